This is an optimization exercise on Yosys and OpenROAD, whose aim is small area, not a production implementation. RTL that was checked went through simulation tests only; none was proved equivalent to the original. The runs stand in the order in which they began. Some may have run side by side, so a run need not build on the results above it, and the first need not be the original design. Some runs may be left out. An edit can pass the tests and still lose a function that they never use. Only the layout flow was run in runs 2 to 4, 12 to 15 and 17 to 19; the RTL was not checked for function there.

[flow/config.mk]
export PLATFORM = sky130hd
export DESIGN_NAME = cordic_native
export DESIGN_NICKNAME = cordic_native
export VERILOG_FILES = /design/flow/design.v
export SDC_FILE = /design/flow/constraint.sdc
export NUM_CORES = 4
export LEC_CHECK = 0
export CAP_MARGIN = 20
export CORE_MARGIN = 2
export CORE_UTILIZATION = 40
export SLEW_MARGIN = 20
[flow/constraint.sdc]
create_clock -name core_clock -period 5.0 [get_ports {I_clk}]
set_input_delay 1.0000 -clock core_clock [delete_from_list [all_inputs] [get_ports {I_clk}]]
set_output_delay 1.0000 -clock core_clock [all_outputs]
set_load 0.01 [all_outputs]
[flow/design.v]
`timescale 1ns / 1ps
module cordic_sin(
    I_rst_n,         
    I_clk,           
    I_phase,         
    O_cos,           
    O_sin           
    );
    input wire I_rst_n;
    input wire I_clk;
    input wire [14 - 1: 0] I_phase;
    output reg [14 - 1: 0] O_cos ;
    output reg [14 - 1: 0] O_sin ;
    wire [14 - 1: 0] S_cos_0 = 14'd4477;
    wire [14 - 1: 0] S_sin_0 = 0;
    reg [14 - 1: 0] R_cos_1 ;
    reg [14 - 1: 0] R_sin_1 ;
    reg [14 - 1: 0] R_phs_1 ;
    reg [14 - 1: 0] R_cos_2 ;
    reg [14 - 1: 0] R_sin_2 ;
    reg [14 - 1: 0] R_phs_2 ;
    reg [14 - 1: 0] R_cos_3 ;
    reg [14 - 1: 0] R_sin_3 ;
    reg [14 - 1: 0] R_phs_3 ;
    reg [14 - 1: 0] R_cos_4 ;
    reg [14 - 1: 0] R_sin_4 ;
    reg [14 - 1: 0] R_phs_4 ;
    reg [14 - 1: 0] R_cos_5 ;
    reg [14 - 1: 0] R_sin_5 ;
    reg [14 - 1: 0] R_phs_5 ;
    reg [14 - 1: 0] R_cos_6 ;
    reg [14 - 1: 0] R_sin_6 ;
    reg [14 - 1: 0] R_phs_6 ;
    reg [14 - 1: 0] R_cos_7 ;
    reg [14 - 1: 0] R_sin_7 ;
    reg [14 - 1: 0] R_phs_7 ;
    reg [14 - 1: 0] R_cos_8 ;
    reg [14 - 1: 0] R_sin_8 ;
    reg [14 - 1: 0] R_phs_8 ;
    reg [14 - 1: 0] R_cos_9 ;
    reg [14 - 1: 0] R_sin_9 ;
    reg [14 - 1: 0] R_phs_9 ;
    reg [14 - 1: 0] R_cos_10 ;
    reg [14 - 1: 0] R_sin_10 ;
    reg [14 - 1: 0] R_phs_10 ;
    reg [14 - 1: 0] R_cos_11 ;
    reg [14 - 1: 0] R_sin_11 ;
    reg [14 - 1: 0] R_phs_11 ;
    reg [14 - 1: 0] R_cos_12 ;
    reg [14 - 1: 0] R_sin_12 ;
    reg [14 - 1: 0] R_phs_12 ;
    always@(posedge I_clk)
    begin
        if (I_rst_n == 1'b0) begin
            R_cos_1 <= 0;
            R_sin_1 <= 0;
            R_phs_1 <= 0;  
        end
        else begin
            if (I_phase[14 - 1] == 1'b0) begin
                R_cos_1 <= S_cos_0;
                R_sin_1 <= S_sin_0 + S_cos_0;
                R_phs_1 <= I_phase - 14'd1024;
            end
            else begin
                R_cos_1 <= S_cos_0;          
                R_sin_1 <= S_sin_0 - S_cos_0;          
                R_phs_1 <= I_phase + 14'd1024;
            end
        end
    end
    always@(posedge I_clk)                           
    begin                                            
        if (I_rst_n == 1'b0) begin                   
            R_cos_2 <= 0;                            
            R_sin_2 <= 0;                            
            R_phs_2 <= 0;                            
        end                                          
        else begin                                   
            if (R_phs_1[14 - 1] == 1'b0) begin
                R_cos_2 <= R_cos_1 - {R_sin_1[14-1],R_sin_1[14 - 1:1]};                
                R_sin_2 <= R_sin_1 + {R_cos_1[14-1],R_cos_1[14 - 1:1]};                   
                R_phs_2 <= R_phs_1 - 14'd605;        
            end                                      
            else begin                               
                R_cos_2 <= R_cos_1 + {R_sin_1[14-1],R_sin_1[14 - 1:1]};             
                R_sin_2 <= R_sin_1 - {R_cos_1[14-1],R_cos_1[14 - 1:1]};                   
                R_phs_2 <= R_phs_1 + 14'd605;        
            end                                      
        end                                          
    end
    always@(posedge I_clk)                                                           
    begin                                                                            
        if (I_rst_n == 1'b0) begin                                                   
            R_cos_3 <= 0;                                                            
            R_sin_3 <= 0;                                                            
            R_phs_3 <= 0;                                                            
        end                                                                          
        else begin                                                                   
            if (R_phs_2[14 - 1] == 1'b0) begin                                
                R_cos_3 <= R_cos_2 - {R_sin_2[14-1],R_sin_2[14-1],R_sin_2[14 - 1:2]};
                R_sin_3 <= R_sin_2 + {R_cos_2[14-1],R_cos_2[14-1],R_cos_2[14 - 1:2]};
                R_phs_3 <= R_phs_2 - 14'd319;                                        
            end                                                                      
            else begin                                                               
                R_cos_3 <= R_cos_2 + {R_sin_2[14-1],R_sin_2[14-1],R_sin_2[14 - 1:2]};
                R_sin_3 <= R_sin_2 - {R_cos_2[14-1],R_cos_2[14-1],R_cos_2[14 - 1:2]};
                R_phs_3 <= R_phs_2 + 14'd319;                                        
            end                                                                      
        end                                                                          
    end
    always@(posedge I_clk)                                                                                
    begin                                                                                                 
        if (I_rst_n == 1'b0) begin                                                                        
            R_cos_4 <= 0;                                                                                 
            R_sin_4 <= 0;                                                                                 
            R_phs_4 <= 0;                                                                                 
        end                                                                                               
        else begin                                                                                        
            if (R_phs_3[14 - 1] == 1'b0) begin                                                     
                R_cos_4 <= R_cos_3 - {R_sin_3[14-1],R_sin_3[14-1],R_sin_3[14-1],R_sin_3[14 - 1:3]};
                R_sin_4 <= R_sin_3 + {R_cos_3[14-1],R_cos_3[14-1],R_cos_3[14-1],R_cos_3[14 - 1:3]};
                R_phs_4 <= R_phs_3 - 14'd162;                                                             
            end                                                                                           
            else begin                                                                                    
                R_cos_4 <= R_cos_3 + {R_sin_3[14-1],R_sin_3[14-1],R_sin_3[14-1],R_sin_3[14 - 1:3]};
                R_sin_4 <= R_sin_3 - {R_cos_3[14-1],R_cos_3[14-1],R_cos_3[14-1],R_cos_3[14 - 1:3]};
                R_phs_4 <= R_phs_3 + 14'd162;                                                             
            end                                                                                           
        end                                                                                               
    end
    always@(posedge I_clk)                                                                                                     
    begin                                                                                                                      
        if (I_rst_n == 1'b0) begin                                                                                             
            R_cos_5 <= 0;                                                                                                      
            R_sin_5 <= 0;                                                                                                      
            R_phs_5 <= 0;                                                                                                      
        end                                                                                                                    
        else begin                                                                                                             
            if (R_phs_4[14 - 1] == 1'b0) begin                                                                          
                R_cos_5 <= R_cos_4 - {R_sin_4[14-1],R_sin_4[14-1],R_sin_4[14-1],R_sin_4[14-1],R_sin_4[14 - 1:4]};
                R_sin_5 <= R_sin_4 + {R_cos_4[14-1],R_cos_4[14-1],R_cos_4[14-1],R_cos_4[14-1],R_cos_4[14 - 1:4]};
                R_phs_5 <= R_phs_4 - 14'd81;                                                                                  
            end                                                                                                                
            else begin                                                                                                         
                R_cos_5 <= R_cos_4 + {R_sin_4[14-1],R_sin_4[14-1],R_sin_4[14-1],R_sin_4[14-1],R_sin_4[14 - 1:4]};
                R_sin_5 <= R_sin_4 - {R_cos_4[14-1],R_cos_4[14-1],R_cos_4[14-1],R_cos_4[14-1],R_cos_4[14 - 1:4]};
                R_phs_5 <= R_phs_4 + 14'd81;                                                                                  
            end                                                                                                                
        end                                                                                                                    
    end
    always@(posedge I_clk)                                                                                                                          
    begin                                                                                                                                           
        if (I_rst_n == 1'b0) begin                                                                                                                  
            R_cos_6 <= 0;                                                                                                                           
            R_sin_6 <= 0;                                                                                                                           
            R_phs_6 <= 0;                                                                                                                           
        end                                                                                                                                         
        else begin                                                                                                                                  
            if (R_phs_5[14 - 1] == 1'b0) begin                                                                                               
                R_cos_6 <= R_cos_5 - {R_sin_5[14-1],R_sin_5[14-1],R_sin_5[14-1],R_sin_5[14-1],R_sin_5[14-1],R_sin_5[14 - 1:5]};
                R_sin_6 <= R_sin_5 + {R_cos_5[14-1],R_cos_5[14-1],R_cos_5[14-1],R_cos_5[14-1],R_cos_5[14-1],R_cos_5[14 - 1:5]};
                R_phs_6 <= R_phs_5 - 14'd41;                                                                                                       
            end                                                                                                                                     
            else begin                                                                                                                              
                R_cos_6 <= R_cos_5 + {R_sin_5[14-1],R_sin_5[14-1],R_sin_5[14-1],R_sin_5[14-1],R_sin_5[14-1],R_sin_5[14 - 1:5]};
                R_sin_6 <= R_sin_5 - {R_cos_5[14-1],R_cos_5[14-1],R_cos_5[14-1],R_cos_5[14-1],R_cos_5[14-1],R_cos_5[14 - 1:5]};
                R_phs_6 <= R_phs_5 + 14'd41;                                                                                                       
            end                                                                                                                                     
        end                                                                                                                                         
    end
    always@(posedge I_clk)                                                                                                                                                
    begin                                                                                                                                                                 
        if (I_rst_n == 1'b0) begin                                                                                                                                        
            R_cos_7 <= 0;                                                                                                                                                 
            R_sin_7 <= 0;                                                                                                                                                 
            R_phs_7 <= 0;                                                                                                                                                 
        end                                                                                                                                                               
        else begin                                                                                                                                                        
            if (R_phs_6[14 - 1] == 1'b0) begin                                                                                                                     
                R_cos_7 <= R_cos_6 - {R_sin_6[14-1],R_sin_6[14-1],R_sin_6[14-1],R_sin_6[14-1],R_sin_6[14-1],R_sin_6[14-1],R_sin_6[14 - 1:6]}; 
                R_sin_7 <= R_sin_6 + {R_cos_6[14-1],R_cos_6[14-1],R_cos_6[14-1],R_cos_6[14-1],R_cos_6[14-1],R_cos_6[14-1],R_cos_6[14 - 1:6]}; 
                R_phs_7 <= R_phs_6 - 14'd20;                                                                                                                             
            end                                                                                                                                                           
            else begin                                                                                                                                                    
                R_cos_7 <= R_cos_6 + {R_sin_6[14-1],R_sin_6[14-1],R_sin_6[14-1],R_sin_6[14-1],R_sin_6[14-1],R_sin_6[14-1],R_sin_6[14 - 1:6]}; 
                R_sin_7 <= R_sin_6 - {R_cos_6[14-1],R_cos_6[14-1],R_cos_6[14-1],R_cos_6[14-1],R_cos_6[14-1],R_cos_6[14-1],R_cos_6[14 - 1:6]}; 
                R_phs_7 <= R_phs_6 + 14'd20;                                                                                                                             
            end                                                                                                                                                           
        end                                                                                                                                                               
    end                                                                                                                                                                   
    always@(posedge I_clk)                                                                                                                                                                    
    begin                                                                                                                                                                                     
        if (I_rst_n == 1'b0) begin                                                                                                                                                            
            R_cos_8 <= 0;                                                                                                                                                                     
            R_sin_8 <= 0;                                                                                                                                                                     
            R_phs_8 <= 0;                                                                                                                                                                     
        end                                                                                                                                                                                   
        else begin                                                                                                                                                                            
            if (R_phs_7[14 - 1] == 1'b0) begin                                                                                                                                         
                R_cos_8 <= R_cos_7 - {R_sin_7[14-1],R_sin_7[14-1],R_sin_7[14-1],R_sin_7[14-1],R_sin_7[14-1],R_sin_7[14-1],R_sin_7[14-1],R_sin_7[14 - 1:7]};
                R_sin_8 <= R_sin_7 + {R_cos_7[14-1],R_cos_7[14-1],R_cos_7[14-1],R_cos_7[14-1],R_cos_7[14-1],R_cos_7[14-1],R_cos_7[14-1],R_cos_7[14 - 1:7]};
                R_phs_8 <= R_phs_7 - 14'd10;                                                                                                                                                 
            end                                                                                                                                                                               
            else begin                                                                                                                                                                        
                R_cos_8 <= R_cos_7 + {R_sin_7[14-1],R_sin_7[14-1],R_sin_7[14-1],R_sin_7[14-1],R_sin_7[14-1],R_sin_7[14-1],R_sin_7[14-1],R_sin_7[14 - 1:7]};
                R_sin_8 <= R_sin_7 - {R_cos_7[14-1],R_cos_7[14-1],R_cos_7[14-1],R_cos_7[14-1],R_cos_7[14-1],R_cos_7[14-1],R_cos_7[14-1],R_cos_7[14 - 1:7]};
                R_phs_8 <= R_phs_7 + 14'd10;                                                                                                                                                 
            end                                                                                                                                                                               
        end                                                                                                                                                                                   
    end 
    always@(posedge I_clk)                                                                                                                                                                                                     
    begin                                                                                                                                                                                                                      
        if (I_rst_n == 1'b0) begin                                                                                                                                                                                             
            R_cos_9 <= 0;                                                                                                                                                                                                      
            R_sin_9 <= 0;                                                                                                                                                                                                      
            R_phs_9 <= 0;                                                                                                                                                                                                      
        end                                                                                                                                                                                                                    
        else begin                                                                                                                                                                                                             
            if (R_phs_8[14 - 1] == 1'b0) begin                                                                                                                                                                          
                R_cos_9 <= R_cos_8 - {R_sin_8[14-1],R_sin_8[14-1],R_sin_8[14-1],R_sin_8[14-1],R_sin_8[14-1],R_sin_8[14-1],R_sin_8[14-1],R_sin_8[14-1],R_sin_8[14 - 1:8]};            
                R_sin_9 <= R_sin_8 + {R_cos_8[14-1],R_cos_8[14-1],R_cos_8[14-1],R_cos_8[14-1],R_cos_8[14-1],R_cos_8[14-1],R_cos_8[14-1],R_cos_8[14-1],R_cos_8[14 - 1:8]};            
                R_phs_9 <= R_phs_8 - 14'd5;                                                                                                                                                                                  
            end                                                                                                                                                                                                                
            else begin                                                                                                                                                                                                         
                R_cos_9 <= R_cos_8 + {R_sin_8[14-1],R_sin_8[14-1],R_sin_8[14-1],R_sin_8[14-1],R_sin_8[14-1],R_sin_8[14-1],R_sin_8[14-1],R_sin_8[14-1],R_sin_8[14 - 1:8]};             
                R_sin_9 <= R_sin_8 - {R_cos_8[14-1],R_cos_8[14-1],R_cos_8[14-1],R_cos_8[14-1],R_cos_8[14-1],R_cos_8[14-1],R_cos_8[14-1],R_cos_8[14-1],R_cos_8[14 - 1:8]};             
                R_phs_9 <= R_phs_8 + 14'd5;                                                                                                                                                                                  
            end                                                                                                                                                                                                                
        end                                                                                                                                                                                                                    
    end
    always@(posedge I_clk)                                                                                                                                                                                                                       
    begin                                                                                                                                                                                                                                        
        if (I_rst_n == 1'b0) begin                                                                                                                                                                                                               
            R_cos_10 <= 0;                                                                                                                                                                                                                        
            R_sin_10 <= 0;                                                                                                                                                                                                                        
            R_phs_10 <= 0;                                                                                                                                                                                                                        
        end                                                                                                                                                                                                                                      
        else begin                                                                                                                                                                                                                               
            if (R_phs_9[14 - 1] == 1'b0) begin                                                                                                                                                                                            
                R_cos_10 <= R_cos_9 - {R_sin_9[14-1],R_sin_9[14-1],R_sin_9[14-1],R_sin_9[14-1],R_sin_9[14-1],R_sin_9[14-1],R_sin_9[14-1],R_sin_9[14-1],R_sin_9[14-1],R_sin_9[14 - 1:9]};         
                R_sin_10 <= R_sin_9 + {R_cos_9[14-1],R_cos_9[14-1],R_cos_9[14-1],R_cos_9[14-1],R_cos_9[14-1],R_cos_9[14-1],R_cos_9[14-1],R_cos_9[14-1],R_cos_9[14-1],R_cos_9[14 - 1:9]};         
                R_phs_10 <= R_phs_9 - 14'd3;                                                                                                                                                                                                    
            end                                                                                                                                                                                                                                  
            else begin                                                                                                                                                                                                                           
                R_cos_10 <= R_cos_9 + {R_sin_9[14-1],R_sin_9[14-1],R_sin_9[14-1],R_sin_9[14-1],R_sin_9[14-1],R_sin_9[14-1],R_sin_9[14-1],R_sin_9[14-1],R_sin_9[14-1],R_sin_9[14 - 1:9]};          
                R_sin_10 <= R_sin_9 - {R_cos_9[14-1],R_cos_9[14-1],R_cos_9[14-1],R_cos_9[14-1],R_cos_9[14-1],R_cos_9[14-1],R_cos_9[14-1],R_cos_9[14-1],R_cos_9[14-1],R_cos_9[14 - 1:9]};          
                R_phs_10 <= R_phs_9 + 14'd3;                                                                                                                                                                                                    
            end                                                                                                                                                                                                                                  
        end                                                                                                                                                                                                                                      
    end                                                                                                                                                                                                                                                        
    always@(posedge I_clk)                                                                                                                                                                                                                                     
    begin                                                                                                                                                                                                                                                      
        if (I_rst_n == 1'b0) begin                                                                                                                                                                                                                             
            R_cos_11 <= 0;                                                                                                                                                                                                                                     
            R_sin_11 <= 0;                                                                                                                                                                                                                                     
            R_phs_11 <= 0;                                                                                                                                                                                                                                     
        end                                                                                                                                                                                                                                                    
        else begin                                                                                                                                                                                                                                             
            if (R_phs_10[14 - 1] == 1'b0) begin                                                                                                                                                                                                          
                R_cos_11 <= R_cos_10 - {R_sin_10[14-1],R_sin_10[14-1],R_sin_10[14-1],R_sin_10[14-1],R_sin_10[14-1],R_sin_10[14-1],R_sin_10[14-1],R_sin_10[14-1],R_sin_10[14-1],R_sin_10[14-1],R_sin_10[14 - 1:10]}; 
                R_sin_11 <= R_sin_10 + {R_cos_10[14-1],R_cos_10[14-1],R_cos_10[14-1],R_cos_10[14-1],R_cos_10[14-1],R_cos_10[14-1],R_cos_10[14-1],R_cos_10[14-1],R_cos_10[14-1],R_cos_10[14-1],R_cos_10[14 - 1:10]}; 
                R_phs_11 <= R_phs_10 - 14'd1;                                                                                                                                                                                                                
            end                                                                                                                                                                                                                                                
            else begin                                                                                                                                                                                                                                         
                R_cos_11 <= R_cos_10 + {R_sin_10[14-1],R_sin_10[14-1],R_sin_10[14-1],R_sin_10[14-1],R_sin_10[14-1],R_sin_10[14-1],R_sin_10[14-1],R_sin_10[14-1],R_sin_10[14-1],R_sin_10[14-1],R_sin_10[14 - 1:10]};
                R_sin_11 <= R_sin_10 - {R_cos_10[14-1],R_cos_10[14-1],R_cos_10[14-1],R_cos_10[14-1],R_cos_10[14-1],R_cos_10[14-1],R_cos_10[14-1],R_cos_10[14-1],R_cos_10[14-1],R_cos_10[14-1],R_cos_10[14 - 1:10]};
                R_phs_11 <= R_phs_10 + 14'd1;                                                                                                                                                                                                                
            end                                                                                                                                                                                                                                                
        end                                                                                                                                                                                                                                                    
    end                                                                                                                                                                                                                                                                                                                                                          
    always@(posedge I_clk)                                                                                                                                                                                                                                     
    begin                                                                                                                                                                                                                                                      
        if (I_rst_n == 1'b0) begin                                                                                                                                                                                                                             
            R_cos_12 <= 0;                                                                                                                                                                                                                                     
            R_sin_12 <= 0;                                                                                                                                                                                                                                     
            R_phs_12 <= 0;                                                                                                                                                                                                                                     
        end                                                                                                                                                                                                                                                    
        else begin                                                                                                                                                                                                                                             
            if (R_phs_11[14 - 1] == 1'b0) begin                                                                                                                                                                                                          
                R_cos_12 <= R_cos_11 - {R_sin_11[14-1],R_sin_11[14-1],R_sin_11[14-1],R_sin_11[14-1],R_sin_11[14-1],R_sin_11[14-1],R_sin_11[14-1],R_sin_11[14-1],R_sin_11[14-1],R_sin_11[14-1],R_sin_11[14-1],R_sin_11[14 - 1:11]}; 
                R_sin_12 <= R_sin_11 + {R_cos_11[14-1],R_cos_11[14-1],R_cos_11[14-1],R_cos_11[14-1],R_cos_11[14-1],R_cos_11[14-1],R_cos_11[14-1],R_cos_11[14-1],R_cos_11[14-1],R_cos_11[14-1],R_cos_11[14-1],R_cos_11[14 - 1:11]}; 
                R_phs_12 <= R_phs_11 - 14'd1;                                                                                                                                                                                                                
            end                                                                                                                                                                                                                                                
            else begin                                                                                                                                                                                                                                         
                R_cos_12 <= R_cos_11 + {R_sin_11[14-1],R_sin_11[14-1],R_sin_11[14-1],R_sin_11[14-1],R_sin_11[14-1],R_sin_11[14-1],R_sin_11[14-1],R_sin_11[14-1],R_sin_11[14-1],R_sin_11[14-1],R_sin_11[14-1],R_sin_11[14 - 1:11]};
                R_sin_12 <= R_sin_11 - {R_cos_11[14-1],R_cos_11[14-1],R_cos_11[14-1],R_cos_11[14-1],R_cos_11[14-1],R_cos_11[14-1],R_cos_11[14-1],R_cos_11[14-1],R_cos_11[14-1],R_cos_11[14-1],R_cos_11[14-1],R_cos_11[14 - 1:11]};
                R_phs_12 <= R_phs_11 + 14'd1;                                                                                                                                                                                                                
            end                                                                                                                                                                                                                                                
        end                                                                                                                                                                                                                                                    
    end
    always@(posedge I_clk)                                                                                                                                                                                                                                     
    begin                                                                                                                                                                                                                                                      
        if (I_rst_n == 1'b0) begin                                                                                                                                                                                                                             
            O_cos <= 0;                                                                                                                                                                                                                                     
            O_sin <= 0;                                                                                                                                                                                                                                                                                                                                                                                                                                                                         
        end                                                                                                                                                                                                                                                    
        else begin                                                                                                                                                                                                                                             
            if (R_phs_12[14 - 1] == 1'b0) begin                                                                                                                                                                                                          
                O_cos <= R_cos_12 - {R_sin_12[14-1],R_sin_12[14-1],R_sin_12[14-1],R_sin_12[14-1],R_sin_12[14-1],R_sin_12[14-1],R_sin_12[14-1],R_sin_12[14-1],R_sin_12[14-1],R_sin_12[14-1],R_sin_12[14-1],R_sin_12[14-1],R_sin_12[14 - 1:12]}; 
                O_sin <= R_sin_12 + {R_cos_12[14-1],R_cos_12[14-1],R_cos_12[14-1],R_cos_12[14-1],R_cos_12[14-1],R_cos_12[14-1],R_cos_12[14-1],R_cos_12[14-1],R_cos_12[14-1],R_cos_12[14-1],R_cos_12[14-1],R_cos_12[14-1],R_cos_12[14 - 1:12]};                                                                                                                                                                                                             
            end                                                                                                                                                                                                                                                
            else begin                                                                                                                                                                                                                                         
                O_cos <= R_cos_12 + {R_sin_12[14-1],R_sin_12[14-1],R_sin_12[14-1],R_sin_12[14-1],R_sin_12[14-1],R_sin_12[14-1],R_sin_12[14-1],R_sin_12[14-1],R_sin_12[14-1],R_sin_12[14-1],R_sin_12[14-1],R_sin_12[14-1],R_sin_12[14 - 1:12]};
                O_sin <= R_sin_12 - {R_cos_12[14-1],R_cos_12[14-1],R_cos_12[14-1],R_cos_12[14-1],R_cos_12[14-1],R_cos_12[14-1],R_cos_12[14-1],R_cos_12[14-1],R_cos_12[14-1],R_cos_12[14-1],R_cos_12[14-1],R_cos_12[14-1],R_cos_12[14 - 1:12]};                                                                                                                                                                                                          
            end                                                                                                                                                                                                                                                
        end                                                                                                                                                                                                                                                    
    end
endmodule
`timescale 1ns / 1ps
module cordic_native(
    I_rst_n,                 
    I_clk,                   
    I_init_phase,            
    I_change_phase,           
    I_inc_phase,             
    O_cos,                   
    O_sin                    
    );
    input wire I_rst_n;
    input wire I_clk;
    input wire [14 - 1: 0] I_init_phase;
    input wire I_change_phase;
    input wire [14 - 1: 0] I_inc_phase;
    output reg [14 - 1: 0] O_cos;
    output reg [14 - 1: 0] O_sin;
    reg [14 - 1: 0] R_current_phase ;
    wire [14 - 1: 0] S_cos;
    wire [14 - 1: 0] S_sin;
    parameter DIR_FWD = 1'b0;
    parameter DIR_BAK = 1'b1;
    reg R_phase_dir ;
    reg R_cos_dir ;
    parameter MAX_PHASE = 14'd2047;
    parameter MIN_PHASE = -14'd2048;
    wire S_reach_top;  
    assign S_reach_top = (R_current_phase[14 - 1]==0)&&(R_current_phase + I_inc_phase > MAX_PHASE);
    wire S_reach_bottom;  
    assign S_reach_bottom = (R_current_phase[14 - 1]==1)&&(R_current_phase - I_inc_phase < MIN_PHASE);
    always@(posedge I_clk)
    begin
        if (I_rst_n == 0) R_phase_dir <= DIR_FWD;
        else begin
            if (R_phase_dir == DIR_FWD)
                if (S_reach_top) R_phase_dir <= DIR_BAK;
                else R_phase_dir <= DIR_FWD;
            else  
            begin
                if (S_reach_bottom) R_phase_dir <= DIR_FWD;
                else R_phase_dir <= DIR_BAK;
            end
        end
    end
    always @(posedge I_clk)
    begin
        if (I_rst_n == 0) R_current_phase <= I_init_phase;
        else if (I_change_phase == 1'b1) R_current_phase <= I_init_phase;
        else 
            case(R_phase_dir)
            DIR_FWD: if (S_reach_top) R_current_phase <= MAX_PHASE - (R_current_phase + I_inc_phase - MAX_PHASE);
                     else R_current_phase <= R_current_phase + I_inc_phase;
            DIR_BAK: if (S_reach_bottom) R_current_phase <= MIN_PHASE + (R_current_phase - I_inc_phase - MIN_PHASE);
                     else R_current_phase <= R_current_phase - I_inc_phase;
            endcase
    end 
    cordic_sin cordic_sin_inst(
       .I_rst_n(I_rst_n),         
       .I_clk(I_clk),           
       .I_phase(R_current_phase),         
       .O_cos(S_cos),           
       .O_sin(S_sin)           
       );
   reg [13-1:0] R_dir_delay ;
   always @(posedge I_clk)
   begin
       R_dir_delay[0] <= R_phase_dir;
       R_dir_delay[1] <= R_dir_delay[0];
       R_dir_delay[2] <= R_dir_delay[1];
       R_dir_delay[3] <= R_dir_delay[2];
       R_dir_delay[4] <= R_dir_delay[3];
       R_dir_delay[5] <= R_dir_delay[4];
       R_dir_delay[6] <= R_dir_delay[5];
       R_dir_delay[7] <= R_dir_delay[6];
       R_dir_delay[8] <= R_dir_delay[7];
       R_dir_delay[9] <= R_dir_delay[8];
       R_dir_delay[10] <= R_dir_delay[9];
       R_dir_delay[11] <= R_dir_delay[10];
       R_dir_delay[12] <= R_dir_delay[11];
       R_cos_dir <= R_dir_delay[12];
   end
   always @(posedge I_clk)
   begin
       O_sin <= S_sin;
       if (R_cos_dir == DIR_FWD) O_cos <= S_cos;
       else O_cos <= -S_cos;
   end
endmodule
[flow/run.sh]
#!/bin/bash
# synth_recipe.tcl (not shown) runs the flow's synth.tcl, then flattens the netlist and writes it again
# the make line also repeats each setting of config.mk as NAME=value (left out here)
make -C /OpenROAD-flow-scripts/flow DESIGN_CONFIG=/design/flow/config.mk WORK_HOME=/design/flow/orfs CLKGATE_MAP_FILE= SYNTH_SCRIPT=/design/flow/synth_recipe.tcl finish
==> results.tsv, run 1 <==
stage	metric	value	unit
status	run status	no timing/DRC/antenna violations	
logic_synthesis	Ys Warns	2	
timing	Slew Viols, Final	0	
logic_synthesis	ys flop type	dfxtp_1	
floorplanning	die span in y	304.4	um
worst_setup_path	crit path DAT	4550	ps
logic_synthesis	Seq/Total Area, Yosys	0.3056	
placed_design	Placement Cell Area	37860	um^2
clock_network	postcts setup bufs	0	
floorplanning	Starting Density	0.4022	
floorplanning	Core Rows	110	
worst_setup_path	startpoint types	input port	
worst_setup_path	Critical Path Start	I_inc_phase[1]	
worst_hold_path	Min-Delay Path Class	reg -> reg	
timing	fmax	248.4	MHz
logic_synthesis	Post-synth EDFFs	0	
finish	# nets final	4827	
clock_network	Sink Count	551	
finish	share of cells above drive strength 1	0.04267	
clock_network	cts repair resizes	0	
grt	first-pass GRT wire length	129500	um
worst_hold_path	Hold Startpoint	cordic_sin_inst.O_sin[13]	
placed_design	DP Wirelength	59450	um
drt	Detail Route Antenna Nets	0	
logic_synthesis	FF+latch count, synth	551	
logic_synthesis	Synth area leaders	dfxtp_1 (31%), ha_1 (17%), xnor2_1 (7.3%), nor2_1 (6.2%), a21oi_1 (4.9%)	
floorplanning	Die Wd	304.4	um
clock_network	Hold-fix buffers, CTS	0	
timing	slew margin rel.	0.3958	
worst_setup_path	reg2reg start	cordic_sin_inst.R_phs_10[13]	
worst_hold_path	Hold Path Stages	0	
clock_network	TritonCTS clock tree	yes	
grt	largest net degree at the start of global routing	175	
timing	period utilization	0.8053	
logic_synthesis	ys async rst share	0	
finish	Final Cell Area	40210	um^2
drt	Total Wirelength	77220	um
timing	Setup TNS Final	0	ps
logic_synthesis	Synth Cell Area	36090	um^2
placed_design	Buffers on Ports	58	
clock_network	clock buffer depth	3	
timing	Fin. Hold Viols	0	
logic_synthesis	Avg Inst Size Synth	8.545	um^2
logic_synthesis	largest area contributor in the netlist	dfxtp_1	
drt	DRC	0	
worst_setup_path	critical path fanouts, max	7	
timing	unrepaired setup endpoints after global routing	no	
clock_network	H-tree levels	3	
clock_network	CTS root buf	clkbuf_16	
grt	antenna violations before repair	1	
worst_setup_path	WP data required	5530	ps
logic_synthesis	Post-Syn Nets	4792	
finish	ANT cells	0	
drt	Via density	5.090	
drt	drt first pass iters	6	
logic_synthesis	Synth cell types	73	
timing	post-layout min period	4026	ps
worst_setup_path	crit end category	register	
clock_network	CTS buffer count	66	
timing	worst clock skew	24.95	ps
floorplanning	core area	89740	um^2
grt	GRT overflow	0	
timing	Slew @ Worst Pin	905.0	ps
finish	Area Overhead vs Synth	11.40	%
grt	GRT Overall Usage	0.1649	
grt	vias in the first global route	27010	
drt	1st-iter DRT viols	1145	
worst_setup_path	Crit Path Category	in -> reg	
timing	Finish-stage setup viols	0	
placed_design	Placer Congestion	0.8592	
worst_setup_path	worst-case reg-to-reg path depth	11	
floorplanning	IO Count	59	
drt	wire per inst	14.07	um
clock_network	clk latency of the worst-skew pair	610	ps
flow_run	count of maximum capacitance violations	0	
logic_synthesis	Mapped Cells	4224	
drt	Vias	27940	
logic_synthesis	post-synth top area share	0.3056	
floorplanning	die area	92660	um^2
clock_network	Worst-path clk slew	60	ps
## placed cells by master (no fill, tap or decap), drive strengths merged, types with 18 or more instances in the layout
cell           count
o21bai           123
a21oi            350
and3              18
clkbuf            87
a31oi             18
o21a              26
ha               498
mux2              22
inv              283
o31ai             24
and2              71
a211oi            53
o21ai            206
nand2b            31
nand3             73
xor2             161
nor2b             39
mux2i             35
dfxtp            551
xnor2            301
nand2            119
a21o              75
fa                39
or2               18
nor3             173
or3               52
clkdlybuf4s50     57
nor3b             42
nor2             592
## final timing paths
path                                        to  slack [ps]
setup / recovery            R_current_phase[1]         970
hold / removal                       O_sin[13]         320
setup reg to reg  cordic_sin_inst.R_phs_11[13]        1360
hold reg to reg                      O_sin[13]         320
## critical path, stage by stage
cell and delay [ps]:
clkdlybuf4s50_1 560, inv_1 110, fa_1 520, o21ba_2 260, o211a_1 240, o21ai_0 270, a21oi_1 110, or3_4 370
a31oi_2 370, mux2_1 360, mux2_2 260, o21ai_1 100
## kinds of logic (layout without fill, tap and decap cells)
logic type | Yosys count | in the layout | share of synthesized area
AND/OR/NAND/NOR | 1256 | 1256 | 0.1624
AO/OA/AOI/OAI | 980 | 980 | 0.1686
flip-flops | 551 | 551 | 0.3056
adder cells (fa/ha/maj) | 537 | 537 | 0.1943
XOR/XNOR | 463 | 463 | 0.1127
buffers and inverters | 380 | 468 | 0.03976
multiplexers | 57 | 57 | 0.01657
## per-layer routing
metal  up-vias  share of wire  track usage  wire length [um]
li1      14750              -            -                 -
met1     12850           0.48       0.2101             36980
met2       245           0.48       0.2938             37080
met3        89          0.023      0.02047              1803
met4         0          0.018      0.04076              1352
met5         -              0            0                 0
## final cells by class
class	count	area, um^2
inverters	276	1044
clock inverters	34	486.7
well taps	1176	1471
clock buffers	87	1862
repair buffers	71	688.2
fillers	8887	49530
multi-input cells	3293	23630
flip-flops and latches	551	11030
## Yosys cell counts (13+ instances only)
library cell	count
a211oi_1	52
a21boi_0	14
a21o_1	75
a21oi_1	350
a31oi_1	17
and2_1	71
and3_1	18
buf_1	13
clkbuf_1	86
dfxtp_1	551
fa_1	39
ha_1	498
inv_1	275
mux2_2	21
mux2i_1	35
nand2_1	119
nand2b_1	30
nand3_1	73
nor2_1	592
nor2b_1	39
nor3_1	173
nor3b_1	42
o21a_1	26
o21ai_0	203
o21bai_1	123
o31ai_1	24
or2_2	16
or3_1	51
xnor2_1	301
xor2_1	161
## per-stage QoR
step	hold WS, ps	instances	setup WS, ps	utilization
2_1_floorplan	309.6	4224	1473	-
3_3_place_gp	310.1	5367	465.9	0.4219
3_5_place_dp	312.1	5367	437.4	0.4219
4_1_cts	325.1	5488	1071	0.4481
5_1_grt	329.2	5488	870.7	0.4481
6_report	324.7	5488	973.5	0.4481
Power of run 1 is left out: the tool's default activity adds up to more than one toggle a clock period on the data nets, which glitch-free logic cannot reach.
==> run 2: changes to the inputs <==
==> flow/design.v (replaced) <==
module cordic_sin(
    input wire I_clk,
    input wire [13:0] I_phase,    
    input wire I_neg,             
    output reg [13:0] O_cos,      
    output reg [13:0] O_sin
    );
    wire S_hi = ~I_phase[13] & (I_phase > 14'd2272);
    wire S_lo =  I_phase[13] & (I_phase < 14'h3720);
    wire [12:0] S_r0 = S_hi ? 13'd2272 : (S_lo ? 13'h171f : I_phase[12:0]);
    wire [12:0] S_rn1 = ~S_r0[12] ? S_r0 - 13'd1024 : S_r0 + 13'd1024;
    reg [11:0] R_r1;
    always @(posedge I_clk) R_r1 <= S_rn1[11:0];
    reg R_d1_1;
    always @(posedge I_clk) R_d1_1 <= (~S_r0[12]);
    wire [11:0] S_rn2 = ~R_r1[11] ? R_r1 - 12'd605 : R_r1 + 12'd605;
    reg [10:0] R_r2;
    always @(posedge I_clk) R_r2 <= S_rn2[10:0];
    reg R_d1_2;
    always @(posedge I_clk) R_d1_2 <= R_d1_1;
    reg R_d2_2;
    always @(posedge I_clk) R_d2_2 <= (~R_r1[11]);
    wire [10:0] S_rn3 = ~R_r2[10] ? R_r2 - 11'd319 : R_r2 + 11'd319;
    reg [9:0] R_r3;
    always @(posedge I_clk) R_r3 <= S_rn3[9:0];
    reg R_d1_3;
    always @(posedge I_clk) R_d1_3 <= R_d1_2;
    reg R_d2_3;
    always @(posedge I_clk) R_d2_3 <= R_d2_2;
    reg R_d3_3;
    always @(posedge I_clk) R_d3_3 <= (~R_r2[10]);
    wire [9:0] S_rn4 = ~R_r3[9] ? R_r3 - 10'd162 : R_r3 + 10'd162;
    reg [8:0] R_r4;
    always @(posedge I_clk) R_r4 <= S_rn4[8:0];
    reg R_d1_4;
    always @(posedge I_clk) R_d1_4 <= R_d1_3;
    reg R_d2_4;
    always @(posedge I_clk) R_d2_4 <= R_d2_3;
    reg R_d3_4;
    always @(posedge I_clk) R_d3_4 <= R_d3_3;
    reg R_d4_4;
    always @(posedge I_clk) R_d4_4 <= (~R_r3[9]);
    wire [8:0] S_rn5 = ~R_r4[8] ? R_r4 - 9'd81 : R_r4 + 9'd81;
    reg [7:0] R_r5;
    always @(posedge I_clk) R_r5 <= S_rn5[7:0];
    reg R_d1_5;
    always @(posedge I_clk) R_d1_5 <= R_d1_4;
    reg R_d2_5;
    always @(posedge I_clk) R_d2_5 <= R_d2_4;
    reg R_d3_5;
    always @(posedge I_clk) R_d3_5 <= R_d3_4;
    reg R_d4_5;
    always @(posedge I_clk) R_d4_5 <= R_d4_4;
    reg R_d5_5;
    always @(posedge I_clk) R_d5_5 <= (~R_r4[8]);
    wire [7:0] S_rn6 = ~R_r5[7] ? R_r5 - 8'd41 : R_r5 + 8'd41;
    reg [6:0] R_r6;
    always @(posedge I_clk) R_r6 <= S_rn6[6:0];
    reg R_d1_6;
    always @(posedge I_clk) R_d1_6 <= R_d1_5;
    reg R_d2_6;
    always @(posedge I_clk) R_d2_6 <= R_d2_5;
    reg R_d3_6;
    always @(posedge I_clk) R_d3_6 <= R_d3_5;
    reg R_d4_6;
    always @(posedge I_clk) R_d4_6 <= R_d4_5;
    reg R_d5_6;
    always @(posedge I_clk) R_d5_6 <= R_d5_5;
    reg R_d6_6;
    always @(posedge I_clk) R_d6_6 <= (~R_r5[7]);
    wire [6:0] S_rn7 = ~R_r6[6] ? R_r6 - 7'd20 : R_r6 + 7'd20;
    reg [5:0] R_r7;
    always @(posedge I_clk) R_r7 <= S_rn7[5:0];
    reg R_d1_7;
    always @(posedge I_clk) R_d1_7 <= R_d1_6;
    reg R_d2_7;
    always @(posedge I_clk) R_d2_7 <= R_d2_6;
    reg R_d3_7;
    always @(posedge I_clk) R_d3_7 <= R_d3_6;
    reg R_d4_7;
    always @(posedge I_clk) R_d4_7 <= R_d4_6;
    reg R_d5_7;
    always @(posedge I_clk) R_d5_7 <= R_d5_6;
    reg R_d6_7;
    always @(posedge I_clk) R_d6_7 <= R_d6_6;
    reg R_d7_7;
    always @(posedge I_clk) R_d7_7 <= (~R_r6[6]);
    wire [5:0] S_rn8 = ~R_r7[5] ? R_r7 - 6'd10 : R_r7 + 6'd10;
    reg [4:0] R_r8;
    always @(posedge I_clk) R_r8 <= S_rn8[4:0];
    reg R_d1_8;
    always @(posedge I_clk) R_d1_8 <= R_d1_7;
    reg R_d2_8;
    always @(posedge I_clk) R_d2_8 <= R_d2_7;
    reg R_d3_8;
    always @(posedge I_clk) R_d3_8 <= R_d3_7;
    reg R_d4_8;
    always @(posedge I_clk) R_d4_8 <= R_d4_7;
    reg R_d5_8;
    always @(posedge I_clk) R_d5_8 <= R_d5_7;
    reg R_d6_8;
    always @(posedge I_clk) R_d6_8 <= R_d6_7;
    reg R_d7_8;
    always @(posedge I_clk) R_d7_8 <= R_d7_7;
    reg R_d8_8;
    always @(posedge I_clk) R_d8_8 <= (~R_r7[5]);
    wire [4:0] S_rn9 = ~R_r8[4] ? R_r8 - 5'd5 : R_r8 + 5'd5;
    reg [3:0] R_r9;
    always @(posedge I_clk) R_r9 <= S_rn9[3:0];
    reg R_d1_9;
    always @(posedge I_clk) R_d1_9 <= R_d1_8;
    reg R_d2_9;
    always @(posedge I_clk) R_d2_9 <= R_d2_8;
    reg R_d3_9;
    always @(posedge I_clk) R_d3_9 <= R_d3_8;
    reg R_d4_9;
    always @(posedge I_clk) R_d4_9 <= R_d4_8;
    reg R_d5_9;
    always @(posedge I_clk) R_d5_9 <= R_d5_8;
    reg R_d6_9;
    always @(posedge I_clk) R_d6_9 <= R_d6_8;
    reg R_d7_9;
    always @(posedge I_clk) R_d7_9 <= R_d7_8;
    reg R_d8_9;
    always @(posedge I_clk) R_d8_9 <= R_d8_8;
    reg R_d9_9;
    always @(posedge I_clk) R_d9_9 <= (~R_r8[4]);
    wire [3:0] S_rn10 = ~R_r9[3] ? R_r9 - 4'd3 : R_r9 + 4'd3;
    reg [2:0] R_r10;
    always @(posedge I_clk) R_r10 <= S_rn10[2:0];
    reg [13:0] S_lx, S_ly;
    always @(*) begin
        case ({R_d1_9,R_d2_9,R_d3_9,R_d4_9,R_d5_9,R_d6_9,R_d7_9})
            7'd0: begin S_lx = 14'd15231; S_ly = 14'd9106; end
            7'd1: begin S_lx = 14'd15459; S_ly = 14'd9072; end
            7'd2: begin S_lx = 14'd15688; S_ly = 14'd9047; end
            7'd3: begin S_lx = 14'd15918; S_ly = 14'd9027; end
            7'd4: begin S_lx = 14'd16145; S_ly = 14'd9018; end
            7'd5: begin S_lx = 14'd16377; S_ly = 14'd9014; end
            7'd6: begin S_lx = 14'd223; S_ly = 14'd9017; end
            7'd7: begin S_lx = 14'd455; S_ly = 14'd9027; end
            7'd8: begin S_lx = 14'd675; S_ly = 14'd9045; end
            7'd9: begin S_lx = 14'd905; S_ly = 14'd9069; end
            7'd10: begin S_lx = 14'd1132; S_ly = 14'd9100; end
            7'd11: begin S_lx = 14'd1360; S_ly = 14'd9138; end
            7'd12: begin S_lx = 14'd1584; S_ly = 14'd9184; end
            7'd13: begin S_lx = 14'd1810; S_ly = 14'd9236; end
            7'd14: begin S_lx = 14'd2032; S_ly = 14'd9297; end
            7'd15: begin S_lx = 14'd2254; S_ly = 14'd9363; end
            7'd16: begin S_lx = 14'd2408; S_ly = 14'd9419; end
            7'd17: begin S_lx = 14'd2626; S_ly = 14'd9497; end
            7'd18: begin S_lx = 14'd2839; S_ly = 14'd9582; end
            7'd19: begin S_lx = 14'd3051; S_ly = 14'd9674; end
            7'd20: begin S_lx = 14'd3258; S_ly = 14'd9772; end
            7'd21: begin S_lx = 14'd3464; S_ly = 14'd9876; end
            7'd22: begin S_lx = 14'd3665; S_ly = 14'd9988; end
            7'd23: begin S_lx = 14'd3865; S_ly = 14'd10104; end
            7'd24: begin S_lx = 14'd4049; S_ly = 14'd10226; end
            7'd25: begin S_lx = 14'd4241; S_ly = 14'd10354; end
            7'd26: begin S_lx = 14'd4428; S_ly = 14'd10490; end
            7'd27: begin S_lx = 14'd4610; S_ly = 14'd10630; end
            7'd28: begin S_lx = 14'd4787; S_ly = 14'd10776; end
            7'd29: begin S_lx = 14'd4961; S_ly = 14'd10928; end
            7'd30: begin S_lx = 14'd5128; S_ly = 14'd11085; end
            7'd31: begin S_lx = 14'd5292; S_ly = 14'd11247; end
            7'd32: begin S_lx = 14'd5133; S_ly = 14'd11095; end
            7'd33: begin S_lx = 14'd5297; S_ly = 14'd11257; end
            7'd34: begin S_lx = 14'd5454; S_ly = 14'd11424; end
            7'd35: begin S_lx = 14'd5608; S_ly = 14'd11596; end
            7'd36: begin S_lx = 14'd5752; S_ly = 14'd11775; end
            7'd37: begin S_lx = 14'd5894; S_ly = 14'd11955; end
            7'd38: begin S_lx = 14'd6030; S_ly = 14'd12142; end
            7'd39: begin S_lx = 14'd6160; S_ly = 14'd12332; end
            7'd40: begin S_lx = 14'd6278; S_ly = 14'd12520; end
            7'd41: begin S_lx = 14'd6396; S_ly = 14'd12718; end
            7'd42: begin S_lx = 14'd6508; S_ly = 14'd12919; end
            7'd43: begin S_lx = 14'd6614; S_ly = 14'd13123; end
            7'd44: begin S_lx = 14'd6710; S_ly = 14'd13332; end
            7'd45: begin S_lx = 14'd6804; S_ly = 14'd13542; end
            7'd46: begin S_lx = 14'd6889; S_ly = 14'd13755; end
            7'd47: begin S_lx = 14'd6969; S_ly = 14'd13971; end
            7'd48: begin S_lx = 14'd7020; S_ly = 14'd14133; end
            7'd49: begin S_lx = 14'd7088; S_ly = 14'd14353; end
            7'd50: begin S_lx = 14'd7147; S_ly = 14'd14575; end
            7'd51: begin S_lx = 14'd7201; S_ly = 14'd14799; end
            7'd52: begin S_lx = 14'd7246; S_ly = 14'd15024; end
            7'd53: begin S_lx = 14'd7286; S_ly = 14'd15250; end
            7'd54: begin S_lx = 14'd7317; S_ly = 14'd15479; end
            7'd55: begin S_lx = 14'd7343; S_ly = 14'd15707; end
            7'd56: begin S_lx = 14'd7357; S_ly = 14'd15929; end
            7'd57: begin S_lx = 14'd7369; S_ly = 14'd16159; end
            7'd58: begin S_lx = 14'd7372; S_ly = 14'd5; end
            7'd59: begin S_lx = 14'd7370; S_ly = 14'd235; end
            7'd60: begin S_lx = 14'd7359; S_ly = 14'd466; end
            7'd61: begin S_lx = 14'd7341; S_ly = 14'd694; end
            7'd62: begin S_lx = 14'd7316; S_ly = 14'd922; end
            7'd63: begin S_lx = 14'd7284; S_ly = 14'd1150; end
            7'd64: begin S_lx = 14'd7279; S_ly = 14'd15235; end
            7'd65: begin S_lx = 14'd7313; S_ly = 14'd15463; end
            7'd66: begin S_lx = 14'd7338; S_ly = 14'd15691; end
            7'd67: begin S_lx = 14'd7358; S_ly = 14'd15919; end
            7'd68: begin S_lx = 14'd7367; S_ly = 14'd16150; end
            7'd69: begin S_lx = 14'd7371; S_ly = 14'd16380; end
            7'd70: begin S_lx = 14'd7368; S_ly = 14'd226; end
            7'd71: begin S_lx = 14'd7358; S_ly = 14'd456; end
            7'd72: begin S_lx = 14'd7338; S_ly = 14'd679; end
            7'd73: begin S_lx = 14'd7314; S_ly = 14'd907; end
            7'd74: begin S_lx = 14'd7283; S_ly = 14'd1134; end
            7'd75: begin S_lx = 14'd7245; S_ly = 14'd1360; end
            7'd76: begin S_lx = 14'd7199; S_ly = 14'd1586; end
            7'd77: begin S_lx = 14'd7147; S_ly = 14'd1810; end
            7'd78: begin S_lx = 14'd7086; S_ly = 14'd2032; end
            7'd79: begin S_lx = 14'd7020; S_ly = 14'd2252; end
            7'd80: begin S_lx = 14'd6965; S_ly = 14'd2412; end
            7'd81: begin S_lx = 14'd6887; S_ly = 14'd2628; end
            7'd82: begin S_lx = 14'd6802; S_ly = 14'd2841; end
            7'd83: begin S_lx = 14'd6710; S_ly = 14'd3051; end
            7'd84: begin S_lx = 14'd6612; S_ly = 14'd3260; end
            7'd85: begin S_lx = 14'd6508; S_ly = 14'd3464; end
            7'd86: begin S_lx = 14'd6396; S_ly = 14'd3665; end
            7'd87: begin S_lx = 14'd6280; S_ly = 14'd3863; end
            7'd88: begin S_lx = 14'd6158; S_ly = 14'd4051; end
            7'd89: begin S_lx = 14'd6030; S_ly = 14'd4241; end
            7'd90: begin S_lx = 14'd5894; S_ly = 14'd4427; end
            7'd91: begin S_lx = 14'd5754; S_ly = 14'd4609; end
            7'd92: begin S_lx = 14'd5608; S_ly = 14'd4787; end
            7'd93: begin S_lx = 14'd5456; S_ly = 14'd4959; end
            7'd94: begin S_lx = 14'd5299; S_ly = 14'd5126; end
            7'd95: begin S_lx = 14'd5137; S_ly = 14'd5288; end
            7'd96: begin S_lx = 14'd5288; S_ly = 14'd5137; end
            7'd97: begin S_lx = 14'd5126; S_ly = 14'd5299; end
            7'd98: begin S_lx = 14'd4959; S_ly = 14'd5456; end
            7'd99: begin S_lx = 14'd4787; S_ly = 14'd5608; end
            7'd100: begin S_lx = 14'd4609; S_ly = 14'd5754; end
            7'd101: begin S_lx = 14'd4427; S_ly = 14'd5894; end
            7'd102: begin S_lx = 14'd4241; S_ly = 14'd6030; end
            7'd103: begin S_lx = 14'd4051; S_ly = 14'd6158; end
            7'd104: begin S_lx = 14'd3863; S_ly = 14'd6280; end
            7'd105: begin S_lx = 14'd3665; S_ly = 14'd6396; end
            7'd106: begin S_lx = 14'd3464; S_ly = 14'd6508; end
            7'd107: begin S_lx = 14'd3260; S_ly = 14'd6612; end
            7'd108: begin S_lx = 14'd3051; S_ly = 14'd6710; end
            7'd109: begin S_lx = 14'd2841; S_ly = 14'd6802; end
            7'd110: begin S_lx = 14'd2628; S_ly = 14'd6887; end
            7'd111: begin S_lx = 14'd2412; S_ly = 14'd6965; end
            7'd112: begin S_lx = 14'd2252; S_ly = 14'd7020; end
            7'd113: begin S_lx = 14'd2032; S_ly = 14'd7086; end
            7'd114: begin S_lx = 14'd1810; S_ly = 14'd7147; end
            7'd115: begin S_lx = 14'd1586; S_ly = 14'd7199; end
            7'd116: begin S_lx = 14'd1360; S_ly = 14'd7245; end
            7'd117: begin S_lx = 14'd1134; S_ly = 14'd7283; end
            7'd118: begin S_lx = 14'd907; S_ly = 14'd7314; end
            7'd119: begin S_lx = 14'd679; S_ly = 14'd7338; end
            7'd120: begin S_lx = 14'd456; S_ly = 14'd7358; end
            7'd121: begin S_lx = 14'd226; S_ly = 14'd7368; end
            7'd122: begin S_lx = 14'd16380; S_ly = 14'd7371; end
            7'd123: begin S_lx = 14'd16150; S_ly = 14'd7367; end
            7'd124: begin S_lx = 14'd15919; S_ly = 14'd7358; end
            7'd125: begin S_lx = 14'd15691; S_ly = 14'd7338; end
            7'd126: begin S_lx = 14'd15463; S_ly = 14'd7313; end
            7'd127: begin S_lx = 14'd15235; S_ly = 14'd7279; end
            default: begin S_lx = 14'd0; S_ly = 14'd0; end
        endcase
    end
    wire [13:0] S_x8;
    add_bk u_S_x8 (.a(S_lx), .b(({{7{S_ly[13]}},S_ly[13:7]}) ^ {14{R_d8_9}}), .ci(R_d8_9), .s(S_x8));
    wire [13:0] S_y8;
    add_bk u_S_y8 (.a(S_ly), .b(({{7{S_lx[13]}},S_lx[13:7]}) ^ {14{~R_d8_9}}), .ci(~R_d8_9), .s(S_y8));
    reg [13:0] R_x10, R_y10;
    always @(posedge I_clk) begin R_x10 <= S_x8; R_y10 <= S_y8; end
    reg R_d9_10;
    always @(posedge I_clk) R_d9_10 <= R_d9_9;
    reg R_d10_10;
    always @(posedge I_clk) R_d10_10 <= (~R_r9[3]);
    wire [2:0] S_rn11 = ~R_r10[2] ? R_r10 - 3'd1 : R_r10 + 3'd1;
    reg [1:0] R_r11;
    always @(posedge I_clk) R_r11 <= S_rn11[1:0];
    wire [13:0] S_x9;
    add_bk u_S_x9 (.a(R_x10), .b(({{8{R_y10[13]}},R_y10[13:8]}) ^ {14{R_d9_10}}), .ci(R_d9_10), .s(S_x9));
    wire [13:0] S_y9;
    add_bk u_S_y9 (.a(R_y10), .b(({{8{R_x10[13]}},R_x10[13:8]}) ^ {14{~R_d9_10}}), .ci(~R_d9_10), .s(S_y9));
    reg [13:0] R_x11, R_y11;
    always @(posedge I_clk) begin R_x11 <= S_x9; R_y11 <= S_y9; end
    reg R_d10_11;
    always @(posedge I_clk) R_d10_11 <= R_d10_10;
    reg R_d11_11;
    always @(posedge I_clk) R_d11_11 <= (~R_r10[2]);
    wire [1:0] S_rn12 = ~R_r11[1] ? R_r11 - 2'd1 : R_r11 + 2'd1;
    reg [0:0] R_r12;
    always @(posedge I_clk) R_r12 <= S_rn12[0:0];
    wire [13:0] S_x10;
    add_bk u_S_x10 (.a(R_x11), .b(({{9{R_y11[13]}},R_y11[13:9]}) ^ {14{R_d10_11}}), .ci(R_d10_11), .s(S_x10));
    wire [13:0] S_y10;
    add_bk u_S_y10 (.a(R_y11), .b(({{9{R_x11[13]}},R_x11[13:9]}) ^ {14{~R_d10_11}}), .ci(~R_d10_11), .s(S_y10));
    reg [13:0] R_x12, R_y12;
    always @(posedge I_clk) begin R_x12 <= S_x10; R_y12 <= S_y10; end
    reg R_d11_12;
    always @(posedge I_clk) R_d11_12 <= R_d11_11;
    reg R_d12_12;
    always @(posedge I_clk) R_d12_12 <= (~R_r11[1]);
    wire [13:0] S_x11;
    add_bk u_S_x11 (.a(R_x12), .b(({{10{R_y12[13]}},R_y12[13:10]}) ^ {14{R_d11_12}}), .ci(R_d11_12), .s(S_x11));
    wire [13:0] S_y11;
    add_bk u_S_y11 (.a(R_y12), .b(({{10{R_x12[13]}},R_x12[13:10]}) ^ {14{~R_d11_12}}), .ci(~R_d11_12), .s(S_y11));
    wire [13:0] S_x12;
    add_bk u_S_x12 (.a(S_x11), .b(({{11{S_y11[13]}},S_y11[13:11]}) ^ {14{R_d12_12}}), .ci(R_d12_12), .s(S_x12));
    wire [13:0] S_y12;
    add_bk u_S_y12 (.a(S_y11), .b(({{11{S_x11[13]}},S_x11[13:11]}) ^ {14{~R_d12_12}}), .ci(~R_d12_12), .s(S_y12));
    reg [13:0] R_x13, R_y13;
    always @(posedge I_clk) begin R_x13 <= S_x12; R_y13 <= S_y12; end
    reg R_d13_13;
    always @(posedge I_clk) R_d13_13 <= (~R_r12[0]);
    wire [13:0] S_x13;
    add_bk u_S_x13 (.a(R_x13), .b(({{12{R_y13[13]}},R_y13[13:12]}) ^ {14{R_d13_13}}), .ci(R_d13_13), .s(S_x13));
    wire [13:0] S_y13;
    add_bk u_S_y13 (.a(R_y13), .b(({{12{R_x13[13]}},R_x13[13:12]}) ^ {14{~R_d13_13}}), .ci(~R_d13_13), .s(S_y13));
    always @(posedge I_clk) begin
        O_sin <= S_y13;
        O_cos <= I_neg ? -S_x13 : S_x13;
    end
endmodule
module add_bk #(parameter W = 14) (input wire [W-1:0] a, input wire [W-1:0] b, input wire ci, output wire [W-1:0] s);
    wire [W-1:0] p = a ^ b; wire [W-1:0] g = a & b;
    wire G_0 = g[0] | (p[0] & ci);
    wire gg1 = g[1] | (p[1] & G_0);
    wire pp1 = p[1] & p[0];
    wire gg2 = g[3] | (p[3] & g[2]);
    wire pp2 = p[3] & p[2];
    wire gg3 = g[5] | (p[5] & g[4]);
    wire pp3 = p[5] & p[4];
    wire gg4 = g[7] | (p[7] & g[6]);
    wire pp4 = p[7] & p[6];
    wire gg5 = g[9] | (p[9] & g[8]);
    wire pp5 = p[9] & p[8];
    wire gg6 = g[11] | (p[11] & g[10]);
    wire pp6 = p[11] & p[10];
    wire gg7 = g[13] | (p[13] & g[12]);
    wire pp7 = p[13] & p[12];
    wire gg8 = gg2 | (pp2 & gg1);
    wire pp8 = pp2 & pp1;
    wire gg9 = gg4 | (pp4 & gg3);
    wire pp9 = pp4 & pp3;
    wire gg10 = gg6 | (pp6 & gg5);
    wire pp10 = pp6 & pp5;
    wire gg11 = gg9 | (pp9 & gg8);
    wire pp11 = pp9 & pp8;
    wire gg12 = gg10 | (pp10 & gg11);
    wire pp12 = pp10 & pp11;
    wire gg13 = gg3 | (pp3 & gg8);
    wire pp13 = pp3 & pp8;
    wire gg14 = gg5 | (pp5 & gg11);
    wire pp14 = pp5 & pp11;
    wire gg15 = gg7 | (pp7 & gg12);
    wire pp15 = pp7 & pp12;
    wire gg16 = g[2] | (p[2] & gg1);
    wire pp16 = p[2] & pp1;
    wire gg17 = g[4] | (p[4] & gg8);
    wire pp17 = p[4] & pp8;
    wire gg18 = g[6] | (p[6] & gg13);
    wire pp18 = p[6] & pp13;
    wire gg19 = g[8] | (p[8] & gg11);
    wire pp19 = p[8] & pp11;
    wire gg20 = g[10] | (p[10] & gg14);
    wire pp20 = p[10] & pp14;
    wire gg21 = g[12] | (p[12] & gg12);
    wire pp21 = p[12] & pp12;
    assign s[0] = p[0] ^ ci;
    assign s[1] = p[1] ^ G_0;
    assign s[2] = p[2] ^ gg1;
    assign s[3] = p[3] ^ gg16;
    assign s[4] = p[4] ^ gg8;
    assign s[5] = p[5] ^ gg17;
    assign s[6] = p[6] ^ gg13;
    assign s[7] = p[7] ^ gg18;
    assign s[8] = p[8] ^ gg11;
    assign s[9] = p[9] ^ gg19;
    assign s[10] = p[10] ^ gg14;
    assign s[11] = p[11] ^ gg20;
    assign s[12] = p[12] ^ gg12;
    assign s[13] = p[13] ^ gg21;
endmodule
module cordic_native(
    input wire I_rst_n,                 
    input wire I_clk,
    input wire [13:0] I_init_phase,
    input wire I_change_phase,
    input wire [13:0] I_inc_phase,
    output wire [13:0] O_cos,
    output wire [13:0] O_sin
    );
    reg [13:0] R_current_phase;
    reg R_phase_dir;                    
    wire [13:0] S_step = R_current_phase + (I_inc_phase ^ {14{R_phase_dir}}) + {13'd0, R_phase_dir};
    wire S_reach_top = ~R_current_phase[13] & (|S_step[13:11]);       
    wire S_reach_bottom = R_current_phase[13] & ~(&S_step[13:11]);     
    wire S_turn = R_phase_dir ? S_reach_bottom : S_reach_top;
    always @(posedge I_clk) begin
        if (I_rst_n == 1'b0) R_phase_dir <= 1'b0;
        else R_phase_dir <= R_phase_dir ^ S_turn;
    end
    always @(posedge I_clk) begin
        if (I_rst_n == 1'b0 || I_change_phase) R_current_phase <= I_init_phase;
        else if (~R_phase_dir & S_reach_top) R_current_phase <= 14'd4094 - S_step;
        else R_current_phase <= S_step;    
    end
    reg [12:0] R_dir_delay;
    reg R_cos_dir;
    always @(posedge I_clk) begin
        R_dir_delay <= {R_dir_delay[11:0], R_phase_dir};
        R_cos_dir <= R_dir_delay[12];
    end
    cordic_sin cordic_sin_inst(.I_clk(I_clk), .I_phase(R_current_phase), .I_neg(R_cos_dir),
                               .O_cos(O_cos), .O_sin(O_sin));
endmodule
--- a/flow/config.mk
+++ b/flow/config.mk
@@ -5,6 +5,7 @@
 export SDC_FILE = /design/flow/constraint.sdc
 export NUM_CORES = 4
 export LEC_CHECK = 0
+export ABC_AREA = 1
 export CAP_MARGIN = 20
 export CORE_MARGIN = 2
 export CORE_UTILIZATION = 40
==> results.tsv, run 2 <==
stage	metric	value	unit
status	run status	no timing/DRC/antenna violations	
drt	wire per inst	16.72	um
floorplanning	IO Count	59	
timing	final hold slack	321.7	ps
clock_network	H-tree levels	2	
finish	most frequent cells in the layout	nand2_1 (374), inv_1 (358), dfxtp_1 (316)	
clock_network	clock buffer depth	3	
timing	period utilization	0.9220	
grt	vias in the first global route	15880	
floorplanning	Starting Density	0.4020	
worst_setup_path	delay-heaviest family, CP	adder cells	
timing	post-layout min period	4610	ps
grt	GRT Overall Usage	0.2047	
drt	Vias	15850	
finish	Filler cells	4809	
worst_setup_path	crit path DAT	5010	ps
worst_setup_path	worst-case reg-to-reg path depth	24	
worst_setup_path	crit end category	register	
timing	Fin. Hold Viols	0	
timing	Slew Viols, Final	0	
logic_synthesis	ys flop type	dfxtp_1	
flow_run	count of maximum capacitance violations	0	
worst_hold_path	Min-Delay Path Class	reg -> reg	
grt	antenna violations before repair	1	
finish	final core occ	0.4579	
worst_setup_path	flop-to-flop setup slack	390	ps
logic_synthesis	ys async rst share	0	
floorplanning	die area	50670	um^2
logic_synthesis	Avg Inst Size Synth	8.294	um^2
worst_setup_path	CP Cell Sequence	buf_4 > mux2_2 > fa_1 > a31oi_1 > nor4_1 > nor4_1 > buf_4 > o31ai_1 > fa_1 > xor2_2 > inv_1 > nand2_4 > nand2_8 > inv_6 > ha_1 > inv_1 > o21bai_1 > a21oi_1 > nand2_2 > nand4_1 > nand2_1 > ha_1 > a31o_2 > xnor2_1	
drt	Via density	5.129	
worst_setup_path	WP data required	5400	ps
logic_synthesis	post-synth top area share	0.3276	
logic_synthesis	largest area contributor in the netlist	dfxtp_1	
clock_network	Hold-fix buffers, CTS	0	
clock_network	Worst-path clk slew	60	ps
finish	ANT cells	0	
finish	commonest non-fill, non-tap cell in the layout	nand2_1	
logic_synthesis	Mapped Cells	2358	
timing	Finish-stage setup viols	0	
worst_setup_path	critical path fanouts, max	12	
worst_setup_path	reg2reg start	cordic_sin_inst.R_d11_12	
timing	Slew @ Worst Pin	1107	ps
worst_hold_path	Hold EP	R_dir_delay[8]	
timing	worst clock skew	20.94	ps
logic_synthesis	Post-synth EDFFs	0	
placed_design	Buffers on Ports	58	
placed_design	Placer Congestion	0.9581	
clock_network	clk latency of the worst-skew pair	540	ps
logic_synthesis	Post-Syn Nets	2658	
finish	# nets final	2742	
grt	GRT overflow	0	
placed_design	DP Wirelength	40180	um
clock_network	postcts setup bufs	0	
drt	DRC	0	
timing	Setup TNS Final	0	ps
finish	Sequential cell area	6411	um^2
floorplanning	Die Wd	225.1	um
worst_setup_path	startpoint types	register	
finish	area of the multi-input gates	11520	um^2
logic_synthesis	Synth cell types	67	
drt	Total Wirelength	51660	um
logic_synthesis	Ys Warns	2	
logic_synthesis	most common library cells after synthesis	nand2_1 (374), inv_1 (359), dfxtp_1 (320)	
logic_synthesis	most numerous cell in the Yosys netlist	nand2_1	
clock_network	cts repair resizes	0	
clock_network	TritonCTS clock tree	yes	
drt	Detail Route Antenna Nets	0	
clock_network	Sink Count	320	
finish	share of cells above drive strength 1	0.06405	
worst_hold_path	Hold Startpoint	R_dir_delay[7]	
worst_hold_path	Hold Path Stages	0	
clock_network	CTS root buf	clkbuf_16	
clock_network	CTS buffer count	37	
floorplanning	die span in y	225.1	um
drt	1st-iter DRT viols	908	
worst_setup_path	Crit-path slowest cell	fa_1	
timing	slew margin rel.	0.2607	
finish	Area Overhead vs Synth	13.90	%
worst_setup_path	FF-to-FF End	cordic_sin_inst.R_y13[13]	
logic_synthesis	FF+latch count, synth	320	
floorplanning	core area	48650	um^2
grt	largest net degree at the start of global routing	49	
grt	first-pass GRT wire length	82040	um
floorplanning	Core Rows	81	
logic_synthesis	Synth area leaders	dfxtp_1 (33%), ha_1 (12%), fa_1 (8.4%), nand2_1 (7.2%), inv_1 (6.9%)	
worst_setup_path	Worst Path Buf+Inv	5	
logic_synthesis	Synth Cell Area	19560	um^2
logic_synthesis	Seq/Total Area, Yosys	0.3276	
worst_setup_path	Largest stage delay, worst path	460	ps
timing	unrepaired setup endpoints after global routing	no	
worst_setup_path	Crit Path Category	reg -> reg	
timing	fmax	216.9	MHz
drt	drt first pass iters	7	
==> run 2: cell families (layout without fill, tap and decap cells) <==
group / Yosys count / count (layout) / share of synthesized area
AOI/OAI and AO/OA: 431 / 431 / 0.1336
buffers and inverters: 426 / 535 / 0.08407
DFF: 320 / 320 / 0.3276
xor gates and xnor gates: 206 / 206 / 0.09303
and+or+nand+nor: 699 / 699 / 0.1545
muxes: 6 / 6 / 0.003135
adders and majority gates: 270 / 270 / 0.2041
==> run 2: worst max-delay path by stage <==
stage | from | to | cells after the start
after global routing | cordic_sin_inst.R_y12[13] | cordic_sin_inst.R_y13[13] | 26
after CTS | cordic_sin_inst.R_d11_12 | cordic_sin_inst.R_x13[11] | 31
after detailed placement | cordic_sin_inst.R_d11_12 | cordic_sin_inst.R_x13[11] | 31
after floorplan | cordic_sin_inst.R_d11_12 | cordic_sin_inst.R_y13[13] | 26
final | cordic_sin_inst.R_d11_12 | cordic_sin_inst.R_y13[13] | 24
after global placement | cordic_sin_inst.R_d11_12 | cordic_sin_inst.R_y13[13] | 24
==> run 2: metal layers <==
metal  global-route usage  wire length (um)
met2               0.3703             25570
met4               0.1186              3018
met1               0.2278             20180
met5                    0                 0
met3              0.03090              2886
==> run 2: final cells by class <==
cell class | count | share of cell area
inverters | 374 | 0.06348
repair buffers | 97 | 0.03921
flip-flops and latches | 320 | 0.2878
clock buffers | 54 | 0.04803
clock inverters | 10 | 0.009212
well taps | 622 | 0.03494
multi-input cells | 1612 | 0.5173
==> run 2: stage by stage <==
step	area [um^2]	instances	setup slack (ps)
after floorplan	19560	2358	109.9
after global routing	22270	3089	37.76
after detailed placement	20980	3025	240.6
final	22270	3089	390.2
after global placement	20980	3025	323.4
after CTS	22260	3089	212.2
Power of run 2 is left out for the same reason.
==> run 3: changes to the inputs <==
--- a/flow/config.mk
+++ b/flow/config.mk
@@ -8,5 +8,8 @@
 export ABC_AREA = 1
 export CAP_MARGIN = 20
 export CORE_MARGIN = 2
-export CORE_UTILIZATION = 40
+export CORE_UTILIZATION = 60
+export CTS_BUF_LIST = sky130_fd_sc_hd__clkbuf_8
+export CTS_CLUSTER_DIAMETER = 60
+export CTS_CLUSTER_SIZE = 20
 export SLEW_MARGIN = 20
==> results.tsv, run 3 <==
stage	metric	value	unit
worst_setup_path	Critical Path Start	cordic_sin_inst.R_y12[13]	
clock_network	postcts setup bufs	0	
clock_network	Hold-fix buffers, CTS	0	
grt	GRT overflow	0	
finish	commonest non-fill, non-tap cell in the layout	nand2_1	
worst_setup_path	critical path fanouts, max	12	
floorplanning	Core Rows	66	
logic_synthesis	Ys Warns	2	
logic_synthesis	fraction of synthesized area in multiplexers	0.003135	
worst_setup_path	Largest stage delay, worst path	460	ps
clock_network	CTS root buf	clkbuf_8	
worst_setup_path	Crit Path Category	reg -> reg	
timing	slew margin rel.	0.3138	
floorplanning	Die Wd	184.5	um
clock_network	H-tree levels	1	
clock_network	clock buffer depth	3	
clock_network	TritonCTS clock tree	yes	
worst_hold_path	Hold Startpoint	R_dir_delay[10]	
logic_synthesis	ys async rst share	0	
timing	period utilization	0.9558	
drt	DRC	0	
drt	Via density	5.616	
drt	drt first pass iters	8	
placed_design	DP Wirelength	38380	um
drt	Total Wirelength	49230	um
logic_synthesis	post-synthesis compound-gate area fraction	0.1336	
clock_network	Sink Count	320	
logic_synthesis	Synth cell types	67	
timing	post-layout min period	4779	ps
logic_synthesis	post-synth top area share	0.3276	
floorplanning	Starting Density	0.6057	
drt	1st-iter DRT viols	1290	
logic_synthesis	Avg Inst Size Synth	8.294	um^2
clock_network	clk latency of the worst-skew pair	600	ps
logic_synthesis	most common library cells after synthesis	nand2_1 (374), inv_1 (359), dfxtp_1 (320)	
logic_synthesis	largest area contributor in the netlist	dfxtp_1	
finish	Area Overhead vs Synth	9.194	%
timing	worst clock skew	29.37	ps
placed_design	Buffers on Ports	58	
finish	most frequent cells in the layout	nand2_1 (374), inv_1 (360), dfxtp_1 (317)	
floorplanning	IO Count	59	
worst_hold_path	Hold Path Stages	0	
placed_design	DP Cell Count	2839	
worst_setup_path	crit end category	register	
logic_synthesis	simple-gate share of the synthesized area	0.1545	
finish	Post-Layout Cell Count	2883	
logic_synthesis	FF+latch count, synth	320	
timing	Fin. Hold Viols	0	
drt	Vias	16190	
grt	GRT Overall Usage	0.2898	
logic_synthesis	Post-synth EDFFs	0	
drt	wire per inst	17.08	um
finish	ANT cells	0	
placed_design	Placer Congestion	1.066	
timing	Slew @ Worst Pin	1028	ps
drt	Detail Route Antenna Nets	0	
logic_synthesis	XOR/XNOR Fraction of Synth Area	0.09303	
logic_synthesis	ys flop type	dfxtp_1	
worst_setup_path	worst-case reg-to-reg path depth	25	
worst_setup_path	WP data required	5490	ps
logic_synthesis	Post-Syn Nets	2658	
worst_setup_path	startpoint types	register	
timing	Finish-stage setup viols	0	
logic_synthesis	Synth Cell Area	19560	um^2
logic_synthesis	Synth Area in Adders	0.2041	
finish	share of cells above drive strength 1	0.05735	
timing	fmax	209.2	MHz
grt	first-pass GRT wire length	78710	um
floorplanning	die area	34050	um^2
floorplanning	core area	32290	um^2
clock_network	Worst-path clk slew	110	ps
logic_synthesis	most numerous cell in the Yosys netlist	nand2_1	
worst_setup_path	crit path DAT	5260	ps
grt	vias in the first global route	16140	
flow_run	count of maximum capacitance violations	0	
grt	antenna violations before repair	0	
worst_setup_path	reg2reg start	cordic_sin_inst.R_y12[13]	
logic_synthesis	Mapped Cells	2358	
grt	largest net degree at the start of global routing	36	
status	run status	no timing/DRC/antenna violations	
timing	Slew Viols, Final	0	
floorplanning	die span in y	184.5	um
logic_synthesis	Synth area leaders	dfxtp_1 (33%), ha_1 (12%), fa_1 (8.4%), nand2_1 (7.2%), inv_1 (6.9%)	
worst_hold_path	Min-Delay Path Class	reg -> reg	
timing	final hold slack	322.1	ps
finish	# nets final	2725	
logic_synthesis	largest family of logic cells by synthesized area	adder cells	
clock_network	CTS buffer count	26	
finish	Filler cells	2645	
logic_synthesis	Seq/Total Area, Yosys	0.3276	
worst_setup_path	Crit-path slowest cell	fa_1	
-- run 3: cell counts after synthesis --
No cell type changed its count.
-- run 3: final timing paths --
check | slack, ps | to
worst max-delay path | 220 | cordic_sin_inst.R_y13[13]
worst min-delay path | 320 | R_dir_delay[11]
worst max register to register | 220 | cordic_sin_inst.R_y13[13]
worst min register to register | 320 | R_dir_delay[11]
-- run 3: metal layers --
layer	global-route usage	vias to the layer above	part of all wire
met5	0	-	0
met4	0.1603	0	0.060
met3	0.03774	200	0.065
met2	0.5355	665	0.50
met1	0.3202	7513	0.38
li1	-	7812	-
-- run 3: final cells by class --
class | count | area [um^2] | area share
multi-input cells | 1612 | 11550 | 0.5408
flip-flops and latches | 320 | 6410 | 0.3002
inverters | 374 | 1414 | 0.06621
repair buffers | 91 | 832.0 | 0.03896
well taps | 442 | 553.0 | 0.02590
clock buffers | 26 | 357.8 | 0.01676
clock inverters | 18 | 240.2 | 0.01125
-- run 3: kinds of logic (layout without fill, tap and decap cells) --
logic type / Yosys count / in the layout
adder cells (fa/ha/maj): 270 / 270
XOR/XNOR: 206 / 206
AND/OR/NAND/NOR: 699 / 699
flip-flops: 320 / 320
AO/OA/AOI/OAI: 431 / 431
buffers and inverters: 426 / 509
multiplexers: 6 / 6
-- run 3: timing repair --
item                       CTS  global route
gates resized for setup      0            11
setup endpoints to repair    0             8
hold endpoints to repair     0             0
-- run 3: critical path: cells and delay by family, from the launching register on --
kind | cells | cell delay, ps
XOR/XNOR | 3 | 530
AND/OR/NAND/NOR | 9 | 970
buffers and inverters | 4 | 480
flip-flops | 1 | 440
adder cells (fa/ha/maj) | 4 | 1340
AO/OA/AOI/OAI | 5 | 890
-- run 3: stage by stage --
step | instance area (um^2) | setup WS, ps | utilization | TNS (ps)
floorplan | 19560 | 109.9 | - | 0
global placement | 20710 | 331.7 | 0.6414 | 0
detailed placement | 20710 | 161.6 | 0.6414 | 0
CTS | 21310 | 124.8 | 0.6599 | 0
global route | 21350 | -83.29 | 0.6614 | -95.97
finish | 21350 | 220.9 | 0.6614 | 0
Power of run 3 is left out for the same reason.
==> run 4: changes to the inputs <==
--- a/flow/config.mk
+++ b/flow/config.mk
@@ -9,7 +9,7 @@
 export CAP_MARGIN = 20
 export CORE_MARGIN = 2
 export CORE_UTILIZATION = 60
-export CTS_BUF_LIST = sky130_fd_sc_hd__clkbuf_8
-export CTS_CLUSTER_DIAMETER = 60
-export CTS_CLUSTER_SIZE = 20
+export CTS_BUF_LIST = sky130_fd_sc_hd__clkbuf_16
+export CTS_CLUSTER_DIAMETER = 100
+export CTS_CLUSTER_SIZE = 30
 export SLEW_MARGIN = 20
==> results.tsv, run 4 <==
stage	metric	value	unit
status	run status	no timing/DRC/antenna violations	
grt	GRT overflow	0	
timing	fmax	215.3	MHz
floorplanning	IO Count	59	
grt	GRT Overall Usage	0.2890	
logic_synthesis	ys flop type	dfxtp_1	
logic_synthesis	XOR/XNOR Fraction of Synth Area	0.09303	
logic_synthesis	post-synth top area share	0.3276	
finish	Area Overhead vs Synth	8.356	%
drt	Via density	5.653	
logic_synthesis	post-synthesis compound-gate area fraction	0.1336	
floorplanning	Starting Density	0.6057	
logic_synthesis	ys async rst share	0	
logic_synthesis	largest area contributor in the netlist	dfxtp_1	
finish	area of the multi-input gates	11540	um^2
timing	setup ws final	354.3	ps
finish	# nets final	2714	
placed_design	Buffers on Ports	58	
grt	antenna violations before repair	0	
floorplanning	die span in y	184.5	um
logic_synthesis	most numerous cell in the Yosys netlist	nand2_1	
clock_network	CTS buffer count	15	
logic_synthesis	Synth area leaders	dfxtp_1 (33%), ha_1 (12%), fa_1 (8.4%), nand2_1 (7.2%), inv_1 (6.9%)	
clock_network	Sink Count	320	
worst_setup_path	startpoint types	register	
logic_synthesis	Post-Syn Nets	2658	
worst_setup_path	crit path DAT	5020	ps
finish	final core occ	0.6563	
logic_synthesis	Seq/Total Area, Yosys	0.3276	
logic_synthesis	Avg Inst Size Synth	8.294	um^2
drt	drt first pass iters	8	
timing	Slew @ Worst Pin	1039	ps
timing	worst clock skew	31.89	ps
logic_synthesis	FF+latch count, synth	320	
drt	Total Wirelength	49260	um
logic_synthesis	largest family of logic cells by synthesized area	adder cells	
floorplanning	core area	32290	um^2
logic_synthesis	fraction of synthesized area in multiplexers	0.003135	
finish	most frequent cells in the layout	nand2_1 (374), inv_1 (359), dfxtp_1 (317)	
worst_hold_path	Min-Delay Path Class	reg -> reg	
drt	Vias	16170	
finish	Sequential cell area	6410	um^2
placed_design	DP Wirelength	38380	um
clock_network	Worst-path clk slew	110	ps
placed_design	Placer Congestion	1.066	
grt	first-pass GRT wire length	78450	um
worst_setup_path	Crit-path slowest cell	fa_1	
drt	1st-iter DRT viols	1444	
worst_setup_path	crit end category	register	
timing	post-layout min period	4646	ps
logic_synthesis	Synth Area in Adders	0.2041	
clock_network	TritonCTS clock tree	yes	
floorplanning	Die Wd	184.5	um
timing	slew margin rel.	0.3065	
drt	wire per inst	17.22	um
logic_synthesis	Ys Warns	2	
clock_network	H-tree levels	1	
timing	Slew Viols, Final	0	
floorplanning	Core Rows	66	
grt	vias in the first global route	16020	
timing	period utilization	0.9291	
timing	Finish-stage setup viols	0	
logic_synthesis	Synth cell types	67	
finish	Filler cells	2656	
drt	DRC	0	
clock_network	postcts setup bufs	0	
timing	Setup TNS Final	0	ps
worst_setup_path	Crit Path Category	reg -> reg	
logic_synthesis	Mapped Cells	2358	
clock_network	clock buffer depth	3	
finish	commonest non-fill, non-tap cell in the layout	nand2_1	
worst_setup_path	critical path fanouts, max	12	
timing	Fin. Hold Viols	0	
timing	unrepaired setup endpoints after global routing	no	
clock_network	clk latency of the worst-skew pair	520	ps
worst_setup_path	WP data required	5370	ps
floorplanning	die area	34050	um^2
finish	share of cells above drive strength 1	0.04839	
drt	Detail Route Antenna Nets	0	
worst_setup_path	Largest stage delay, worst path	460	ps
clock_network	CTS root buf	clkbuf_16	
grt	largest net degree at the start of global routing	36	
clock_network	Hold-fix buffers, CTS	0	
logic_synthesis	Post-synth EDFFs	0	
placed_design	pre-CTS setup slack	161.6	ps
logic_synthesis	most common library cells after synthesis	nand2_1 (374), inv_1 (359), dfxtp_1 (320)	
logic_synthesis	simple-gate share of the synthesized area	0.1545	
logic_synthesis	Synth Cell Area	19560	um^2
flow_run	count of maximum capacitance violations	0	
[run 4: cell type report]
type,count,area share
diodes,1,0.0001181
clock buffers,15,0.01771
clock inverters,6,0.002775
inverters,374,0.06672
multi-input cells,1612,0.5448
flip-flops and latches,320,0.3025
well taps,442,0.02610
repair buffers,91,0.03927
[run 4: per-stage QoR]
stage	cell area (um^2)	instances	hold slack, ps
global placement	20710	2839	309.8
global route	21190	2860	328.5
CTS	21140	2860	323.4
floorplan	19560	2358	309.6
detailed placement	20710	2839	312.1
finish	21190	2861	319.1
[run 4: worst paths after layout]
path	startpoint	to	slack [ps]	cells past startpoint
max	cordic_sin_inst.R_y12[13]	cordic_sin_inst.R_y13[13]	350	25
min	cordic_sin_inst.R_d1_2	cordic_sin_inst.R_d1_3	320	0
max reg2reg	cordic_sin_inst.R_y12[13]	cordic_sin_inst.R_y13[13]	350	25
min reg2reg	cordic_sin_inst.R_d1_2	cordic_sin_inst.R_d1_3	320	0
[run 4: routing by layer]
| layer | up-vias | share of wire | track usage |
|---|---|---|---|
| met3 | 215 | 0.063 | 0.03497 |
| met2 | 685 | 0.50 | 0.5392 |
| li1 | 7784 | - | - |
| met1 | 7489 | 0.38 | 0.3210 |
| met5 | - | 0 | 0 |
| met4 | 0 | 0.061 | 0.1485 |
[run 4: logic make-up after synthesis]
group | Yosys count
AO/OA/AOI/OAI | 431
XOR/XNOR | 206
adder cells (fa/ha/maj) | 270
buffers and inverters | 426
flip-flops | 320
multiplexers | 6
AND/OR/NAND/NOR | 699
[run 4: worst max-delay path: cells and delay by family (launching register included)]
kind / cells / cell delay (ps)
AND/OR/NAND/NOR: 9 / 940
buffers and inverters: 4 / 410
XOR/XNOR: 3 / 530
flip-flops: 1 / 450
adder cells (fa/ha/maj): 4 / 1370
AO/OA/AOI/OAI: 5 / 850
[run 4: repair_timing]
item	in CTS	in global routing
gates resized for setup	0	11
setup endpoints to repair	0	8
hold endpoints to repair	0	0
Power of run 4 is left out for the same reason.
==> run 5: changes to the inputs <==
--- a/flow/design.v
+++ b/flow/design.v
@@ -128,9 +128,32 @@
     wire [3:0] S_rn10 = ~R_r9[3] ? R_r9 - 4'd3 : R_r9 + 4'd3;
     reg [2:0] R_r10;
     always @(posedge I_clk) R_r10 <= S_rn10[2:0];
+    reg R_d1_10;
+    always @(posedge I_clk) R_d1_10 <= R_d1_9;
+    reg R_d2_10;
+    always @(posedge I_clk) R_d2_10 <= R_d2_9;
+    reg R_d3_10;
+    always @(posedge I_clk) R_d3_10 <= R_d3_9;
+    reg R_d4_10;
+    always @(posedge I_clk) R_d4_10 <= R_d4_9;
+    reg R_d5_10;
+    always @(posedge I_clk) R_d5_10 <= R_d5_9;
+    reg R_d6_10;
+    always @(posedge I_clk) R_d6_10 <= R_d6_9;
+    reg R_d7_10;
+    always @(posedge I_clk) R_d7_10 <= R_d7_9;
+    reg R_d8_10;
+    always @(posedge I_clk) R_d8_10 <= R_d8_9;
+    reg R_d9_10;
+    always @(posedge I_clk) R_d9_10 <= R_d9_9;
+    reg R_d10_10;
+    always @(posedge I_clk) R_d10_10 <= (~R_r9[3]);
+    wire [2:0] S_rn11 = ~R_r10[2] ? R_r10 - 3'd1 : R_r10 + 3'd1;
+    reg [1:0] R_r11;
+    always @(posedge I_clk) R_r11 <= S_rn11[1:0];
     reg [13:0] S_lx, S_ly;
     always @(*) begin
-        case ({R_d1_9,R_d2_9,R_d3_9,R_d4_9,R_d5_9,R_d6_9,R_d7_9})
+        case ({R_d1_10,R_d2_10,R_d3_10,R_d4_10,R_d5_10,R_d6_10,R_d7_10})
             7'd0: begin S_lx = 14'd15231; S_ly = 14'd9106; end
             7'd1: begin S_lx = 14'd15459; S_ly = 14'd9072; end
             7'd2: begin S_lx = 14'd15688; S_ly = 14'd9047; end
@@ -263,24 +286,13 @@
         endcase
     end
     wire [13:0] S_x8;
-    add_bk u_S_x8 (.a(S_lx), .b(({{7{S_ly[13]}},S_ly[13:7]}) ^ {14{R_d8_9}}), .ci(R_d8_9), .s(S_x8));
+    add_sk u_S_x8 (.a(S_lx), .b(({{7{S_ly[13]}},S_ly[13:7]}) ^ {14{R_d8_10}}), .ci(R_d8_10), .s(S_x8));
     wire [13:0] S_y8;
-    add_bk u_S_y8 (.a(S_ly), .b(({{7{S_lx[13]}},S_lx[13:7]}) ^ {14{~R_d8_9}}), .ci(~R_d8_9), .s(S_y8));
-    reg [13:0] R_x10, R_y10;
-    always @(posedge I_clk) begin R_x10 <= S_x8; R_y10 <= S_y8; end
-    reg R_d9_10;
-    always @(posedge I_clk) R_d9_10 <= R_d9_9;
-    reg R_d10_10;
-    always @(posedge I_clk) R_d10_10 <= (~R_r9[3]);
-    wire [2:0] S_rn11 = ~R_r10[2] ? R_r10 - 3'd1 : R_r10 + 3'd1;
-    reg [1:0] R_r11;
-    always @(posedge I_clk) R_r11 <= S_rn11[1:0];
-    wire [13:0] S_x9;
-    add_bk u_S_x9 (.a(R_x10), .b(({{8{R_y10[13]}},R_y10[13:8]}) ^ {14{R_d9_10}}), .ci(R_d9_10), .s(S_x9));
-    wire [13:0] S_y9;
-    add_bk u_S_y9 (.a(R_y10), .b(({{8{R_x10[13]}},R_x10[13:8]}) ^ {14{~R_d9_10}}), .ci(~R_d9_10), .s(S_y9));
+    add_sk u_S_y8 (.a(S_ly), .b(({{7{S_lx[13]}},S_lx[13:7]}) ^ {14{~R_d8_10}}), .ci(~R_d8_10), .s(S_y8));
     reg [13:0] R_x11, R_y11;
-    always @(posedge I_clk) begin R_x11 <= S_x9; R_y11 <= S_y9; end
+    always @(posedge I_clk) begin R_x11 <= S_x8; R_y11 <= S_y8; end
+    reg R_d9_11;
+    always @(posedge I_clk) R_d9_11 <= R_d9_10;
     reg R_d10_11;
     always @(posedge I_clk) R_d10_11 <= R_d10_10;
     reg R_d11_11;
@@ -288,10 +300,14 @@
     wire [1:0] S_rn12 = ~R_r11[1] ? R_r11 - 2'd1 : R_r11 + 2'd1;
     reg [0:0] R_r12;
     always @(posedge I_clk) R_r12 <= S_rn12[0:0];
+    wire [13:0] S_x9;
+    add_sk u_S_x9 (.a(R_x11), .b(({{8{R_y11[13]}},R_y11[13:8]}) ^ {14{R_d9_11}}), .ci(R_d9_11), .s(S_x9));
+    wire [13:0] S_y9;
+    add_sk u_S_y9 (.a(R_y11), .b(({{8{R_x11[13]}},R_x11[13:8]}) ^ {14{~R_d9_11}}), .ci(~R_d9_11), .s(S_y9));
     wire [13:0] S_x10;
-    add_bk u_S_x10 (.a(R_x11), .b(({{9{R_y11[13]}},R_y11[13:9]}) ^ {14{R_d10_11}}), .ci(R_d10_11), .s(S_x10));
+    add_sk u_S_x10 (.a(S_x9), .b(({{9{S_y9[13]}},S_y9[13:9]}) ^ {14{R_d10_11}}), .ci(R_d10_11), .s(S_x10));
     wire [13:0] S_y10;
-    add_bk u_S_y10 (.a(R_y11), .b(({{9{R_x11[13]}},R_x11[13:9]}) ^ {14{~R_d10_11}}), .ci(~R_d10_11), .s(S_y10));
+    add_sk u_S_y10 (.a(S_y9), .b(({{9{S_x9[13]}},S_x9[13:9]}) ^ {14{~R_d10_11}}), .ci(~R_d10_11), .s(S_y10));
     reg [13:0] R_x12, R_y12;
     always @(posedge I_clk) begin R_x12 <= S_x10; R_y12 <= S_y10; end
     reg R_d11_12;
@@ -299,21 +315,21 @@
     reg R_d12_12;
     always @(posedge I_clk) R_d12_12 <= (~R_r11[1]);
     wire [13:0] S_x11;
-    add_bk u_S_x11 (.a(R_x12), .b(({{10{R_y12[13]}},R_y12[13:10]}) ^ {14{R_d11_12}}), .ci(R_d11_12), .s(S_x11));
+    add_sk u_S_x11 (.a(R_x12), .b(({{10{R_y12[13]}},R_y12[13:10]}) ^ {14{R_d11_12}}), .ci(R_d11_12), .s(S_x11));
     wire [13:0] S_y11;
-    add_bk u_S_y11 (.a(R_y12), .b(({{10{R_x12[13]}},R_x12[13:10]}) ^ {14{~R_d11_12}}), .ci(~R_d11_12), .s(S_y11));
+    add_sk u_S_y11 (.a(R_y12), .b(({{10{R_x12[13]}},R_x12[13:10]}) ^ {14{~R_d11_12}}), .ci(~R_d11_12), .s(S_y11));
     wire [13:0] S_x12;
-    add_bk u_S_x12 (.a(S_x11), .b(({{11{S_y11[13]}},S_y11[13:11]}) ^ {14{R_d12_12}}), .ci(R_d12_12), .s(S_x12));
+    add_sk u_S_x12 (.a(S_x11), .b(({{11{S_y11[13]}},S_y11[13:11]}) ^ {14{R_d12_12}}), .ci(R_d12_12), .s(S_x12));
     wire [13:0] S_y12;
-    add_bk u_S_y12 (.a(S_y11), .b(({{11{S_x11[13]}},S_x11[13:11]}) ^ {14{~R_d12_12}}), .ci(~R_d12_12), .s(S_y12));
+    add_sk u_S_y12 (.a(S_y11), .b(({{11{S_x11[13]}},S_x11[13:11]}) ^ {14{~R_d12_12}}), .ci(~R_d12_12), .s(S_y12));
     reg [13:0] R_x13, R_y13;
     always @(posedge I_clk) begin R_x13 <= S_x12; R_y13 <= S_y12; end
     reg R_d13_13;
     always @(posedge I_clk) R_d13_13 <= (~R_r12[0]);
     wire [13:0] S_x13;
-    add_bk u_S_x13 (.a(R_x13), .b(({{12{R_y13[13]}},R_y13[13:12]}) ^ {14{R_d13_13}}), .ci(R_d13_13), .s(S_x13));
+    add_sk u_S_x13 (.a(R_x13), .b(({{12{R_y13[13]}},R_y13[13:12]}) ^ {14{R_d13_13}}), .ci(R_d13_13), .s(S_x13));
     wire [13:0] S_y13;
-    add_bk u_S_y13 (.a(R_y13), .b(({{12{R_x13[13]}},R_x13[13:12]}) ^ {14{~R_d13_13}}), .ci(~R_d13_13), .s(S_y13));
+    add_sk u_S_y13 (.a(R_y13), .b(({{12{R_x13[13]}},R_x13[13:12]}) ^ {14{~R_d13_13}}), .ci(~R_d13_13), .s(S_y13));
     always @(posedge I_clk) begin
         O_sin <= S_y13;
         O_cos <= I_neg ? -S_x13 : S_x13;
@@ -379,6 +395,74 @@
     assign s[12] = p[12] ^ gg12;
     assign s[13] = p[13] ^ gg21;
 endmodule
+module add_sk #(parameter W = 14) (input wire [W-1:0] a, input wire [W-1:0] b, input wire ci, output wire [W-1:0] s);
+    wire [W-1:0] p = a ^ b; wire [W-1:0] g = a & b;
+    wire G_0 = g[0] | (p[0] & ci);
+    wire gg1 = g[1] | (p[1] & G_0);
+    wire pp1 = p[1] & p[0];
+    wire gg2 = g[3] | (p[3] & g[2]);
+    wire pp2 = p[3] & p[2];
+    wire gg3 = g[5] | (p[5] & g[4]);
+    wire pp3 = p[5] & p[4];
+    wire gg4 = g[7] | (p[7] & g[6]);
+    wire pp4 = p[7] & p[6];
+    wire gg5 = g[9] | (p[9] & g[8]);
+    wire pp5 = p[9] & p[8];
+    wire gg6 = g[11] | (p[11] & g[10]);
+    wire pp6 = p[11] & p[10];
+    wire gg7 = g[13] | (p[13] & g[12]);
+    wire pp7 = p[13] & p[12];
+    wire gg8 = g[2] | (p[2] & gg1);
+    wire pp8 = p[2] & pp1;
+    wire gg9 = gg2 | (pp2 & gg1);
+    wire pp9 = pp2 & pp1;
+    wire gg10 = g[6] | (p[6] & gg3);
+    wire pp10 = p[6] & pp3;
+    wire gg11 = gg4 | (pp4 & gg3);
+    wire pp11 = pp4 & pp3;
+    wire gg12 = g[10] | (p[10] & gg5);
+    wire pp12 = p[10] & pp5;
+    wire gg13 = gg6 | (pp6 & gg5);
+    wire pp13 = pp6 & pp5;
+    wire gg14 = g[4] | (p[4] & gg9);
+    wire pp14 = p[4] & pp9;
+    wire gg15 = gg3 | (pp3 & gg9);
+    wire pp15 = pp3 & pp9;
+    wire gg16 = gg10 | (pp10 & gg9);
+    wire pp16 = pp10 & pp9;
+    wire gg17 = gg11 | (pp11 & gg9);
+    wire pp17 = pp11 & pp9;
+    wire gg18 = g[12] | (p[12] & gg13);
+    wire pp18 = p[12] & pp13;
+    wire gg19 = gg7 | (pp7 & gg13);
+    wire pp19 = pp7 & pp13;
+    wire gg20 = g[8] | (p[8] & gg17);
+    wire pp20 = p[8] & pp17;
+    wire gg21 = gg5 | (pp5 & gg17);
+    wire pp21 = pp5 & pp17;
+    wire gg22 = gg12 | (pp12 & gg17);
+    wire pp22 = pp12 & pp17;
+    wire gg23 = gg13 | (pp13 & gg17);
+    wire pp23 = pp13 & pp17;
+    wire gg24 = gg18 | (pp18 & gg17);
+    wire pp24 = pp18 & pp17;
+    wire gg25 = gg19 | (pp19 & gg17);
+    wire pp25 = pp19 & pp17;
+    assign s[0] = p[0] ^ ci;
+    assign s[1] = p[1] ^ G_0;
+    assign s[2] = p[2] ^ gg1;
+    assign s[3] = p[3] ^ gg8;
+    assign s[4] = p[4] ^ gg9;
+    assign s[5] = p[5] ^ gg14;
+    assign s[6] = p[6] ^ gg15;
+    assign s[7] = p[7] ^ gg16;
+    assign s[8] = p[8] ^ gg17;
+    assign s[9] = p[9] ^ gg20;
+    assign s[10] = p[10] ^ gg21;
+    assign s[11] = p[11] ^ gg22;
+    assign s[12] = p[12] ^ gg23;
+    assign s[13] = p[13] ^ gg24;
+endmodule
 module cordic_native(
     input wire I_rst_n,                 
     input wire I_clk,
@@ -390,7 +474,8 @@
     );
     reg [13:0] R_current_phase;
     reg R_phase_dir;                    
-    wire [13:0] S_step = R_current_phase + (I_inc_phase ^ {14{R_phase_dir}}) + {13'd0, R_phase_dir};
+    wire [13:0] S_step;
+    add_bk u_step (.a(R_current_phase), .b(I_inc_phase ^ {14{R_phase_dir}}), .ci(R_phase_dir), .s(S_step));
     wire S_reach_top = ~R_current_phase[13] & (|S_step[13:11]);       
     wire S_reach_bottom = R_current_phase[13] & ~(&S_step[13:11]);     
     wire S_turn = R_phase_dir ? S_reach_bottom : S_reach_top;
==> results.tsv, run 5 <==
stage	metric	value	unit
status	run status	no timing/DRC/antenna violations	
worst_setup_path	flop-to-flop setup slack	470	ps
worst_setup_path	FF-to-FF End	cordic_sin_inst.R_x12[9]	
floorplanning	Starting Density	0.6076	
logic_synthesis	Post-synth EDFFs	0	
finish	# nets final	2760	
placed_design	Buffers on Ports	58	
clock_network	CTS root buf	clkbuf_16	
timing	Slew Viols, Final	0	
worst_setup_path	crit end category	register	
floorplanning	Core Rows	65	
grt	vias in the first global route	17080	
worst_setup_path	WP data required	5410	ps
logic_synthesis	largest area contributor in the netlist	dfxtp_1	
finish	Area Overhead vs Synth	7.929	%
finish	share of cells above drive strength 1	0.04666	
logic_synthesis	most numerous cell in the Yosys netlist	nand2_1	
clock_network	CTS buffer count	14	
worst_setup_path	critical path fanouts, max	8	
logic_synthesis	Ys Warns	2	
flow_run	count of maximum capacitance violations	0	
worst_setup_path	Largest stage delay, worst path	460	ps
clock_network	clk latency of the worst-skew pair	510	ps
logic_synthesis	most common library cells after synthesis	nand2_1 (477), inv_1 (328), dfxtp_1 (301)	
worst_setup_path	Critical Path Start	cordic_sin_inst.R_d9_11	
worst_setup_path	crit path to	cordic_sin_inst.R_x12[9]	
worst_setup_path	Crit-path slowest cell	dfxtp_2	
drt	DRC	0	
logic_synthesis	Avg Inst Size Synth	7.857	um^2
drt	drt first pass iters	5	
finish	final core occ	0.6558	
timing	Fin. Hold Viols	0	
clock_network	clock buffer depth	3	
clock_network	Worst-path clk slew	110	ps
logic_synthesis	Synth cell types	63	
timing	Slew @ Worst Pin	1010	ps
timing	Setup TNS Final	0	ps
clock_network	Sink Count	301	
worst_setup_path	startpoint types	register	
timing	slew margin rel.	0.3244	
grt	first-pass GRT wire length	85930	um
floorplanning	Die Wd	182.5	um
logic_synthesis	post-synth top area share	0.3151	
logic_synthesis	FF+latch count, synth	301	
finish	ANT cells	0	
finish	most frequent cells in the layout	nand2_1 (477), inv_1 (328), dfxtp_1 (298)	
drt	Via density	5.761	
timing	Finish-stage setup viols	0	
placed_design	DP Wirelength	43550	um
worst_hold_path	Min-Delay Path Class	reg -> reg	
floorplanning	die area	33320	um^2
worst_setup_path	crit path DAT	4940	ps
worst_setup_path	Most common cell on crit path	nand2_1	
timing	post-layout min period	4526	ps
worst_setup_path	worst-case reg-to-reg path depth	26	
worst_setup_path	Crit Path Category	reg -> reg	
drt	wire per inst	18.90	um
logic_synthesis	ys flop type	dfxtp_1	
finish	commonest non-fill, non-tap cell in the layout	nand2_1	
drt	1st-iter DRT viols	1326	
floorplanning	die span in y	182.5	um
grt	GRT Overall Usage	0.3274	
logic_synthesis	Synth Cell Area	19120	um^2
clock_network	TritonCTS clock tree	yes	
timing	worst clock skew	14.40	ps
logic_synthesis	ys async rst share	0	
logic_synthesis	Seq/Total Area, Yosys	0.3151	
logic_synthesis	Synth area leaders	dfxtp_1 (32%), ha_1 (12%), nand2_1 (9.4%), xor2_1 (6.5%), inv_1 (6.4%)	
worst_setup_path	reg2reg start	cordic_sin_inst.R_d9_11	
drt	Detail Route Antenna Nets	0	
finish	Post-Layout Cell Count	2888	
grt	antenna violations before repair	0	
floorplanning	IO Count	59	
grt	largest net degree at the start of global routing	41	
drt	Vias	16640	
placed_design	DP Cell Count	2870	
timing	period utilization	0.9051	
drt	Total Wirelength	54600	um
grt	GRT overflow	0	
timing	fmax	221.0	MHz
clock_network	H-tree levels	1	
floorplanning	core area	31470	um^2
placed_design	Placer Congestion	1.038	
clock_network	Hold-fix buffers, CTS	0	
logic_synthesis	Post-Syn Nets	2710	
timing	unrepaired setup endpoints after global routing	no	
logic_synthesis	Mapped Cells	2434	
-- run 5: stage by stage --
step | setup WS (ps) | area [um^2] | hold slack (ps)
floorplan | 653.9 | 19120 | 309.6
global placement | 193.0 | 20230 | 309.8
CTS | 281.3 | 20630 | 320.5
global route | 59.18 | 20640 | 321.9
finish | 474.3 | 20640 | 318.7
detailed placement | 90.68 | 20230 | 312.0
-- run 5: critical path, delay by kind of cell (launching register included) --
family,cells,cell delay [ps]
adders and majority gates,4,1460
xor gates and xnor gates,2,390
AOI/OAI and AO/OA,5,700
buffers and inverters,6,630
and+or+nand+nor,9,780
DFF,1,460
-- run 5: how the worst min path moves through the flow --
stage | startpoint | endpoint | slack (ps) | cells past startpoint
2_1_floorplan | R_dir_delay[12] | R_cos_dir | 310 | 0
6_report | cordic_sin_inst.R_d1_2 | cordic_sin_inst.R_d1_3 | 320 | 0
4_1_cts | cordic_sin_inst.R_d1_2 | cordic_sin_inst.R_d1_3 | 320 | 0
3_3_place_gp | R_dir_delay[6] | R_dir_delay[7] | 310 | 0
5_1_grt | cordic_sin_inst.R_d1_2 | cordic_sin_inst.R_d1_3 | 320 | 0
3_5_place_dp | cordic_sin_inst.R_d5_8 | cordic_sin_inst.R_d5_9 | 310 | 0
-- run 5: cell type report --
class,instances,area (um^2)
clock inverter,3,32.53
multi-input combinational,1732,11580
clock buffer,15,375.4
tap,402,503.0
fill,2611,10830
sequential,301,6030
timing repair buffer,91,828.3
inverter,344,1294
-- run 5: routing by layer --
metal,vias to the layer above,GRT usage,routed length (um)
met2,649,0.6221,28010
li1,7981,-,-
met4,0,0.2371,4446
met1,7769,0.3308,19390
met5,-,0,0
met3,239,0.03552,2758
-- run 5: timing repair --
item	4_1_cts	5_1_grt
hold endpoints to repair	0	0
resized for setup	0	2
endpoints found under the setup margin	0	6
setup buffers	0	0
-- run 5: logic make-up (layout without fill, tap and decap cells) --
kind of cell    count (synthesis)  in the layout  share of synthesized area
simple gates                  851            851                     0.1901
compound gates                409            409                     0.1265
flops                         301            301                     0.3151
xor+xnor                      222            222                     0.1021
buf+inv                       401            453                    0.07975
mux                             5              5                   0.002748
fa+ha+maj                     245            245                     0.1838
Power of run 5 is left out for the same reason.
==> run 6: changes to the inputs <==
--- a/flow/design.v
+++ b/flow/design.v
@@ -151,9 +151,34 @@
     wire [2:0] S_rn11 = ~R_r10[2] ? R_r10 - 3'd1 : R_r10 + 3'd1;
     reg [1:0] R_r11;
     always @(posedge I_clk) R_r11 <= S_rn11[1:0];
+    reg R_d1_11;
+    always @(posedge I_clk) R_d1_11 <= R_d1_10;
+    reg R_d2_11;
+    always @(posedge I_clk) R_d2_11 <= R_d2_10;
+    reg R_d3_11;
+    always @(posedge I_clk) R_d3_11 <= R_d3_10;
+    reg R_d4_11;
+    always @(posedge I_clk) R_d4_11 <= R_d4_10;
+    reg R_d5_11;
+    always @(posedge I_clk) R_d5_11 <= R_d5_10;
+    reg R_d6_11;
+    always @(posedge I_clk) R_d6_11 <= R_d6_10;
+    reg R_d7_11;
+    always @(posedge I_clk) R_d7_11 <= R_d7_10;
+    reg R_d8_11;
+    always @(posedge I_clk) R_d8_11 <= R_d8_10;
+    reg R_d9_11;
+    always @(posedge I_clk) R_d9_11 <= R_d9_10;
+    reg R_d10_11;
+    always @(posedge I_clk) R_d10_11 <= R_d10_10;
+    reg R_d11_11;
+    always @(posedge I_clk) R_d11_11 <= (~R_r10[2]);
+    wire [1:0] S_rn12 = ~R_r11[1] ? R_r11 - 2'd1 : R_r11 + 2'd1;
+    reg [0:0] R_r12;
+    always @(posedge I_clk) R_r12 <= S_rn12[0:0];
     reg [13:0] S_lx, S_ly;
     always @(*) begin
-        case ({R_d1_10,R_d2_10,R_d3_10,R_d4_10,R_d5_10,R_d6_10,R_d7_10})
+        case ({R_d1_11,R_d2_11,R_d3_11,R_d4_11,R_d5_11,R_d6_11,R_d7_11})
             7'd0: begin S_lx = 14'd15231; S_ly = 14'd9106; end
             7'd1: begin S_lx = 14'd15459; S_ly = 14'd9072; end
             7'd2: begin S_lx = 14'd15688; S_ly = 14'd9047; end
@@ -286,53 +311,48 @@
         endcase
     end
     wire [13:0] S_x8;
-    add_sk u_S_x8 (.a(S_lx), .b(({{7{S_ly[13]}},S_ly[13:7]}) ^ {14{R_d8_10}}), .ci(R_d8_10), .s(S_x8));
+    add_sk u_S_x8 (.a(S_lx), .b(({{7{S_ly[13]}},S_ly[13:7]}) ^ {14{R_d8_11}}), .ci(R_d8_11), .s(S_x8));
     wire [13:0] S_y8;
-    add_sk u_S_y8 (.a(S_ly), .b(({{7{S_lx[13]}},S_lx[13:7]}) ^ {14{~R_d8_10}}), .ci(~R_d8_10), .s(S_y8));
-    reg [13:0] R_x11, R_y11;
-    always @(posedge I_clk) begin R_x11 <= S_x8; R_y11 <= S_y8; end
-    reg R_d9_11;
-    always @(posedge I_clk) R_d9_11 <= R_d9_10;
-    reg R_d10_11;
-    always @(posedge I_clk) R_d10_11 <= R_d10_10;
-    reg R_d11_11;
-    always @(posedge I_clk) R_d11_11 <= (~R_r10[2]);
-    wire [1:0] S_rn12 = ~R_r11[1] ? R_r11 - 2'd1 : R_r11 + 2'd1;
-    reg [0:0] R_r12;
-    always @(posedge I_clk) R_r12 <= S_rn12[0:0];
+    add_sk u_S_y8 (.a(S_ly), .b(({{7{S_lx[13]}},S_lx[13:7]}) ^ {14{~R_d8_11}}), .ci(~R_d8_11), .s(S_y8));
     wire [13:0] S_x9;
-    add_sk u_S_x9 (.a(R_x11), .b(({{8{R_y11[13]}},R_y11[13:8]}) ^ {14{R_d9_11}}), .ci(R_d9_11), .s(S_x9));
+    add_sk u_S_x9 (.a(S_x8), .b(({{8{S_y8[13]}},S_y8[13:8]}) ^ {14{R_d9_11}}), .ci(R_d9_11), .s(S_x9));
     wire [13:0] S_y9;
-    add_sk u_S_y9 (.a(R_y11), .b(({{8{R_x11[13]}},R_x11[13:8]}) ^ {14{~R_d9_11}}), .ci(~R_d9_11), .s(S_y9));
-    wire [13:0] S_x10;
-    add_sk u_S_x10 (.a(S_x9), .b(({{9{S_y9[13]}},S_y9[13:9]}) ^ {14{R_d10_11}}), .ci(R_d10_11), .s(S_x10));
-    wire [13:0] S_y10;
-    add_sk u_S_y10 (.a(S_y9), .b(({{9{S_x9[13]}},S_x9[13:9]}) ^ {14{~R_d10_11}}), .ci(~R_d10_11), .s(S_y10));
+    add_sk u_S_y9 (.a(S_y8), .b(({{8{S_x8[13]}},S_x8[13:8]}) ^ {14{~R_d9_11}}), .ci(~R_d9_11), .s(S_y9));
     reg [13:0] R_x12, R_y12;
-    always @(posedge I_clk) begin R_x12 <= S_x10; R_y12 <= S_y10; end
+    always @(posedge I_clk) begin R_x12 <= S_x9; R_y12 <= S_y9; end
+    reg R_d10_12;
+    always @(posedge I_clk) R_d10_12 <= R_d10_11;
     reg R_d11_12;
     always @(posedge I_clk) R_d11_12 <= R_d11_11;
     reg R_d12_12;
     always @(posedge I_clk) R_d12_12 <= (~R_r11[1]);
+    wire [13:0] S_x10;
+    add_sk u_S_x10 (.a(R_x12), .b(({{9{R_y12[13]}},R_y12[13:9]}) ^ {14{R_d10_12}}), .ci(R_d10_12), .s(S_x10));
+    wire [13:0] S_y10;
+    add_sk u_S_y10 (.a(R_y12), .b(({{9{R_x12[13]}},R_x12[13:9]}) ^ {14{~R_d10_12}}), .ci(~R_d10_12), .s(S_y10));
     wire [13:0] S_x11;
-    add_sk u_S_x11 (.a(R_x12), .b(({{10{R_y12[13]}},R_y12[13:10]}) ^ {14{R_d11_12}}), .ci(R_d11_12), .s(S_x11));
+    add_sk u_S_x11 (.a(S_x10), .b(({{10{S_y10[13]}},S_y10[13:10]}) ^ {14{R_d11_12}}), .ci(R_d11_12), .s(S_x11));
     wire [13:0] S_y11;
-    add_sk u_S_y11 (.a(R_y12), .b(({{10{R_x12[13]}},R_x12[13:10]}) ^ {14{~R_d11_12}}), .ci(~R_d11_12), .s(S_y11));
-    wire [13:0] S_x12;
-    add_sk u_S_x12 (.a(S_x11), .b(({{11{S_y11[13]}},S_y11[13:11]}) ^ {14{R_d12_12}}), .ci(R_d12_12), .s(S_x12));
-    wire [13:0] S_y12;
-    add_sk u_S_y12 (.a(S_y11), .b(({{11{S_x11[13]}},S_x11[13:11]}) ^ {14{~R_d12_12}}), .ci(~R_d12_12), .s(S_y12));
+    add_sk u_S_y11 (.a(S_y10), .b(({{10{S_x10[13]}},S_x10[13:10]}) ^ {14{~R_d11_12}}), .ci(~R_d11_12), .s(S_y11));
     reg [13:0] R_x13, R_y13;
-    always @(posedge I_clk) begin R_x13 <= S_x12; R_y13 <= S_y12; end
+    always @(posedge I_clk) begin R_x13 <= S_x11; R_y13 <= S_y11; end
+    reg R_d12_13;
+    always @(posedge I_clk) R_d12_13 <= R_d12_12;
     reg R_d13_13;
     always @(posedge I_clk) R_d13_13 <= (~R_r12[0]);
-    wire [13:0] S_x13;
-    add_sk u_S_x13 (.a(R_x13), .b(({{12{R_y13[13]}},R_y13[13:12]}) ^ {14{R_d13_13}}), .ci(R_d13_13), .s(S_x13));
+    wire [13:0] S_x12;
+    add_sk u_S_x12 (.a(R_x13), .b(({{11{R_y13[13]}},R_y13[13:11]}) ^ {14{R_d12_13}}), .ci(R_d12_13), .s(S_x12));
+    wire [13:0] S_y12;
+    add_sk u_S_y12 (.a(R_y13), .b(({{11{R_x13[13]}},R_x13[13:11]}) ^ {14{~R_d12_13}}), .ci(~R_d12_13), .s(S_y12));
+    wire [2:0] S_v = {S_y12[13], S_y12[13:12]} ^ {3{R_d13_13}};
+    wire [2:0] S_w = I_neg ? 3'd0 - S_v : S_v;
+    wire [13:0] S_xo;
+    add_sk u_S_xo (.a(S_x12 ^ {14{I_neg}}), .b({{11{S_w[2]}},S_w}), .ci(I_neg ^ R_d13_13), .s(S_xo));
     wire [13:0] S_y13;
-    add_sk u_S_y13 (.a(R_y13), .b(({{12{R_x13[13]}},R_x13[13:12]}) ^ {14{~R_d13_13}}), .ci(~R_d13_13), .s(S_y13));
+    add_sk u_S_y13 (.a(S_y12), .b(({{12{S_x12[13]}},S_x12[13:12]}) ^ {14{~R_d13_13}}), .ci(~R_d13_13), .s(S_y13));
     always @(posedge I_clk) begin
         O_sin <= S_y13;
-        O_cos <= I_neg ? -S_x13 : S_x13;
+        O_cos <= S_xo;
     end
 endmodule
 module add_bk #(parameter W = 14) (input wire [W-1:0] a, input wire [W-1:0] b, input wire ci, output wire [W-1:0] s);
--- a/flow/config.mk
+++ b/flow/config.mk
@@ -12,4 +12,5 @@
 export CTS_BUF_LIST = sky130_fd_sc_hd__clkbuf_16
 export CTS_CLUSTER_DIAMETER = 100
 export CTS_CLUSTER_SIZE = 30
+export SETUP_SLACK_MARGIN = 0.15
 export SLEW_MARGIN = 20
==> results.tsv, run 6 <==
stage	metric	value	unit
drt	Vias	15250	
floorplanning	IO Count	59	
logic_synthesis	Synth area leaders	dfxtp_1 (32%), ha_1 (13%), xor2_1 (8.1%), fa_1 (6.9%), nand2_1 (6.8%)	
floorplanning	Starting Density	0.6068	
logic_synthesis	largest area contributor in the netlist	dfxtp_1	
timing	slew margin rel.	0.2145	
status	run status	no timing/DRC/antenna violations	
timing	Slew Viols, Final	0	
logic_synthesis	most common library cells after synthesis	nand2_1 (327), inv_1 (286), dfxtp_1 (283)	
worst_setup_path	Crit Path Category	reg -> reg	
logic_synthesis	Ys Warns	2	
clock_network	CTS buffer count	14	
drt	DRC	0	
drt	drt first pass iters	6	
clock_network	clk latency of the worst-skew pair	510	ps
floorplanning	Core Rows	63	
drt	1st-iter DRT viols	1196	
grt	largest net degree at the start of global routing	47	
clock_network	H-tree levels	1	
clock_network	CTS root buf	clkbuf_16	
timing	period utilization	0.9460	
clock_network	clock buffer depth	3	
grt	GRT overflow	0	
clock_network	TritonCTS clock tree	yes	
logic_synthesis	ys async rst share	0	
drt	wire per inst	17.94	um
flow_run	count of maximum capacitance violations	0	
worst_setup_path	flop-to-flop setup slack	270	ps
logic_synthesis	Mapped Cells	2200	
worst_setup_path	crit end category	register	
floorplanning	die span in y	176.9	um
logic_synthesis	ys flop type	dfxtp_1	
finish	Post-Layout Cell Count	2677	
grt	vias in the first global route	15430	
timing	Slew @ Worst Pin	1174	ps
worst_setup_path	Largest stage delay, worst path	490	ps
timing	unrepaired setup endpoints after global routing	yes	
drt	Total Wirelength	48030	um
logic_synthesis	Post-Syn Nets	2486	
drt	Via density	5.696	
clock_network	Worst-path clk slew	110	ps
finish	commonest non-fill, non-tap cell in the layout	nand2_1	
grt	GRT Overall Usage	0.3052	
finish	Area Overhead vs Synth	10.93	%
placed_design	Placer Congestion	1.032	
timing	Setup TNS Final	0	ps
drt	Detail Route Antenna Nets	0	
logic_synthesis	Synth cell types	61	
logic_synthesis	most numerous cell in the Yosys netlist	nand2_1	
worst_setup_path	Crit-path slowest cell	fa_1	
floorplanning	Die Wd	176.9	um
timing	worst clock skew	30.15	ps
worst_setup_path	crit path DAT	5140	ps
logic_synthesis	Avg Inst Size Synth	8.153	um^2
placed_design	DP Cell Count	2648	
worst_setup_path	delay-heaviest family, CP	compound AO/OA/AOI/OAI gates	
clock_network	Sink Count	283	
finish	most frequent cells in the layout	nand2_1 (320), inv_1 (286), dfxtp_1 (278)	
floorplanning	core area	29560	um^2
finish	ANT cells	0	
worst_setup_path	startpoint types	register	
logic_synthesis	post-synth top area share	0.3158	
timing	post-layout min period	4730	ps
worst_hold_path	Min-Delay Path Class	reg -> reg	
logic_synthesis	FF+latch count, synth	283	
worst_setup_path	Critical Path Start	cordic_sin_inst.R_d8_11	
worst_hold_path	Hold Startpoint	cordic_sin_inst.R_d2_6	
logic_synthesis	Synth Cell Area	17940	um^2
floorplanning	die area	31290	um^2
logic_synthesis	Post-synth EDFFs	0	
worst_setup_path	WP data required	5410	ps
placed_design	Buffers on Ports	58	
timing	Finish-stage setup viols	0	
grt	antenna violations before repair	1	
grt	first-pass GRT wire length	75560	um
worst_setup_path	critical path fanouts, max	5	
timing	Fin. Hold Viols	0	
finish	share of cells above drive strength 1	0.07652	
clock_network	Hold-fix buffers, CTS	0	
placed_design	DP Wirelength	36660	um
worst_setup_path	reg2reg start	cordic_sin_inst.R_d8_11	
finish	# nets final	2569	
timing	fmax	211.4	MHz
worst_setup_path	Worst Path Buf+Inv	3	
logic_synthesis	Seq/Total Area, Yosys	0.3158	
==> run 6: path summary, 6_finish.rpt <==
path                               end  cells past startpoint
min             cordic_sin_inst.R_d2_7                      0
max reg2reg  cordic_sin_inst.R_y12[13]                     27
max          cordic_sin_inst.R_y12[13]                     27
min reg2reg     cordic_sin_inst.R_d2_7                      0
==> run 6: cell type report <==
| class | count | area, um^2 |
|---|---|---|
| well taps | 390 | 488.0 |
| clock buffers | 14 | 350.3 |
| multi-input cells | 1569 | 11120 |
| flip-flops and latches | 283 | 5679 |
| fillers | 2422 | 9662 |
| repair buffers | 122 | 1074 |
| clock inverters | 6 | 77.57 |
| inverters | 293 | 1105 |
==> run 6: timing repair <==
item,in CTS,in global routing
setup buffers,0,9
resized for setup,11,52
setup endpoints to repair,16,21
pin swaps,0,13
==> run 6: cells by family (layout without fill, tap and decap cells) <==
| kind of cell | Yosys count | in the layout | synth area share |
|---|---|---|---|
| xor+xnor | 235 | 235 | 0.1147 |
| compound gates | 433 | 433 | 0.1377 |
| simple gates | 642 | 642 | 0.1517 |
| flops | 283 | 283 | 0.3158 |
| mux | 4 | 4 | 0.002372 |
| buf+inv | 348 | 435 | 0.07380 |
| fa+ha+maj | 255 | 255 | 0.2038 |
==> run 6: routing by layer <==
metal | wire length, um | global-route usage | part of all wire
met5 | 0 | 0 | 0
met4 | 3291 | 0.1880 | 0.069
met3 | 3104 | 0.03436 | 0.065
met2 | 23960 | 0.5646 | 0.50
met1 | 17680 | 0.3322 | 0.37
==> run 6: per-stage QoR <==
step                  util  hold slack, ps  area, um^2  setup slack (ps)
finish              0.6731           317.5       19900             270.0
global route        0.6731           315.3       19900             67.15
CTS                 0.6651           318.6       19660             70.01
detailed placement  0.6497           312.1       19200            -162.6
global placement    0.6497           309.7       19200             32.95
floorplan                -           309.6       17950             185.7
Power of run 6 is left out for the same reason.
==> run 7: changes to the inputs <==
--- a/flow/config.mk
+++ b/flow/config.mk
@@ -8,9 +8,9 @@
 export ABC_AREA = 1
 export CAP_MARGIN = 20
 export CORE_MARGIN = 2
-export CORE_UTILIZATION = 60
+export CORE_UTILIZATION = 70
 export CTS_BUF_LIST = sky130_fd_sc_hd__clkbuf_16
 export CTS_CLUSTER_DIAMETER = 100
 export CTS_CLUSTER_SIZE = 30
-export SETUP_SLACK_MARGIN = 0.15
+export SETUP_SLACK_MARGIN = 0.05
 export SLEW_MARGIN = 20
==> results.tsv, run 7 <==
stage	metric	value	unit
clock_network	Sink Count	283	
clock_network	CTS buffer count	13	
logic_synthesis	most numerous cell in the Yosys netlist	nand2_1	
logic_synthesis	Mapped Cells	2200	
logic_synthesis	Synth area leaders	dfxtp_1 (32%), ha_1 (13%), xor2_1 (8.1%), fa_1 (6.9%), nand2_1 (6.8%)	
logic_synthesis	ys async rst share	0	
logic_synthesis	ys flop type	dfxtp_1	
status	First Error	[ERROR GRT-0232] Routing congestion too high. Check the congestion heatmap in the GUI.	
floorplanning	Die Wd	164.1	um
clock_network	CTS root buf	clkbuf_16	
logic_synthesis	Post-synth EDFFs	0	
logic_synthesis	largest area contributor in the netlist	dfxtp_1	
logic_synthesis	Post-Syn Nets	2486	
placed_design	DP Wirelength	38630	um
logic_synthesis	Synth cell types	61	
timing	Worst EP Category	sequential cell input	
floorplanning	die span in y	164.1	um
logic_synthesis	most common library cells after synthesis	nand2_1 (327), inv_1 (286), dfxtp_1 (283)	
clock_network	H-tree levels	1	
grt	GRT overflow	89	
timing	worst setup endpoint GRT	cordic_sin_inst.R_x13[13]$_DFF_P_/D	
clock_network	Hold-fix buffers, CTS	0	
logic_synthesis	FF+latch count, synth	283	
placed_design	Buffers on Ports	58	
logic_synthesis	post-synth top area share	0.3158	
logic_synthesis	Ys Warns	2	
status	run status	aborted with a tool error	
grt	GRT Overall Usage	0.7353	
placed_design	pre-CTS setup slack	-417.0	ps
floorplanning	Starting Density	0.7123	
status	last stage reached	global routing (5_1_grt)	
logic_synthesis	Avg Inst Size Synth	8.153	um^2
grt	largest net degree at the start of global routing	47	
placed_design	Placer Congestion	1.057	
grt	antenna violations before repair	15	
floorplanning	Core Rows	58	
clock_network	clock buffer depth	3	
logic_synthesis	Seq/Total Area, Yosys	0.3158	
floorplanning	IO Count	59	
logic_synthesis	Synth Cell Area	17940	um^2
[run 7: cell counts after synthesis]
No cell type changed its count.
[run 7: logic make-up after synthesis]
logic type	count (synthesis)	synth area share
fa+ha+maj	255	0.2038
mux	4	0.002372
buf+inv	348	0.07380
simple gates	642	0.1517
compound gates	433	0.1377
xor+xnor	235	0.1147
flops	283	0.3158
[run 7: per-layer routing]
| metal | GRT overflow | global-route usage |
|---|---|---|
| met1 | 6 | 0.7333 |
| met2 | 35 | 0.8878 |
| met3 | 3 | 0.6091 |
| met4 | 45 | 0.6970 |
| met5 | 0 | 0.3693 |
[run 7: metrics by stage]
stage | util | hold WS (ps) | instance area, um^2 | instances | TNS (ps)
after floorplan | - | 309.6 | 17940 | 2200 | 0
after global placement | 0.7585 | 309.7 | 19100 | 2585 | 0
after detailed placement | 0.7585 | 312.1 | 19100 | 2585 | -1470
after CTS | 0.7760 | 326.1 | 19540 | 2604 | 0
[run 7: how the worst max path moves through the flow]
| stage | from | end | slack [ps] | cells after the start |
|---|---|---|---|---|
| after floorplan | cordic_sin_inst.R_d10_12 | cordic_sin_inst.R_x13[13] | 100 | 24 |
| after detailed placement | cordic_sin_inst.R_d8_11 | cordic_sin_inst.R_y12[13] | -420 | 29 |
| after global placement | cordic_sin_inst.R_d8_11 | cordic_sin_inst.R_x12[13] | 60 | 28 |
| after CTS | cordic_sin_inst.S_ly[7] | cordic_sin_inst.R_y12[13] | 30 | 29 |
[run 7: what timing repair did]
| item | 4_1_cts |
|---|---|
| endpoints found under the setup margin | 23 |
| gates resized for setup | 26 |
| pin swaps | 4 |
| setup buffers | 3 |
==> run 8: changes to the inputs <==
==> flow/flow/run.sh (new file) <==
#!/bin/bash
# Layout flow: the standard flow (standard.sh), with the port buffers
# made from buf_1 instead of the delay-cell buffers buffer_ports picks.
set -e
export BUFFER_PORTS_ARGS="-buffer_cell sky130_fd_sc_hd__buf_1"
bash standard.sh > standard.log 2>&1
==> flow/standard.sh (new file) <==
#!/bin/bash
# synth_recipe.tcl (not shown) runs the flow's synth.tcl, then flattens the netlist and writes it again
# the make line also repeats each setting of config.mk as NAME=value (left out here)
make -C /OpenROAD-flow-scripts/flow DESIGN_CONFIG=/design/flow/config.mk WORK_HOME=/design/flow/orfs CLKGATE_MAP_FILE= SYNTH_SCRIPT=/design/flow/synth_recipe.tcl "${@:-finish}"
--- a/flow/config.mk
+++ b/flow/config.mk
@@ -8,9 +8,10 @@
 export ABC_AREA = 1
 export CAP_MARGIN = 20
 export CORE_MARGIN = 2
-export CORE_UTILIZATION = 70
+export CORE_UTILIZATION = 60
 export CTS_BUF_LIST = sky130_fd_sc_hd__clkbuf_16
 export CTS_CLUSTER_DIAMETER = 100
 export CTS_CLUSTER_SIZE = 30
+export GPL_TIMING_DRIVEN = 0
 export SETUP_SLACK_MARGIN = 0.05
 export SLEW_MARGIN = 20
removed: flow/run.sh
==> results.tsv, run 8 <==
stage	metric	value	unit
floorplanning	core area	29560	um^2
drt	Vias	16940	
worst_setup_path	Crit Path Category	reg -> reg	
timing	setup ws final	-137.1	ps
worst_hold_path	Min-Delay Path Class	reg -> reg	
logic_synthesis	Post-synth EDFFs	0	
timing	fmax	194.7	MHz
finish	commonest non-fill, non-tap cell in the layout	nand2_1	
logic_synthesis	Mapped Cells	2200	
logic_synthesis	Synth Cell Area	17940	um^2
grt	first-pass GRT wire length	88280	um
drt	drt first pass iters	5	
worst_setup_path	crit end category	register	
placed_design	Placer Congestion	1.087	
drt	Via density	6.241	
worst_setup_path	Most common cell on crit path	nand2_1	
flow_run	count of maximum capacitance violations	0	
logic_synthesis	Synth area leaders	dfxtp_1 (32%), ha_1 (13%), xor2_1 (8.1%), fa_1 (6.9%), nand2_1 (6.8%)	
clock_network	H-tree levels	1	
grt	GRT Overall Usage	0.3674	
clock_network	Sink Count	283	
placed_design	DP Wirelength	43380	um
timing	worst clock skew	34.40	ps
floorplanning	die area	31290	um^2
grt	largest net degree at the start of global routing	31	
clock_network	clock buffer depth	3	
clock_network	Worst-path clk slew	110	ps
worst_setup_path	startpoint types	register	
logic_synthesis	largest area contributor in the netlist	dfxtp_1	
floorplanning	Die Wd	176.9	um
grt	antenna violations before repair	1	
logic_synthesis	most common library cells after synthesis	nand2_1 (327), inv_1 (286), dfxtp_1 (283)	
placed_design	Buffers on Ports	58	
floorplanning	Starting Density	0.6068	
grt	GRT overflow	0	
timing	Slew @ Worst Pin	1270	ps
placed_design	pre-CTS setup slack	-894.3	ps
worst_setup_path	WP data required	5440	ps
timing	post-layout min period	5137	ps
worst_setup_path	critical path fanouts, max	9	
finish	Filler cells	2178	
logic_synthesis	most numerous cell in the Yosys netlist	nand2_1	
logic_synthesis	post-synth top area share	0.3158	
worst_setup_path	Crit-path slowest cell	fa_2	
finish	# nets final	2607	
finish	share of cells above drive strength 1	0.08610	
clock_network	clk latency of the worst-skew pair	510	ps
logic_synthesis	FF+latch count, synth	283	
logic_synthesis	Synth cell types	61	
drt	1st-iter DRT viols	1774	
floorplanning	IO Count	59	
drt	wire per inst	23.49	um
logic_synthesis	Ys Warns	2	
logic_synthesis	Post-Syn Nets	2486	
timing	Finish-stage setup viols	5	
status	SO Faults	negative setup slack	
clock_network	TritonCTS clock tree	yes	
drt	Total Wirelength	63760	um
timing	unrepaired setup endpoints after global routing	yes	
grt	vias in the first global route	16300	
finish	Post-Layout Cell Count	2714	
status	run status	complete, but fails checks	
clock_network	CTS buffer count	14	
drt	Detail Route Antenna Nets	0	
floorplanning	Core Rows	63	
timing	Fin. Hold Viols	0	
logic_synthesis	ys flop type	dfxtp_1	
logic_synthesis	Seq/Total Area, Yosys	0.3158	
worst_setup_path	Largest stage delay, worst path	470	ps
timing	slew margin rel.	0.1499	
finish	Final Cell Area	19910	um^2
drt	DRC	0	
clock_network	Hold-fix buffers, CTS	0	
timing	period utilization	1.027	
logic_synthesis	Avg Inst Size Synth	8.153	um^2
clock_network	CTS root buf	clkbuf_16	
worst_setup_path	delay-heaviest family, CP	simple AND/OR/NAND/NOR gates	
floorplanning	die span in y	176.9	um
worst_setup_path	Worst Path Buf+Inv	3	
finish	most frequent cells in the layout	nand2_1 (310), inv_1 (280), dfxtp_1 (279)	
timing	Slew Viols, Final	0	
worst_setup_path	crit path DAT	5580	ps
finish	Area Overhead vs Synth	11.02	%
placed_design	Placement Cell Area	18640	um^2
logic_synthesis	ys async rst share	0	
placed_design	DP Cell Count	2648	
[run 8: cell counts after synthesis]
No cell type changed its count.
[run 8: worst paths after layout]
kind | depth (start not counted) | slack [ps] | to | from
min | 0 | 330 | cordic_sin_inst.R_d3_7 | cordic_sin_inst.R_d3_6
max reg2reg | 30 | -140 | cordic_sin_inst.R_x13[13] | cordic_sin_inst.R_d10_12
max | 30 | -140 | cordic_sin_inst.R_x13[13] | cordic_sin_inst.R_d10_12
min reg2reg | 0 | 330 | cordic_sin_inst.R_d3_7 | cordic_sin_inst.R_d3_6
[run 8: timing repair]
| action | 4_1_cts | 5_1_grt |
|---|---|---|
| gates resized for setup | 32 | 85 |
| endpoints found under the setup margin | 36 | 40 |
| pin swaps | 6 | 38 |
| setup buffers | 9 | 39 |
[run 8: logic make-up (layout without fill, tap and decap cells)]
logic type               Yosys count  in the layout  share of synthesized area
flip-flops                       283            283                     0.3158
AO/OA/AOI/OAI                    433            433                     0.1377
buffers and inverters            348            471                    0.07380
AND/OR/NAND/NOR                  642            642                     0.1517
XOR/XNOR                         235            235                     0.1147
adder cells (fa/ha/maj)          255            255                     0.2038
other                              0              1                          0
multiplexers                       4              4                   0.002372
[run 8: through the flow]
step | utilization | hold WS [ps] | setup TNS, ps
after CTS | 0.6512 | 333.7 | -9.877
after floorplan | - | 309.6 | 0
after detailed placement | 0.6307 | 312.1 | -10220
final | 0.6737 | 334.0 | -408.9
after global placement | 0.6307 | 310.1 | -4297
after global routing | 0.6736 | 340.2 | -2063
[run 8: area by class of cell]
type                       count  area [um^2]  area share
buffer                        54        241.5     0.01213
multi-input combinational   1569        11380      0.5716
clock inverter                 4        78.83    0.003958
antenna                        1        2.502   0.0001257
sequential                   283         5673      0.2849
tap                          390        488.0     0.02450
clock buffer                  14        350.3     0.01759
timing repair buffer         106        585.6     0.02940
inverter                     293         1111     0.05579
[run 8: metal layers]
layer  GRT usage  routed length, um  share of wire
met1      0.4247              23040           0.36
met2      0.6296              29780           0.47
met3      0.1044               6568           0.10
met4      0.1687               4370          0.069
met5           0                  0              0
Power of run 8 is left out for the same reason.
==> run 9: changes to the inputs <==
--- a/flow/config.mk
+++ b/flow/config.mk
@@ -12,6 +12,5 @@
 export CTS_BUF_LIST = sky130_fd_sc_hd__clkbuf_16
 export CTS_CLUSTER_DIAMETER = 100
 export CTS_CLUSTER_SIZE = 30
-export GPL_TIMING_DRIVEN = 0
-export SETUP_SLACK_MARGIN = 0.05
+export SETUP_SLACK_MARGIN = 0.15
 export SLEW_MARGIN = 20
==> results.tsv, run 9 <==
stage	metric	value	unit
status	run status	no timing/DRC/antenna violations	
finish	most frequent cells in the layout	nand2_1 (321), inv_1 (284), dfxtp_1 (275)	
drt	Via density	5.707	
finish	Area Overhead vs Synth	9.075	%
worst_setup_path	startpoint types	register	
finish	commonest non-fill, non-tap cell in the layout	nand2_1	
grt	largest net degree at the start of global routing	47	
logic_synthesis	simple-gate share of the synthesized area	0.1517	
worst_setup_path	crit path DAT	4980	ps
clock_network	CTS root buf	clkbuf_16	
timing	Finish-stage setup viols	0	
finish	area of the multi-input gates	11240	um^2
worst_setup_path	Most common cell on crit path	nand2_1	
timing	period utilization	0.9173	
timing	worst clock skew	17.92	ps
timing	unrepaired setup endpoints after global routing	yes	
placed_design	Placer Congestion	1.013	
finish	# nets final	2557	
worst_hold_path	Min-Delay Path Class	reg -> reg	
timing	slew margin rel.	0.1814	
floorplanning	die span in y	176.9	um
timing	Fin. Hold Viols	0	
logic_synthesis	ys flop type	dfxtp_1	
logic_synthesis	Synth Cell Area	17940	um^2
logic_synthesis	Post-synth EDFFs	0	
clock_network	Hold-fix buffers, CTS	0	
clock_network	Worst-path clk slew	110	ps
drt	Detail Route Antenna Nets	0	
logic_synthesis	Ys Warns	2	
clock_network	clock buffer depth	3	
logic_synthesis	most common library cells after synthesis	nand2_1 (327), inv_1 (286), dfxtp_1 (283)	
logic_synthesis	Synth area leaders	dfxtp_1 (32%), ha_1 (13%), xor2_1 (8.1%), fa_1 (6.9%), nand2_1 (6.8%)	
worst_setup_path	Crit Path Category	reg -> reg	
clock_network	clk latency of the worst-skew pair	510	ps
grt	vias in the first global route	15160	
timing	Slew Viols, Final	0	
floorplanning	die area	31290	um^2
drt	DRC	0	
floorplanning	core area	29560	um^2
drt	wire per inst	18.21	um
logic_synthesis	XOR/XNOR Fraction of Synth Area	0.1147	
clock_network	Sink Count	283	
floorplanning	Die Wd	176.9	um
worst_setup_path	Largest stage delay, worst path	430	ps
worst_setup_path	Crit-path slowest cell	fa_1	
drt	Total Wirelength	48550	um
logic_synthesis	post-synth top area share	0.3158	
timing	post-layout min period	4587	ps
logic_synthesis	post-synthesis compound-gate area fraction	0.1377	
timing	fmax	218.0	MHz
logic_synthesis	Mapped Cells	2200	
logic_synthesis	fraction of synthesized area in multiplexers	0.002372	
logic_synthesis	ys async rst share	0	
grt	first-pass GRT wire length	76220	um
placed_design	DP Wirelength	37460	um
worst_setup_path	crit end category	register	
logic_synthesis	Seq/Total Area, Yosys	0.3158	
logic_synthesis	largest area contributor in the netlist	dfxtp_1	
grt	GRT Overall Usage	0.3084	
logic_synthesis	Synth Area in Adders	0.2038	
logic_synthesis	Post-Syn Nets	2486	
placed_design	Buffers on Ports	58	
logic_synthesis	FF+latch count, synth	283	
finish	Sequential cell area	5680	um^2
logic_synthesis	most numerous cell in the Yosys netlist	nand2_1	
grt	GRT overflow	0	
worst_setup_path	WP data required	5400	ps
drt	Vias	15220	
clock_network	TritonCTS clock tree	yes	
floorplanning	IO Count	59	
finish	share of cells above drive strength 1	0.07780	
clock_network	H-tree levels	1	
timing	Slew @ Worst Pin	1226	ps
drt	drt first pass iters	7	
finish	Filler cells	2474	
worst_setup_path	critical path fanouts, max	6	
timing	Setup TNS Final	0	ps
flow_run	count of maximum capacitance violations	0	
drt	1st-iter DRT viols	1269	
logic_synthesis	Avg Inst Size Synth	8.153	um^2
floorplanning	Core Rows	63	
clock_network	CTS buffer count	14	
grt	antenna violations before repair	1	
logic_synthesis	largest family of logic cells by synthesized area	adder cells	
logic_synthesis	Synth cell types	61	
floorplanning	Starting Density	0.6068	
[run 9: changes by cell type in the layout (fill, tap and decap cells not counted), sizes merged]
cell | previous run | this run
clkinv | 7 | 6
clkinvlp | 1 | 2
buf | 116 | 109
clkbuf | 58 | 15
inv | 289 | 291
[run 9: path summary, 6_finish.rpt]
check                               start                         to  slack (ps)  cells after the start
setup / recovery  cordic_sin_inst.R_d8_11  cordic_sin_inst.R_x12[13]         410                     28
hold / removal     cordic_sin_inst.R_d4_6     cordic_sin_inst.R_d4_7         320                      0
setup reg to reg  cordic_sin_inst.R_d8_11  cordic_sin_inst.R_x12[13]         410                     28
hold reg to reg    cordic_sin_inst.R_d4_6     cordic_sin_inst.R_d4_7         320                      0
[run 9: layout make-up]
| cell class | instances | share of cell area |
|---|---|---|
| multi-input cells | 1569 | 0.5747 |
| flip-flops and latches | 283 | 0.2903 |
| inverters | 293 | 0.05653 |
| repair buffers | 109 | 0.03070 |
| well taps | 390 | 0.02494 |
| clock buffers | 15 | 0.01919 |
| clock inverters | 5 | 0.003134 |
| repair inverters | 1 | 0.0003837 |
| diodes | 1 | 0.0001279 |
[run 9: cells by family after synthesis]
kind of cell | Yosys count
AND/OR/NAND/NOR | 642
AO/OA/AOI/OAI | 433
adder cells (fa/ha/maj) | 255
multiplexers | 4
flip-flops | 283
buffers and inverters | 348
XOR/XNOR | 235
[run 9: what timing repair did]
item / in CTS / in global routing
endpoints found under the setup margin: 5 / 25
resized for setup: 5 / 69
setup buffers: 0 / 10
pin swaps: 0 / 19
gates cloned: 0 / 1
[run 9: through the flow]
| stage | util | setup slack (ps) | instance area [um^2] | std cells | hold slack, ps |
|---|---|---|---|---|---|
| after detailed placement | 0.6339 | 2.786 | 18740 | 2634 | 312.0 |
| final | 0.6619 | 413.4 | 19570 | 2666 | 321.7 |
| after global placement | 0.6339 | 174.9 | 18740 | 2634 | 309.6 |
| after CTS | 0.6488 | 99.74 | 19180 | 2654 | 321.5 |
| after floorplan | - | 185.7 | 17950 | 2200 | 309.6 |
| after global routing | 0.6618 | 89.47 | 19560 | 2665 | 323.7 |
[run 9: critical path, delay by kind of cell (launching register included)]
kind	cells	cell delay (ps)
AOI/OAI and AO/OA	5	770
and+or+nand+nor	14	1260
xor gates and xnor gates	4	710
adders and majority gates	3	1130
DFF	1	380
buffers and inverters	2	240
[run 9: layer usage]
| layer | global-route usage | up-vias | routed length, um |
|---|---|---|---|
| li1 | - | 7344 | - |
| met1 | 0.3677 | 7042 | 19350 |
| met2 | 0.5446 | 631 | 23100 |
| met3 | 0.05326 | 197 | 3484 |
| met4 | 0.1343 | 2 | 2603 |
| met5 | 0 | - | 13 |
Power of run 9 is left out for the same reason.
==> run 10: changes to the inputs <==
--- a/flow/design.v
+++ b/flow/design.v
@@ -8,19 +8,22 @@
     wire S_hi = ~I_phase[13] & (I_phase > 14'd2272);
     wire S_lo =  I_phase[13] & (I_phase < 14'h3720);
     wire [12:0] S_r0 = S_hi ? 13'd2272 : (S_lo ? 13'h171f : I_phase[12:0]);
-    wire [12:0] S_rn1 = ~S_r0[12] ? S_r0 - 13'd1024 : S_r0 + 13'd1024;
+    wire [12:0] S_rn1;
+    add_rca #(13) u_rn1 (.a(S_r0), .b(~S_r0[12] ? 13'd7168 : 13'd1024), .ci(1'b0), .s(S_rn1));
     reg [11:0] R_r1;
     always @(posedge I_clk) R_r1 <= S_rn1[11:0];
     reg R_d1_1;
     always @(posedge I_clk) R_d1_1 <= (~S_r0[12]);
-    wire [11:0] S_rn2 = ~R_r1[11] ? R_r1 - 12'd605 : R_r1 + 12'd605;
+    wire [11:0] S_rn2;
+    add_rca #(12) u_rn2 (.a(R_r1), .b(~R_r1[11] ? 12'd3491 : 12'd605), .ci(1'b0), .s(S_rn2));
     reg [10:0] R_r2;
     always @(posedge I_clk) R_r2 <= S_rn2[10:0];
     reg R_d1_2;
     always @(posedge I_clk) R_d1_2 <= R_d1_1;
     reg R_d2_2;
     always @(posedge I_clk) R_d2_2 <= (~R_r1[11]);
-    wire [10:0] S_rn3 = ~R_r2[10] ? R_r2 - 11'd319 : R_r2 + 11'd319;
+    wire [10:0] S_rn3;
+    add_rca #(11) u_rn3 (.a(R_r2), .b(~R_r2[10] ? 11'd1729 : 11'd319), .ci(1'b0), .s(S_rn3));
     reg [9:0] R_r3;
     always @(posedge I_clk) R_r3 <= S_rn3[9:0];
     reg R_d1_3;
@@ -29,7 +32,8 @@
     always @(posedge I_clk) R_d2_3 <= R_d2_2;
     reg R_d3_3;
     always @(posedge I_clk) R_d3_3 <= (~R_r2[10]);
-    wire [9:0] S_rn4 = ~R_r3[9] ? R_r3 - 10'd162 : R_r3 + 10'd162;
+    wire [9:0] S_rn4;
+    add_rca #(10) u_rn4 (.a(R_r3), .b(~R_r3[9] ? 10'd862 : 10'd162), .ci(1'b0), .s(S_rn4));
     reg [8:0] R_r4;
     always @(posedge I_clk) R_r4 <= S_rn4[8:0];
     reg R_d1_4;
@@ -40,7 +44,8 @@
     always @(posedge I_clk) R_d3_4 <= R_d3_3;
     reg R_d4_4;
     always @(posedge I_clk) R_d4_4 <= (~R_r3[9]);
-    wire [8:0] S_rn5 = ~R_r4[8] ? R_r4 - 9'd81 : R_r4 + 9'd81;
+    wire [8:0] S_rn5;
+    add_rca #(9) u_rn5 (.a(R_r4), .b(~R_r4[8] ? 9'd431 : 9'd81), .ci(1'b0), .s(S_rn5));
     reg [7:0] R_r5;
     always @(posedge I_clk) R_r5 <= S_rn5[7:0];
     reg R_d1_5;
@@ -53,7 +58,8 @@
     always @(posedge I_clk) R_d4_5 <= R_d4_4;
     reg R_d5_5;
     always @(posedge I_clk) R_d5_5 <= (~R_r4[8]);
-    wire [7:0] S_rn6 = ~R_r5[7] ? R_r5 - 8'd41 : R_r5 + 8'd41;
+    wire [7:0] S_rn6;
+    add_rca #(8) u_rn6 (.a(R_r5), .b(~R_r5[7] ? 8'd215 : 8'd41), .ci(1'b0), .s(S_rn6));
     reg [6:0] R_r6;
     always @(posedge I_clk) R_r6 <= S_rn6[6:0];
     reg R_d1_6;
@@ -68,7 +74,8 @@
     always @(posedge I_clk) R_d5_6 <= R_d5_5;
     reg R_d6_6;
     always @(posedge I_clk) R_d6_6 <= (~R_r5[7]);
-    wire [6:0] S_rn7 = ~R_r6[6] ? R_r6 - 7'd20 : R_r6 + 7'd20;
+    wire [6:0] S_rn7;
+    add_rca #(7) u_rn7 (.a(R_r6), .b(~R_r6[6] ? 7'd108 : 7'd20), .ci(1'b0), .s(S_rn7));
     reg [5:0] R_r7;
     always @(posedge I_clk) R_r7 <= S_rn7[5:0];
     reg R_d1_7;
@@ -85,7 +92,8 @@
     always @(posedge I_clk) R_d6_7 <= R_d6_6;
     reg R_d7_7;
     always @(posedge I_clk) R_d7_7 <= (~R_r6[6]);
-    wire [5:0] S_rn8 = ~R_r7[5] ? R_r7 - 6'd10 : R_r7 + 6'd10;
+    wire [5:0] S_rn8;
+    add_rca #(6) u_rn8 (.a(R_r7), .b(~R_r7[5] ? 6'd54 : 6'd10), .ci(1'b0), .s(S_rn8));
     reg [4:0] R_r8;
     always @(posedge I_clk) R_r8 <= S_rn8[4:0];
     reg R_d1_8;
@@ -104,7 +112,8 @@
     always @(posedge I_clk) R_d7_8 <= R_d7_7;
     reg R_d8_8;
     always @(posedge I_clk) R_d8_8 <= (~R_r7[5]);
-    wire [4:0] S_rn9 = ~R_r8[4] ? R_r8 - 5'd5 : R_r8 + 5'd5;
+    wire [4:0] S_rn9;
+    add_rca #(5) u_rn9 (.a(R_r8), .b(~R_r8[4] ? 5'd27 : 5'd5), .ci(1'b0), .s(S_rn9));
     reg [3:0] R_r9;
     always @(posedge I_clk) R_r9 <= S_rn9[3:0];
     reg R_d1_9;
@@ -125,7 +134,8 @@
     always @(posedge I_clk) R_d8_9 <= R_d8_8;
     reg R_d9_9;
     always @(posedge I_clk) R_d9_9 <= (~R_r8[4]);
-    wire [3:0] S_rn10 = ~R_r9[3] ? R_r9 - 4'd3 : R_r9 + 4'd3;
+    wire [3:0] S_rn10;
+    add_rca #(4) u_rn10 (.a(R_r9), .b(~R_r9[3] ? 4'd13 : 4'd3), .ci(1'b0), .s(S_rn10));
     reg [2:0] R_r10;
     always @(posedge I_clk) R_r10 <= S_rn10[2:0];
     reg R_d1_10;
@@ -148,7 +158,8 @@
     always @(posedge I_clk) R_d9_10 <= R_d9_9;
     reg R_d10_10;
     always @(posedge I_clk) R_d10_10 <= (~R_r9[3]);
-    wire [2:0] S_rn11 = ~R_r10[2] ? R_r10 - 3'd1 : R_r10 + 3'd1;
+    wire [2:0] S_rn11;
+    add_rca #(3) u_rn11 (.a(R_r10), .b(~R_r10[2] ? 3'd7 : 3'd1), .ci(1'b0), .s(S_rn11));
     reg [1:0] R_r11;
     always @(posedge I_clk) R_r11 <= S_rn11[1:0];
     reg R_d1_11;
@@ -173,7 +184,8 @@
     always @(posedge I_clk) R_d10_11 <= R_d10_10;
     reg R_d11_11;
     always @(posedge I_clk) R_d11_11 <= (~R_r10[2]);
-    wire [1:0] S_rn12 = ~R_r11[1] ? R_r11 - 2'd1 : R_r11 + 2'd1;
+    wire [1:0] S_rn12;
+    add_rca #(2) u_rn12 (.a(R_r11), .b(~R_r11[1] ? 2'd3 : 2'd1), .ci(1'b0), .s(S_rn12));
     reg [0:0] R_r12;
     always @(posedge I_clk) R_r12 <= S_rn12[0:0];
     reg [13:0] S_lx, S_ly;
@@ -415,6 +427,11 @@
     assign s[12] = p[12] ^ gg12;
     assign s[13] = p[13] ^ gg21;
 endmodule
+module add_rca #(parameter W = 14) (input wire [W-1:0] a, input wire [W-1:0] b, input wire ci, output wire [W-1:0] s);
+    wire [W:0] c; assign c[0] = ci; genvar i;
+    generate for (i = 0; i < W; i = i + 1) begin : g
+        assign s[i] = a[i] ^ b[i] ^ c[i]; assign c[i+1] = (a[i] & b[i]) | (a[i] & c[i]) | (b[i] & c[i]);
+    end endgenerate endmodule
 module add_sk #(parameter W = 14) (input wire [W-1:0] a, input wire [W-1:0] b, input wire ci, output wire [W-1:0] s);
     wire [W-1:0] p = a ^ b; wire [W-1:0] g = a & b;
     wire G_0 = g[0] | (p[0] & ci);
@@ -508,12 +525,8 @@
         else if (~R_phase_dir & S_reach_top) R_current_phase <= 14'd4094 - S_step;
         else R_current_phase <= S_step;    
     end
-    reg [12:0] R_dir_delay;
-    reg R_cos_dir;
-    always @(posedge I_clk) begin
-        R_dir_delay <= {R_dir_delay[11:0], R_phase_dir};
-        R_cos_dir <= R_dir_delay[12];
-    end
-    cordic_sin cordic_sin_inst(.I_clk(I_clk), .I_phase(R_current_phase), .I_neg(R_cos_dir),
+    reg [13:0] R_dir_delay;
+    always @(posedge I_clk) R_dir_delay <= {R_dir_delay[13-1:0], R_phase_dir};
+    cordic_sin cordic_sin_inst(.I_clk(I_clk), .I_phase(R_current_phase), .I_neg(R_dir_delay[13]),
                                .O_cos(O_cos), .O_sin(O_sin));
 endmodule
--- a/flow/config.mk
+++ b/flow/config.mk
@@ -6,11 +6,11 @@
 export NUM_CORES = 4
 export LEC_CHECK = 0
 export ABC_AREA = 1
-export CAP_MARGIN = 20
+export CAP_MARGIN = 0
 export CORE_MARGIN = 2
 export CORE_UTILIZATION = 60
 export CTS_BUF_LIST = sky130_fd_sc_hd__clkbuf_16
 export CTS_CLUSTER_DIAMETER = 100
 export CTS_CLUSTER_SIZE = 30
 export SETUP_SLACK_MARGIN = 0.15
-export SLEW_MARGIN = 20
+export SLEW_MARGIN = 0
==> results.tsv, run 10 <==
stage	metric	value	unit
logic_synthesis	largest area contributor in the netlist	dfxtp_1	
placed_design	Placement Cell Area	18690	um^2
worst_setup_path	Most common cell on crit path	fa_1	
drt	Total Wirelength	48090	um
drt	Via density	5.715	
timing	fmax	220.0	MHz
floorplanning	die span in y	177.8	um
finish	ANT cells	0	
grt	largest net degree at the start of global routing	51	
worst_hold_path	Min-Delay Path Class	reg -> reg	
clock_network	Worst-path clk slew	120	ps
logic_synthesis	Synth Cell Area	18130	um^2
clock_network	Sink Count	283	
clock_network	clock buffer depth	3	
clock_network	CTS root buf	clkbuf_16	
grt	first-pass GRT wire length	75840	um
finish	Final Cell Area	19070	um^2
drt	1st-iter DRT viols	1025	
worst_setup_path	Worst Path Buf+Inv	5	
drt	DRC	0	
grt	GR Layer Usage met3	0.04092	
placed_design	Placer Congestion	1.031	
floorplanning	Starting Density	0.6100	
timing	slew margin rel.	0.4772	
timing	Setup TNS Final	0	ps
floorplanning	die area	31620	um^2
worst_setup_path	critical path fanouts, max	10	
floorplanning	core area	29720	um^2
grt	gr busiest metal	met2	
clock_network	CTS buffer count	13	
clock_network	clk latency of the worst-skew pair	490	ps
logic_synthesis	ys flop type	dfxtp_1	
grt	GRT Overall Usage	0.3077	
logic_synthesis	Synth cell types	61	
timing	unrepaired setup endpoints after global routing	no	
logic_synthesis	Mapped Cells	2218	
finish	most frequent cells in the layout	nand2_1 (412), inv_1 (311), dfxtp_1 (278)	
floorplanning	IO Count	59	
logic_synthesis	Ys Warns	2	
drt	drt first pass iters	5	
finish	# nets final	2541	
worst_setup_path	delay-heaviest family, CP	adder cells	
logic_synthesis	post-synth top area share	0.3126	
finish	area of the multi-input gates	10980	um^2
floorplanning	Die Wd	177.8	um
grt	Global Route met1 Usage	0.3457	
timing	post-layout min period	4545	ps
timing	period utilization	0.9091	
timing	Slew @ Worst Pin	783.0	ps
logic_synthesis	FF+latch count, synth	283	
worst_setup_path	WP data required	5370	ps
logic_synthesis	Avg Inst Size Synth	8.172	um^2
status	run status	no timing/DRC/antenna violations	
timing	Slew Viols, Final	0	
worst_setup_path	crit path DAT	4920	ps
drt	Detail Route Antenna Nets	0	
logic_synthesis	ys async rst share	0	
flow_run	count of maximum capacitance violations	0	
grt	vias in the first global route	14930	
worst_setup_path	Crit-path slowest cell	dfxtp_1	
worst_setup_path	crit end category	register	
grt	antenna violations before repair	0	
finish	share of cells above drive strength 1	0.04388	
finish	Area Overhead vs Synth	5.204	%
placed_design	Buffers on Ports	58	
finish	Sequential cell area	5672	um^2
logic_synthesis	Post-synth EDFFs	0	
worst_setup_path	startpoint types	register	
logic_synthesis	Seq/Total Area, Yosys	0.3126	
logic_synthesis	Post-Syn Nets	2504	
grt	GRT overflow	0	
clock_network	postcts setup bufs	0	
drt	wire per inst	18.17	um
finish	commonest non-fill, non-tap cell in the layout	nand2_1	
finish	Filler cells	2558	
drt	Vias	15120	
clock_network	TritonCTS clock tree	yes	
worst_setup_path	Crit Path Category	reg -> reg	
placed_design	DP Wirelength	37790	um
floorplanning	Core Rows	63	
logic_synthesis	most numerous cell in the Yosys netlist	nand2_1	
logic_synthesis	most common library cells after synthesis	nand2_1 (412), inv_1 (313), dfxtp_1 (283)	
grt	met2 GRT Util	0.5525	
timing	worst clock skew	24.07	ps
timing	Fin. Hold Viols	0	
timing	Finish-stage setup viols	0	
worst_setup_path	CP Cell Sequence	inv_1 > fa_1 > fa_1 > fa_1 > fa_1 > inv_1 > fa_1 > inv_1 > fa_1 > inv_1 > fa_1 > fa_1 > inv_1 > fa_1 > xor2_1	
logic_synthesis	Synth area leaders	dfxtp_1 (31%), ha_1 (11%), fa_1 (11%), nand2_1 (8.5%), inv_1 (6.5%)	
clock_network	H-tree levels	1	
worst_setup_path	Largest stage delay, worst path	650	ps
-- run 10: cell count changes in the layout (fill, tap and decap cells not counted), sizes merged, moves of 38 or more --
cell and delta:
inv +38, nor2 -47, nand2 +89, o21ai -40, xor2 -56, nand3 +52
-- run 10: repair_timing --
action / 4_1_cts / 5_1_grt
hold buffers: 0 / 0
endpoints found under the setup margin: 0 / 19
resized for setup: 0 / 11
-- run 10: final cells by class --
class | instances | area share
clock buffer | 13 | 0.01706
clock inverter | 3 | 0.001443
inverter | 330 | 0.06542
multi-input combinational | 1554 | 0.5758
sequential | 283 | 0.2974
tap | 390 | 0.02559
timing repair buffer | 73 | 0.01732
-- run 10: path summary, 6_finish.rpt --
kind,depth (start not counted),start,to,slack [ps]
worst max-delay path,15,cordic_sin_inst.R_r1[11],cordic_sin_inst.R_r2[10],450
worst min-delay path,0,cordic_sin_inst.R_d11_11,cordic_sin_inst.R_d11_12,320
worst max register to register,15,cordic_sin_inst.R_r1[11],cordic_sin_inst.R_r2[10],450
worst min register to register,0,cordic_sin_inst.R_d11_11,cordic_sin_inst.R_d11_12,320
-- run 10: logic make-up (layout without fill, tap and decap cells) --
group / count (synthesis) / after routing / share of synthesized area
AOI/OAI and AO/OA: 373 / 373 / 0.1200
and+or+nand+nor: 735 / 735 / 0.1745
buffers and inverters: 381 / 419 / 0.08297
xor gates and xnor gates: 189 / 189 / 0.09257
muxes: 2 / 2 / 0.001173
adders and majority gates: 255 / 255 / 0.2162
DFF: 283 / 283 / 0.3126
-- run 10: per-stage QoR --
stage | hold slack [ps] | utilization | setup slack, ps | instances
finish | 321.9 | 0.6417 | 454.6 | 2646
detailed placement | 312.1 | 0.6288 | 224.4 | 2630
global placement | 309.6 | 0.6288 | 435.3 | 2630
global route | 332.2 | 0.6417 | 173.6 | 2646
CTS | 323.1 | 0.6407 | 206.8 | 2646
floorplan | 309.6 | - | 275.5 | 2218
-- run 10: metal layers --
layer,part of all wire,routed length (um),vias to the layer above
met5,0,0,-
met4,0.067,3203,0
met3,0.065,3133,198
met2,0.49,23690,626
met1,0.38,18070,7048
li1,-,-,7250
Power of run 10 is left out for the same reason.
==> run 11: changes to the inputs <==
--- a/flow/config.mk
+++ b/flow/config.mk
@@ -6,11 +6,11 @@
 export NUM_CORES = 4
 export LEC_CHECK = 0
 export ABC_AREA = 1
-export CAP_MARGIN = 0
+export CAP_MARGIN = 20
 export CORE_MARGIN = 2
 export CORE_UTILIZATION = 60
 export CTS_BUF_LIST = sky130_fd_sc_hd__clkbuf_16
 export CTS_CLUSTER_DIAMETER = 100
 export CTS_CLUSTER_SIZE = 30
 export SETUP_SLACK_MARGIN = 0.15
-export SLEW_MARGIN = 0
+export SLEW_MARGIN = 20
==> results.tsv, run 11 <==
stage	metric	value	unit
floorplanning	die area	31620	um^2
drt	wire per inst	18.17	um
finish	commonest non-fill, non-tap cell in the layout	nand2_1	
worst_setup_path	worst-case reg-to-reg path depth	15	
finish	Filler cells	2558	
worst_setup_path	crit path DAT	4920	ps
placed_design	Buffers on Ports	58	
worst_setup_path	FF-to-FF End	cordic_sin_inst.R_r2[10]	
worst_setup_path	reg2reg start	cordic_sin_inst.R_r1[11]	
drt	Detail Route Antenna Nets	0	
grt	GRT overflow	0	
grt	GRT Overall Usage	0.3077	
drt	Vias	15120	
clock_network	Worst-path clk slew	120	ps
logic_synthesis	ys async rst share	0	
logic_synthesis	Ys Warns	2	
timing	fmax	220.0	MHz
floorplanning	core area	29720	um^2
grt	largest net degree at the start of global routing	51	
floorplanning	Die Wd	177.8	um
flow_run	count of maximum capacitance violations	0	
clock_network	Sink Count	283	
logic_synthesis	Post-synth EDFFs	0	
finish	# nets final	2541	
worst_setup_path	flop-to-flop setup slack	450	ps
logic_synthesis	ys flop type	dfxtp_1	
timing	Finish-stage setup viols	0	
timing	slew margin rel.	0.4772	
floorplanning	Core Rows	63	
timing	Fin. Hold Viols	0	
worst_hold_path	Hold EP	cordic_sin_inst.R_d11_12	
clock_network	CTS root buf	clkbuf_16	
worst_setup_path	Critical Path Start	cordic_sin_inst.R_r1[11]	
floorplanning	Starting Density	0.6100	
worst_setup_path	crit end category	register	
drt	met2 wire len	23690	um
logic_synthesis	Avg Inst Size Synth	8.172	um^2
worst_setup_path	WP data required	5370	ps
timing	worst clock skew	24.07	ps
timing	unrepaired setup endpoints after global routing	no	
finish	Area Overhead vs Synth	5.204	%
drt	met3 wire len	3133	um
finish	share of cells above drive strength 1	0.04388	
drt	M1 wire length	18070	um
clock_network	clock buffer depth	3	
grt	vias in the first global route	14930	
drt	DRC	0	
logic_synthesis	most numerous cell in the Yosys netlist	nand2_1	
drt	drt first pass iters	5	
status	run status	no timing/DRC/antenna violations	
placed_design	DP Wirelength	37790	um
worst_hold_path	Hold Startpoint	cordic_sin_inst.R_d11_11	
drt	1st-iter DRT viols	1025	
finish	ANT cells	0	
logic_synthesis	FF+latch count, synth	283	
logic_synthesis	Seq/Total Area, Yosys	0.3126	
grt	antenna violations before repair	0	
logic_synthesis	Post-Syn Nets	2504	
logic_synthesis	Mapped Cells	2218	
logic_synthesis	post-synth top area share	0.3126	
timing	post-layout min period	4545	ps
logic_synthesis	most common library cells after synthesis	nand2_1 (412), inv_1 (313), dfxtp_1 (283)	
timing	Setup TNS Final	0	ps
worst_setup_path	Crit Path Category	reg -> reg	
timing	Slew Viols, Final	0	
logic_synthesis	Synth Cell Area	18130	um^2
placed_design	Placer Congestion	1.031	
worst_hold_path	Hold Path Stages	0	
clock_network	CTS buffer count	13	
clock_network	TritonCTS clock tree	yes	
drt	top sig layer	met4	
grt	first-pass GRT wire length	75840	um
drt	Via density	5.715	
floorplanning	die span in y	177.8	um
clock_network	H-tree levels	1	
finish	area of the multi-input gates	10980	um^2
worst_setup_path	critical path fanouts, max	10	
floorplanning	IO Count	59	
finish	most frequent cells in the layout	nand2_1 (412), inv_1 (311), dfxtp_1 (278)	
timing	period utilization	0.9091	
drt	Total Wirelength	48090	um
finish	Sequential cell area	5672	um^2
logic_synthesis	Synth cell types	61	
logic_synthesis	largest area contributor in the netlist	dfxtp_1	
timing	Slew @ Worst Pin	783.0	ps
worst_setup_path	startpoint types	register	
worst_hold_path	Min-Delay Path Class	reg -> reg	
logic_synthesis	Synth area leaders	dfxtp_1 (31%), ha_1 (11%), fa_1 (11%), nand2_1 (8.5%), inv_1 (6.5%)	
clock_network	clk latency of the worst-skew pair	490	ps
run 11: cell families (layout without fill, tap and decap cells):
group                      Yosys count  in the layout  share of synthesized area
xor gates and xnor gates           189            189                    0.09257
DFF                                283            283                     0.3126
and+or+nand+nor                    735            735                     0.1745
AOI/OAI and AO/OA                  373            373                     0.1200
buffers and inverters              381            419                    0.08297
adders and majority gates          255            255                     0.2162
muxes                                2              2                   0.001173
run 11: how the worst max path moves through the flow:
stage | to | slack, ps | cells after the start
3_3_place_gp | cordic_sin_inst.O_cos[8] | 440 | 21
3_5_place_dp | cordic_sin_inst.O_cos[9] | 220 | 21
2_1_floorplan | cordic_sin_inst.O_cos[9] | 280 | 21
4_1_cts | cordic_sin_inst.O_cos[9] | 210 | 21
6_report | cordic_sin_inst.R_r2[10] | 450 | 15
5_1_grt | cordic_sin_inst.O_cos[9] | 170 | 21
run 11: cell type report:
cell class	count	area share
flip-flops and latches	283	0.2974
clock buffers	13	0.01706
clock inverters	3	0.001443
inverters	330	0.06542
well taps	390	0.02559
repair buffers	73	0.01732
multi-input cells	1554	0.5758
run 11: metal layers:
layer | vias up | track usage
met5 | - | 0
met3 | 198 | 0.04092
met4 | 0 | 0.1861
li1 | 7250 | -
met1 | 7048 | 0.3457
met2 | 626 | 0.5525
run 11: critical path: stages (launching register included):
cell and delay, ps:
dfxtp_1 650, inv_1 140, fa_1 420, fa_1 470, fa_1 470, fa_1 440, inv_1 100, fa_1 170
inv_1 60, fa_1 420, inv_1 90, fa_1 200, fa_1 180, inv_1 60, fa_1 420, xor2_1 160
run 11: timing repair:
action,in CTS,in global routing
resized for setup,0,11
hold buffers,0,0
setup endpoints to repair,0,19
setup buffers,0,0
run 11: stage by stage:
step / hold slack, ps / util / cell area [um^2] / setup slack [ps] / cells
2_1_floorplan: 309.6 / - / 18130 / 275.5 / 2218
3_3_place_gp: 309.6 / 0.6288 / 18690 / 435.3 / 2630
3_5_place_dp: 312.1 / 0.6288 / 18690 / 224.4 / 2630
4_1_cts: 323.1 / 0.6407 / 19040 / 206.8 / 2646
5_1_grt: 332.2 / 0.6417 / 19070 / 173.6 / 2646
6_report: 321.9 / 0.6417 / 19070 / 454.6 / 2646
Power of run 11 is left out for the same reason.
==> run 12: changes to the inputs <==
--- a/flow/design.v
+++ b/flow/design.v
@@ -12,185 +12,185 @@
     add_rca #(13) u_rn1 (.a(S_r0), .b(~S_r0[12] ? 13'd7168 : 13'd1024), .ci(1'b0), .s(S_rn1));
     reg [11:0] R_r1;
     always @(posedge I_clk) R_r1 <= S_rn1[11:0];
-    reg R_d1_1;
-    always @(posedge I_clk) R_d1_1 <= (~S_r0[12]);
+    reg R_n1_1;
+    always @(posedge I_clk) R_n1_1 <= S_r0[12];
     wire [11:0] S_rn2;
     add_rca #(12) u_rn2 (.a(R_r1), .b(~R_r1[11] ? 12'd3491 : 12'd605), .ci(1'b0), .s(S_rn2));
     reg [10:0] R_r2;
     always @(posedge I_clk) R_r2 <= S_rn2[10:0];
-    reg R_d1_2;
-    always @(posedge I_clk) R_d1_2 <= R_d1_1;
-    reg R_d2_2;
-    always @(posedge I_clk) R_d2_2 <= (~R_r1[11]);
+    reg R_n1_2;
+    always @(posedge I_clk) R_n1_2 <= R_n1_1;
+    reg R_n2_2;
+    always @(posedge I_clk) R_n2_2 <= R_r1[11];
     wire [10:0] S_rn3;
     add_rca #(11) u_rn3 (.a(R_r2), .b(~R_r2[10] ? 11'd1729 : 11'd319), .ci(1'b0), .s(S_rn3));
     reg [9:0] R_r3;
     always @(posedge I_clk) R_r3 <= S_rn3[9:0];
-    reg R_d1_3;
-    always @(posedge I_clk) R_d1_3 <= R_d1_2;
-    reg R_d2_3;
-    always @(posedge I_clk) R_d2_3 <= R_d2_2;
-    reg R_d3_3;
-    always @(posedge I_clk) R_d3_3 <= (~R_r2[10]);
+    reg R_n1_3;
+    always @(posedge I_clk) R_n1_3 <= R_n1_2;
+    reg R_n2_3;
+    always @(posedge I_clk) R_n2_3 <= R_n2_2;
+    reg R_n3_3;
+    always @(posedge I_clk) R_n3_3 <= R_r2[10];
     wire [9:0] S_rn4;
     add_rca #(10) u_rn4 (.a(R_r3), .b(~R_r3[9] ? 10'd862 : 10'd162), .ci(1'b0), .s(S_rn4));
     reg [8:0] R_r4;
     always @(posedge I_clk) R_r4 <= S_rn4[8:0];
-    reg R_d1_4;
-    always @(posedge I_clk) R_d1_4 <= R_d1_3;
-    reg R_d2_4;
-    always @(posedge I_clk) R_d2_4 <= R_d2_3;
-    reg R_d3_4;
-    always @(posedge I_clk) R_d3_4 <= R_d3_3;
-    reg R_d4_4;
-    always @(posedge I_clk) R_d4_4 <= (~R_r3[9]);
+    reg R_n1_4;
+    always @(posedge I_clk) R_n1_4 <= R_n1_3;
+    reg R_n2_4;
+    always @(posedge I_clk) R_n2_4 <= R_n2_3;
+    reg R_n3_4;
+    always @(posedge I_clk) R_n3_4 <= R_n3_3;
+    reg R_n4_4;
+    always @(posedge I_clk) R_n4_4 <= R_r3[9];
     wire [8:0] S_rn5;
     add_rca #(9) u_rn5 (.a(R_r4), .b(~R_r4[8] ? 9'd431 : 9'd81), .ci(1'b0), .s(S_rn5));
     reg [7:0] R_r5;
     always @(posedge I_clk) R_r5 <= S_rn5[7:0];
-    reg R_d1_5;
-    always @(posedge I_clk) R_d1_5 <= R_d1_4;
-    reg R_d2_5;
-    always @(posedge I_clk) R_d2_5 <= R_d2_4;
-    reg R_d3_5;
-    always @(posedge I_clk) R_d3_5 <= R_d3_4;
-    reg R_d4_5;
-    always @(posedge I_clk) R_d4_5 <= R_d4_4;
-    reg R_d5_5;
-    always @(posedge I_clk) R_d5_5 <= (~R_r4[8]);
+    reg R_n1_5;
+    always @(posedge I_clk) R_n1_5 <= R_n1_4;
+    reg R_n2_5;
+    always @(posedge I_clk) R_n2_5 <= R_n2_4;
+    reg R_n3_5;
+    always @(posedge I_clk) R_n3_5 <= R_n3_4;
+    reg R_n4_5;
+    always @(posedge I_clk) R_n4_5 <= R_n4_4;
+    reg R_n5_5;
+    always @(posedge I_clk) R_n5_5 <= R_r4[8];
     wire [7:0] S_rn6;
     add_rca #(8) u_rn6 (.a(R_r5), .b(~R_r5[7] ? 8'd215 : 8'd41), .ci(1'b0), .s(S_rn6));
     reg [6:0] R_r6;
     always @(posedge I_clk) R_r6 <= S_rn6[6:0];
-    reg R_d1_6;
-    always @(posedge I_clk) R_d1_6 <= R_d1_5;
-    reg R_d2_6;
-    always @(posedge I_clk) R_d2_6 <= R_d2_5;
-    reg R_d3_6;
-    always @(posedge I_clk) R_d3_6 <= R_d3_5;
-    reg R_d4_6;
-    always @(posedge I_clk) R_d4_6 <= R_d4_5;
-    reg R_d5_6;
-    always @(posedge I_clk) R_d5_6 <= R_d5_5;
-    reg R_d6_6;
-    always @(posedge I_clk) R_d6_6 <= (~R_r5[7]);
+    reg R_n1_6;
+    always @(posedge I_clk) R_n1_6 <= R_n1_5;
+    reg R_n2_6;
+    always @(posedge I_clk) R_n2_6 <= R_n2_5;
+    reg R_n3_6;
+    always @(posedge I_clk) R_n3_6 <= R_n3_5;
+    reg R_n4_6;
+    always @(posedge I_clk) R_n4_6 <= R_n4_5;
+    reg R_n5_6;
+    always @(posedge I_clk) R_n5_6 <= R_n5_5;
+    reg R_n6_6;
+    always @(posedge I_clk) R_n6_6 <= R_r5[7];
     wire [6:0] S_rn7;
     add_rca #(7) u_rn7 (.a(R_r6), .b(~R_r6[6] ? 7'd108 : 7'd20), .ci(1'b0), .s(S_rn7));
     reg [5:0] R_r7;
     always @(posedge I_clk) R_r7 <= S_rn7[5:0];
-    reg R_d1_7;
-    always @(posedge I_clk) R_d1_7 <= R_d1_6;
-    reg R_d2_7;
-    always @(posedge I_clk) R_d2_7 <= R_d2_6;
-    reg R_d3_7;
-    always @(posedge I_clk) R_d3_7 <= R_d3_6;
-    reg R_d4_7;
-    always @(posedge I_clk) R_d4_7 <= R_d4_6;
-    reg R_d5_7;
-    always @(posedge I_clk) R_d5_7 <= R_d5_6;
-    reg R_d6_7;
-    always @(posedge I_clk) R_d6_7 <= R_d6_6;
-    reg R_d7_7;
-    always @(posedge I_clk) R_d7_7 <= (~R_r6[6]);
+    reg R_n1_7;
+    always @(posedge I_clk) R_n1_7 <= R_n1_6;
+    reg R_n2_7;
+    always @(posedge I_clk) R_n2_7 <= R_n2_6;
+    reg R_n3_7;
+    always @(posedge I_clk) R_n3_7 <= R_n3_6;
+    reg R_n4_7;
+    always @(posedge I_clk) R_n4_7 <= R_n4_6;
+    reg R_n5_7;
+    always @(posedge I_clk) R_n5_7 <= R_n5_6;
+    reg R_n6_7;
+    always @(posedge I_clk) R_n6_7 <= R_n6_6;
+    reg R_n7_7;
+    always @(posedge I_clk) R_n7_7 <= R_r6[6];
     wire [5:0] S_rn8;
     add_rca #(6) u_rn8 (.a(R_r7), .b(~R_r7[5] ? 6'd54 : 6'd10), .ci(1'b0), .s(S_rn8));
     reg [4:0] R_r8;
     always @(posedge I_clk) R_r8 <= S_rn8[4:0];
-    reg R_d1_8;
-    always @(posedge I_clk) R_d1_8 <= R_d1_7;
-    reg R_d2_8;
-    always @(posedge I_clk) R_d2_8 <= R_d2_7;
-    reg R_d3_8;
-    always @(posedge I_clk) R_d3_8 <= R_d3_7;
-    reg R_d4_8;
-    always @(posedge I_clk) R_d4_8 <= R_d4_7;
-    reg R_d5_8;
-    always @(posedge I_clk) R_d5_8 <= R_d5_7;
-    reg R_d6_8;
-    always @(posedge I_clk) R_d6_8 <= R_d6_7;
-    reg R_d7_8;
-    always @(posedge I_clk) R_d7_8 <= R_d7_7;
-    reg R_d8_8;
-    always @(posedge I_clk) R_d8_8 <= (~R_r7[5]);
+    reg R_n1_8;
+    always @(posedge I_clk) R_n1_8 <= R_n1_7;
+    reg R_n2_8;
+    always @(posedge I_clk) R_n2_8 <= R_n2_7;
+    reg R_n3_8;
+    always @(posedge I_clk) R_n3_8 <= R_n3_7;
+    reg R_n4_8;
+    always @(posedge I_clk) R_n4_8 <= R_n4_7;
+    reg R_n5_8;
+    always @(posedge I_clk) R_n5_8 <= R_n5_7;
+    reg R_n6_8;
+    always @(posedge I_clk) R_n6_8 <= R_n6_7;
+    reg R_n7_8;
+    always @(posedge I_clk) R_n7_8 <= R_n7_7;
+    reg R_n8_8;
+    always @(posedge I_clk) R_n8_8 <= R_r7[5];
     wire [4:0] S_rn9;
     add_rca #(5) u_rn9 (.a(R_r8), .b(~R_r8[4] ? 5'd27 : 5'd5), .ci(1'b0), .s(S_rn9));
     reg [3:0] R_r9;
     always @(posedge I_clk) R_r9 <= S_rn9[3:0];
-    reg R_d1_9;
-    always @(posedge I_clk) R_d1_9 <= R_d1_8;
-    reg R_d2_9;
-    always @(posedge I_clk) R_d2_9 <= R_d2_8;
-    reg R_d3_9;
-    always @(posedge I_clk) R_d3_9 <= R_d3_8;
-    reg R_d4_9;
-    always @(posedge I_clk) R_d4_9 <= R_d4_8;
-    reg R_d5_9;
-    always @(posedge I_clk) R_d5_9 <= R_d5_8;
-    reg R_d6_9;
-    always @(posedge I_clk) R_d6_9 <= R_d6_8;
-    reg R_d7_9;
-    always @(posedge I_clk) R_d7_9 <= R_d7_8;
-    reg R_d8_9;
-    always @(posedge I_clk) R_d8_9 <= R_d8_8;
-    reg R_d9_9;
-    always @(posedge I_clk) R_d9_9 <= (~R_r8[4]);
+    reg R_n1_9;
+    always @(posedge I_clk) R_n1_9 <= R_n1_8;
+    reg R_n2_9;
+    always @(posedge I_clk) R_n2_9 <= R_n2_8;
+    reg R_n3_9;
+    always @(posedge I_clk) R_n3_9 <= R_n3_8;
+    reg R_n4_9;
+    always @(posedge I_clk) R_n4_9 <= R_n4_8;
+    reg R_n5_9;
+    always @(posedge I_clk) R_n5_9 <= R_n5_8;
+    reg R_n6_9;
+    always @(posedge I_clk) R_n6_9 <= R_n6_8;
+    reg R_n7_9;
+    always @(posedge I_clk) R_n7_9 <= R_n7_8;
+    reg R_n8_9;
+    always @(posedge I_clk) R_n8_9 <= R_n8_8;
+    reg R_n9_9;
+    always @(posedge I_clk) R_n9_9 <= R_r8[4];
     wire [3:0] S_rn10;
     add_rca #(4) u_rn10 (.a(R_r9), .b(~R_r9[3] ? 4'd13 : 4'd3), .ci(1'b0), .s(S_rn10));
     reg [2:0] R_r10;
     always @(posedge I_clk) R_r10 <= S_rn10[2:0];
-    reg R_d1_10;
-    always @(posedge I_clk) R_d1_10 <= R_d1_9;
-    reg R_d2_10;
-    always @(posedge I_clk) R_d2_10 <= R_d2_9;
-    reg R_d3_10;
-    always @(posedge I_clk) R_d3_10 <= R_d3_9;
-    reg R_d4_10;
-    always @(posedge I_clk) R_d4_10 <= R_d4_9;
-    reg R_d5_10;
-    always @(posedge I_clk) R_d5_10 <= R_d5_9;
-    reg R_d6_10;
-    always @(posedge I_clk) R_d6_10 <= R_d6_9;
-    reg R_d7_10;
-    always @(posedge I_clk) R_d7_10 <= R_d7_9;
-    reg R_d8_10;
-    always @(posedge I_clk) R_d8_10 <= R_d8_9;
-    reg R_d9_10;
-    always @(posedge I_clk) R_d9_10 <= R_d9_9;
-    reg R_d10_10;
-    always @(posedge I_clk) R_d10_10 <= (~R_r9[3]);
+    reg R_n1_10;
+    always @(posedge I_clk) R_n1_10 <= R_n1_9;
+    reg R_n2_10;
+    always @(posedge I_clk) R_n2_10 <= R_n2_9;
+    reg R_n3_10;
+    always @(posedge I_clk) R_n3_10 <= R_n3_9;
+    reg R_n4_10;
+    always @(posedge I_clk) R_n4_10 <= R_n4_9;
+    reg R_n5_10;
+    always @(posedge I_clk) R_n5_10 <= R_n5_9;
+    reg R_n6_10;
+    always @(posedge I_clk) R_n6_10 <= R_n6_9;
+    reg R_n7_10;
+    always @(posedge I_clk) R_n7_10 <= R_n7_9;
+    reg R_n8_10;
+    always @(posedge I_clk) R_n8_10 <= R_n8_9;
+    reg R_n9_10;
+    always @(posedge I_clk) R_n9_10 <= R_n9_9;
+    reg R_n10_10;
+    always @(posedge I_clk) R_n10_10 <= R_r9[3];
     wire [2:0] S_rn11;
     add_rca #(3) u_rn11 (.a(R_r10), .b(~R_r10[2] ? 3'd7 : 3'd1), .ci(1'b0), .s(S_rn11));
     reg [1:0] R_r11;
     always @(posedge I_clk) R_r11 <= S_rn11[1:0];
-    reg R_d1_11;
-    always @(posedge I_clk) R_d1_11 <= R_d1_10;
-    reg R_d2_11;
-    always @(posedge I_clk) R_d2_11 <= R_d2_10;
-    reg R_d3_11;
-    always @(posedge I_clk) R_d3_11 <= R_d3_10;
-    reg R_d4_11;
-    always @(posedge I_clk) R_d4_11 <= R_d4_10;
-    reg R_d5_11;
-    always @(posedge I_clk) R_d5_11 <= R_d5_10;
-    reg R_d6_11;
-    always @(posedge I_clk) R_d6_11 <= R_d6_10;
-    reg R_d7_11;
-    always @(posedge I_clk) R_d7_11 <= R_d7_10;
-    reg R_d8_11;
-    always @(posedge I_clk) R_d8_11 <= R_d8_10;
-    reg R_d9_11;
-    always @(posedge I_clk) R_d9_11 <= R_d9_10;
-    reg R_d10_11;
-    always @(posedge I_clk) R_d10_11 <= R_d10_10;
-    reg R_d11_11;
-    always @(posedge I_clk) R_d11_11 <= (~R_r10[2]);
+    reg R_n1_11;
+    always @(posedge I_clk) R_n1_11 <= R_n1_10;
+    reg R_n2_11;
+    always @(posedge I_clk) R_n2_11 <= R_n2_10;
+    reg R_n3_11;
+    always @(posedge I_clk) R_n3_11 <= R_n3_10;
+    reg R_n4_11;
+    always @(posedge I_clk) R_n4_11 <= R_n4_10;
+    reg R_n5_11;
+    always @(posedge I_clk) R_n5_11 <= R_n5_10;
+    reg R_n6_11;
+    always @(posedge I_clk) R_n6_11 <= R_n6_10;
+    reg R_n7_11;
+    always @(posedge I_clk) R_n7_11 <= R_n7_10;
+    reg R_n8_11;
+    always @(posedge I_clk) R_n8_11 <= R_n8_10;
+    reg R_n9_11;
+    always @(posedge I_clk) R_n9_11 <= R_n9_10;
+    reg R_n10_11;
+    always @(posedge I_clk) R_n10_11 <= R_n10_10;
+    reg R_n11_11;
+    always @(posedge I_clk) R_n11_11 <= R_r10[2];
     wire [1:0] S_rn12;
     add_rca #(2) u_rn12 (.a(R_r11), .b(~R_r11[1] ? 2'd3 : 2'd1), .ci(1'b0), .s(S_rn12));
     reg [0:0] R_r12;
     always @(posedge I_clk) R_r12 <= S_rn12[0:0];
     reg [13:0] S_lx, S_ly;
     always @(*) begin
-        case ({R_d1_11,R_d2_11,R_d3_11,R_d4_11,R_d5_11,R_d6_11,R_d7_11})
+        case ({(~R_n1_11),(~R_n2_11),(~R_n3_11),(~R_n4_11),(~R_n5_11),(~R_n6_11),(~R_n7_11)})
             7'd0: begin S_lx = 14'd15231; S_ly = 14'd9106; end
             7'd1: begin S_lx = 14'd15459; S_ly = 14'd9072; end
             7'd2: begin S_lx = 14'd15688; S_ly = 14'd9047; end
@@ -323,45 +323,45 @@
         endcase
     end
     wire [13:0] S_x8;
-    add_sk u_S_x8 (.a(S_lx), .b(({{7{S_ly[13]}},S_ly[13:7]}) ^ {14{R_d8_11}}), .ci(R_d8_11), .s(S_x8));
+    add_sk u_S_x8 (.a(S_lx), .b(({{7{S_ly[13]}},S_ly[13:7]}) ^ {14{(~R_n8_11)}}), .ci((~R_n8_11)), .s(S_x8));
     wire [13:0] S_y8;
-    add_sk u_S_y8 (.a(S_ly), .b(({{7{S_lx[13]}},S_lx[13:7]}) ^ {14{~R_d8_11}}), .ci(~R_d8_11), .s(S_y8));
+    add_sk u_S_y8 (.a(S_ly), .b(({{7{S_lx[13]}},S_lx[13:7]}) ^ {14{~(~R_n8_11)}}), .ci(~(~R_n8_11)), .s(S_y8));
     wire [13:0] S_x9;
-    add_sk u_S_x9 (.a(S_x8), .b(({{8{S_y8[13]}},S_y8[13:8]}) ^ {14{R_d9_11}}), .ci(R_d9_11), .s(S_x9));
+    add_sk u_S_x9 (.a(S_x8), .b(({{8{S_y8[13]}},S_y8[13:8]}) ^ {14{(~R_n9_11)}}), .ci((~R_n9_11)), .s(S_x9));
     wire [13:0] S_y9;
-    add_sk u_S_y9 (.a(S_y8), .b(({{8{S_x8[13]}},S_x8[13:8]}) ^ {14{~R_d9_11}}), .ci(~R_d9_11), .s(S_y9));
+    add_sk u_S_y9 (.a(S_y8), .b(({{8{S_x8[13]}},S_x8[13:8]}) ^ {14{~(~R_n9_11)}}), .ci(~(~R_n9_11)), .s(S_y9));
     reg [13:0] R_x12, R_y12;
     always @(posedge I_clk) begin R_x12 <= S_x9; R_y12 <= S_y9; end
-    reg R_d10_12;
-    always @(posedge I_clk) R_d10_12 <= R_d10_11;
-    reg R_d11_12;
-    always @(posedge I_clk) R_d11_12 <= R_d11_11;
-    reg R_d12_12;
-    always @(posedge I_clk) R_d12_12 <= (~R_r11[1]);
+    reg R_n10_12;
+    always @(posedge I_clk) R_n10_12 <= R_n10_11;
+    reg R_n11_12;
+    always @(posedge I_clk) R_n11_12 <= R_n11_11;
+    reg R_n12_12;
+    always @(posedge I_clk) R_n12_12 <= R_r11[1];
     wire [13:0] S_x10;
-    add_sk u_S_x10 (.a(R_x12), .b(({{9{R_y12[13]}},R_y12[13:9]}) ^ {14{R_d10_12}}), .ci(R_d10_12), .s(S_x10));
+    add_sk u_S_x10 (.a(R_x12), .b(({{9{R_y12[13]}},R_y12[13:9]}) ^ {14{(~R_n10_12)}}), .ci((~R_n10_12)), .s(S_x10));
     wire [13:0] S_y10;
-    add_sk u_S_y10 (.a(R_y12), .b(({{9{R_x12[13]}},R_x12[13:9]}) ^ {14{~R_d10_12}}), .ci(~R_d10_12), .s(S_y10));
+    add_sk u_S_y10 (.a(R_y12), .b(({{9{R_x12[13]}},R_x12[13:9]}) ^ {14{~(~R_n10_12)}}), .ci(~(~R_n10_12)), .s(S_y10));
     wire [13:0] S_x11;
-    add_sk u_S_x11 (.a(S_x10), .b(({{10{S_y10[13]}},S_y10[13:10]}) ^ {14{R_d11_12}}), .ci(R_d11_12), .s(S_x11));
+    add_sk u_S_x11 (.a(S_x10), .b(({{10{S_y10[13]}},S_y10[13:10]}) ^ {14{(~R_n11_12)}}), .ci((~R_n11_12)), .s(S_x11));
     wire [13:0] S_y11;
-    add_sk u_S_y11 (.a(S_y10), .b(({{10{S_x10[13]}},S_x10[13:10]}) ^ {14{~R_d11_12}}), .ci(~R_d11_12), .s(S_y11));
+    add_sk u_S_y11 (.a(S_y10), .b(({{10{S_x10[13]}},S_x10[13:10]}) ^ {14{~(~R_n11_12)}}), .ci(~(~R_n11_12)), .s(S_y11));
     reg [13:0] R_x13, R_y13;
     always @(posedge I_clk) begin R_x13 <= S_x11; R_y13 <= S_y11; end
-    reg R_d12_13;
-    always @(posedge I_clk) R_d12_13 <= R_d12_12;
-    reg R_d13_13;
-    always @(posedge I_clk) R_d13_13 <= (~R_r12[0]);
+    reg R_n12_13;
+    always @(posedge I_clk) R_n12_13 <= R_n12_12;
+    reg R_n13_13;
+    always @(posedge I_clk) R_n13_13 <= R_r12[0];
     wire [13:0] S_x12;
-    add_sk u_S_x12 (.a(R_x13), .b(({{11{R_y13[13]}},R_y13[13:11]}) ^ {14{R_d12_13}}), .ci(R_d12_13), .s(S_x12));
+    add_sk u_S_x12 (.a(R_x13), .b(({{11{R_y13[13]}},R_y13[13:11]}) ^ {14{(~R_n12_13)}}), .ci((~R_n12_13)), .s(S_x12));
     wire [13:0] S_y12;
-    add_sk u_S_y12 (.a(R_y13), .b(({{11{R_x13[13]}},R_x13[13:11]}) ^ {14{~R_d12_13}}), .ci(~R_d12_13), .s(S_y12));
-    wire [2:0] S_v = {S_y12[13], S_y12[13:12]} ^ {3{R_d13_13}};
+    add_sk u_S_y12 (.a(R_y13), .b(({{11{R_x13[13]}},R_x13[13:11]}) ^ {14{~(~R_n12_13)}}), .ci(~(~R_n12_13)), .s(S_y12));
+    wire [2:0] S_v = {S_y12[13], S_y12[13:12]} ^ {3{(~R_n13_13)}};
     wire [2:0] S_w = I_neg ? 3'd0 - S_v : S_v;
     wire [13:0] S_xo;
-    add_sk u_S_xo (.a(S_x12 ^ {14{I_neg}}), .b({{11{S_w[2]}},S_w}), .ci(I_neg ^ R_d13_13), .s(S_xo));
+    add_sk u_S_xo (.a(S_x12 ^ {14{I_neg}}), .b({{11{S_w[2]}},S_w}), .ci(I_neg ^ (~R_n13_13)), .s(S_xo));
     wire [13:0] S_y13;
-    add_sk u_S_y13 (.a(S_y12), .b(({{12{S_x12[13]}},S_x12[13:12]}) ^ {14{~R_d13_13}}), .ci(~R_d13_13), .s(S_y13));
+    add_sk u_S_y13 (.a(S_y12), .b(({{12{S_x12[13]}},S_x12[13:12]}) ^ {14{~(~R_n13_13)}}), .ci(~(~R_n13_13)), .s(S_y13));
     always @(posedge I_clk) begin
         O_sin <= S_y13;
         O_cos <= S_xo;
==> results.tsv, run 12 <==
stage	metric	value	unit
status	run status	aborted with a tool error	
status	last stage reached	global routing (5_1_grt)	
status	First Error	[ERROR GRT-0232] Routing congestion too high. Check the congestion heatmap in the GUI.	
logic_synthesis	most common library cells after synthesis	nand2_1 (421), inv_1 (338), dfxtp_1 (262)	
logic_synthesis	Synth cell types	62	
floorplanning	die span in y	175.4	um
logic_synthesis	Ys Warns	2	
floorplanning	IO Count	59	
floorplanning	Starting Density	0.6124	
clock_network	Hold-fix buffers, CTS	0	
floorplanning	Die Wd	175.4	um
floorplanning	Core Rows	62	
logic_synthesis	Post-synth EDFFs	0	
clock_network	Sink Count	262	
placed_design	DP Cell Count	2935	
grt	GRT overflow	125	
logic_synthesis	ys flop type	dfxtp_1	
logic_synthesis	Avg Inst Size Synth	8.026	um^2
clock_network	H-tree levels	1	
logic_synthesis	Post-Syn Nets	2470	
timing	worst setup endpoint GRT	cordic_sin_inst.R_x12[8]$_DFF_P_/D	
logic_synthesis	Synth Cell Area	17630	um^2
placed_design	Buffers on Ports	58	
logic_synthesis	Seq/Total Area, Yosys	0.2976	
timing	Worst EP Category	sequential cell input	
grt	GRT Overall Usage	0.7552	
logic_synthesis	post-synth top area share	0.2976	
logic_synthesis	Mapped Cells	2196	
logic_synthesis	FF+latch count, synth	262	
placed_design	Placement Cell Area	20960	um^2
grt	largest net degree at the start of global routing	54	
clock_network	CTS buffer count	13	
logic_synthesis	Synth area leaders	dfxtp_1 (30%), fa_1 (11%), ha_1 (10%), nand2_1 (9.0%), inv_1 (7.2%)	
clock_network	clock buffer depth	3	
logic_synthesis	ys async rst share	0	
logic_synthesis	most numerous cell in the Yosys netlist	nand2_1	
clock_network	CTS root buf	clkbuf_16	
placed_design	Placer Congestion	1.041	
logic_synthesis	largest area contributor in the netlist	dfxtp_1	
placed_design	DP Wirelength	52070	um
==> run 12: worst min-delay path by stage <==
| stage | slack [ps] | startpoint | end |
|---|---|---|---|
| 4_1_cts | 330 | R_dir_delay[11] | R_dir_delay[12] |
| 3_5_place_dp | 310 | R_dir_delay[9] | R_dir_delay[10] |
| 3_3_place_gp | 310 | cordic_sin_inst.R_n4_9 | cordic_sin_inst.R_n4_10 |
| 2_1_floorplan | 310 | cordic_sin_inst.R_n6_10 | cordic_sin_inst.R_n6_11 |
==> run 12: metal layers <==
metal  overflow  GRT usage
met2         67     0.9050
met5          1     0.4551
met1         13     0.7675
met4         33     0.6740
met3         11     0.6297
==> run 12: timing repair <==
action | 4_1_cts
pin swaps | 55
resized for setup | 146
setup endpoints to repair | 48
buffers inserted | 37
==> run 12: logic make-up after synthesis <==
| group | share of synthesized area |
|---|---|
| xor+xnor | 0.09988 |
| buf+inv | 0.08930 |
| fa+ha+maj | 0.2138 |
| simple gates | 0.1753 |
| compound gates | 0.1217 |
| mux | 0.002414 |
| flops | 0.2976 |
==> run 12: stage by stage <==
stage | setup TNS (ps) | util | worst slack (ps)
after global placement | -2631 | 0.7281 | -253.0
after detailed placement | -8614 | 0.7281 | -578.1
after floorplan | 0 | - | 116.1
after CTS | -1625 | 0.7686 | -249.9
==> run 13: changes to the inputs <==
--- a/flow/design.v
+++ b/flow/design.v
@@ -322,14 +322,10 @@
             default: begin S_lx = 14'd0; S_ly = 14'd0; end
         endcase
     end
-    wire [13:0] S_x8;
-    add_sk u_S_x8 (.a(S_lx), .b(({{7{S_ly[13]}},S_ly[13:7]}) ^ {14{(~R_n8_11)}}), .ci((~R_n8_11)), .s(S_x8));
-    wire [13:0] S_y8;
-    add_sk u_S_y8 (.a(S_ly), .b(({{7{S_lx[13]}},S_lx[13:7]}) ^ {14{~(~R_n8_11)}}), .ci(~(~R_n8_11)), .s(S_y8));
-    wire [13:0] S_x9;
-    add_sk u_S_x9 (.a(S_x8), .b(({{8{S_y8[13]}},S_y8[13:8]}) ^ {14{(~R_n9_11)}}), .ci((~R_n9_11)), .s(S_x9));
-    wire [13:0] S_y9;
-    add_sk u_S_y9 (.a(S_y8), .b(({{8{S_x8[13]}},S_x8[13:8]}) ^ {14{~(~R_n9_11)}}), .ci(~(~R_n9_11)), .s(S_y9));
+    wire [13:0] S_x8 = S_lx + (({{7{S_ly[13]}},S_ly[13:7]}) ^ {14{(~R_n8_11)}}) + {13'd0, (~R_n8_11)};
+    wire [13:0] S_y8 = S_ly + (({{7{S_lx[13]}},S_lx[13:7]}) ^ {14{~(~R_n8_11)}}) + {13'd0, ~(~R_n8_11)};
+    wire [13:0] S_x9 = S_x8 + (({{8{S_y8[13]}},S_y8[13:8]}) ^ {14{(~R_n9_11)}}) + {13'd0, (~R_n9_11)};
+    wire [13:0] S_y9 = S_y8 + (({{8{S_x8[13]}},S_x8[13:8]}) ^ {14{~(~R_n9_11)}}) + {13'd0, ~(~R_n9_11)};
     reg [13:0] R_x12, R_y12;
     always @(posedge I_clk) begin R_x12 <= S_x9; R_y12 <= S_y9; end
     reg R_n10_12;
==> results.tsv, run 13 <==
stage	metric	value	unit
status	run status	aborted with a tool error	
status	last stage reached	global routing (5_1_grt)	
status	First Error	[ERROR GRT-0232] Routing congestion too high. Check the congestion heatmap in the GUI.	
timing	worst setup endpoint GRT	cordic_sin_inst.R_x12[12]$_DFF_P_/D	
clock_network	CTS root buf	clkbuf_16	
clock_network	clock buffer depth	3	
logic_synthesis	most numerous cell in the Yosys netlist	nand2_1	
floorplanning	Core Rows	63	
logic_synthesis	Avg Inst Size Synth	7.827	um^2
logic_synthesis	ys flop type	dfxtp_1	
placed_design	Placer Congestion	1.041	
placed_design	DP Wirelength	53600	um
clock_network	Sink Count	262	
logic_synthesis	post-synth top area share	0.2910	
floorplanning	Die Wd	177.3	um
logic_synthesis	Synth area leaders	dfxtp_1 (29%), ha_1 (11%), nand2_1 (10%), fa_1 (9.4%), inv_1 (6.8%)	
placed_design	Placement Cell Area	21700	um^2
logic_synthesis	Synth Cell Area	18030	um^2
logic_synthesis	Mapped Cells	2303	
placed_design	Buffers on Ports	58	
grt	largest net degree at the start of global routing	31	
logic_synthesis	Post-Syn Nets	2581	
logic_synthesis	ys async rst share	0	
floorplanning	die span in y	177.3	um
logic_synthesis	largest area contributor in the netlist	dfxtp_1	
logic_synthesis	Synth cell types	58	
grt	GRT overflow	88	
timing	Worst EP Category	sequential cell input	
clock_network	H-tree levels	1	
floorplanning	IO Count	59	
floorplanning	Starting Density	0.6082	
logic_synthesis	FF+latch count, synth	262	
logic_synthesis	Ys Warns	2	
logic_synthesis	most common library cells after synthesis	nand2_1 (478), inv_1 (328), dfxtp_1 (262)	
logic_synthesis	Seq/Total Area, Yosys	0.2910	
grt	GRT Overall Usage	0.7708	
clock_network	CTS buffer count	13	
logic_synthesis	Post-synth EDFFs	0	
## run 13: changes by cell type after synthesis, moves of 8 or more
cell,previous run,this run
o21ai_0,113,132
nor2_1,123,136
o21ai_1,9,0
nand2_1,421,478
ha_1,146,162
nand3_1,94,119
buf_2,19,11
a21oi_1,114,137
inv_1,338,328
fa_1,97,85
## run 13: worst max-delay path by stage
| stage | end | slack [ps] | cells past startpoint |
|---|---|---|---|
| after floorplan | cordic_sin_inst.R_x12[12] | 100 | 36 |
| after global placement | cordic_sin_inst.R_y12[10] | -360 | 26 |
| after detailed placement | cordic_sin_inst.R_x12[12] | -490 | 32 |
| after CTS | cordic_sin_inst.R_x12[12] | -130 | 35 |
## run 13: per-stage QoR
stage / instances / setup slack [ps]
4_1_cts: 3148 / -128.9
3_3_place_gp: 3103 / -361.4
2_1_floorplan: 2303 / 103.8
3_5_place_dp: 3103 / -485.3
## run 13: per-layer routing
metal	global-route usage	overflow
met4	0.6885	28
met2	0.9162	52
met5	0.5080	1
met3	0.6763	6
met1	0.7638	1
## run 13: logic make-up after synthesis
logic type,after synthesis,synth area share
compound gates,389,0.1263
xor+xnor,208,0.1049
fa+ha+maj,247,0.2068
buf+inv,393,0.08447
flops,262,0.2910
mux,3,0.001805
simple gates,801,0.1847
## run 13: timing repair
| action | CTS |
|---|---|
| setup endpoints to repair | 48 |
| hold buffers | 0 |
| hold endpoints to repair | 0 |
| pin swaps | 77 |
| setup buffers | 25 |
| gates cloned | 1 |
| resized for setup | 199 |
==> run 14: changes to the inputs <==
--- a/flow/design.v
+++ b/flow/design.v
@@ -322,10 +322,14 @@
             default: begin S_lx = 14'd0; S_ly = 14'd0; end
         endcase
     end
-    wire [13:0] S_x8 = S_lx + (({{7{S_ly[13]}},S_ly[13:7]}) ^ {14{(~R_n8_11)}}) + {13'd0, (~R_n8_11)};
-    wire [13:0] S_y8 = S_ly + (({{7{S_lx[13]}},S_lx[13:7]}) ^ {14{~(~R_n8_11)}}) + {13'd0, ~(~R_n8_11)};
-    wire [13:0] S_x9 = S_x8 + (({{8{S_y8[13]}},S_y8[13:8]}) ^ {14{(~R_n9_11)}}) + {13'd0, (~R_n9_11)};
-    wire [13:0] S_y9 = S_y8 + (({{8{S_x8[13]}},S_x8[13:8]}) ^ {14{~(~R_n9_11)}}) + {13'd0, ~(~R_n9_11)};
+    wire [13:0] S_x8;
+    add_sk u_S_x8 (.a(S_lx), .b(({{7{S_ly[13]}},S_ly[13:7]}) ^ {14{(~R_n8_11)}}), .ci((~R_n8_11)), .s(S_x8));
+    wire [13:0] S_y8;
+    add_sk u_S_y8 (.a(S_ly), .b(({{7{S_lx[13]}},S_lx[13:7]}) ^ {14{~(~R_n8_11)}}), .ci(~(~R_n8_11)), .s(S_y8));
+    wire [13:0] S_x9;
+    add_sk u_S_x9 (.a(S_x8), .b(({{8{S_y8[13]}},S_y8[13:8]}) ^ {14{(~R_n9_11)}}), .ci((~R_n9_11)), .s(S_x9));
+    wire [13:0] S_y9;
+    add_sk u_S_y9 (.a(S_y8), .b(({{8{S_x8[13]}},S_x8[13:8]}) ^ {14{~(~R_n9_11)}}), .ci(~(~R_n9_11)), .s(S_y9));
     reg [13:0] R_x12, R_y12;
     always @(posedge I_clk) begin R_x12 <= S_x9; R_y12 <= S_y9; end
     reg R_n10_12;
--- a/flow/config.mk
+++ b/flow/config.mk
@@ -8,7 +8,7 @@
 export ABC_AREA = 1
 export CAP_MARGIN = 20
 export CORE_MARGIN = 2
-export CORE_UTILIZATION = 60
+export CORE_UTILIZATION = 50
 export CTS_BUF_LIST = sky130_fd_sc_hd__clkbuf_16
 export CTS_CLUSTER_DIAMETER = 100
 export CTS_CLUSTER_SIZE = 30
==> results.tsv, run 14 <==
stage	metric	value	unit
finish	final core occ	0.6690	
worst_setup_path	WP data required	5420	ps
worst_setup_path	startpoint types	register	
drt	Detail Route Antenna Nets	0	
drt	met2 wire len	30410	um
floorplanning	Die Wd	191.8	um
timing	unrepaired setup endpoints after global routing	yes	
clock_network	Worst-path clk slew	110	ps
clock_network	Sink Count	262	
floorplanning	Starting Density	0.5090	
finish	Filler cells	2774	
clock_network	CTS root buf	clkbuf_16	
logic_synthesis	Seq/Total Area, Yosys	0.2976	
logic_synthesis	FF+latch count, synth	262	
timing	Setup TNS Final	-2048	ps
worst_setup_path	Crit Path Category	reg -> reg	
logic_synthesis	Post-synth EDFFs	0	
worst_setup_path	delay-heaviest family, CP	adder cells	
placed_design	Placer Congestion	1.021	
drt	M1 wire length	25330	um
drt	1st-iter DRT viols	1291	
finish	most frequent cells in the layout	buf_4 (428), nand2_1 (381), inv_1 (320)	
logic_synthesis	most numerous cell in the Yosys netlist	nand2_1	
finish	Post-Layout Cell Count	3126	
finish	area of the multi-input gates	11750	um^2
worst_setup_path	crit end category	register	
worst_hold_path	Min-Delay Path Class	reg -> reg	
drt	top sig layer	met5	
drt	DRC	0	
timing	fmax	189.6	MHz
timing	slew margin rel.	0.5186	
finish	# nets final	2939	
placed_design	DP Wirelength	50240	um
timing	post-layout min period	5274	ps
grt	GRT Overall Usage	0.3381	
status	SO Faults	negative setup slack	
worst_setup_path	critical path fanouts, max	5	
timing	Slew @ Worst Pin	722.1	ps
clock_network	clk latency of the worst-skew pair	510	ps
clock_network	Hold-fix buffers, CTS	0	
logic_synthesis	ys async rst share	0	
finish	share of cells above drive strength 1	0.2712	
drt	Total Wirelength	62840	um
drt	wire per inst	20.10	um
flow_run	count of maximum capacitance violations	0	
clock_network	H-tree levels	1	
floorplanning	IO Count	59	
logic_synthesis	Avg Inst Size Synth	8.026	um^2
floorplanning	die area	36770	um^2
logic_synthesis	ys flop type	dfxtp_1	
status	run status	complete, but fails checks	
drt	Vias	16740	
logic_synthesis	Synth area leaders	dfxtp_1 (30%), fa_1 (11%), ha_1 (10%), nand2_1 (9.0%), inv_1 (7.2%)	
logic_synthesis	most common library cells after synthesis	nand2_1 (421), inv_1 (338), dfxtp_1 (262)	
worst_setup_path	Largest stage delay, worst path	510	ps
worst_setup_path	Worst Path Buf+Inv	6	
logic_synthesis	Post-Syn Nets	2470	
timing	Slew Viols, Final	0	
drt	drt first pass iters	6	
placed_design	DP Cell Count	3045	
finish	commonest non-fill, non-tap cell in the layout	buf_4	
grt	antenna violations before repair	2	
worst_setup_path	Crit-path slowest cell	fa_2	
logic_synthesis	largest area contributor in the netlist	dfxtp_1	
grt	GRT overflow	0	
finish	Area Overhead vs Synth	31.44	%
logic_synthesis	Ys Warns	2	
timing	Fin. Hold Viols	0	
placed_design	Buffers on Ports	58	
timing	period utilization	1.055	
grt	first-pass GRT wire length	94250	um
drt	met3 wire len	3733	um
clock_network	TritonCTS clock tree	yes	
clock_network	CTS buffer count	13	
grt	largest net degree at the start of global routing	42	
logic_synthesis	Mapped Cells	2196	
timing	Finish-stage setup viols	13	
floorplanning	Core Rows	68	
timing	worst clock skew	18.18	ps
logic_synthesis	post-synth top area share	0.2976	
worst_setup_path	flop-to-flop setup slack	-270	ps
placed_design	pre-CTS setup slack	-467.6	ps
timing	setup ws final	-274.0	ps
clock_network	clock buffer depth	3	
finish	Sequential cell area	5269	um^2
floorplanning	core area	34630	um^2
grt	vias in the first global route	16940	
logic_synthesis	Synth cell types	62	
drt	Via density	5.353	
worst_setup_path	crit path DAT	5690	ps
logic_synthesis	Synth Cell Area	17630	um^2
floorplanning	die span in y	191.8	um
run 14: cell count changes after synthesis, moves of 6 or more:
cell       change
nand2_1       -57
nand3_1       -25
a21oi_1       -23
o21ai_0       -19
ha_1          -16
nor2_1        -13
fa_1          +12
inv_1         +10
o21ai_1        +9
buf_2          +8
nand2_4        +7
o31ai_1        +7
o2111ai_1      +6
o311ai_0       +6
run 14: layer usage:
layer	vias to the layer above	global-route usage
met5	-	0
met4	2	0.1583
met3	174	0.05006
met2	584	0.5997
met1	7974	0.4009
li1	8001	-
run 14: final timing paths:
kind,startpoint,to,cells after the start
max,cordic_sin_inst.R_n7_11,cordic_sin_inst.R_x12[8],32
min,cordic_sin_inst.R_r6[1],cordic_sin_inst.R_r7[1],0
max reg2reg,cordic_sin_inst.R_n7_11,cordic_sin_inst.R_x12[8],32
min reg2reg,cordic_sin_inst.R_r6[1],cordic_sin_inst.R_r7[1],0
run 14: repair_timing:
| action | 4_1_cts | 5_1_grt |
|---|---|---|
| setup endpoints to repair | 45 | 55 |
| setup buffers | 37 | 23 |
| pin swaps | 41 | 54 |
| resized for setup | 138 | 122 |
run 14: cell type report:
class / count / share of cell area
multi-input cells: 1527 / 0.5072
clock inverters: 7 / 0.005293
well taps: 455 / 0.02457
inverters: 351 / 0.05784
diodes: 1 / 0.0001080
clock buffers: 13 / 0.01404
repair buffers: 510 / 0.1635
flip-flops and latches: 262 / 0.2274
run 14: through the flow:
step	hold WS, ps	cell area (um^2)
after global routing	336.9	23160
final	328.9	23170
after CTS	332.2	22500
after floorplan	308.9	17760
after detailed placement	312.1	21320
after global placement	309.8	21320
run 14: kinds of logic (layout without fill, tap and decap cells):
kind of cell / count (synthesis) / count (layout) / share of synthesized area
and+or+nand+nor: 719 / 719 / 0.1753
buffers and inverters: 407 / 881 / 0.08930
AOI/OAI and AO/OA: 360 / 360 / 0.1217
DFF: 262 / 262 / 0.2976
adders and majority gates: 243 / 243 / 0.2138
xor gates and xnor gates: 201 / 201 / 0.09988
muxes: 4 / 4 / 0.002414
other: 0 / 1 / 0
run 14: worst reg2reg max path, delay by kind of cell (launching register included):
family / cells / cell delay [ps]
AOI/OAI and AO/OA: 7 / 890
adders and majority gates: 5 / 1930
buffers and inverters: 6 / 460
DFF: 1 / 400
and+or+nand+nor: 14 / 1500
Power of run 14 is left out for the same reason.
==> run 15: changes to the inputs <==
--- a/flow/design.v
+++ b/flow/design.v
@@ -322,14 +322,10 @@
             default: begin S_lx = 14'd0; S_ly = 14'd0; end
         endcase
     end
-    wire [13:0] S_x8;
-    add_sk u_S_x8 (.a(S_lx), .b(({{7{S_ly[13]}},S_ly[13:7]}) ^ {14{(~R_n8_11)}}), .ci((~R_n8_11)), .s(S_x8));
-    wire [13:0] S_y8;
-    add_sk u_S_y8 (.a(S_ly), .b(({{7{S_lx[13]}},S_lx[13:7]}) ^ {14{~(~R_n8_11)}}), .ci(~(~R_n8_11)), .s(S_y8));
-    wire [13:0] S_x9;
-    add_sk u_S_x9 (.a(S_x8), .b(({{8{S_y8[13]}},S_y8[13:8]}) ^ {14{(~R_n9_11)}}), .ci((~R_n9_11)), .s(S_x9));
-    wire [13:0] S_y9;
-    add_sk u_S_y9 (.a(S_y8), .b(({{8{S_x8[13]}},S_x8[13:8]}) ^ {14{~(~R_n9_11)}}), .ci(~(~R_n9_11)), .s(S_y9));
+    wire [13:0] S_x8 = S_lx + (({{7{S_ly[13]}},S_ly[13:7]}) ^ {14{(~R_n8_11)}}) + {13'd0, (~R_n8_11)};
+    wire [13:0] S_y8 = S_ly + (({{7{S_lx[13]}},S_lx[13:7]}) ^ {14{~(~R_n8_11)}}) + {13'd0, ~(~R_n8_11)};
+    wire [13:0] S_x9 = S_x8 + (({{8{S_y8[13]}},S_y8[13:8]}) ^ {14{(~R_n9_11)}}) + {13'd0, (~R_n9_11)};
+    wire [13:0] S_y9 = S_y8 + (({{8{S_x8[13]}},S_x8[13:8]}) ^ {14{~(~R_n9_11)}}) + {13'd0, ~(~R_n9_11)};
     reg [13:0] R_x12, R_y12;
     always @(posedge I_clk) begin R_x12 <= S_x9; R_y12 <= S_y9; end
     reg R_n10_12;
==> results.tsv, run 15 <==
stage	metric	value	unit
status	run status	complete, but fails checks	
status	SO Faults	negative setup slack	
logic_synthesis	most numerous cell in the Yosys netlist	nand2_1	
floorplanning	die area	37590	um^2
drt	1st-iter DRT viols	1512	
worst_setup_path	worst-case reg-to-reg path depth	33	
timing	Finish-stage setup viols	6	
floorplanning	Core Rows	69	
finish	commonest non-fill, non-tap cell in the layout	buf_4	
logic_synthesis	most common library cells after synthesis	nand2_1 (478), inv_1 (328), dfxtp_1 (262)	
worst_setup_path	critical path fanouts, max	4	
logic_synthesis	ys async rst share	0	
logic_synthesis	largest family of logic cells by synthesized area	adder cells	
clock_network	clock buffer depth	3	
clock_network	clk latency of the worst-skew pair	550	ps
grt	GRT overflow	0	
timing	Slew @ Worst Pin	727.9	ps
worst_setup_path	crit path DAT	5810	ps
logic_synthesis	Synth Cell Area	18030	um^2
floorplanning	core area	35570	um^2
drt	Vias	17980	
worst_setup_path	Crit-path slowest cell	dfxtp_4	
grt	GRT Overall Usage	0.3317	
grt	antenna violations before repair	1	
logic_synthesis	Post-synth EDFFs	0	
timing	final hold slack	325.4	ps
timing	slew margin rel.	0.5142	
logic_synthesis	Seq/Total Area, Yosys	0.2910	
logic_synthesis	post-synthesis compound-gate area fraction	0.1263	
clock_network	TritonCTS clock tree	yes	
timing	Fin. Hold Viols	0	
placed_design	Buffers on Ports	58	
logic_synthesis	fraction of synthesized area in multiplexers	0.001805	
drt	Detail Route Antenna Nets	0	
timing	Slew Viols, Final	0	
finish	# nets final	3083	
placed_design	Placer Congestion	1.082	
logic_synthesis	largest area contributor in the netlist	dfxtp_1	
finish	Area Overhead vs Synth	36.22	%
drt	met3 wire len	4260	um
timing	fmax	187.0	MHz
worst_hold_path	Hold EP	cordic_sin_inst.R_n6_11	
logic_synthesis	simple-gate share of the synthesized area	0.1847	
placed_design	DP Wirelength	50480	um
finish	most frequent cells in the layout	buf_4 (443), nand2_1 (409), inv_1 (309)	
logic_synthesis	FF+latch count, synth	262	
drt	met2 wire len	32430	um
logic_synthesis	ys flop type	dfxtp_1	
worst_hold_path	Hold Path Stages	0	
timing	period utilization	1.070	
logic_synthesis	post-synth top area share	0.2910	
worst_setup_path	Crit Path Category	reg -> reg	
finish	share of cells above drive strength 1	0.3043	
logic_synthesis	Synth Area in Adders	0.2068	
worst_setup_path	reg2reg start	cordic_sin_inst.R_n6_11	
logic_synthesis	Synth cell types	58	
logic_synthesis	Mapped Cells	2303	
drt	Total Wirelength	66400	um
timing	unrepaired setup endpoints after global routing	yes	
worst_setup_path	startpoint types	register	
logic_synthesis	Ys Warns	2	
logic_synthesis	Post-Syn Nets	2581	
drt	Via density	5.495	
timing	post-layout min period	5349	ps
floorplanning	IO Count	59	
drt	top sig layer	met4	
worst_setup_path	FF-to-FF End	cordic_sin_inst.R_y12[12]	
worst_setup_path	flop-to-flop setup slack	-350	ps
grt	vias in the first global route	17700	
grt	first-pass GRT wire length	97250	um
drt	DRC	0	
clock_network	CTS buffer count	14	
worst_setup_path	WP data required	5460	ps
worst_setup_path	Most common cell on crit path	nand2_1	
worst_hold_path	Min-Delay Path Class	reg -> reg	
drt	M1 wire length	24940	um
clock_network	H-tree levels	1	
logic_synthesis	Avg Inst Size Synth	7.827	um^2
flow_run	count of maximum capacitance violations	0	
floorplanning	Die Wd	193.9	um
timing	setup ws final	-348.6	ps
floorplanning	die span in y	193.9	um
floorplanning	Starting Density	0.5068	
worst_hold_path	Hold Startpoint	cordic_sin_inst.R_n6_10	
worst_setup_path	Largest stage delay, worst path	380	ps
grt	largest net degree at the start of global routing	31	
drt	drt first pass iters	6	
clock_network	CTS root buf	clkbuf_16	
worst_setup_path	crit end category	register	
logic_synthesis	XOR/XNOR Fraction of Synth Area	0.1049	
clock_network	Sink Count	262	
logic_synthesis	Synth area leaders	dfxtp_1 (29%), ha_1 (11%), nand2_1 (10%), fa_1 (9.4%), inv_1 (6.8%)	
timing	Setup TNS Final	-838.6	ps
drt	wire per inst	20.29	um
timing	worst clock skew	53.25	ps
clock_network	Worst-path clk slew	110	ps
-- run 15: cell type report --
cell class	count	area, um^2
Timing Repair Buffer	538	4056
Tap cell	461	576.8
Antenna cell	1	2.502
Fill cell	2823	11010
Clock buffer	15	375.4
Clock inverter	6	110.1
Sequential cell	262	5266
Multi-Input combinational cell	1648	12870
Inverter	341	1300
-- run 15: per-layer routing --
metal / track usage / vias to the layer above
met1: 0.3913 / 8486
met3: 0.04592 / 274
met2: 0.5815 / 791
met5: 0 / -
met4: 0.1849 / 0
li1: - / 8430
-- run 15: cells by family (layout without fill, tap and decap cells) --
| family | count (synthesis) | after routing |
|---|---|---|
| AND/OR/NAND/NOR | 801 | 801 |
| buffers and inverters | 393 | 900 |
| AO/OA/AOI/OAI | 389 | 389 |
| XOR/XNOR | 208 | 208 |
| multiplexers | 3 | 3 |
| flip-flops | 262 | 262 |
| other | 0 | 1 |
| adder cells (fa/ha/maj) | 247 | 247 |
-- run 15: worst max-delay path: cells and delay by family (launching register included) --
family / cells / cell delay (ps)
AOI/OAI and AO/OA: 8 / 1340
xor gates and xnor gates: 1 / 150
adders and majority gates: 3 / 840
buffers and inverters: 8 / 920
DFF: 1 / 380
and+or+nand+nor: 13 / 1640
-- run 15: worst max-delay path by stage --
stage / slack [ps] / endpoint / from
2_1_floorplan: 100 / cordic_sin_inst.R_x12[12] / cordic_sin_inst.R_n6_11
3_3_place_gp: -660 / cordic_sin_inst.R_x12[12] / cordic_sin_inst.R_n6_11
3_5_place_dp: -630 / cordic_sin_inst.R_x12[12] / cordic_sin_inst.R_n7_11
4_1_cts: -30 / cordic_sin_inst.R_x12[12] / cordic_sin_inst.R_n6_11
5_1_grt: -480 / cordic_sin_inst.R_y12[12] / cordic_sin_inst.R_n6_11
6_report: -350 / cordic_sin_inst.R_y12[12] / cordic_sin_inst.R_n6_11
-- run 15: metrics by stage --
step	std cells	util	cell area [um^2]	setup slack, ps
2_1_floorplan	2303	-	18070	103.8
3_3_place_gp	3182	0.6140	21840	-661.2
6_report	3272	0.6903	24550	-348.6
4_1_cts	3229	0.6511	23160	-32.48
5_1_grt	3271	0.6903	24550	-483.6
3_5_place_dp	3182	0.6140	21840	-630.2
-- run 15: timing repair --
| item | CTS | global route |
|---|---|---|
| setup buffers | 26 | 42 |
| pin swaps | 52 | 113 |
| hold buffers | 0 | 0 |
| hold endpoints to repair | 0 | 0 |
| setup endpoints to repair | 42 | 46 |
| resized for setup | 167 | 261 |
Power of run 15 is left out for the same reason.
==> run 16: changes to the inputs <==
==> flow/design.v: back to that of run 10 <==
--- a/flow/config.mk
+++ b/flow/config.mk
@@ -8,9 +8,8 @@
 export ABC_AREA = 1
 export CAP_MARGIN = 20
 export CORE_MARGIN = 2
-export CORE_UTILIZATION = 50
+export CORE_UTILIZATION = 60
 export CTS_BUF_LIST = sky130_fd_sc_hd__clkbuf_16
 export CTS_CLUSTER_DIAMETER = 100
 export CTS_CLUSTER_SIZE = 30
-export SETUP_SLACK_MARGIN = 0.15
 export SLEW_MARGIN = 20
==> results.tsv, run 16 <==
stage	metric	value	unit
clock_network	TritonCTS clock tree	yes	
clock_network	Hold-fix buffers, CTS	0	
worst_setup_path	WP data required	5400	ps
logic_synthesis	Synth Cell Area	18130	um^2
finish	share of cells above drive strength 1	0.04167	
logic_synthesis	Post-synth EDFFs	0	
logic_synthesis	Synth cell types	61	
clock_network	Worst-path clk slew	110	ps
clock_network	Sink Count	283	
drt	Detail Route Antenna Nets	0	
worst_setup_path	Crit Path Category	reg -> reg	
drt	drt first pass iters	6	
worst_setup_path	reg2reg start	cordic_sin_inst.R_d12_13	
timing	unrepaired setup endpoints after global routing	no	
clock_network	CTS buffer count	13	
status	run status	no timing/DRC/antenna violations	
drt	Vias	15150	
floorplanning	Starting Density	0.6100	
worst_setup_path	startpoint types	register	
logic_synthesis	Ys Warns	2	
grt	GRT overflow	0	
clock_network	clock buffer depth	3	
drt	DRC	0	
finish	Post-Layout Cell Count	2647	
finish	Filler cells	2561	
finish	final core occ	0.6411	
clock_network	H-tree levels	1	
timing	Fin. Hold Viols	0	
logic_synthesis	Mapped Cells	2218	
grt	vias in the first global route	14930	
drt	Total Wirelength	48060	um
worst_hold_path	Hold Startpoint	cordic_sin_inst.R_d5_8	
timing	slew margin rel.	0.4631	
floorplanning	die span in y	177.8	um
drt	1st-iter DRT viols	1042	
worst_setup_path	Critical Path Start	cordic_sin_inst.R_d12_13	
timing	Finish-stage setup viols	0	
timing	period utilization	0.9168	
timing	worst clock skew	23.68	ps
logic_synthesis	Seq/Total Area, Yosys	0.3126	
floorplanning	Die Wd	177.8	um
floorplanning	core area	29720	um^2
worst_hold_path	Min-Delay Path Class	reg -> reg	
clock_network	clk latency of the worst-skew pair	490	ps
finish	Sequential cell area	5669	um^2
logic_synthesis	ys flop type	dfxtp_1	
logic_synthesis	most common library cells after synthesis	nand2_1 (412), inv_1 (313), dfxtp_1 (283)	
drt	wire per inst	18.16	um
worst_setup_path	critical path fanouts, max	11	
timing	final hold slack	323.7	ps
timing	fmax	218.2	MHz
logic_synthesis	most numerous cell in the Yosys netlist	nand2_1	
finish	commonest non-fill, non-tap cell in the layout	nand2_1	
timing	Setup TNS Final	0	ps
finish	most frequent cells in the layout	nand2_1 (412), inv_1 (312), dfxtp_1 (280)	
logic_synthesis	post-synth top area share	0.3126	
floorplanning	die area	31620	um^2
grt	antenna violations before repair	0	
finish	area of the multi-input gates	10960	um^2
logic_synthesis	largest area contributor in the netlist	dfxtp_1	
grt	GRT Overall Usage	0.3077	
worst_setup_path	crit path DAT	4980	ps
timing	Slew @ Worst Pin	804.2	ps
logic_synthesis	Synth area leaders	dfxtp_1 (31%), ha_1 (11%), fa_1 (11%), nand2_1 (8.5%), inv_1 (6.5%)	
placed_design	Buffers on Ports	58	
clock_network	postcts setup bufs	0	
floorplanning	Core Rows	63	
timing	Slew Viols, Final	0	
placed_design	Placer Congestion	1.031	
drt	Via density	5.725	
logic_synthesis	Post-Syn Nets	2504	
finish	Area Overhead vs Synth	5.101	%
logic_synthesis	Avg Inst Size Synth	8.172	um^2
clock_network	CTS root buf	clkbuf_16	
floorplanning	IO Count	59	
logic_synthesis	ys async rst share	0	
grt	first-pass GRT wire length	75840	um
placed_design	DP Cell Count	2630	
timing	post-layout min period	4584	ps
grt	largest net degree at the start of global routing	51	
finish	# nets final	2541	
worst_setup_path	crit end category	register	
flow_run	count of maximum capacitance violations	0	
placed_design	DP Wirelength	37790	um
logic_synthesis	FF+latch count, synth	283	
## run 16: stage by stage
stage | worst slack [ps] | instance area (um^2)
floorplan | 275.5 | 18130
global placement | 435.3 | 18690
detailed placement | 224.4 | 18690
CTS | 206.8 | 19040
global route | 30.24 | 19050
finish | 416.1 | 19050
## run 16: routing by layer
layer	GRT usage	wire length [um]	up-vias
met5	0	0	-
met4	0.1861	3205	0
met3	0.04092	3030	194
met2	0.5525	23600	623
met1	0.3457	18230	7083
li1	-	-	7254
## run 16: repair_timing
item,CTS,global route
endpoints found under the setup margin,0,12
hold endpoints to repair,0,0
gates resized for setup,0,6
## run 16: cell type report
class | instances | share of cell area
Multi-Input combinational cell | 1554 | 0.5755
Sequential cell | 283 | 0.2976
Inverter | 330 | 0.06528
Tap cell | 390 | 0.02561
Timing Repair Buffer | 73 | 0.01734
Clock buffer | 13 | 0.01708
Clock inverter | 3 | 0.001445
Antenna cell | 1 | 0.0001314
## run 16: final timing paths
check | to | slack [ps] | cells after the start
setup / recovery | cordic_sin_inst.O_cos[9] | 420 | 21
hold / removal | cordic_sin_inst.R_d5_9 | 320 | 0
setup reg to reg | cordic_sin_inst.O_cos[9] | 420 | 21
hold reg to reg | cordic_sin_inst.R_d5_9 | 320 | 0
## run 16: worst max-delay path, stage by stage, from the launching register on
cell      delay [ps]
dfxtp_1          470
inv_2             70
nand2_1          100
nand2_2          160
ha_1             360
or2_2            310
nand3_1           90
nand2_1          110
a21oi_1          190
xnor2_1          230
xor2_1           180
ha_1             250
o21ai_0          270
inv_2            180
ha_1             360
nand3_1           80
nand3_1           90
a21boi_1         120
o21ai_1          250
inv_1             90
fa_1             390
xnor2_1          140
## run 16: kinds of logic (layout without fill, tap and decap cells)
kind of cell,Yosys count,count (layout),share of synthesized area
multiplexers,2,2,0.001173
buffers and inverters,381,419,0.08297
AND/OR/NAND/NOR,735,735,0.1745
AO/OA/AOI/OAI,373,373,0.1200
other,0,1,0
adder cells (fa/ha/maj),255,255,0.2162
XOR/XNOR,189,189,0.09257
flip-flops,283,283,0.3126
Power of run 16 is left out for the same reason.
==> run 17: changes to the inputs <==
--- a/flow/design.v
+++ b/flow/design.v
@@ -12,185 +12,159 @@
     add_rca #(13) u_rn1 (.a(S_r0), .b(~S_r0[12] ? 13'd7168 : 13'd1024), .ci(1'b0), .s(S_rn1));
     reg [11:0] R_r1;
     always @(posedge I_clk) R_r1 <= S_rn1[11:0];
-    reg R_d1_1;
-    always @(posedge I_clk) R_d1_1 <= (~S_r0[12]);
+    reg R_n1_1;
+    always @(posedge I_clk) R_n1_1 <= S_r0[12];
     wire [11:0] S_rn2;
     add_rca #(12) u_rn2 (.a(R_r1), .b(~R_r1[11] ? 12'd3491 : 12'd605), .ci(1'b0), .s(S_rn2));
     reg [10:0] R_r2;
     always @(posedge I_clk) R_r2 <= S_rn2[10:0];
-    reg R_d1_2;
-    always @(posedge I_clk) R_d1_2 <= R_d1_1;
-    reg R_d2_2;
-    always @(posedge I_clk) R_d2_2 <= (~R_r1[11]);
+    reg R_n1_2;
+    always @(posedge I_clk) R_n1_2 <= R_n1_1;
+    reg R_n2_2;
+    always @(posedge I_clk) R_n2_2 <= R_r1[11];
     wire [10:0] S_rn3;
     add_rca #(11) u_rn3 (.a(R_r2), .b(~R_r2[10] ? 11'd1729 : 11'd319), .ci(1'b0), .s(S_rn3));
     reg [9:0] R_r3;
     always @(posedge I_clk) R_r3 <= S_rn3[9:0];
-    reg R_d1_3;
-    always @(posedge I_clk) R_d1_3 <= R_d1_2;
-    reg R_d2_3;
-    always @(posedge I_clk) R_d2_3 <= R_d2_2;
-    reg R_d3_3;
-    always @(posedge I_clk) R_d3_3 <= (~R_r2[10]);
+    reg R_n1_3;
+    always @(posedge I_clk) R_n1_3 <= R_n1_2;
+    reg R_n2_3;
+    always @(posedge I_clk) R_n2_3 <= R_n2_2;
+    reg R_n3_3;
+    always @(posedge I_clk) R_n3_3 <= R_r2[10];
     wire [9:0] S_rn4;
     add_rca #(10) u_rn4 (.a(R_r3), .b(~R_r3[9] ? 10'd862 : 10'd162), .ci(1'b0), .s(S_rn4));
     reg [8:0] R_r4;
     always @(posedge I_clk) R_r4 <= S_rn4[8:0];
-    reg R_d1_4;
-    always @(posedge I_clk) R_d1_4 <= R_d1_3;
-    reg R_d2_4;
-    always @(posedge I_clk) R_d2_4 <= R_d2_3;
-    reg R_d3_4;
-    always @(posedge I_clk) R_d3_4 <= R_d3_3;
-    reg R_d4_4;
-    always @(posedge I_clk) R_d4_4 <= (~R_r3[9]);
+    reg R_n1_4;
+    always @(posedge I_clk) R_n1_4 <= R_n1_3;
+    reg R_n2_4;
+    always @(posedge I_clk) R_n2_4 <= R_n2_3;
+    reg R_n3_4;
+    always @(posedge I_clk) R_n3_4 <= R_n3_3;
+    reg R_n4_4;
+    always @(posedge I_clk) R_n4_4 <= R_r3[9];
     wire [8:0] S_rn5;
     add_rca #(9) u_rn5 (.a(R_r4), .b(~R_r4[8] ? 9'd431 : 9'd81), .ci(1'b0), .s(S_rn5));
     reg [7:0] R_r5;
     always @(posedge I_clk) R_r5 <= S_rn5[7:0];
-    reg R_d1_5;
-    always @(posedge I_clk) R_d1_5 <= R_d1_4;
-    reg R_d2_5;
-    always @(posedge I_clk) R_d2_5 <= R_d2_4;
-    reg R_d3_5;
-    always @(posedge I_clk) R_d3_5 <= R_d3_4;
-    reg R_d4_5;
-    always @(posedge I_clk) R_d4_5 <= R_d4_4;
-    reg R_d5_5;
-    always @(posedge I_clk) R_d5_5 <= (~R_r4[8]);
+    reg R_n1_5;
+    always @(posedge I_clk) R_n1_5 <= R_n1_4;
+    reg R_n2_5;
+    always @(posedge I_clk) R_n2_5 <= R_n2_4;
+    reg R_n3_5;
+    always @(posedge I_clk) R_n3_5 <= R_n3_4;
+    reg R_n4_5;
+    always @(posedge I_clk) R_n4_5 <= R_n4_4;
+    reg R_n5_5;
+    always @(posedge I_clk) R_n5_5 <= R_r4[8];
     wire [7:0] S_rn6;
     add_rca #(8) u_rn6 (.a(R_r5), .b(~R_r5[7] ? 8'd215 : 8'd41), .ci(1'b0), .s(S_rn6));
     reg [6:0] R_r6;
     always @(posedge I_clk) R_r6 <= S_rn6[6:0];
-    reg R_d1_6;
-    always @(posedge I_clk) R_d1_6 <= R_d1_5;
-    reg R_d2_6;
-    always @(posedge I_clk) R_d2_6 <= R_d2_5;
-    reg R_d3_6;
-    always @(posedge I_clk) R_d3_6 <= R_d3_5;
-    reg R_d4_6;
-    always @(posedge I_clk) R_d4_6 <= R_d4_5;
-    reg R_d5_6;
-    always @(posedge I_clk) R_d5_6 <= R_d5_5;
-    reg R_d6_6;
-    always @(posedge I_clk) R_d6_6 <= (~R_r5[7]);
+    reg R_n1_6;
+    always @(posedge I_clk) R_n1_6 <= R_n1_5;
+    reg R_n2_6;
+    always @(posedge I_clk) R_n2_6 <= R_n2_5;
+    reg R_n3_6;
+    always @(posedge I_clk) R_n3_6 <= R_n3_5;
+    reg R_n4_6;
+    always @(posedge I_clk) R_n4_6 <= R_n4_5;
+    reg R_n5_6;
+    always @(posedge I_clk) R_n5_6 <= R_n5_5;
+    reg R_n6_6;
+    always @(posedge I_clk) R_n6_6 <= R_r5[7];
     wire [6:0] S_rn7;
     add_rca #(7) u_rn7 (.a(R_r6), .b(~R_r6[6] ? 7'd108 : 7'd20), .ci(1'b0), .s(S_rn7));
     reg [5:0] R_r7;
     always @(posedge I_clk) R_r7 <= S_rn7[5:0];
-    reg R_d1_7;
-    always @(posedge I_clk) R_d1_7 <= R_d1_6;
-    reg R_d2_7;
-    always @(posedge I_clk) R_d2_7 <= R_d2_6;
-    reg R_d3_7;
-    always @(posedge I_clk) R_d3_7 <= R_d3_6;
-    reg R_d4_7;
-    always @(posedge I_clk) R_d4_7 <= R_d4_6;
-    reg R_d5_7;
-    always @(posedge I_clk) R_d5_7 <= R_d5_6;
-    reg R_d6_7;
-    always @(posedge I_clk) R_d6_7 <= R_d6_6;
-    reg R_d7_7;
-    always @(posedge I_clk) R_d7_7 <= (~R_r6[6]);
+    reg R_n1_7;
+    always @(posedge I_clk) R_n1_7 <= R_n1_6;
+    reg R_n2_7;
+    always @(posedge I_clk) R_n2_7 <= R_n2_6;
+    reg R_n3_7;
+    always @(posedge I_clk) R_n3_7 <= R_n3_6;
+    reg R_n4_7;
+    always @(posedge I_clk) R_n4_7 <= R_n4_6;
+    reg R_n5_7;
+    always @(posedge I_clk) R_n5_7 <= R_n5_6;
+    reg R_n6_7;
+    always @(posedge I_clk) R_n6_7 <= R_n6_6;
+    reg R_n7_7;
+    always @(posedge I_clk) R_n7_7 <= R_r6[6];
     wire [5:0] S_rn8;
     add_rca #(6) u_rn8 (.a(R_r7), .b(~R_r7[5] ? 6'd54 : 6'd10), .ci(1'b0), .s(S_rn8));
     reg [4:0] R_r8;
     always @(posedge I_clk) R_r8 <= S_rn8[4:0];
-    reg R_d1_8;
-    always @(posedge I_clk) R_d1_8 <= R_d1_7;
-    reg R_d2_8;
-    always @(posedge I_clk) R_d2_8 <= R_d2_7;
-    reg R_d3_8;
-    always @(posedge I_clk) R_d3_8 <= R_d3_7;
-    reg R_d4_8;
-    always @(posedge I_clk) R_d4_8 <= R_d4_7;
-    reg R_d5_8;
-    always @(posedge I_clk) R_d5_8 <= R_d5_7;
-    reg R_d6_8;
-    always @(posedge I_clk) R_d6_8 <= R_d6_7;
-    reg R_d7_8;
-    always @(posedge I_clk) R_d7_8 <= R_d7_7;
-    reg R_d8_8;
-    always @(posedge I_clk) R_d8_8 <= (~R_r7[5]);
+    reg R_n1_8;
+    always @(posedge I_clk) R_n1_8 <= R_n1_7;
+    reg R_n2_8;
+    always @(posedge I_clk) R_n2_8 <= R_n2_7;
+    reg R_n3_8;
+    always @(posedge I_clk) R_n3_8 <= R_n3_7;
+    reg R_n4_8;
+    always @(posedge I_clk) R_n4_8 <= R_n4_7;
+    reg R_n5_8;
+    always @(posedge I_clk) R_n5_8 <= R_n5_7;
+    reg R_n6_8;
+    always @(posedge I_clk) R_n6_8 <= R_n6_7;
+    reg R_n7_8;
+    always @(posedge I_clk) R_n7_8 <= R_n7_7;
+    reg R_n8_8;
+    always @(posedge I_clk) R_n8_8 <= R_r7[5];
     wire [4:0] S_rn9;
     add_rca #(5) u_rn9 (.a(R_r8), .b(~R_r8[4] ? 5'd27 : 5'd5), .ci(1'b0), .s(S_rn9));
     reg [3:0] R_r9;
     always @(posedge I_clk) R_r9 <= S_rn9[3:0];
-    reg R_d1_9;
-    always @(posedge I_clk) R_d1_9 <= R_d1_8;
-    reg R_d2_9;
-    always @(posedge I_clk) R_d2_9 <= R_d2_8;
-    reg R_d3_9;
-    always @(posedge I_clk) R_d3_9 <= R_d3_8;
-    reg R_d4_9;
-    always @(posedge I_clk) R_d4_9 <= R_d4_8;
-    reg R_d5_9;
-    always @(posedge I_clk) R_d5_9 <= R_d5_8;
-    reg R_d6_9;
-    always @(posedge I_clk) R_d6_9 <= R_d6_8;
-    reg R_d7_9;
-    always @(posedge I_clk) R_d7_9 <= R_d7_8;
-    reg R_d8_9;
-    always @(posedge I_clk) R_d8_9 <= R_d8_8;
-    reg R_d9_9;
-    always @(posedge I_clk) R_d9_9 <= (~R_r8[4]);
+    reg R_n1_9;
+    always @(posedge I_clk) R_n1_9 <= R_n1_8;
+    reg R_n2_9;
+    always @(posedge I_clk) R_n2_9 <= R_n2_8;
+    reg R_n3_9;
+    always @(posedge I_clk) R_n3_9 <= R_n3_8;
+    reg R_n4_9;
+    always @(posedge I_clk) R_n4_9 <= R_n4_8;
+    reg R_n5_9;
+    always @(posedge I_clk) R_n5_9 <= R_n5_8;
+    reg R_n6_9;
+    always @(posedge I_clk) R_n6_9 <= R_n6_8;
+    reg R_n7_9;
+    always @(posedge I_clk) R_n7_9 <= R_n7_8;
+    reg R_n8_9;
+    always @(posedge I_clk) R_n8_9 <= R_n8_8;
+    reg R_n9_9;
+    always @(posedge I_clk) R_n9_9 <= R_r8[4];
     wire [3:0] S_rn10;
     add_rca #(4) u_rn10 (.a(R_r9), .b(~R_r9[3] ? 4'd13 : 4'd3), .ci(1'b0), .s(S_rn10));
     reg [2:0] R_r10;
     always @(posedge I_clk) R_r10 <= S_rn10[2:0];
-    reg R_d1_10;
-    always @(posedge I_clk) R_d1_10 <= R_d1_9;
-    reg R_d2_10;
-    always @(posedge I_clk) R_d2_10 <= R_d2_9;
-    reg R_d3_10;
-    always @(posedge I_clk) R_d3_10 <= R_d3_9;
-    reg R_d4_10;
-    always @(posedge I_clk) R_d4_10 <= R_d4_9;
-    reg R_d5_10;
-    always @(posedge I_clk) R_d5_10 <= R_d5_9;
-    reg R_d6_10;
-    always @(posedge I_clk) R_d6_10 <= R_d6_9;
-    reg R_d7_10;
-    always @(posedge I_clk) R_d7_10 <= R_d7_9;
-    reg R_d8_10;
-    always @(posedge I_clk) R_d8_10 <= R_d8_9;
-    reg R_d9_10;
-    always @(posedge I_clk) R_d9_10 <= R_d9_9;
-    reg R_d10_10;
-    always @(posedge I_clk) R_d10_10 <= (~R_r9[3]);
+    reg R_n1_10;
+    always @(posedge I_clk) R_n1_10 <= R_n1_9;
+    reg R_n2_10;
+    always @(posedge I_clk) R_n2_10 <= R_n2_9;
+    reg R_n3_10;
+    always @(posedge I_clk) R_n3_10 <= R_n3_9;
+    reg R_n4_10;
+    always @(posedge I_clk) R_n4_10 <= R_n4_9;
+    reg R_n5_10;
+    always @(posedge I_clk) R_n5_10 <= R_n5_9;
+    reg R_n6_10;
+    always @(posedge I_clk) R_n6_10 <= R_n6_9;
+    reg R_n7_10;
+    always @(posedge I_clk) R_n7_10 <= R_n7_9;
+    reg R_n8_10;
+    always @(posedge I_clk) R_n8_10 <= R_n8_9;
+    reg R_n9_10;
+    always @(posedge I_clk) R_n9_10 <= R_n9_9;
+    reg R_n10_10;
+    always @(posedge I_clk) R_n10_10 <= R_r9[3];
     wire [2:0] S_rn11;
     add_rca #(3) u_rn11 (.a(R_r10), .b(~R_r10[2] ? 3'd7 : 3'd1), .ci(1'b0), .s(S_rn11));
     reg [1:0] R_r11;
     always @(posedge I_clk) R_r11 <= S_rn11[1:0];
-    reg R_d1_11;
-    always @(posedge I_clk) R_d1_11 <= R_d1_10;
-    reg R_d2_11;
-    always @(posedge I_clk) R_d2_11 <= R_d2_10;
-    reg R_d3_11;
-    always @(posedge I_clk) R_d3_11 <= R_d3_10;
-    reg R_d4_11;
-    always @(posedge I_clk) R_d4_11 <= R_d4_10;
-    reg R_d5_11;
-    always @(posedge I_clk) R_d5_11 <= R_d5_10;
-    reg R_d6_11;
-    always @(posedge I_clk) R_d6_11 <= R_d6_10;
-    reg R_d7_11;
-    always @(posedge I_clk) R_d7_11 <= R_d7_10;
-    reg R_d8_11;
-    always @(posedge I_clk) R_d8_11 <= R_d8_10;
-    reg R_d9_11;
-    always @(posedge I_clk) R_d9_11 <= R_d9_10;
-    reg R_d10_11;
-    always @(posedge I_clk) R_d10_11 <= R_d10_10;
-    reg R_d11_11;
-    always @(posedge I_clk) R_d11_11 <= (~R_r10[2]);
-    wire [1:0] S_rn12;
-    add_rca #(2) u_rn12 (.a(R_r11), .b(~R_r11[1] ? 2'd3 : 2'd1), .ci(1'b0), .s(S_rn12));
-    reg [0:0] R_r12;
-    always @(posedge I_clk) R_r12 <= S_rn12[0:0];
     reg [13:0] S_lx, S_ly;
     always @(*) begin
-        case ({R_d1_11,R_d2_11,R_d3_11,R_d4_11,R_d5_11,R_d6_11,R_d7_11})
+        case ({(~R_n1_10),(~R_n2_10),(~R_n3_10),(~R_n4_10),(~R_n5_10),(~R_n6_10),(~R_n7_10)})
             7'd0: begin S_lx = 14'd15231; S_ly = 14'd9106; end
             7'd1: begin S_lx = 14'd15459; S_ly = 14'd9072; end
             7'd2: begin S_lx = 14'd15688; S_ly = 14'd9047; end
@@ -322,46 +296,60 @@
             default: begin S_lx = 14'd0; S_ly = 14'd0; end
         endcase
     end
+    reg [13:0] R_x11, R_y11;
+    always @(posedge I_clk) begin R_x11 <= S_lx; R_y11 <= S_ly; end
+    reg R_n8_11;
+    always @(posedge I_clk) R_n8_11 <= R_n8_10;
+    reg R_n9_11;
+    always @(posedge I_clk) R_n9_11 <= R_n9_10;
+    reg R_n10_11;
+    always @(posedge I_clk) R_n10_11 <= R_n10_10;
+    reg R_n11_11;
+    always @(posedge I_clk) R_n11_11 <= R_r10[2];
+    wire [1:0] S_rn12;
+    add_rca #(2) u_rn12 (.a(R_r11), .b(~R_r11[1] ? 2'd3 : 2'd1), .ci(1'b0), .s(S_rn12));
+    reg [0:0] R_r12;
+    always @(posedge I_clk) R_r12 <= S_rn12[0:0];
     wire [13:0] S_x8;
-    add_sk u_S_x8 (.a(S_lx), .b(({{7{S_ly[13]}},S_ly[13:7]}) ^ {14{R_d8_11}}), .ci(R_d8_11), .s(S_x8));
+    add_sk u_S_x8 (.a(R_x11), .b(({{7{R_y11[13]}},R_y11[13:7]}) ^ {14{(~R_n8_11)}}), .ci((~R_n8_11)), .s(S_x8));
     wire [13:0] S_y8;
-    add_sk u_S_y8 (.a(S_ly), .b(({{7{S_lx[13]}},S_lx[13:7]}) ^ {14{~R_d8_11}}), .ci(~R_d8_11), .s(S_y8));
+    add_sk u_S_y8 (.a(R_y11), .b(({{7{R_x11[13]}},R_x11[13:7]}) ^ {14{~(~R_n8_11)}}), .ci(~(~R_n8_11)), .s(S_y8));
     wire [13:0] S_x9;
-    add_sk u_S_x9 (.a(S_x8), .b(({{8{S_y8[13]}},S_y8[13:8]}) ^ {14{R_d9_11}}), .ci(R_d9_11), .s(S_x9));
+    add_sk u_S_x9 (.a(S_x8), .b(({{8{S_y8[13]}},S_y8[13:8]}) ^ {14{(~R_n9_11)}}), .ci((~R_n9_11)), .s(S_x9));
     wire [13:0] S_y9;
-    add_sk u_S_y9 (.a(S_y8), .b(({{8{S_x8[13]}},S_x8[13:8]}) ^ {14{~R_d9_11}}), .ci(~R_d9_11), .s(S_y9));
+    add_sk u_S_y9 (.a(S_y8), .b(({{8{S_x8[13]}},S_x8[13:8]}) ^ {14{~(~R_n9_11)}}), .ci(~(~R_n9_11)), .s(S_y9));
     reg [13:0] R_x12, R_y12;
     always @(posedge I_clk) begin R_x12 <= S_x9; R_y12 <= S_y9; end
-    reg R_d10_12;
-    always @(posedge I_clk) R_d10_12 <= R_d10_11;
-    reg R_d11_12;
-    always @(posedge I_clk) R_d11_12 <= R_d11_11;
-    reg R_d12_12;
-    always @(posedge I_clk) R_d12_12 <= (~R_r11[1]);
+    reg R_n10_12;
+    always @(posedge I_clk) R_n10_12 <= R_n10_11;
+    reg R_n11_12;
+    always @(posedge I_clk) R_n11_12 <= R_n11_11;
+    reg R_n12_12;
+    always @(posedge I_clk) R_n12_12 <= R_r11[1];
     wire [13:0] S_x10;
-    add_sk u_S_x10 (.a(R_x12), .b(({{9{R_y12[13]}},R_y12[13:9]}) ^ {14{R_d10_12}}), .ci(R_d10_12), .s(S_x10));
+    add_sk u_S_x10 (.a(R_x12), .b(({{9{R_y12[13]}},R_y12[13:9]}) ^ {14{(~R_n10_12)}}), .ci((~R_n10_12)), .s(S_x10));
     wire [13:0] S_y10;
-    add_sk u_S_y10 (.a(R_y12), .b(({{9{R_x12[13]}},R_x12[13:9]}) ^ {14{~R_d10_12}}), .ci(~R_d10_12), .s(S_y10));
+    add_sk u_S_y10 (.a(R_y12), .b(({{9{R_x12[13]}},R_x12[13:9]}) ^ {14{~(~R_n10_12)}}), .ci(~(~R_n10_12)), .s(S_y10));
     wire [13:0] S_x11;
-    add_sk u_S_x11 (.a(S_x10), .b(({{10{S_y10[13]}},S_y10[13:10]}) ^ {14{R_d11_12}}), .ci(R_d11_12), .s(S_x11));
+    add_sk u_S_x11 (.a(S_x10), .b(({{10{S_y10[13]}},S_y10[13:10]}) ^ {14{(~R_n11_12)}}), .ci((~R_n11_12)), .s(S_x11));
     wire [13:0] S_y11;
-    add_sk u_S_y11 (.a(S_y10), .b(({{10{S_x10[13]}},S_x10[13:10]}) ^ {14{~R_d11_12}}), .ci(~R_d11_12), .s(S_y11));
+    add_sk u_S_y11 (.a(S_y10), .b(({{10{S_x10[13]}},S_x10[13:10]}) ^ {14{~(~R_n11_12)}}), .ci(~(~R_n11_12)), .s(S_y11));
     reg [13:0] R_x13, R_y13;
     always @(posedge I_clk) begin R_x13 <= S_x11; R_y13 <= S_y11; end
-    reg R_d12_13;
-    always @(posedge I_clk) R_d12_13 <= R_d12_12;
-    reg R_d13_13;
-    always @(posedge I_clk) R_d13_13 <= (~R_r12[0]);
+    reg R_n12_13;
+    always @(posedge I_clk) R_n12_13 <= R_n12_12;
+    reg R_n13_13;
+    always @(posedge I_clk) R_n13_13 <= R_r12[0];
     wire [13:0] S_x12;
-    add_sk u_S_x12 (.a(R_x13), .b(({{11{R_y13[13]}},R_y13[13:11]}) ^ {14{R_d12_13}}), .ci(R_d12_13), .s(S_x12));
+    add_sk u_S_x12 (.a(R_x13), .b(({{11{R_y13[13]}},R_y13[13:11]}) ^ {14{(~R_n12_13)}}), .ci((~R_n12_13)), .s(S_x12));
     wire [13:0] S_y12;
-    add_sk u_S_y12 (.a(R_y13), .b(({{11{R_x13[13]}},R_x13[13:11]}) ^ {14{~R_d12_13}}), .ci(~R_d12_13), .s(S_y12));
-    wire [2:0] S_v = {S_y12[13], S_y12[13:12]} ^ {3{R_d13_13}};
+    add_sk u_S_y12 (.a(R_y13), .b(({{11{R_x13[13]}},R_x13[13:11]}) ^ {14{~(~R_n12_13)}}), .ci(~(~R_n12_13)), .s(S_y12));
+    wire [2:0] S_v = {S_y12[13], S_y12[13:12]} ^ {3{(~R_n13_13)}};
     wire [2:0] S_w = I_neg ? 3'd0 - S_v : S_v;
     wire [13:0] S_xo;
-    add_sk u_S_xo (.a(S_x12 ^ {14{I_neg}}), .b({{11{S_w[2]}},S_w}), .ci(I_neg ^ R_d13_13), .s(S_xo));
+    add_sk u_S_xo (.a(S_x12 ^ {14{I_neg}}), .b({{11{S_w[2]}},S_w}), .ci(I_neg ^ (~R_n13_13)), .s(S_xo));
     wire [13:0] S_y13;
-    add_sk u_S_y13 (.a(S_y12), .b(({{12{S_x12[13]}},S_x12[13:12]}) ^ {14{~R_d13_13}}), .ci(~R_d13_13), .s(S_y13));
+    add_sk u_S_y13 (.a(S_y12), .b(({{12{S_x12[13]}},S_x12[13:12]}) ^ {14{~(~R_n13_13)}}), .ci(~(~R_n13_13)), .s(S_y13));
     always @(posedge I_clk) begin
         O_sin <= S_y13;
         O_cos <= S_xo;
==> results.tsv, run 17 <==
stage	metric	value	unit
status	run status	no timing/DRC/antenna violations	
logic_synthesis	FF+latch count, synth	283	
clock_network	TritonCTS clock tree	yes	
finish	Area Overhead vs Synth	6.011	%
worst_setup_path	Largest stage delay, worst path	780	ps
clock_network	postcts setup bufs	0	
timing	unrepaired setup endpoints after global routing	no	
logic_synthesis	post-synth top area share	0.3118	
finish	# nets final	2572	
finish	commonest non-fill, non-tap cell in the layout	nand2_1	
flow_run	count of maximum capacitance violations	0	
worst_setup_path	startpoint types	register	
floorplanning	die area	31690	um^2
logic_synthesis	most common library cells after synthesis	nand2_1 (418), inv_1 (345), dfxtp_1 (283)	
logic_synthesis	Post-Syn Nets	2533	
floorplanning	IO Count	59	
floorplanning	Die Wd	178.0	um
worst_setup_path	Crit-path slowest cell	dfxtp_1	
timing	period utilization	0.9306	
floorplanning	Starting Density	0.6114	
grt	first-pass GRT wire length	77550	um
finish	ANT cells	0	
finish	Filler cells	2591	
grt	antenna violations before repair	1	
timing	post-layout min period	4653	ps
placed_design	DP Wirelength	38030	um
timing	fmax	214.9	MHz
placed_design	Placer Congestion	1.007	
timing	Slew Viols, Final	0	
timing	Slew @ Worst Pin	877.8	ps
finish	most frequent cells in the layout	nand2_1 (418), inv_1 (343), dfxtp_1 (280)	
logic_synthesis	Post-synth EDFFs	0	
drt	Via density	5.643	
logic_synthesis	most numerous cell in the Yosys netlist	nand2_1	
logic_synthesis	Synth Cell Area	18170	um^2
logic_synthesis	ys async rst share	0	
logic_synthesis	largest area contributor in the netlist	dfxtp_1	
worst_setup_path	crit path DAT	5070	ps
worst_setup_path	critical path fanouts, max	14	
worst_setup_path	Crit Path Category	reg -> reg	
grt	vias in the first global route	14860	
placed_design	Buffers on Ports	58	
grt	GRT overflow	0	
clock_network	CTS buffer count	14	
drt	1st-iter DRT viols	1287	
clock_network	CTS root buf	clkbuf_16	
timing	Fin. Hold Viols	0	
logic_synthesis	Synth area leaders	dfxtp_1 (31%), ha_1 (11%), fa_1 (11%), nand2_1 (8.6%), inv_1 (7.1%)	
drt	Detail Route Antenna Nets	0	
logic_synthesis	Mapped Cells	2246	
timing	slew margin rel.	0.4106	
timing	Setup TNS Final	0	ps
logic_synthesis	Ys Warns	2	
drt	Vias	15130	
floorplanning	Core Rows	63	
grt	GRT Overall Usage	0.3116	
worst_setup_path	delay-heaviest family, CP	adder cells	
drt	drt first pass iters	6	
clock_network	Sink Count	283	
finish	share of cells above drive strength 1	0.03579	
timing	Finish-stage setup viols	0	
drt	DRC	0	
clock_network	Worst-path clk slew	110	ps
worst_setup_path	crit end category	register	
clock_network	clk latency of the worst-skew pair	510	ps
logic_synthesis	ys flop type	dfxtp_1	
drt	wire per inst	18.15	um
floorplanning	core area	29720	um^2
worst_setup_path	WP data required	5420	ps
logic_synthesis	Synth cell types	58	
grt	largest net degree at the start of global routing	42	
clock_network	clock buffer depth	3	
drt	Total Wirelength	48660	um
clock_network	Hold-fix buffers, CTS	0	
worst_setup_path	Worst Path Buf+Inv	3	
clock_network	H-tree levels	1	
floorplanning	die span in y	178.0	um
timing	worst clock skew	12.43	ps
logic_synthesis	Seq/Total Area, Yosys	0.3118	
worst_setup_path	CP Cell Sequence	xor2_1 > fa_1 > nand2_1 > nand2_1 > nand2_1 > o211ai_2 > fa_1 > inv_1 > or2_2 > o21ai_0 > fa_1 > nand3_1 > nand2_1 > nand4_1 > o211ai_1 > inv_1 > fa_1 > inv_1	
logic_synthesis	Avg Inst Size Synth	8.090	um^2
worst_hold_path	Min-Delay Path Class	reg -> reg	
[run 17: worst paths after layout]
path / startpoint / endpoint / slack (ps) / depth (start not counted)
setup / recovery: cordic_sin_inst.R_n8_11 / cordic_sin_inst.R_x12[8] / 350 / 18
setup reg to reg: cordic_sin_inst.R_n8_11 / cordic_sin_inst.R_x12[8] / 350 / 18
hold reg to reg: cordic_sin_inst.R_n2_9 / cordic_sin_inst.R_n2_10 / 330 / 0
hold / removal: cordic_sin_inst.R_n2_9 / cordic_sin_inst.R_n2_10 / 330 / 0
[run 17: repair_timing]
action / CTS / global route
gates resized for setup: 0 / 6
hold endpoints to repair: 0 / 0
setup endpoints to repair: 0 / 6
[run 17: logic make-up after synthesis]
family / count (synthesis) / share of synthesized area
AND/OR/NAND/NOR: 735 / 0.1697
buffers and inverters: 409 / 0.08766
AO/OA/AOI/OAI: 371 / 0.1205
flip-flops: 283 / 0.3118
adder cells (fa/ha/maj): 256 / 0.2164
XOR/XNOR: 186 / 0.09041
multiplexers: 6 / 0.003512
[run 17: layer usage]
metal	vias to the layer above	wire, um	track usage
li1	7330	-	-
met1	7064	20080	0.3913
met2	589	23170	0.5381
met3	144	3305	0.04731
met4	2	2086	0.1223
met5	-	13	0
[run 17: cell type report]
class,instances,area [um^2],area share
Multi-Input combinational cell,1554,10940,0.5680
Sequential cell,283,5669,0.2943
Inverter,352,1324,0.06872
Tap cell,390,488.0,0.02533
Timing Repair Buffer,80,382.9,0.01988
Clock buffer,15,375.4,0.01949
Clock inverter,7,82.58,0.004287
[run 17: stage by stage]
stage | hold WS (ps) | std cells | instance area, um^2 | setup slack (ps) | utilization
floorplan | 309.6 | 2246 | 18170 | 174.0 | -
global placement | 309.8 | 2659 | 18770 | 231.5 | 0.6317
detailed placement | 312.1 | 2659 | 18770 | 65.00 | 0.6317
CTS | 334.4 | 2681 | 19230 | 23.29 | 0.6471
global route | 340.8 | 2681 | 19260 | 2.651 | 0.6482
finish | 333.6 | 2681 | 19260 | 346.9 | 0.6482
Power of run 17 is left out for the same reason.
==> run 18: changes to the inputs <==
--- a/flow/design.v
+++ b/flow/design.v
@@ -164,140 +164,80 @@
     always @(posedge I_clk) R_r11 <= S_rn11[1:0];
     reg [13:0] S_lx, S_ly;
     always @(*) begin
-        case ({(~R_n1_10),(~R_n2_10),(~R_n3_10),(~R_n4_10),(~R_n5_10),(~R_n6_10),(~R_n7_10)})
-            7'd0: begin S_lx = 14'd15231; S_ly = 14'd9106; end
-            7'd1: begin S_lx = 14'd15459; S_ly = 14'd9072; end
-            7'd2: begin S_lx = 14'd15688; S_ly = 14'd9047; end
-            7'd3: begin S_lx = 14'd15918; S_ly = 14'd9027; end
-            7'd4: begin S_lx = 14'd16145; S_ly = 14'd9018; end
-            7'd5: begin S_lx = 14'd16377; S_ly = 14'd9014; end
-            7'd6: begin S_lx = 14'd223; S_ly = 14'd9017; end
-            7'd7: begin S_lx = 14'd455; S_ly = 14'd9027; end
-            7'd8: begin S_lx = 14'd675; S_ly = 14'd9045; end
-            7'd9: begin S_lx = 14'd905; S_ly = 14'd9069; end
-            7'd10: begin S_lx = 14'd1132; S_ly = 14'd9100; end
-            7'd11: begin S_lx = 14'd1360; S_ly = 14'd9138; end
-            7'd12: begin S_lx = 14'd1584; S_ly = 14'd9184; end
-            7'd13: begin S_lx = 14'd1810; S_ly = 14'd9236; end
-            7'd14: begin S_lx = 14'd2032; S_ly = 14'd9297; end
-            7'd15: begin S_lx = 14'd2254; S_ly = 14'd9363; end
-            7'd16: begin S_lx = 14'd2408; S_ly = 14'd9419; end
-            7'd17: begin S_lx = 14'd2626; S_ly = 14'd9497; end
-            7'd18: begin S_lx = 14'd2839; S_ly = 14'd9582; end
-            7'd19: begin S_lx = 14'd3051; S_ly = 14'd9674; end
-            7'd20: begin S_lx = 14'd3258; S_ly = 14'd9772; end
-            7'd21: begin S_lx = 14'd3464; S_ly = 14'd9876; end
-            7'd22: begin S_lx = 14'd3665; S_ly = 14'd9988; end
-            7'd23: begin S_lx = 14'd3865; S_ly = 14'd10104; end
-            7'd24: begin S_lx = 14'd4049; S_ly = 14'd10226; end
-            7'd25: begin S_lx = 14'd4241; S_ly = 14'd10354; end
-            7'd26: begin S_lx = 14'd4428; S_ly = 14'd10490; end
-            7'd27: begin S_lx = 14'd4610; S_ly = 14'd10630; end
-            7'd28: begin S_lx = 14'd4787; S_ly = 14'd10776; end
-            7'd29: begin S_lx = 14'd4961; S_ly = 14'd10928; end
-            7'd30: begin S_lx = 14'd5128; S_ly = 14'd11085; end
-            7'd31: begin S_lx = 14'd5292; S_ly = 14'd11247; end
-            7'd32: begin S_lx = 14'd5133; S_ly = 14'd11095; end
-            7'd33: begin S_lx = 14'd5297; S_ly = 14'd11257; end
-            7'd34: begin S_lx = 14'd5454; S_ly = 14'd11424; end
-            7'd35: begin S_lx = 14'd5608; S_ly = 14'd11596; end
-            7'd36: begin S_lx = 14'd5752; S_ly = 14'd11775; end
-            7'd37: begin S_lx = 14'd5894; S_ly = 14'd11955; end
-            7'd38: begin S_lx = 14'd6030; S_ly = 14'd12142; end
-            7'd39: begin S_lx = 14'd6160; S_ly = 14'd12332; end
-            7'd40: begin S_lx = 14'd6278; S_ly = 14'd12520; end
-            7'd41: begin S_lx = 14'd6396; S_ly = 14'd12718; end
-            7'd42: begin S_lx = 14'd6508; S_ly = 14'd12919; end
-            7'd43: begin S_lx = 14'd6614; S_ly = 14'd13123; end
-            7'd44: begin S_lx = 14'd6710; S_ly = 14'd13332; end
-            7'd45: begin S_lx = 14'd6804; S_ly = 14'd13542; end
-            7'd46: begin S_lx = 14'd6889; S_ly = 14'd13755; end
-            7'd47: begin S_lx = 14'd6969; S_ly = 14'd13971; end
-            7'd48: begin S_lx = 14'd7020; S_ly = 14'd14133; end
-            7'd49: begin S_lx = 14'd7088; S_ly = 14'd14353; end
-            7'd50: begin S_lx = 14'd7147; S_ly = 14'd14575; end
-            7'd51: begin S_lx = 14'd7201; S_ly = 14'd14799; end
-            7'd52: begin S_lx = 14'd7246; S_ly = 14'd15024; end
-            7'd53: begin S_lx = 14'd7286; S_ly = 14'd15250; end
-            7'd54: begin S_lx = 14'd7317; S_ly = 14'd15479; end
-            7'd55: begin S_lx = 14'd7343; S_ly = 14'd15707; end
-            7'd56: begin S_lx = 14'd7357; S_ly = 14'd15929; end
-            7'd57: begin S_lx = 14'd7369; S_ly = 14'd16159; end
-            7'd58: begin S_lx = 14'd7372; S_ly = 14'd5; end
-            7'd59: begin S_lx = 14'd7370; S_ly = 14'd235; end
-            7'd60: begin S_lx = 14'd7359; S_ly = 14'd466; end
-            7'd61: begin S_lx = 14'd7341; S_ly = 14'd694; end
-            7'd62: begin S_lx = 14'd7316; S_ly = 14'd922; end
-            7'd63: begin S_lx = 14'd7284; S_ly = 14'd1150; end
-            7'd64: begin S_lx = 14'd7279; S_ly = 14'd15235; end
-            7'd65: begin S_lx = 14'd7313; S_ly = 14'd15463; end
-            7'd66: begin S_lx = 14'd7338; S_ly = 14'd15691; end
-            7'd67: begin S_lx = 14'd7358; S_ly = 14'd15919; end
-            7'd68: begin S_lx = 14'd7367; S_ly = 14'd16150; end
-            7'd69: begin S_lx = 14'd7371; S_ly = 14'd16380; end
-            7'd70: begin S_lx = 14'd7368; S_ly = 14'd226; end
-            7'd71: begin S_lx = 14'd7358; S_ly = 14'd456; end
-            7'd72: begin S_lx = 14'd7338; S_ly = 14'd679; end
-            7'd73: begin S_lx = 14'd7314; S_ly = 14'd907; end
-            7'd74: begin S_lx = 14'd7283; S_ly = 14'd1134; end
-            7'd75: begin S_lx = 14'd7245; S_ly = 14'd1360; end
-            7'd76: begin S_lx = 14'd7199; S_ly = 14'd1586; end
-            7'd77: begin S_lx = 14'd7147; S_ly = 14'd1810; end
-            7'd78: begin S_lx = 14'd7086; S_ly = 14'd2032; end
-            7'd79: begin S_lx = 14'd7020; S_ly = 14'd2252; end
-            7'd80: begin S_lx = 14'd6965; S_ly = 14'd2412; end
-            7'd81: begin S_lx = 14'd6887; S_ly = 14'd2628; end
-            7'd82: begin S_lx = 14'd6802; S_ly = 14'd2841; end
-            7'd83: begin S_lx = 14'd6710; S_ly = 14'd3051; end
-            7'd84: begin S_lx = 14'd6612; S_ly = 14'd3260; end
-            7'd85: begin S_lx = 14'd6508; S_ly = 14'd3464; end
-            7'd86: begin S_lx = 14'd6396; S_ly = 14'd3665; end
-            7'd87: begin S_lx = 14'd6280; S_ly = 14'd3863; end
-            7'd88: begin S_lx = 14'd6158; S_ly = 14'd4051; end
-            7'd89: begin S_lx = 14'd6030; S_ly = 14'd4241; end
-            7'd90: begin S_lx = 14'd5894; S_ly = 14'd4427; end
-            7'd91: begin S_lx = 14'd5754; S_ly = 14'd4609; end
-            7'd92: begin S_lx = 14'd5608; S_ly = 14'd4787; end
-            7'd93: begin S_lx = 14'd5456; S_ly = 14'd4959; end
-            7'd94: begin S_lx = 14'd5299; S_ly = 14'd5126; end
-            7'd95: begin S_lx = 14'd5137; S_ly = 14'd5288; end
-            7'd96: begin S_lx = 14'd5288; S_ly = 14'd5137; end
-            7'd97: begin S_lx = 14'd5126; S_ly = 14'd5299; end
-            7'd98: begin S_lx = 14'd4959; S_ly = 14'd5456; end
-            7'd99: begin S_lx = 14'd4787; S_ly = 14'd5608; end
-            7'd100: begin S_lx = 14'd4609; S_ly = 14'd5754; end
-            7'd101: begin S_lx = 14'd4427; S_ly = 14'd5894; end
-            7'd102: begin S_lx = 14'd4241; S_ly = 14'd6030; end
-            7'd103: begin S_lx = 14'd4051; S_ly = 14'd6158; end
-            7'd104: begin S_lx = 14'd3863; S_ly = 14'd6280; end
-            7'd105: begin S_lx = 14'd3665; S_ly = 14'd6396; end
-            7'd106: begin S_lx = 14'd3464; S_ly = 14'd6508; end
-            7'd107: begin S_lx = 14'd3260; S_ly = 14'd6612; end
-            7'd108: begin S_lx = 14'd3051; S_ly = 14'd6710; end
-            7'd109: begin S_lx = 14'd2841; S_ly = 14'd6802; end
-            7'd110: begin S_lx = 14'd2628; S_ly = 14'd6887; end
-            7'd111: begin S_lx = 14'd2412; S_ly = 14'd6965; end
-            7'd112: begin S_lx = 14'd2252; S_ly = 14'd7020; end
-            7'd113: begin S_lx = 14'd2032; S_ly = 14'd7086; end
-            7'd114: begin S_lx = 14'd1810; S_ly = 14'd7147; end
-            7'd115: begin S_lx = 14'd1586; S_ly = 14'd7199; end
-            7'd116: begin S_lx = 14'd1360; S_ly = 14'd7245; end
-            7'd117: begin S_lx = 14'd1134; S_ly = 14'd7283; end
-            7'd118: begin S_lx = 14'd907; S_ly = 14'd7314; end
-            7'd119: begin S_lx = 14'd679; S_ly = 14'd7338; end
-            7'd120: begin S_lx = 14'd456; S_ly = 14'd7358; end
-            7'd121: begin S_lx = 14'd226; S_ly = 14'd7368; end
-            7'd122: begin S_lx = 14'd16380; S_ly = 14'd7371; end
-            7'd123: begin S_lx = 14'd16150; S_ly = 14'd7367; end
-            7'd124: begin S_lx = 14'd15919; S_ly = 14'd7358; end
-            7'd125: begin S_lx = 14'd15691; S_ly = 14'd7338; end
-            7'd126: begin S_lx = 14'd15463; S_ly = 14'd7313; end
-            7'd127: begin S_lx = 14'd15235; S_ly = 14'd7279; end
+        case ({(~R_n1_10),(~R_n2_10),(~R_n3_10),(~R_n4_10),(~R_n5_10),(~R_n6_10)})
+            6'd0: begin S_lx = 14'd15345; S_ly = 14'd9089; end
+            6'd1: begin S_lx = 14'd15803; S_ly = 14'd9037; end
+            6'd2: begin S_lx = 14'd16261; S_ly = 14'd9016; end
+            6'd3: begin S_lx = 14'd339; S_ly = 14'd9022; end
+            6'd4: begin S_lx = 14'd790; S_ly = 14'd9057; end
+            6'd5: begin S_lx = 14'd1246; S_ly = 14'd9119; end
+            6'd6: begin S_lx = 14'd1697; S_ly = 14'd9210; end
+            6'd7: begin S_lx = 14'd2143; S_ly = 14'd9330; end
+            6'd8: begin S_lx = 14'd2517; S_ly = 14'd9458; end
+            6'd9: begin S_lx = 14'd2945; S_ly = 14'd9628; end
+            6'd10: begin S_lx = 14'd3361; S_ly = 14'd9824; end
+            6'd11: begin S_lx = 14'd3765; S_ly = 14'd10046; end
+            6'd12: begin S_lx = 14'd4145; S_ly = 14'd10290; end
+            6'd13: begin S_lx = 14'd4519; S_ly = 14'd10560; end
+            6'd14: begin S_lx = 14'd4874; S_ly = 14'd10852; end
+            6'd15: begin S_lx = 14'd5210; S_ly = 14'd11166; end
+            6'd16: begin S_lx = 14'd5215; S_ly = 14'd11176; end
+            6'd17: begin S_lx = 14'd5531; S_ly = 14'd11510; end
+            6'd18: begin S_lx = 14'd5823; S_ly = 14'd11865; end
+            6'd19: begin S_lx = 14'd6095; S_ly = 14'd12237; end
+            6'd20: begin S_lx = 14'd6337; S_ly = 14'd12619; end
+            6'd21: begin S_lx = 14'd6561; S_ly = 14'd13021; end
+            6'd22: begin S_lx = 14'd6757; S_ly = 14'd13437; end
+            6'd23: begin S_lx = 14'd6929; S_ly = 14'd13863; end
+            6'd24: begin S_lx = 14'd7054; S_ly = 14'd14243; end
+            6'd25: begin S_lx = 14'd7174; S_ly = 14'd14687; end
+            6'd26: begin S_lx = 14'd7266; S_ly = 14'd15137; end
+            6'd27: begin S_lx = 14'd7330; S_ly = 14'd15593; end
+            6'd28: begin S_lx = 14'd7363; S_ly = 14'd16044; end
+            6'd29: begin S_lx = 14'd7371; S_ly = 14'd120; end
+            6'd30: begin S_lx = 14'd7350; S_ly = 14'd580; end
+            6'd31: begin S_lx = 14'd7300; S_ly = 14'd1036; end
+            6'd32: begin S_lx = 14'd7296; S_ly = 14'd15349; end
+            6'd33: begin S_lx = 14'd7348; S_ly = 14'd15805; end
+            6'd34: begin S_lx = 14'd7369; S_ly = 14'd16265; end
+            6'd35: begin S_lx = 14'd7363; S_ly = 14'd341; end
+            6'd36: begin S_lx = 14'd7326; S_ly = 14'd793; end
+            6'd37: begin S_lx = 14'd7264; S_ly = 14'd1247; end
+            6'd38: begin S_lx = 14'd7173; S_ly = 14'd1698; end
+            6'd39: begin S_lx = 14'd7053; S_ly = 14'd2142; end
+            6'd40: begin S_lx = 14'd6926; S_ly = 14'd2520; end
+            6'd41: begin S_lx = 14'd6756; S_ly = 14'd2946; end
+            6'd42: begin S_lx = 14'd6560; S_ly = 14'd3362; end
+            6'd43: begin S_lx = 14'd6338; S_ly = 14'd3764; end
+            6'd44: begin S_lx = 14'd6094; S_ly = 14'd4146; end
+            6'd45: begin S_lx = 14'd5824; S_ly = 14'd4518; end
+            6'd46: begin S_lx = 14'd5532; S_ly = 14'd4873; end
+            6'd47: begin S_lx = 14'd5218; S_ly = 14'd5207; end
+            6'd48: begin S_lx = 14'd5207; S_ly = 14'd5218; end
+            6'd49: begin S_lx = 14'd4873; S_ly = 14'd5532; end
+            6'd50: begin S_lx = 14'd4518; S_ly = 14'd5824; end
+            6'd51: begin S_lx = 14'd4146; S_ly = 14'd6094; end
+            6'd52: begin S_lx = 14'd3764; S_ly = 14'd6338; end
+            6'd53: begin S_lx = 14'd3362; S_ly = 14'd6560; end
+            6'd54: begin S_lx = 14'd2946; S_ly = 14'd6756; end
+            6'd55: begin S_lx = 14'd2520; S_ly = 14'd6926; end
+            6'd56: begin S_lx = 14'd2142; S_ly = 14'd7053; end
+            6'd57: begin S_lx = 14'd1698; S_ly = 14'd7173; end
+            6'd58: begin S_lx = 14'd1247; S_ly = 14'd7264; end
+            6'd59: begin S_lx = 14'd793; S_ly = 14'd7326; end
+            6'd60: begin S_lx = 14'd341; S_ly = 14'd7363; end
+            6'd61: begin S_lx = 14'd16265; S_ly = 14'd7369; end
+            6'd62: begin S_lx = 14'd15805; S_ly = 14'd7348; end
+            6'd63: begin S_lx = 14'd15349; S_ly = 14'd7296; end
             default: begin S_lx = 14'd0; S_ly = 14'd0; end
         endcase
     end
+    wire [13:0] S_x7;
+    add_bk u_S_x7 (.a(S_lx), .b(({{6{S_ly[13]}},S_ly[13:6]}) ^ {14{(~R_n7_10)}}), .ci((~R_n7_10)), .s(S_x7));
+    wire [13:0] S_y7;
+    add_bk u_S_y7 (.a(S_ly), .b(({{6{S_lx[13]}},S_lx[13:6]}) ^ {14{~(~R_n7_10)}}), .ci(~(~R_n7_10)), .s(S_y7));
     reg [13:0] R_x11, R_y11;
-    always @(posedge I_clk) begin R_x11 <= S_lx; R_y11 <= S_ly; end
+    always @(posedge I_clk) begin R_x11 <= S_x7; R_y11 <= S_y7; end
     reg R_n8_11;
     always @(posedge I_clk) R_n8_11 <= R_n8_10;
     reg R_n9_11;
==> results.tsv, run 18 <==
stage	metric	value	unit
finish	Area Overhead vs Synth	6.455	%
logic_synthesis	Avg Inst Size Synth	8.617	um^2
logic_synthesis	Post-synth EDFFs	0	
worst_setup_path	crit end category	register	
clock_network	Worst-path clk slew	110	ps
timing	Slew Viols, Final	0	
logic_synthesis	Seq/Total Area, Yosys	0.3143	
drt	1st-iter DRT viols	910	
clock_network	Sink Count	283	
timing	fmax	219.4	MHz
drt	Via density	5.265	
worst_setup_path	Largest stage delay, worst path	500	ps
floorplanning	Starting Density	0.6082	
worst_setup_path	Crit-path slowest cell	dfxtp_1	
worst_setup_path	WP data required	5400	ps
drt	Total Wirelength	39440	um
worst_setup_path	Worst Path Buf+Inv	6	
finish	final core occ	0.6475	
logic_synthesis	ys flop type	dfxtp_1	
drt	Vias	13430	
finish	Filler cells	2547	
worst_setup_path	CP Cell Sequence	xnor2_4 > clkinvlp_4 > buf_4 > buf_4 > ha_1 > nand2_1 > inv_1 > nand2_1 > nand2_1 > a21oi_1 > xnor2_1 > xor2_1 > ha_1 > o21ai_0 > inv_2 > ha_1 > nand3b_1 > nand3_1 > nand4_1 > nand3_1 > inv_1 > fa_1 > xnor2_1	
clock_network	H-tree levels	1	
grt	largest net degree at the start of global routing	38	
logic_synthesis	largest area contributor in the netlist	dfxtp_1	
worst_setup_path	critical path fanouts, max	11	
clock_network	Hold-fix buffers, CTS	0	
worst_setup_path	Crit Path Category	reg -> reg	
placed_design	DP Wirelength	32240	um
clock_network	clk latency of the worst-skew pair	510	ps
logic_synthesis	Post-Syn Nets	2413	
finish	most frequent cells in the layout	nand2_1 (359), inv_1 (308), dfxtp_1 (282)	
clock_network	CTS root buf	clkbuf_16	
logic_synthesis	Ys Warns	2	
logic_synthesis	post-synth top area share	0.3143	
grt	first-pass GRT wire length	65070	um
clock_network	CTS buffer count	14	
finish	commonest non-fill, non-tap cell in the layout	nand2_1	
logic_synthesis	Synth area leaders	dfxtp_1 (31%), ha_1 (12%), fa_1 (12%), nand2_1 (7.5%), xor2_1 (6.7%)	
finish	# nets final	2476	
worst_setup_path	startpoint types	register	
placed_design	Placer Congestion	0.9115	
timing	setup ws final	441.7	ps
worst_hold_path	Min-Delay Path Class	reg -> reg	
placed_design	pre-CTS setup slack	196.7	ps
timing	post-layout min period	4558	ps
flow_run	count of maximum capacitance violations	0	
placed_design	DP Cell Count	2526	
clock_network	clock buffer depth	3	
floorplanning	Die Wd	177.3	um
drt	drt first pass iters	5	
clock_network	TritonCTS clock tree	yes	
grt	antenna violations before repair	0	
status	run status	no timing/DRC/antenna violations	
floorplanning	IO Count	59	
drt	DRC	0	
finish	Post-Layout Cell Count	2550	
timing	period utilization	0.9117	
timing	worst clock skew	16.93	ps
grt	vias in the first global route	13310	
grt	GRT Overall Usage	0.2584	
finish	Sequential cell area	5667	um^2
floorplanning	Core Rows	63	
floorplanning	die area	31450	um^2
worst_setup_path	delay-heaviest family, CP	adder cells	
finish	area of the multi-input gates	10940	um^2
timing	slew margin rel.	0.3938	
timing	Fin. Hold Viols	0	
timing	Setup TNS Final	0	ps
timing	unrepaired setup endpoints after global routing	no	
floorplanning	core area	29640	um^2
logic_synthesis	ys async rst share	0	
worst_setup_path	crit path DAT	4960	ps
grt	GRT overflow	0	
drt	Detail Route Antenna Nets	0	
logic_synthesis	Synth cell types	61	
logic_synthesis	Mapped Cells	2092	
timing	Finish-stage setup viols	0	
logic_synthesis	Synth Cell Area	18030	um^2
floorplanning	die span in y	177.3	um
drt	wire per inst	15.47	um
finish	share of cells above drive strength 1	0.05185	
logic_synthesis	most common library cells after synthesis	nand2_1 (359), inv_1 (310), dfxtp_1 (283)	
timing	Slew @ Worst Pin	908.1	ps
logic_synthesis	most numerous cell in the Yosys netlist	nand2_1	
logic_synthesis	FF+latch count, synth	283	
placed_design	Buffers on Ports	58	
finish	ANT cells	0	
-- run 18: cell types whose count changed after synthesis, sizes merged, moves of 10 or more --
| cell | before | now |
|---|---|---|
| o221ai | 11 | 0 |
| inv | 349 | 323 |
| clkbuf | 27 | 10 |
| o2111ai | 11 | 1 |
| nand2 | 423 | 370 |
| nand3 | 134 | 113 |
| o21ai | 120 | 98 |
| nor2 | 122 | 96 |
| ha | 159 | 179 |
| xor2 | 110 | 140 |
| fa | 97 | 111 |
| o211ai | 23 | 7 |
-- run 18: worst paths after layout --
| kind | startpoint | endpoint | slack (ps) | cells past startpoint |
|---|---|---|---|---|
| worst min register to register | R_dir_delay[10] | R_dir_delay[11] | 330 | 0 |
| worst min-delay path | R_dir_delay[10] | R_dir_delay[11] | 330 | 0 |
| worst max register to register | cordic_sin_inst.R_x13[13] | cordic_sin_inst.O_cos[9] | 440 | 23 |
| worst max-delay path | cordic_sin_inst.R_x13[13] | cordic_sin_inst.O_cos[9] | 440 | 23 |
-- run 18: logic make-up after synthesis --
logic type,Yosys count,share of synthesized area
compound gates,299,0.09516
xor+xnor,221,0.1098
fa+ha+maj,290,0.2475
buf+inv,365,0.08037
flops,283,0.3143
mux,3,0.001804
simple gates,631,0.1511
-- run 18: what timing repair did --
action | CTS | global route
setup endpoints to repair | 0 | 9
setup buffers | 0 | 3
resized for setup | 0 | 5
-- run 18: cell type report --
| class | count | area share |
|---|---|---|
| clock inverters | 6 | 0.003325 |
| repair buffers | 86 | 0.02230 |
| inverters | 326 | 0.06409 |
| multi-input cells | 1444 | 0.5700 |
| flip-flops and latches | 283 | 0.2953 |
| clock buffers | 15 | 0.01956 |
| well taps | 390 | 0.02543 |
-- run 18: through the flow --
| stage | hold WS (ps) | area [um^2] |
|---|---|---|
| 5_1_grt | 338.7 | 19190 |
| 4_1_cts | 320.4 | 19140 |
| 2_1_floorplan | 309.6 | 18030 |
| 3_3_place_gp | 309.5 | 18700 |
| 3_5_place_dp | 312.1 | 18700 |
| 6_report | 326.0 | 19190 |
-- run 18: worst reg2reg max path, stage by stage, from the launching register on --
cell and delay, ps:
dfxtp_1 500, xnor2_4 200, clkinvlp_4 110, buf_4 180, buf_4 160, ha_1 330, nand2_1 120, inv_1 50
nand2_1 50, nand2_1 70, a21oi_1 170, xnor2_1 210, xor2_1 160, ha_1 240, o21ai_0 280, inv_2 190
ha_1 380, nand3b_1 100, nand3_1 120, nand4_1 90, nand3_1 160, inv_1 90, fa_1 380, xnor2_1 130
-- run 18: per-layer routing --
metal | GRT usage | routed length (um) | vias up
met1 | 0.3349 | 17580 | 6289
met4 | 0.06626 | 986 | 0
met5 | 0 | 0 | -
li1 | - | - | 6805
met3 | 0.02614 | 1487 | 64
met2 | 0.4614 | 19390 | 268
Power of run 18 is left out for the same reason.
==> run 19: changes to the inputs <==
--- a/flow/design.v
+++ b/flow/design.v
@@ -233,9 +233,9 @@
         endcase
     end
     wire [13:0] S_x7;
-    add_bk u_S_x7 (.a(S_lx), .b(({{6{S_ly[13]}},S_ly[13:6]}) ^ {14{(~R_n7_10)}}), .ci((~R_n7_10)), .s(S_x7));
+    add_sk u_S_x7 (.a(S_lx), .b(({{6{S_ly[13]}},S_ly[13:6]}) ^ {14{(~R_n7_10)}}), .ci((~R_n7_10)), .s(S_x7));
     wire [13:0] S_y7;
-    add_bk u_S_y7 (.a(S_ly), .b(({{6{S_lx[13]}},S_lx[13:6]}) ^ {14{~(~R_n7_10)}}), .ci(~(~R_n7_10)), .s(S_y7));
+    add_sk u_S_y7 (.a(S_ly), .b(({{6{S_lx[13]}},S_lx[13:6]}) ^ {14{~(~R_n7_10)}}), .ci(~(~R_n7_10)), .s(S_y7));
     reg [13:0] R_x11, R_y11;
     always @(posedge I_clk) begin R_x11 <= S_x7; R_y11 <= S_y7; end
     reg R_n8_11;
==> results.tsv, run 19 <==
stage	metric	value	unit
logic_synthesis	largest area contributor in the netlist	dfxtp_1	
clock_network	clock buffer depth	3	
worst_setup_path	Crit-path slowest cell	dfxtp_1	
logic_synthesis	most numerous cell in the Yosys netlist	nand2_1	
floorplanning	Die Wd	178.0	um
placed_design	Placer Congestion	0.9163	
clock_network	CTS root buf	clkbuf_16	
worst_setup_path	crit end category	register	
logic_synthesis	post-synth top area share	0.3120	
clock_network	Sink Count	283	
clock_network	TritonCTS clock tree	yes	
floorplanning	Starting Density	0.6111	
timing	fmax	221.8	MHz
timing	final hold slack	332.1	ps
grt	vias in the first global route	13450	
timing	post-layout min period	4508	ps
finish	share of cells above drive strength 1	0.03329	
timing	period utilization	0.9016	
grt	largest net degree at the start of global routing	65	
timing	Finish-stage setup viols	0	
status	run status	no timing/DRC/antenna violations	
worst_setup_path	delay-heaviest family, CP	adder cells	
clock_network	Hold-fix buffers, CTS	0	
clock_network	Worst-path clk slew	110	ps
logic_synthesis	Ys Warns	2	
finish	Area Overhead vs Synth	6.097	%
finish	# nets final	2536	
logic_synthesis	Mapped Cells	2167	
flow_run	count of maximum capacitance violations	0	
timing	slew margin rel.	0.2886	
worst_setup_path	WP data required	5400	ps
floorplanning	core area	29720	um^2
logic_synthesis	Synth area leaders	dfxtp_1 (31%), ha_1 (12%), fa_1 (12%), nand2_1 (8.3%), inv_1 (7.2%)	
grt	first-pass GRT wire length	64720	um
logic_synthesis	FF+latch count, synth	283	
worst_setup_path	Worst Path Buf+Inv	4	
timing	worst clock skew	12.93	ps
finish	commonest non-fill, non-tap cell in the layout	nand2_1	
timing	unrepaired setup endpoints after global routing	no	
timing	Setup TNS Final	0	ps
finish	Filler cells	2539	
timing	Slew @ Worst Pin	1063	ps
drt	Vias	13640	
floorplanning	Core Rows	63	
drt	Total Wirelength	39190	um
drt	Detail Route Antenna Nets	0	
logic_synthesis	most common library cells after synthesis	nand2_1 (403), inv_1 (348), dfxtp_1 (283)	
worst_setup_path	CP Cell Sequence	xnor2_2 > inv_2 > ha_1 > or2_1 > nand3_1 > nand2_1 > a21oi_1 > xnor2_1 > xor2_1 > inv_1 > ha_1 > o21ai_1 > inv_1 > ha_1 > nand3b_1 > nand3_1 > nand4_1 > nand3_1 > inv_1 > fa_1 > xnor2_1	
timing	Fin. Hold Viols	0	
logic_synthesis	ys flop type	dfxtp_1	
worst_setup_path	critical path fanouts, max	12	
clock_network	clk latency of the worst-skew pair	510	ps
logic_synthesis	Seq/Total Area, Yosys	0.3120	
clock_network	H-tree levels	1	
finish	Final Cell Area	19270	um^2
floorplanning	die span in y	178.0	um
timing	Slew Viols, Final	0	
finish	ANT cells	0	
finish	most frequent cells in the layout	nand2_1 (403), inv_1 (347), dfxtp_1 (283)	
floorplanning	IO Count	59	
floorplanning	die area	31670	um^2
drt	wire per inst	15.00	um
placed_design	Placement Cell Area	18790	um^2
worst_setup_path	startpoint types	register	
logic_synthesis	Synth Cell Area	18160	um^2
worst_hold_path	Min-Delay Path Class	reg -> reg	
grt	antenna violations before repair	1	
placed_design	DP Wirelength	31610	um
worst_setup_path	Crit Path Category	reg -> reg	
drt	1st-iter DRT viols	983	
worst_setup_path	Largest stage delay, worst path	500	ps
placed_design	Buffers on Ports	58	
drt	DRC	0	
grt	GRT overflow	0	
logic_synthesis	Synth cell types	62	
logic_synthesis	Post-synth EDFFs	0	
worst_setup_path	crit path DAT	4910	ps
logic_synthesis	Avg Inst Size Synth	8.380	um^2
drt	Via density	5.220	
logic_synthesis	Post-Syn Nets	2484	
grt	GRT Overall Usage	0.2541	
drt	drt first pass iters	7	
logic_synthesis	ys async rst share	0	
clock_network	CTS buffer count	15	
[run 19: changes by cell type after synthesis, sizes merged, moves of 6 or more]
cell and change:
fa -6, nand3 +28, inv +33, nand2 +36, xor2 -6, o21ai -19
[run 19: final cells by class]
class / instances / area [um^2] / share of cell area
Clock inverter: 6 / 91.34 / 0.004741
Timing Repair Buffer: 77 / 360.3 / 0.01870
Sequential cell: 283 / 5665 / 0.2940
Multi-Input combinational cell: 1483 / 10940 / 0.5676
Tap cell: 390 / 488.0 / 0.02533
Clock buffer: 15 / 375.4 / 0.01948
Inverter: 359 / 1350 / 0.07007
[run 19: cells by family after synthesis]
group,count (synthesis),synth area share
xor+xnor,216,0.1061
flops,283,0.3120
buf+inv,401,0.08661
simple gates,692,0.1612
mux,5,0.002963
fa+ha+maj,286,0.2405
compound gates,284,0.09067
[run 19: worst paths after layout]
path                             from  slack [ps]  cells past startpoint                  endpoint
min reg2reg    cordic_sin_inst.R_n4_9         330                      0   cordic_sin_inst.R_n4_10
max reg2reg  cordic_sin_inst.R_n12_13         490                     21  cordic_sin_inst.O_cos[9]
max          cordic_sin_inst.R_n12_13         490                     21  cordic_sin_inst.O_cos[9]
min            cordic_sin_inst.R_n4_9         330                      0   cordic_sin_inst.R_n4_10
[run 19: layer usage]
layer,global-route usage,vias to the layer above,share of wire
li1,-,6985,-
met1,0.3394,6277,0.45
met2,0.4419,321,0.48
met3,0.02387,58,0.044
met4,0.06694,0,0.025
met5,0,-,0
[run 19: what timing repair did]
item                       in CTS  in global routing
setup buffers                   0                  0
setup endpoints to repair       0                  6
gates resized for setup         0                  2
hold endpoints to repair        0                  0
[run 19: per-stage QoR]
stage	util	std cells	setup slack, ps
2_1_floorplan	-	2167	396.6
3_3_place_gp	0.6321	2592	433.3
3_5_place_dp	0.6321	2592	269.6
4_1_cts	0.6478	2613	235.3
5_1_grt	0.6484	2613	69.42
6_report	0.6484	2613	491.9
Power of run 19 is left out for the same reason.

re-timing with driven ports:
How much do the figures lean on ideal ports? The routed layouts below were timed once more, with nothing changed but the port constraints. Step 1: set_driving_cell puts a clkbuf_16 on I_clk and a buf_2 on each other input, an assumption about the parent block. Step 2 adds t to the input delays and takes it off the output delays; t is the mean of the earliest and latest rising clock arrival at the registers after step 1. Input paths then give back, and output paths get back, about the clock's delay inside the block. Slacks: no drivers / after step 1 / after step 2; pairs: no drivers / after step 1.
run | shift t [ns] | setup slack, ns | hold slack, ns
run 1 | 0.665 | 0.974 / 1.014 / 0.349 | 0.325 / 0.325 / 0.325
run 2 | 0.581 | 0.390 / 0.390 / 0.390 | 0.322 / 0.322 / 0.322
run 3 | 0.639 | 0.221 / 0.221 / 0.221 | 0.322 / 0.322 / 0.322
run 4 | 0.552 | 0.354 / 0.354 / 0.354 | 0.319 / 0.319 / 0.319
run 5 | 0.558 | 0.474 / 0.474 / 0.057 | 0.319 / 0.319 / 0.319
run 6 | 0.550 | 0.270 / 0.270 / 0.183 | 0.318 / 0.318 / 0.318
run 8 | 0.561 | -0.137 / -0.137 / -0.137 | 0.334 / 0.334 / 0.334
run 9 | 0.557 | 0.413 / 0.413 / 0.388 | 0.322 / 0.322 / 0.322
run 10 | 0.531 | 0.455 / 0.455 / 0.455 | 0.322 / 0.322 / 0.322
run 11 | 0.531 | 0.455 / 0.455 / 0.455 | 0.322 / 0.322 / 0.322
run 14 | 0.555 | -0.274 / -0.274 / -0.274 | 0.329 / 0.329 / 0.329
run 15 | 0.569 | -0.349 / -0.349 / -0.349 | 0.325 / 0.325 / 0.325
run 16 | 0.530 | 0.416 / 0.416 / 0.416 | 0.324 / 0.324 / 0.324
run 17 | 0.558 | 0.347 / 0.347 / 0.347 | 0.334 / 0.334 / 0.334
run 18 | 0.546 | 0.442 / 0.442 / 0.442 | 0.326 / 0.326 / 0.326
run 19 | 0.559 | 0.492 / 0.492 / 0.492 | 0.332 / 0.332 / 0.332
For run 1, which loses most, drivers alone change the setup slack by +0.040 ns; drivers and shift together by -0.625 ns.
